Background: an optimization exercise with open tools, aiming at small area, a short achievable clock period and few clock cycles per item. Do not read the settings as production practice. RTL that was checked went through simulation tests only; none was proved equivalent to the original. Runs are listed by start time; runs that overlapped did not see each other's results, and the first one shown may already differ from the original design. Not every run is shown, and edits may drop behaviour that the tests do not exercise. For runs 2 to 6, 8, 10 to 13, 17 and 23 to 25, only the layout was checked, not whether the RTL still works. Power is estimated from default activity; no workload was simulated.

==> design/flow/design.v <==
module Rsa256Core (
	input          i_clk,
	input          i_rst,
	input          i_start,
	input  [255:0] i_a,  
	input  [255:0] i_d,  
	input  [255:0] i_n,
	output [255:0] o_a_pow_d,  
	output         o_finished
);
logic [255:0] test_input_t, test_input_d, test_input_n ;
logic [255:0] read_t, read_d, read_n ;
logic mont_f ;
logic expsqr_f;
logic [1:0] state_r, state_w;
logic [255:0] i_t;
logic start_expo_by_sqr ;
logic expo_by_sqr ;
logic [255:0] decrypt ;
assign o_a_pow_d = decrypt ;
assign o_finished =  expsqr_f;
MoP mop(
.rst(i_rst),
.clk(i_clk), 
.Divisor_N(i_n),
.Multipiler(i_a), 
.curr_state(state_r),
.Modulo_m(i_t),
.MoP_Done(start_expo_by_sqr)
);
always_comb begin
	state_w = 0 ;
	case(state_r)
	0 : state_w = (i_start)? 1 : 0 ;
	1 : state_w = (start_expo_by_sqr)? 0 : 1 ;
	2 : state_w = 0 ;
	3 : state_w = 0 ;
	endcase
end
always_comb begin
	read_t = (start_expo_by_sqr)? i_t : test_input_t ;
	read_d = (i_start)? i_d : test_input_d  ;
	read_n = (i_start)? i_n : test_input_n  ;
end
EXPO_by_SQR expo_sqr(
    .i_clk(i_clk),
    .i_rst(i_rst),
    .i_start(expo_by_sqr),
    .i_a(test_input_t), 
    .i_d(test_input_d),
    .i_n(test_input_n),
    .finish_expsqr(expsqr_f),
	.finish_all(decrypt)
);
always_ff @(posedge i_clk or posedge i_rst) begin
	if(i_rst)  state_r <= 0 ;
	else state_r <= state_w ;
end
always_ff @(posedge i_clk or posedge i_rst) begin
	if(i_rst)  begin
		test_input_t <= 0 ;
		test_input_d <= 0 ;
		test_input_n <= 0 ;
		expo_by_sqr <= 0 ;
	end
	else begin
		test_input_t <= read_t ;
		test_input_d <= read_d ;
		test_input_n <= read_n ;
		expo_by_sqr <= start_expo_by_sqr ;
	end
end
endmodule
module EXPO_by_SQR(
	input i_clk,
	input i_rst,
	input i_start,
	input [255:0] i_a, 
	input [255:0] i_d,
	input [255:0] i_n,
	output finish_expsqr,
	output [255:0] finish_all
);
logic [255:0] t_r, t_w;
logic [255:0] m_r, m_w;
logic [255:0] m_mul_t ;
logic [255:0] t_mul_t ;
logic [255:0] d, n;
logic [7:0] counter_r, counter_w;
logic [7:0] delay_counter ;
logic finish_signal_r;
logic finish_mont1 ;
logic finish_mont2 ;
logic start_mont ;
logic stay_start;
assign finish_expsqr = finish_signal_r && (counter_r==0) ; 
assign finish_all = m_r ;
always_comb begin
    counter_w = (i_start || stay_start)? 0 : (finish_mont1 | finish_mont2)? counter_r + 1 : counter_r ;
end
always_comb begin
	m_w = (i_start)? 256'd1 :(stay_start)? m_r : (d[counter_r]==1 && finish_mont1)? m_mul_t : m_r ;
	t_w = (i_start)? i_a    :(stay_start)? t_r : (finish_mont2)? t_mul_t : t_r ;
end
Mont m_mul_t_mod_n( .i_N(n), .i_a(m_r), .i_b(t_r) , .output_mod(m_mul_t) , .mont_finish(finish_mont1) , .i_clk(i_clk) , .i_rst(i_rst) , .i_start(i_start) );
Mont t_mul_t_mod_n( .i_N(n), .i_a(t_r), .i_b(t_r) , .output_mod(t_mul_t) , .mont_finish(finish_mont2) , .i_clk(i_clk) , .i_rst(i_rst) , .i_start(i_start) );
always_ff @(posedge i_clk or posedge i_rst) begin
	if (i_rst) begin
		counter_r <= 0 ;
		delay_counter <= 0 ;
		t_r <= 0 ;
		m_r <= 0 ;
		finish_signal_r <= 0 ;
		stay_start <= 0 ;
		n <= 0 ;
		d <= 0 ;
	end
	else begin
		counter_r <= counter_w ;
		delay_counter <= counter_r ;
		t_r <= t_w ;
		m_r <= m_w ;
		finish_signal_r <= (counter_r==8'd255)? 1 : 0 ;
		stay_start <= i_start ;
		n <= (i_start)? i_n : n  ;
		d <= (i_start)? i_d : d  ;
	end
end
endmodule
module Mont(
	input  [255:0] i_N,  
	input  [255:0] i_a,  
	input  [255:0] i_b,
	output [255:0] output_mod,
	output mont_finish,
	input  i_clk,
	input  i_rst,
	input  i_start
);
integer  i;
logic [256:0] m_r, m_w;
logic [7:0] mont_counter_r, mont_counter_w;
logic finish_one_task ; 
logic [257:0] temp1;
logic [257:0] temp2;
logic plus_logic ;
logic odd_logic ;
logic one_more_time ;
logic [1:0]state_r, state_w ;
assign plus_logic = (i_a[mont_counter_r]==1) ; 
assign odd_logic  = (temp1[0]==1) ; 
assign mont_finish = finish_one_task ;
assign output_mod = m_r[255:0] ;
always_comb begin
	mont_counter_w = (i_start || state_r==1)? 0 : mont_counter_r + 1 ;
end
always_comb begin
	state_w = 0 ;
	case(state_r)
	0 :    state_w = (mont_counter_r==255)? 1 : 0 ;
	1 :    state_w = 2 ;
	2 :    state_w = 0 ;
	3 :    state_w = 0 ;
	endcase
end
always_comb begin
	temp1 = (plus_logic)? m_r+i_b : m_r ;
	temp2 = (odd_logic)? temp1+i_N : temp1 ;
	m_w = (state_r==1)? m_r : (mont_counter_r==255)? ((temp2[257:1]>{1'b0,i_N})? temp2[257:1] - {1'b0,i_N} : temp2[257:1]  ) : temp2[257:1]  ;
end
always_ff @(posedge i_clk or posedge i_rst) begin
	if (i_rst) begin
		mont_counter_r <= 0 ;
		m_r <= 0 ;
		finish_one_task <= 0 ;
		state_r <= 0 ;
	end
	else begin
		mont_counter_r <= (i_start)? 0 : mont_counter_w ;
		m_r <= (i_start || (state_r==1))? 0 : m_w ;
		finish_one_task <= (mont_counter_r==255)  ;
		state_r <= (i_start)? 0 : state_w ;
	end
end
endmodule
module MoP(
rst,
clk, 
curr_state,
Divisor_N,
Multipiler, 
Modulo_m,
MoP_Done
);
input          rst, clk;
input  [1 : 0] curr_state;
input  [255:0] Divisor_N;
input  [255:0] Multipiler;
output [255:0] Modulo_m;
output         MoP_Done;
parameter   IDLE = 2'd00;  
parameter	PREP = 2'd01;  
logic [257:0] mod_count_r, mod_count_w;
logic [8  :0] counter_r, counter_w;
logic [257:0] Temp_T_r, Temp_T_w;
logic [257:0] Divis_r, Divis_w;
logic save_w, save_r;
always@(posedge rst or posedge clk)begin
	if(rst)begin
		mod_count_r    <= 0;
		counter_r      <= 0;
		Temp_T_r       <= 0;
		Divis_r        <= 0;
		save_r         <= 0;
	end
	else begin
		mod_count_r    <= mod_count_w;
		counter_r      <= counter_w;
		Temp_T_r       <= Temp_T_w;
		Divis_r        <= Divis_w;
		save_r         <= save_w;
	end
end 
always_comb begin: counter_work
	save_w = save_r;
	counter_w = counter_r;
	if(curr_state != PREP)begin
		counter_w = 0;
		save_w = 0;
	end
	else begin
		counter_w = (counter_r == 256) ? 0 : counter_r + 1;
		save_w = (counter_r == 256);
	end
end
always_comb begin: Value_assignment
	mod_count_w  = mod_count_r;
	Temp_T_w     = Temp_T_r;
	Divis_w      = Divis_r;
	if(curr_state != PREP)begin
		mod_count_w  = 0;
		Temp_T_w     = Multipiler;
		Divis_w      = Divisor_N;
	end
	else begin
		if(counter_r == 256)begin
			mod_count_w = (Temp_T_r >= Divis_r) ? Temp_T_r - Divis_r : Temp_T_r;
		end
		Temp_T_w = ((Temp_T_r << 1) >= Divis_r) ? (Temp_T_r << 1) - Divis_r : (Temp_T_r << 1);
	end
end
assign Modulo_m = (mod_count_r[255:0]);
assign MoP_Done = save_r;
endmodule
==> design/flow/run.sh <==
#!/bin/bash
# synth_recipe.tcl (not shown) runs the flow's synth.tcl, then flattens the netlist and writes it again
# the make line also repeats each setting of config.mk as NAME=value (left out here)
make -C /OpenROAD-flow-scripts/flow DESIGN_CONFIG=/design/flow/config.mk WORK_HOME=/design/flow/orfs CLKGATE_MAP_FILE= SYNTH_SCRIPT=/design/flow/synth_recipe.tcl finish
==> design/flow/config.mk <==
export PLATFORM = sky130hd
export DESIGN_NAME = Rsa256Core
export DESIGN_NICKNAME = Rsa256Core
export VERILOG_FILES = /design/flow/design.v
export SDC_FILE = /design/flow/constraint.sdc
export NUM_CORES = 8
export LEC_CHECK = 0
export CAP_MARGIN = 20
export CORE_MARGIN = 2
export CORE_UTILIZATION = 40
export SETUP_SLACK_MARGIN = 0.5
export SLEW_MARGIN = 20
==> design/flow/constraint.sdc <==
create_clock -name core_clock -period 16.0 [get_ports {i_clk}]
set_input_delay 3.2000 -clock core_clock [delete_from_list [all_inputs] [get_ports {i_clk}]]
set_output_delay 3.2000 -clock core_clock [all_outputs]
set_load 0.01 [all_outputs]
==> impl_metrics.ini, run 1 <==
[placed_design]
dp_hpwl_mm = 1400
port_buffers = 1027
post_dp_cell_area_um2 = 310000
place.gp.congestion = 1.13

[cts]
tritoncts = built
clock_sinks = 3120
cts.htree.levels = 5
cts_buffer_depth = 4
tritoncts.num_buffers = 380
cts_root_buf = clkbuf_16
clk_pin_slew_ns = 0.07
clkLatencyLatePin_ns = 1.16

[critical_path]
startpoint = expo_sqr.m_mul_t_mod_n.mont_counter_r[1]
timing.rr.end = expo_sqr.m_mul_t_mod_n.m_r[61]
arrival_ns = 16.42
critical_path.endpoint_type = register
cpMaxStageDelayCell = or4_1
critical_path.startpoint_type = register
r2r-start = expo_sqr.m_mul_t_mod_n.mont_counter_r[1]
crit_path_end = expo_sqr.m_mul_t_mod_n.m_r[61]
critical_path_class = reg -> reg
max_stage_delay_ns = 0.81
cp_data_required_time_ns = 16.97
path_max_fanout = 23
crit_top_cell = buf_12
r2r_slack_ns = 0.54
rr_worst_depth = 55

[floorplan]
initial_core_util_pct = 40.1
die_w_um = 835
rows = 305
core_area_um2 = 688000
pin_count = 1028
die_height_um = 835
die_area_um2 = 697000

[power]
power_frac_seq_pct = 28.3
sw_frac_of_total_pct = 42.0
power_w = 0.0331
power.share.clock_pct = 29.3
intPower_w = 0.0192
power.density_nw_per_um2 = 102
combPwrFrac_pct = 42.4
ir_drop_v = 0.000180
leakagePower_nw = 147
p_switching_w = 0.0139

[sta]
finalHoldViolCount = 0
clock_skew_ns = 0.126
relSlewSlack_pct = 11.8
worst_pin_slew_ns = 1.31
setup_tns_ns = 0
slew_viol_final = 0
setup_violations = 0
min_period_ns = 15.46
rsz0062_at_grt = yes
period_share_pct = 96.6
fmax_ghz = 0.0647

[drt]
vias_per_cell = 6.39
initialDrtViolationCount = 42000
routed_wl_mm = 1660
ant_nets = 0
vias = 298000
wl_per_cell_um = 35.6
remaining_drc_errors = 0
first_pass_iters = 10

[global_route]
grt_pass1_wl_mm = 2230
grt_remaining_overflow = 0
grt_max_degree = 177
grt_pass1_vias = 274000
grt_antenna_before_repair = 361
track_usage_pct = 45.6

[job]
drv_cap = 0

[final_layout]
fin_area_um2 = 325000
synthToLayoutAreaGrowth_pct = 17.9
finalNetCount = 39700
drive_gt1_share_pct = 14.1

[yosys]
ys.flop_type = dfrtp_1
mappedNetlistArea_um2 = 276000
ys_ff_latch = 3120
ys_seq_area_share_pct = 28.3
async_flop_share_pct = 100
syn_avg_cell_area_um2 = 7.89
synth.distinct_cells = 115
synth_edf_count = 0
ys_warn_count = 4
syn_inst = 35000

[outcome]
status = finished clean

[hold_path]
hold_class = reg -> reg
-- metal layers --
metal | GRT usage, % | vias up | part of all wire [%] | routed length [um]
met5 | 1.54 | - | 0.19 | 3150
met4 | 20.7 | 158 | 5.4 | 90200
met3 | 24.8 | 2746 | 16 | 274000
met2 | 57.1 | 18700 | 36 | 601000
met1 | 62.4 | 147000 | 42 | 694000
li1 | - | 129000 | - | -
-- final cells by class --
cell class | instances | area [um^2]
antenna | 237 | 593
clock buffer | 496 | 10600
clock inverter | 213 | 3090
fill | 68600 | 363000
inverter | 1365 | 5130
multi-input combinational | 28400 | 185000
sequential | 3120 | 78100
tap | 9210 | 11500
timing repair buffer | 3631 | 31100
-- cell usage in the layout, fill, tap and decap left out, drive strengths merged, types with 237 or more instances in the layout --
| master | instances |
|---|---|
| nor3 | 446 |
| nand4 | 1032 |
| diode | 237 |
| nor2 | 2972 |
| a31oi | 242 |
| nand2 | 4435 |
| inv | 1393 |
| mux2i | 588 |
| dfrtp | 3120 |
| o21a | 249 |
| o21bai | 711 |
| clkbuf | 498 |
| mux2 | 1469 |
| o21ai | 3242 |
| xor2 | 732 |
| ha | 2052 |
| xnor2 | 1290 |
| clkdlybuf4s50 | 1026 |
| buf | 2603 |
| nand3 | 293 |
| a21oi | 4850 |
| a21o | 1095 |
-- worst min-delay path by stage --
stage / startpoint / endpoint / slack [ns] / cells after the start
5_1_grt: expo_sqr.t_mul_t_mod_n.state_r[1] / expo_sqr.t_mul_t_mod_n.state_r[1] / 0.49 / 1
6_report: mop.mod_count_r[137] / test_input_t[137] / 0.45 / 1
3_3_place_gp: expo_sqr.t_mul_t_mod_n.state_r[1] / expo_sqr.t_mul_t_mod_n.state_r[1] / 0.44 / 1
2_1_floorplan: mop.save_r / expo_by_sqr / 0.35 / 0
4_1_cts: expo_sqr.m_mul_t_mod_n.state_r[1] / expo_sqr.m_mul_t_mod_n.state_r[0] / 0.46 / 1
3_5_place_dp: expo_sqr.t_mul_t_mod_n.state_r[1] / expo_sqr.t_mul_t_mod_n.state_r[1] / 0.45 / 1
-- critical path: cells and delay by family (launching register included) --
kind / cells / cell delay (ns)
DFF: 1 / 0.55
AOI/OAI and AO/OA: 24 / 5.73
adders and majority gates: 2 / 0.76
buffers and inverters: 10 / 1.77
xor gates and xnor gates: 1 / 0.12
and+or+nand+nor: 17 / 5.81
muxes: 1 / 0.39
-- synthesized netlist by cell type, types with 30 or more instances --
library cell     n  area share [%]
a22oi_1         37            0.10
o211ai_1        96            0.26
a21o_1        1094             3.0
a221oi_1        91            0.29
nand4_1       1032             2.3
ha_1          2052             9.3
mux4_2         188             1.5
or4_1           41            0.11
o31ai_1        141            0.38
a211o_1         30           0.095
nand2_1       4434             6.0
o21bai_1       709             1.9
buf_2          148            0.27
nand3_1        293            0.53
xnor2_1       1290             4.1
a21oi_1       4849             8.8
mux2_2        1464             6.0
buf_1           65           0.088
nor4_1         141            0.32
clkbuf_1      1861             2.5
a41oi_1         42            0.13
a211oi_1       206            0.56
xor2_1         732             2.3
o41ai_1         48            0.15
nor3_1         442            0.80
o31a_1          43            0.14
mux2i_1        588             2.1
o21ai_1        122            0.22
o221ai_1        68            0.22
nor2_1        2972             4.0
a221o_1         43            0.16
nor2b_1        193            0.44
a21boi_0       193            0.53
or2_2           95            0.22
o21ai_0       3117             5.7
a31oi_1        242            0.55
and3_1         113            0.26
nand2b_1       210            0.48
a31o_2          37            0.12
inv_1         1365             1.9
dfrtp_1       3120              28
and2_1          86            0.19
and4_1          68            0.22
o21a_1         249            0.68
or3_1           98            0.22
-- power by group through the flow --
stage / combinational [W] / clock [W] / sequential, W
2_1_floorplan: 0.00961 / 0 / 0.00910
3_3_place_gp: 0.0135 / 0 / 0.00944
3_5_place_dp: 0.0135 / 0 / 0.00946
4_1_cts: 0.0136 / 0.00975 / 0.00932
5_1_grt: 0.0152 / 0.0100 / 0.00941
6_report: 0.0140 / 0.00970 / 0.00938
-- timing repair --
item,4_1_cts,5_1_grt
pin swaps,1,7
buffers inserted,11,10
gates resized for setup,19,73
hold buffers,0,0
setup endpoints to repair,513,514
-- flip-flops by register name, summed over array words and instances (netlist names), 2 cells and up --
signal / cells
test_input_t: 256
expo_sqr.t_mul_t_mod_n.mont_counter_r: 8
expo_sqr.t_r: 256
mop.mod_count_r: 256
mop.Temp_T_r: 258
test_input_d: 256
expo_sqr.t_mul_t_mod_n.m_r: 257
expo_sqr.m_r: 256
test_input_n: 256
mop.counter_r: 9
expo_sqr.m_mul_t_mod_n.m_r: 257
expo_sqr.counter_r: 8
expo_sqr.t_mul_t_mod_n.state_r: 2
expo_sqr.m_mul_t_mod_n.mont_counter_r: 8
expo_sqr.m_mul_t_mod_n.state_r: 2
expo_sqr.d: 256
mop.Divis_r: 256
expo_sqr.n: 256
-- metrics by stage --
step	utilization (%)	hold WS (ns)	worst slack, ns	std cells
6_report	47.3	0.451	0.543	46700
5_1_grt	47.2	0.487	0.386	46500
4_1_cts	47.1	0.461	0.561	46400
3_5_place_dp	45.1	0.454	-0.760	45700
3_3_place_gp	45.1	0.442	-0.917	45700
2_1_floorplan	-	0.352	-30.63	35000
-- cell families (layout without fill, tap and decap cells) --
group	count (synthesis)	after routing	share of synthesized area (%)
AO/OA/AOI/OAI	11700	11700	24.8
XOR/XNOR	2022	2022	6.42
flip-flops	3120	3120	28.3
buffers and inverters	3473	5705	4.85
AND/OR/NAND/NOR	10300	10300	16.6
multiplexers	2245	2245	9.66
other	0	237	0
adder cells (fa/ha/maj)	2060	2060	9.36
Testbench counts, summed over its fixed seeds: cycles 1,585,256, ops 24.
## Run 2: large edit since run 1, in outline
design/flow/design.v: 254 -> 4770 lines; modules unchanged: 0
  rsa_fa: new, 4 lines
  Rsa256Core: edited, 73 -> 4766 lines, shown in part
  removed: EXPO_by_SQR, Mont, MoP
==> module rsa_fa as of run 2 <==
module rsa_fa (input a, input b, input c, output s, output y);
  assign s = a ^ b ^ c;
  assign y = (a & b) | (a & c) | (b & c);
endmodule
==> module Rsa256Core, changes in run 2, first 75 of 4837 lines <==
@@ -1,73 +1,4766 @@
 module Rsa256Core (
-	input          i_clk,
-	input          i_rst,
-	input          i_start,
-	input  [255:0] i_a,  
-	input  [255:0] i_d,  
-	input  [255:0] i_n,
-	output [255:0] o_a_pow_d,  
-	output         o_finished
+  input          i_clk,
+  input          i_rst,
+  input          i_start,
+  input  [255:0] i_a,
+  input  [255:0] i_d,
+  input  [255:0] i_n,
+  output [255:0] o_a_pow_d,
+  output         o_finished
 );
-logic [255:0] test_input_t, test_input_d, test_input_n ;
-logic [255:0] read_t, read_d, read_n ;
-logic mont_f ;
-logic expsqr_f;
-logic [1:0] state_r, state_w;
-logic [255:0] i_t;
-logic start_expo_by_sqr ;
-logic expo_by_sqr ;
-logic [255:0] decrypt ;
-assign o_a_pow_d = decrypt ;
-assign o_finished =  expsqr_f;
-MoP mop(
-.rst(i_rst),
-.clk(i_clk), 
-.Divisor_N(i_n),
-.Multipiler(i_a), 
-.curr_state(state_r),
-.Modulo_m(i_t),
-.MoP_Done(start_expo_by_sqr)
-);
-always_comb begin
-	state_w = 0 ;
-	case(state_r)
-	0 : state_w = (i_start)? 1 : 0 ;
-	1 : state_w = (start_expo_by_sqr)? 0 : 1 ;
-	2 : state_w = 0 ;
-	3 : state_w = 0 ;
-	endcase
-end
-always_comb begin
-	read_t = (start_expo_by_sqr)? i_t : test_input_t ;
-	read_d = (i_start)? i_d : test_input_d  ;
-	read_n = (i_start)? i_n : test_input_n  ;
-end
-EXPO_by_SQR expo_sqr(
-    .i_clk(i_clk),
-    .i_rst(i_rst),
-    .i_start(expo_by_sqr),
-    .i_a(test_input_t), 
-    .i_d(test_input_d),
-    .i_n(test_input_n),
-    .finish_expsqr(expsqr_f),
-	.finish_all(decrypt)
-);
-always_ff @(posedge i_clk or posedge i_rst) begin
-	if(i_rst)  state_r <= 0 ;
-	else state_r <= state_w ;
-end
-always_ff @(posedge i_clk or posedge i_rst) begin
-	if(i_rst)  begin
-		test_input_t <= 0 ;
-		test_input_d <= 0 ;
-		test_input_n <= 0 ;
-		expo_by_sqr <= 0 ;
-	end
-	else begin
--- a/design/flow/config.mk
+++ b/design/flow/config.mk
@@ -11,2 +11,3 @@
 export SETUP_SLACK_MARGIN = 0.5
 export SLEW_MARGIN = 20
+export SYNTH_HIERARCHICAL = 1
==> run 2 against run 1 <==
Net effect: utilization shrank 1.4 points; non-clock buffer count shrank 2458; still clean; critical path depth shrank 35; critical endpoint is now B[251].
==> impl_metrics.ini, run 2 <==
[cts]
tritoncts = built
cts_buffer_depth = 4
tritoncts.num_buffers = 154
cts.htree.levels = 4
cts_resized = 0
cts_hold_buf = 0
clock_sinks = 1079
cts_root_buf = clkbuf_16
post_cts_buffers = 0
clk_pin_slew_ns = 0.06
clkLatencyLatePin_ns = 0.89

[hold_path]
hold_class = reg -> reg

[global_route]
grt_remaining_overflow = 0
grt_antenna_before_repair = 89
grt_max_degree = 178
track_usage_pct = 33.0
grt_pass1_vias = 103000
grt_pass1_wl_mm = 744

[placed_design]
dp_hpwl_mm = 404
post_dp_cell_area_um2 = 134000
place.gp.congestion = 1.04
port_buffers = 1027

[floorplan]
die_w_um = 556
initial_core_util_pct = 40.2
die_height_um = 556
pin_count = 1028
rows = 202
core_area_um2 = 303000
die_area_um2 = 309000

[final_layout]
drive_gt1_share_pct = 5.27
seqCellArea_um2 = 27100
multi_input_area_um2 = 89700
n_fill_cell = 28200
fin_area_um2 = 139000
finalNetCount = 15000
layout_commonest_cell = fa_1
largest_reg_flops = 258
regMostFlops = C
synthToLayoutAreaGrowth_pct = 13.9
layout_common_cells = 2060 x fa_1, 1816 x and2_1, 1027 x clkdlybuf4s50_1

[drt]
remaining_drc_errors = 0
vias_per_cell = 6.05
first_pass_iters = 7
initialDrtViolationCount = 10200
wl_per_cell_um = 31.9
routed_wl_mm = 513
ant_nets = 0
vias = 97300

[critical_path]
max_stage_delay_ns = 0.99
cpMaxStageDelayCell = dfrtp_1
cpLargestDelayFamily = compound AO/OA/AOI/OAI gates
critical_path.endpoint_type = register
r2r_slack_ns = 7.02
crit_chain = nor3b_2 -> buf_4 -> a21o_1 -> ha_1 -> a21oi_1 -> o21ai_0 -> a21oi_1 -> o31a_1 -> o21ai_0 -> a21oi_1 -> nand3_1 -> a211o_2 -> a211o_2 -> a21oi_4 -> nand2b_4 -> nor2_4 -> buf_4 -> buf_4 -> a221oi_1 -> o311ai_1
critical_path.startpoint_type = register
path_max_fanout = 66
arrival_ns = 9.61
cp_data_required_time_ns = 16.63
cp_num_buf_inv = 3
critical_path_class = reg -> reg

[yosys]
syn_avg_cell_area_um2 = 10.5
synth.most_common_cell = fa_1
ys.flop_type = edfxtp_1
ys_seq_area_share_pct = 22.2
netlist_top_cells_count = 2060 x fa_1, 1816 x and2_1, 818 x o21ai_0
synth_edf_count = 543
mappedNetlistArea_um2 = 122000
syn_inst = 11600
ys_warn_count = 7
yosysTopAreaCellShare_pct = 33.8
ys_ff_latch = 1079
netlist_top_cells_area = fa_1 34%, edfxtp_1 13%, and2_1 9.3%, dfxtp_1 8.7%, o21ai_0 3.4%
async_flop_share_pct = 0.371
yosys.area.top_type = fa_1
synth.distinct_cells = 99

[sta]
period_share_pct = 56.1
finalHoldViolCount = 0
clock_skew_ns = 0.0788
fmax_ghz = 0.111
min_period_ns = 8.98
setup_tns_ns = 0
worst_pin_slew_ns = 1.20
slew_viol_final = 0
setup_violations = 0
relSlewSlack_pct = 19.6
rsz0062_at_grt = no

[job]
drv_cap = 0

[outcome]
status = finished clean
-- run 2: cell types whose count changed after synthesis, moves of 1730 or more --
cell,delta
and2_1,+1730
ha_1,-1780
nor2_1,-2540
nand2_1,-3656
dfrtp_1,-3116
o21ai_0,-2299
fa_1,+2052
a21oi_1,-4228
-- run 2: kinds of logic after synthesis --
| group | count (synthesis) | synth area share [%] |
|---|---|---|
| AOI/OAI and AO/OA | 2471 | 12.4 |
| other | 1 | 0.00308 |
| DFF | 1079 | 22.2 |
| adders and majority gates | 2332 | 36.6 |
| and+or+nand+nor | 4023 | 18.2 |
| muxes | 307 | 4.15 |
| buffers and inverters | 1142 | 4.37 |
| xor gates and xnor gates | 283 | 2.03 |
-- run 2: stage by stage --
stage / hold slack [ns] / setup WS, ns / utilization, % / cells
final: 0.544 / 7.02 / 45.8 / 16100
after CTS: 0.538 / 7.22 / 45.8 / 16000
after global routing: 0.566 / 6.79 / 45.8 / 16000
after global placement: 0.551 / 7.55 / 44.1 / 15800
after floorplan: 0.492 / 0.831 / - / 11600
after detailed placement: 0.565 / 7.30 / 44.1 / 15800
-- run 2: final timing paths --
path,start,endpoint,cells past startpoint
max,state[0],B[251],20
min,B[256],A[256],0
max reg2reg,state[0],B[251],20
min reg2reg,B[256],A[256],0
max in group asynchronous,i_rst,state[2],2
min in group asynchronous,i_rst,fin_r,2
-- run 2: cell type report --
| cell class | count | share of cell area (%) |
|---|---|---|
| Antenna cell | 26 | 0.0469 |
| Clock inverter | 69 | 0.542 |
| Multi-Input combinational cell | 9417 | 64.6 |
| Inverter | 120 | 0.330 |
| Timing Repair Buffer | 1173 | 8.27 |
| Clock buffer | 203 | 3.15 |
| Tap cell | 3978 | 3.59 |
| Sequential cell | 1079 | 19.5 |
-- run 2: Yosys stat by module, one instance, submodules excluded --
module	times used	flip-flops and latches
Rsa256Core	1	1079
rsa_fa	2054	0
-- run 2: per-layer routing --
metal | wire length (um) | GRT usage (%)
met1 | 200000 | 42.5
met2 | 229000 | 50.7
met3 | 54200 | 9.87
met4 | 29500 | 16.1
met5 | 499 | 0
Power of run 2 is not shown: default switching activity piles up to over one toggle a cycle in this logic, so the estimate is an artifact.
## Run 3: large edit since run 2, in outline
design/flow/design.v: 4770 -> 6041 lines; modules unchanged: 1
  rsa_add: new, 1271 lines, not shown
  Rsa256Core: edited, 4766 -> 4766 lines, shown in part
==> module Rsa256Core, changes in run 3, first 49 of 6386 lines <==
@@ -9,7 +9,6 @@
   output         o_finished
 );
-  localparam ST_IDLE = 3'd0, ST_CONV = 3'd1, ST_SCAN = 3'd2, ST_SETUP = 3'd3, ST_MONT = 3'd4;
   localparam OP_SQ = 2'd0, OP_MUL = 2'd1, OP_OUT = 2'd2, OP_DONE = 2'd3;
-  reg  [2:0]  state;
+  reg         st_idle, st_conv, st_fix, st_scan, st_setup, st_mont;
   reg         fin_r;
   reg  [1:0]  op;         
@@ -19,8 +18,9 @@
   reg         scan_ph;
   reg  [15:0] d_l1;
-  reg  [257:0] S, C;
-  reg         cin;
+  reg  [257:0] Sn, Cn;   
+  reg         cinn;
   reg  [256:0] B, A;
-  reg  [3:0] dig, np;
+  reg  [3:0] dig, np, dB;
+  reg         sgn;
   assign o_a_pow_d = B[255:0];
   assign o_finished = fin_r;
@@ -35,49 +35,51 @@
     end
   endfunction
-  wire conv = (state == ST_CONV);
-  wire [257:0] cx = S | ({B, 1'b0} & {258{conv}});
-  wire [259:0] Pw = {1'b0, cx, 1'b1} + {1'b0, C, conv | cin};
-  wire [258:0] P = Pw[259:1];
-  wire [3:0] t0 = S[3:0] + C[3:0] + {3'd0, cin} + dig * B[3:0];
+  wire [256:0] cx = ~Sn[256:0] | ({B[255:0], 1'b0} & {257{st_conv}}) | (B & {257{st_fix}});
+  wire ymask = st_conv & ~sgn;
+  wire [256:0] cy = ~Cn[256:0] ^ {257{ymask}};
+  wire cci = st_conv ? ~sgn : (st_setup & ~cinn);
+  wire [256:0] P;
+  rsa_add u_add (.x(cx), .y(cy), .ci(cci), .s(P));
+  wire [3:0] t0 = ~Sn[3:0] + ~Cn[3:0] + {3'd0, ~cinn} + dB;
   wire [3:0] q = t0 * np;
-  wire [256:0] pp0 = B & {257{dig[0]}};
-  wire [255:0] qq0 = i_n & {256{q[0]}};
-  wire [256:0] pp1 = B & {257{dig[1]}};
-  wire [255:0] qq1 = i_n & {256{q[1]}};
-  wire [256:0] pp2 = B & {257{dig[2]}};
-  wire [255:0] qq2 = i_n & {256{q[2]}};
-  wire [256:0] pp3 = B & {257{dig[3]}};
-  wire [255:0] qq3 = i_n & {256{q[3]}};
-  wire [261:0] Vs, Vc;
+  wire [256:0] ppn0 = ~(B & {257{dig[0]}});
+  wire [255:0] qqn0 = ~(i_n & {256{q[0]}});
==> run 3 against run 2 <==
Net effect: still clean; die area down 7.3%; register-to-register slack better by 0.14 ns; utilization about the same; maximum frequency up 1.6%; first-iteration DRC count down 27%.
==> impl_metrics.ini, run 3 <==
[sta]
finalHoldViolCount = 0
setup_tns_ns = 0
setup_violations = 0
rsz0062_at_grt = no
worst_pin_slew_ns = 1.33
slew_viol_final = 0
fmax_ghz = 0.113
clock_skew_ns = 0.0398
period_share_pct = 55.3
relSlewSlack_pct = 11.3
min_period_ns = 8.84

[final_layout]
layout_commonest_cell = nand2_1
finalNetCount = 14100
layout_common_cells = 2438 x nand2_1, 2187 x fa_1, 1027 x clkdlybuf4s50_1
layout.cells.non_filler = 14700
n_fill_cell = 25800
synthToLayoutAreaGrowth_pct = 14.2
drive_gt1_share_pct = 5.31

[yosys]
ys_seq_area_share_pct = 21.8
synth.distinct_cells = 87
syn_avg_cell_area_um2 = 10.6
netlist_top_cells_count = 2438 x nand2_1, 2187 x fa_1, 799 x dfxtp_1
yosysTopAreaCellShare_pct = 38.8
synth.most_common_cell = nand2_1
mappedNetlistArea_um2 = 113000
synth_edf_count = 280
async_flop_share_pct = 0.645
syn_inst = 10600
ys_ff_latch = 1086
netlist_top_cells_area = fa_1 39%, dfxtp_1 14%, nand2_1 8.1%, edfxtp_1 7.4%, mux2i_1 3.4%
ys_warn_count = 7
yosys.area.top_type = fa_1
ys.flop_type = dfxtp_1

[critical_path]
critical_path_class = reg -> reg
r2r-start = st_conv
startpoint = st_conv
arrival_ns = 9.56
cpLargestDelayFamily = compound AO/OA/AOI/OAI gates
max_stage_delay_ns = 0.77
cpMaxStageDelayCell = dfrtp_4
crit_chain = inv_1 -> nor2_4 -> buf_4 -> buf_4 -> buf_4 -> xnor2_1 -> ha_1 -> nand2_1 -> o21ai_0 -> a221oi_1 -> o21ai_0 -> a21oi_1 -> o22ai_1 -> a221oi_1 -> nand2_1 -> a31oi_1 -> o21ai_1 -> a31o_1 -> fa_1 -> xor2_1 -> nor2_1 -> a211oi_1
critical_path.endpoint_type = register
critical_path.startpoint_type = register
path_max_fanout = 39
cp_data_required_time_ns = 16.72
crit_top_cell = buf_4
cp_num_buf_inv = 4

[hold_path]
hold_class = reg -> reg
holdCritStartpoint = idx[2]

[placed_design]
placed_cells = 14400
dp_hpwl_mm = 314
port_buffers = 1027
place.gp.congestion = 0.921

[floorplan]
rows = 195
die_w_um = 535
initial_core_util_pct = 40.1
pin_count = 1028
die_height_um = 535
core_area_um2 = 282000
die_area_um2 = 287000

[drt]
vias = 84500
initialDrtViolationCount = 7519
wl_per_cell_um = 28.1
remaining_drc_errors = 0
first_pass_iters = 6
ant_nets = 0
vias_per_cell = 5.73
routed_wl_mm = 415

[cts]
clock_sinks = 1086
cts_hold_buf = 0
cts_buffer_depth = 3
cts.htree.levels = 4
cts_resized = 0
clk_pin_slew_ns = 0.06
tritoncts.num_buffers = 148
post_cts_buffers = 0
tritoncts = built
clkLatencyLatePin_ns = 0.83
cts_root_buf = clkbuf_16

[job]
drv_cap = 0

[global_route]
grt_remaining_overflow = 0
grt_pass1_wl_mm = 620
grt_pass1_vias = 92100
grt_max_degree = 194
track_usage_pct = 29.1
grt_antenna_before_repair = 79

[outcome]
status = finished clean
[run 3: cell types whose count changed after synthesis, sizes merged, moves of 263 or more]
cell and change:
a21o -269, and2 -1800, and3 -518, dfxtp +267
edfxtp -263, nand2 +1660, o21ai -738
[run 3: logic make-up (layout without fill, tap and decap cells)]
kind of cell	after synthesis	count (layout)	share of synthesized area (%)
and+or+nand+nor	3518	3518	13.3
other	1	54	0.00332
buffers and inverters	1268	1587	5.37
adders and majority gates	2461	2461	41.8
muxes	548	548	6.64
xor gates and xnor gates	414	414	3.21
DFF	1086	1086	21.8
AOI/OAI and AO/OA	1335	1335	7.88
[run 3: final timing paths]
path,cells after the start,endpoint,slack [ns]
worst max-delay path,22,B[246],7.16
worst min-delay path,1,idx[2],0.52
worst max register to register,22,B[246],7.16
worst min register to register,1,idx[2],0.52
max in group asynchronous,2,st_idle,12.77
min in group asynchronous,2,fin_r,2.94
[run 3: final cells by class]
| type | count | area (um^2) | area share (%) |
|---|---|---|---|
| Timing Repair Buffer | 1163 | 11500 | 8.95 |
| Sequential cell | 1086 | 24600 | 19.1 |
| Tap cell | 3743 | 4680 | 3.63 |
| Clock buffer | 203 | 4230 | 3.28 |
| Multi-Input combinational cell | 8278 | 82400 | 63.9 |
| Clock inverter | 73 | 828 | 0.642 |
| Antenna cell | 52 | 130 | 0.101 |
| Inverter | 148 | 557 | 0.432 |
[run 3: metal layers]
metal / wire (um) / track usage [%] / part of all wire (%) / up-vias
met5: 216 / 0 / 0.052 / -
met4: 21000 / 14.1 / 5.1 / 30
met3: 35600 / 6.54 / 8.6 / 749
met2: 193000 / 46.0 / 46 / 4145
met1: 165000 / 37.8 / 40 / 44400
li1: - / - / - / 35200
[run 3: per-stage QoR]
step                area, um^2  util [%]  setup WS (ns)  hold slack (ns)
finish                  129000      45.8           7.16            0.521
global route            129000      45.8           6.58            0.532
detailed placement      124000      43.9           6.71            0.502
global placement        124000      43.9           6.84            0.490
floorplan               113000         -           8.16            0.426
CTS                     129000      45.7           6.71            0.524
[run 3: per-module statistics from Yosys (local to each module, per instance)]
module,flops+latches,cells inside,cell area [um^2]
Rsa256Core,1086,7341,60800
rsa_add,0,1236,11000
rsa_fa,0,1,20.0
Power of run 3 is left out for the same reason.
==> inputs of run 4 (changes only) <==
==> design/flow/flow/run.sh (new file) <==
#!/bin/bash
# Own layout flow: the standard synthesis, then the standard ORFS layout steps with
# repair_timing aiming for extra setup slack (the clock and constraints are unchanged).
set -uo pipefail
MARGIN=$(cat flow/margin.txt 2>/dev/null || echo 10)
bash standard.sh synth > synth.log 2>&1 || { tail -50 synth.log; exit 1; }
bash standard.sh SETUP_SLACK_MARGIN=$MARGIN finish > layout.log 2>&1 || { tail -50 layout.log; exit 1; }
==> design/flow/flow/margin.txt (new file) <==
10
==> design/flow/standard.sh (new file) <==
#!/bin/bash
# synth_recipe.tcl (not shown) runs the flow's synth.tcl, then flattens the netlist and writes it again
# the make line also repeats each setting of config.mk as NAME=value (left out here)
make -C /OpenROAD-flow-scripts/flow DESIGN_CONFIG=/design/flow/config.mk WORK_HOME=/design/flow/orfs CLKGATE_MAP_FILE= SYNTH_SCRIPT=/design/flow/synth_recipe.tcl "${@:-finish}"
removed: design/flow/run.sh
==> run 4 against run 3 <==
Net effect: now fails the layout checks on slew limit; sequential share of layout area down 0.34 points; non-clock buffer count rose by 77; highest routed layer unchanged; register-to-register slack better by 2.9 ns; first-iteration DRC count grew 3.1%; worst setup slack better by 2.9 ns; critical path type unchanged; critical endpoint is now Cn[124].
==> impl_metrics.ini, run 4 <==
[yosys]
yosysTopAreaCellShare_pct = 38.8
syn_avg_cell_area_um2 = 10.6
ys_warn_count = 7
netlist_top_cells_count = 2438 x nand2_1, 2187 x fa_1, 799 x dfxtp_1
ys_ff_latch = 1086
ys_seq_area_share_pct = 21.8
syn_inst = 10600
synth.distinct_cells = 87
synth_edf_count = 280
netlist_top_cells_area = fa_1 39%, dfxtp_1 14%, nand2_1 8.1%, edfxtp_1 7.4%, mux2i_1 3.4%
async_flop_share_pct = 0.645
mappedNetlistArea_um2 = 113000
ys.flop_type = dfxtp_1
synth.most_common_cell = nand2_1
yosys.area.top_type = fa_1

[sta]
fmax_ghz = 0.170
relSlewSlack_pct = -2.79
period_share_pct = 36.8
slew_viol_final = 44
finalHoldViolCount = 0
rsz0062_at_grt = yes
clock_skew_ns = 0.0775
worst_pin_slew_ns = 1.54
setup_tns_ns = 0
min_period_ns = 5.89
setup_violations = 0

[floorplan]
core_area_um2 = 282000
pin_count = 1028
die_area_um2 = 287000
rows = 195
die_height_um = 535
die_w_um = 535
initial_core_util_pct = 40.1

[critical_path]
cpMaxStageDelayCell = fa_2
rr_worst_depth = 22
max_stage_delay_ns = 0.60
critical_path.endpoint_type = register
cp_num_buf_inv = 5
crit_top_cell = fa_1
cpLargestDelayFamily = adder cells
r2r-start = Cn[0]
critical_path_class = reg -> reg
timing.rr.end = Cn[124]
cp_data_required_time_ns = 16.66
path_max_fanout = 7
crit_chain = inv_2 -> fa_1 -> ha_2 -> inv_2 -> fa_1 -> nor2b_1 -> ha_1 -> ha_4 -> ha_4 -> xnor2_4 -> xnor2_2 -> xnor2_2 -> xnor2_4 -> buf_12 -> buf_16 -> buf_16 -> nand2_2 -> fa_2 -> fa_2 -> fa_1 -> nor2b_1 -> a21oi_1
startpoint = Cn[0]
critical_path.startpoint_type = register
r2r_slack_ns = 10.11
crit_path_end = Cn[124]
arrival_ns = 6.55
cp.depth = 22

[job]
drv_cap = 0

[global_route]
grt_remaining_overflow = 0
grt_antenna_before_repair = 66
grt_pass1_vias = 92800
track_usage_pct = 29.8
grt_pass1_wl_mm = 632
grt_max_degree = 198

[placed_design]
port_buffers = 1027
place.gp.congestion = 0.929
dp_hpwl_mm = 316

[drt]
routed_wl_mm = 437
first_pass_iters = 6
wl_per_cell_um = 29.5
ant_nets = 0
vias = 85600
vias_per_cell = 5.77
initialDrtViolationCount = 7751
remaining_drc_errors = 0

[outcome]
check.faults = slew limit
status = finished with violations

[final_layout]
n_fill_cell = 25900
drive_gt1_share_pct = 7.07
layout_commonest_cell = nand2_1
layout_common_cells = 2432 x nand2_1, 2133 x fa_1, 1027 x clkdlybuf4s50_1
finalNetCount = 14100
synthToLayoutAreaGrowth_pct = 16.3

[cts]
cts_root_buf = clkbuf_16
tritoncts = built
clock_sinks = 1086
clk_pin_slew_ns = 0.06
tritoncts.num_buffers = 159
cts.htree.levels = 4
clkLatencyLatePin_ns = 0.86
cts_buffer_depth = 4

[hold_path]
hold_class = reg -> reg
-- run 4: cell counts after synthesis --
Identical to the previous run, type by type.
-- run 4: layout make-up --
cell class / instances / area (um^2) / area share [%]
well taps: 3743 / 4680 / 3.57
clock inverters: 67 / 818 / 0.623
clock buffers: 218 / 4530 / 3.45
inverters: 148 / 557 / 0.424
multi-input cells: 8278 / 82900 / 63.1
flip-flops and latches: 1086 / 24600 / 18.7
repair buffers: 1240 / 13100 / 10.0
diodes: 50 / 125 / 0.0953
-- run 4: worst register-to-register path, delay by kind of cell (launching register included) --
kind	cells	cell delay (ns)
fa+ha+maj	9	3.46
xor+xnor	4	0.78
buf+inv	5	0.75
flops	1	0.36
simple gates	3	0.32
compound gates	1	0.08
-- run 4: logic make-up after synthesis --
family	Yosys count	share of synthesized area (%)
muxes	548	6.64
and+or+nand+nor	3518	13.3
buffers and inverters	1268	5.37
AOI/OAI and AO/OA	1335	7.88
xor gates and xnor gates	414	3.21
other	1	0.00332
adders and majority gates	2461	41.8
DFF	1086	21.8
-- run 4: per-stage QoR --
| step | hold slack [ns] | cell area [um^2] | util (%) | worst slack [ns] | cells |
|---|---|---|---|---|---|
| floorplan | 0.426 | 113000 | - | 10.03 | 10600 |
| global placement | 0.497 | 124000 | 43.9 | 7.09 | 14400 |
| detailed placement | 0.506 | 124000 | 43.9 | 7.04 | 14400 |
| CTS | 0.518 | 130000 | 46.2 | 9.95 | 14700 |
| global route | 0.547 | 131000 | 46.6 | 9.98 | 14800 |
| finish | 0.513 | 131000 | 46.6 | 10.11 | 14800 |
-- run 4: timing repair --
item,4_1_cts,5_1_grt
gates cloned,10,24
gates resized for setup,76,124
setup endpoints to repair,641,463
hold buffers,0,0
buffers inserted,25,28
pin swaps,8,28
-- run 4: modules after synthesis (local to each module, per instance) --
module / flip-flops and latches / copies in the design
Rsa256Core: 1086 / 1
rsa_fa: 0 / 2054
rsa_add: 0 / 1
-- run 4: layer usage --
layer	up-vias	routed length, um	GRT usage (%)
met1	45100	171000	38.3
met2	4329	204000	47.4
li1	35400	-	-
met5	-	167	0
met4	24	23600	14.9
met3	825	38500	6.59
-- run 4: worst min path at each step --
stage | from | end | cells after the start
2_1_floorplan | B[163] | A[163] | 0
3_3_place_gp | idx[3] | idx[3] | 1
3_5_place_dp | idx[2] | idx[2] | 1
4_1_cts | idx[3] | idx[3] | 1
5_1_grt | idx[3] | idx[3] | 1
6_report | idx[3] | idx[3] | 1
Power of run 4 is left out for the same reason.
==> inputs of run 5 (changes only) <==
==> design/flow/flow/run.sh (replaced) <==
#!/bin/bash
# Own layout flow: the standard synthesis, then the standard ORFS layout steps with
# repair_timing aiming for extra setup slack (the clock and constraints are unchanged).
set -uo pipefail
KNOBS=$(cat flow/knobs.txt 2>/dev/null || echo "SETUP_SLACK_MARGIN=10")
bash standard.sh synth > synth.log 2>&1 || { tail -50 synth.log; exit 1; }
bash standard.sh $KNOBS finish > layout.log 2>&1 || { tail -50 layout.log; exit 1; }
==> design/flow/flow/knobs.txt (new file) <==
SETUP_SLACK_MARGIN=10 SKIP_BUFFER_REMOVAL=1
removed: design/flow/flow/margin.txt
==> run 5 against run 4 <==
Net effect: final cell count did not move; first-iteration DRC count did not move; count of clock-buffer cells in the layout did not move; largest cell class unchanged; cell area did not move; global-route usage did not move; non-clock buffer count did not move; utilization did not move; the layout still fails its checks (slew limit); die area did not move; worst setup slack did not move; worst hold slack did not move.
==> impl_metrics.ini, run 5 <==
[outcome]
status = finished with violations
check.faults = slew limit

[yosys]
syn_inst = 10600
synth.distinct_cells = 87
netlist_top_cells_area = fa_1 39%, dfxtp_1 14%, nand2_1 8.1%, edfxtp_1 7.4%, mux2i_1 3.4%
ys_ff_latch = 1086
synth_edf_count = 280
syn_avg_cell_area_um2 = 10.6
netlist_top_cells_count = 2438 x nand2_1, 2187 x fa_1, 799 x dfxtp_1
ys.flop_type = dfxtp_1
ys_warn_count = 7
yosys.area.top_type = fa_1
ys_seq_area_share_pct = 21.8
async_flop_share_pct = 0.645
yosysTopAreaCellShare_pct = 38.8
mappedNetlistArea_um2 = 113000
synth.most_common_cell = nand2_1

[final_layout]
drive_gt1_share_pct = 7.07
layout_commonest_cell = nand2_1
synthToLayoutAreaGrowth_pct = 16.3
layout.cells.non_filler = 14800
layout_common_cells = 2432 x nand2_1, 2133 x fa_1, 1027 x clkdlybuf4s50_1
finalNetCount = 14100

[floorplan]
core_area_um2 = 282000
pin_count = 1028
initial_core_util_pct = 40.1
die_w_um = 535
die_height_um = 535
rows = 195
die_area_um2 = 287000

[cts]
clock_sinks = 1086
tritoncts.num_buffers = 159
clk_pin_slew_ns = 0.06
cts.htree.levels = 4
tritoncts = built
clkLatencyLatePin_ns = 0.86
cts_root_buf = clkbuf_16
cts_buffer_depth = 4

[drt]
vias = 85600
wl_per_cell_um = 29.5
ant_nets = 0
first_pass_iters = 6
routed_wl_mm = 437
remaining_drc_errors = 0
initialDrtViolationCount = 7751
vias_per_cell = 5.77

[placed_design]
port_buffers = 1027
dp_hpwl_mm = 316
place_ws_ns = 7.04
place.gp.congestion = 0.929
placed_cells = 14400

[critical_path]
crit_top_cell = fa_1
arrival_ns = 6.55
cpLargestDelayFamily = adder cells
r2r_slack_ns = 10.11
critical_path.startpoint_type = register
max_stage_delay_ns = 0.60
cpMaxStageDelayCell = fa_2
critical_path.endpoint_type = register
critical_path_class = reg -> reg
cp_data_required_time_ns = 16.66
cp_num_buf_inv = 5
crit_chain = inv_2 -> fa_1 -> ha_2 -> inv_2 -> fa_1 -> nor2b_1 -> ha_1 -> ha_4 -> ha_4 -> xnor2_4 -> xnor2_2 -> xnor2_2 -> xnor2_4 -> buf_12 -> buf_16 -> buf_16 -> nand2_2 -> fa_2 -> fa_2 -> fa_1 -> nor2b_1 -> a21oi_1
path_max_fanout = 7

[sta]
period_share_pct = 36.8
clock_skew_ns = 0.0775
rsz0062_at_grt = yes
setup_violations = 0
worst_pin_slew_ns = 1.54
relSlewSlack_pct = -2.79
finalHoldViolCount = 0
fmax_ghz = 0.170
min_period_ns = 5.89
setup_tns_ns = 0
slew_viol_final = 44
finalWorstSetupSlack_ns = 10.11

[hold_path]
hold_class = reg -> reg

[global_route]
grt_antenna_before_repair = 66
track_usage_pct = 29.8
grt_pass1_vias = 92800
grt_max_degree = 198
grt_remaining_overflow = 0
grt_pass1_wl_mm = 632

[job]
drv_cap = 0
-- run 5: cell counts after synthesis --
No cell type changed its count.
-- run 5: layout make-up --
| type | count | area [um^2] |
|---|---|---|
| fill | 25900 | 150000 |
| multi-input combinational | 8278 | 82900 |
| sequential | 1086 | 24600 |
| timing repair buffer | 1240 | 13100 |
| tap | 3743 | 4680 |
| clock buffer | 218 | 4530 |
| clock inverter | 67 | 818 |
| inverter | 148 | 557 |
| antenna | 50 | 125 |
-- run 5: modules after synthesis (local to each module, per instance) --
module      copies in the design  flip-flops and latches  cell area, um^2  cells
rsa_fa                      2054                       0             20.0      1
Rsa256Core                     1                    1086            60800   7341
rsa_add                        1                       0            11000   1236
-- run 5: cells by family (layout without fill, tap and decap cells) --
group	Yosys count	in the layout	synth area share, %
muxes	548	548	6.64
buffers and inverters	1268	1673	5.37
adders and majority gates	2461	2461	41.8
and+or+nand+nor	3518	3518	13.3
DFF	1086	1086	21.8
other	1	52	0.00332
AOI/OAI and AO/OA	1335	1335	7.88
xor gates and xnor gates	414	414	3.21
-- run 5: repair_timing --
item                       in CTS  in global routing
resized for setup              76                124
buffers inserted               25                 28
setup endpoints to repair     641                463
pin swaps                       8                 28
gates cloned                   10                 24
hold buffers                    0                  0
-- run 5: routing by layer --
metal,track usage (%),wire length [um]
met5,0,167
met4,14.9,23600
met3,6.59,38500
met2,47.4,204000
met1,38.3,171000
-- run 5: path summary, 6_finish.rpt --
check                      cells after the start    from       to
max reg2reg                                   22   Cn[0]  Cn[124]
max in group asynchronous                      2   i_rst  st_idle
min in group asynchronous                      2   i_rst  st_mont
min                                            1  idx[3]   idx[3]
max                                           22   Cn[0]  Cn[124]
min reg2reg                                    1  idx[3]   idx[3]
-- run 5: stage by stage --
step	utilization [%]	hold slack [ns]	cell area, um^2
2_1_floorplan	-	0.426	113000
3_3_place_gp	43.9	0.497	124000
3_5_place_dp	43.9	0.506	124000
4_1_cts	46.2	0.518	130000
5_1_grt	46.6	0.547	131000
6_report	46.6	0.513	131000
Power of run 5 is left out for the same reason.
--- run 6: outline of the changes from run 5 ---
design/flow/design.v: 6041 -> 4276 lines; modules unchanged: 1
  rsa_han: new, 4 lines
  rsa_xor2: new, 1 line
  rsa_xnor2: new, 1 line
  rsa_nand2: new, 1 line
  rsa_nor2: new, 1 line
  rsa_inv: new, 1 line
  rsa_aoi21: new, 1 line
  rsa_oai21: new, 1 line
  rsa_q: new, 24 lines
  rsa_add: edited, 1271 -> 1269 lines, not shown
  Rsa256Core: edited, 4766 -> 2968 lines, shown in part
==> module rsa_han as of run 6 <==
module rsa_han (input a, input b, output s, output y);
  assign s = ~(a ^ b);
  assign y = a | b;
endmodule
==> module rsa_xor2 as of run 6 <==
module rsa_xor2 (input a, input b, output y); assign y = a ^ b; endmodule
==> module rsa_xnor2 as of run 6 <==
module rsa_xnor2 (input a, input b, output y); assign y = ~(a ^ b); endmodule
==> module rsa_nand2 as of run 6 <==
module rsa_nand2 (input a, input b, output y); assign y = ~(a & b); endmodule
==> module rsa_nor2 as of run 6 <==
module rsa_nor2 (input a, input b, output y); assign y = ~(a | b); endmodule
==> module rsa_inv as of run 6 <==
module rsa_inv (input a, output y); assign y = ~a; endmodule
==> module rsa_aoi21 as of run 6 <==
module rsa_aoi21 (input a, input b, input c, output y); assign y = ~((a & b) | c); endmodule
==> module rsa_oai21 as of run 6 <==
module rsa_oai21 (input a, input b, input c, output y); assign y = ~((a | b) & c); endmodule
==> module rsa_q as of run 6 <==
module rsa_q (input [3:0] sn, input [3:0] cn, input cinn, input [3:1] np, output [3:0] q);
  wire [3:0] p;
  rsa_xor2 xp0 (.a(sn[0]), .b(cn[0]), .y(p[0]));
  rsa_xor2 xp1 (.a(sn[1]), .b(cn[1]), .y(p[1]));
  rsa_xor2 xp2 (.a(sn[2]), .b(cn[2]), .y(p[2]));
  rsa_xor2 xp3 (.a(sn[3]), .b(cn[3]), .y(p[3]));
  wire [2:0] g = ~(sn[2:0] | cn[2:0]);
  wire c0 = ~cinn;
  wire c1 = g[0] | (p[0] & c0);
  wire c2 = g[1] | (p[1] & g[0]) | (p[1] & p[0] & c0);
  wire c3 = g[2] | (p[2] & g[1]) | (p[2] & p[1] & g[0]) | (p[2] & p[1] & p[0] & c0);
  wire [3:0] t;
  rsa_xor2 xt0 (.a(p[0]), .b(c0), .y(t[0]));
  rsa_xor2 xt1 (.a(p[1]), .b(c1), .y(t[1]));
  rsa_xor2 xt2 (.a(p[2]), .b(c2), .y(t[2]));
  rsa_xor2 xt3 (.a(p[3]), .b(c3), .y(t[3]));
  assign q[0] = t[0];
  assign q[1] = t[1] ^ (t[0] & np[1]);
  wire a = t[2], b = t[1] & np[1], c = t[0] & np[2], d = t[1] & t[0] & np[1];
  assign q[2] = a ^ b ^ c ^ d;
  wire k = ((a & b) ^ (c & d)) ^ ((a ^ b) & (c ^ d));
  wire f3 = (t[2] & np[1]) ^ (t[1] & np[2]) ^ (t[0] & np[3]) ^ k;
  rsa_xor2 xq3 (.a(t[3]), .b(f3), .y(q[3]));
endmodule
==> module Rsa256Core, changes in run 6, first 48 of 7606 lines <==
@@ -10,5 +10,5 @@
 );
   localparam OP_SQ = 2'd0, OP_MUL = 2'd1, OP_OUT = 2'd2, OP_DONE = 2'd3;
-  reg         st_idle, st_conv, st_fix, st_scan, st_setup, st_mont;
+  reg         st_idle, st_cl, st_ca, st_scan, st_setup, st_mont;
   reg         fin_r;
   reg  [1:0]  op;         
@@ -20,7 +20,10 @@
   reg  [257:0] Sn, Cn;   
   reg         cinn;
-  reg  [256:0] B, A;
-  reg  [3:0] dig, np, dB;
-  reg         sgn;
+  reg  [256:0] B;        
+  reg  [256:0] A;        
+  reg  [3:0]  dig, dign;    
+  reg  [7:0]  dBln;         
+  reg  [3:1]  np;           
+  reg         sgn;          
   assign o_a_pow_d = B[255:0];
   assign o_finished = fin_r;
@@ -31,4674 +34,2872 @@
     begin
       x = n;
-      for (t = 0; t < 5; t = t + 1) x = x * (2 - n * x);
+      for (t = 0; t < 3; t = t + 1) x = x * (4'd2 - n * x);
       neginv = -x;
     end
   endfunction
-  wire [256:0] cx = ~Sn[256:0] | ({B[255:0], 1'b0} & {257{st_conv}}) | (B & {257{st_fix}});
-  wire ymask = st_conv & ~sgn;
-  wire [256:0] cy = ~Cn[256:0] ^ {257{ymask}};
-  wire cci = st_conv ? ~sgn : (st_setup & ~cinn);
+  wire conv_last = (cnt == 9'd259);
+  wire cci = (st_ca & ~sgn & ~conv_last) | (~st_ca & ~cinn);
   wire [256:0] P;
-  rsa_add u_add (.x(cx), .y(cy), .ci(cci), .s(P));
-  wire [3:0] t0 = ~Sn[3:0] + ~Cn[3:0] + {3'd0, ~cinn} + dB;
-  wire [3:0] q = t0 * np;
+  rsa_add u_add (.x(~Sn[256:0]), .y(~Cn[256:0]), .ci(cci), .s(P));
+  wire [3:0] q0;
+  rsa_q u_q0 (.sn(Sn[3:0]), .cn(Cn[3:0]), .cinn(cinn), .np(np), .q(q0));
+  wire [3:0] q1;
+  rsa_q u_q1 (.sn(Sn[3:0]), .cn(Cn[3:0]), .cinn(cinn), .np(np), .q(q1));
+  wire [3:0] q2;
+  rsa_q u_q2 (.sn(Sn[3:0]), .cn(Cn[3:0]), .cinn(cinn), .np(np), .q(q2));
+  wire [3:0] q3;
+  rsa_q u_q3 (.sn(Sn[3:0]), .cn(Cn[3:0]), .cinn(cinn), .np(np), .q(q3));
--- a/design/flow/flow/run.sh
+++ b/design/flow/flow/run.sh
@@ -4,4 +4,5 @@
 set -uo pipefail
 KNOBS=$(cat flow/knobs.txt 2>/dev/null || echo "SETUP_SLACK_MARGIN=10")
+[[ -f flow/env.sh ]] && source flow/env.sh
 bash standard.sh synth > synth.log 2>&1 || { tail -50 synth.log; exit 1; }
 bash standard.sh $KNOBS finish > layout.log 2>&1 || { tail -50 layout.log; exit 1; }
==> design/flow/flow/env.sh (new file) <==
export BUFFER_PORTS_ARGS="-buffer_cell sky130_fd_sc_hd__buf_4"
==> design/flow/flow/knobs.txt (replaced) <==
SETUP_SLACK_MARGIN=11 SLEW_MARGIN=30
==> run 6 against run 5 <==
Net effect: the run now finishes clean; final cell count is 17% higher; clock skew is 0.023 ns lower; global-route usage is 0.76 points lower; highest routed layer unchanged.
==> impl_metrics.ini, run 6 <==
[placed_design]
place_ws_ns = 8.66
place.gp.congestion = 0.937
port_buffers = 1027
placed_cells = 16900
dp_hpwl_mm = 355

[cts]
clk_pin_slew_ns = 0.06
tritoncts.num_buffers = 152
clkLatencyLatePin_ns = 0.88
clock_sinks = 1094
tritoncts = built
cts.htree.levels = 4
cts_hold_buf = 0
cts_root_buf = clkbuf_16
cts_buffer_depth = 4

[final_layout]
layout.cells.non_filler = 17400
multi_input_area_um2 = 91800
layout_commonest_cell = nand2_1
finalNetCount = 16700
top_regs = Cn x258, Sn x258
n_fill_cell = 29200
synthToLayoutAreaGrowth_pct = 15.8
drive_gt1_share_pct = 20.3
layout_common_cells = 2680 x nand2_1, 2049 x fa_1, 1633 x inv_1
seqCellArea_um2 = 24900

[floorplan]
die_height_um = 562
die_area_um2 = 315000
core_area_um2 = 309000
rows = 204
die_w_um = 562
initial_core_util_pct = 40.2
pin_count = 1028

[drt]
first_pass_iters = 6
vias = 93900
wl_per_cell_um = 26.8
vias_per_cell = 5.40
remaining_drc_errors = 0
ant_nets = 0
initialDrtViolationCount = 7046
routed_wl_mm = 465

[critical_path]
rr_worst_depth = 23
cp_data_required_time_ns = 16.58
max_stage_delay_ns = 0.54
timing.rr.end = dBln[7]
path_max_fanout = 27
crit_top_cell = buf_4
r2r_slack_ns = 10.61
arrival_ns = 5.98
cpMaxStageDelayCell = fa_1
critical_path_class = reg -> reg
critical_path.startpoint_type = register
critical_path.endpoint_type = register
r2r-start = cnt[0]
crit_chain = buf_12 -> or2_4 -> buf_6 -> buf_8 -> o221ai_4 -> nand4_1 -> buf_4 -> buf_4 -> a21oi_4 -> a2111oi_4 -> buf_4 -> nand2_1 -> nand2b_1 -> fa_1 -> fa_1 -> inv_1 -> ha_1 -> a21o_1 -> a21oi_2 -> o21bai_1 -> a21oi_1 -> xnor2_1 -> a21oi_1

[yosys]
yosys.area.top_type = fa_1
netlist_top_cells_area = fa_1 33%, dfxtp_1 13%, ha_1 8.3%, nand2_1 8.1%, mux2_2 7.0%
ys.flop_type = dfxtp_1
ys_seq_area_share_pct = 19.9
syn_inst = 12500
synth.most_common_cell = nand2_1
netlist_top_cells_count = 2691 x nand2_1, 2051 x fa_1, 1642 x inv_1
yosysTopAreaCellShare_pct = 33.0
synth.distinct_cells = 92
syn_avg_cell_area_um2 = 9.98
synth_edf_count = 286
mappedNetlistArea_um2 = 124000
async_flop_share_pct = 0.640
ys_ff_latch = 1094
ys_warn_count = 7

[sta]
period_share_pct = 33.7
min_period_ns = 5.39
finalHoldViolCount = 0
relSlewSlack_pct = 26.6
rsz0062_at_grt = yes
setup_violations = 0
worst_pin_slew_ns = 1.10
finalWorstSetupSlack_ns = 10.61
slew_viol_final = 0
setup_tns_ns = 0
clock_skew_ns = 0.0544
fmax_ghz = 0.185

[global_route]
grt_remaining_overflow = 0
grt_antenna_before_repair = 82
grt_max_degree = 171
grt_pass1_vias = 97700
grt_pass1_wl_mm = 672
track_usage_pct = 29.0

[hold_path]
whs_path_depth = 1
hold_class = reg -> reg
hold_end = first
holdCritStartpoint = st_setup

[outcome]
status = finished clean

[job]
drv_cap = 0
## run 6: timing repair
item / in CTS / in global routing
gates resized for setup: 161 / 121
setup buffers: 60 / 86
cloned: 14 / 8
pin swaps: 40 / 79
endpoints found under the setup margin: 1014 / 565
endpoints found under the hold margin: 0 / 0
## run 6: cell type report
class	count	area share, %
tap	4120	3.58
antenna	41	0.0713
clock inverter	68	0.565
inverter	1649	4.31
clock buffer	207	2.91
multi-input combinational	8904	63.7
sequential	1094	17.3
timing repair buffer	1293	7.57
## run 6: routing by layer
metal	vias up	part of all wire (%)	GRT usage [%]	wire length, um
met4	38	5.8	14.2	27100
met1	48300	39	36.5	182000
met2	3846	47	47.5	218000
li1	40900	-	-	-
met3	866	8.1	6.09	37600
met5	-	0.048	0	225
## run 6: metrics by stage
step           hold slack, ns  instance area, um^2  utilization, %
5_1_grt                 0.511               144000            46.6
2_1_floorplan           0.352               126000               -
3_3_place_gp            0.489               135000            43.8
3_5_place_dp            0.486               136000            43.9
4_1_cts                 0.496               142000            46.0
6_report                0.503               144000            46.6
## run 6: worst max-delay path by stage
stage           start  endpoint  cells past startpoint
2_1_floorplan  A[256]   dBln[7]                     24
3_3_place_gp    op[0]   dBln[7]                     20
6_report       cnt[0]   dBln[7]                     23
3_5_place_dp    op[0]   dBln[7]                     20
5_1_grt        cnt[3]   dBln[7]                     27
4_1_cts         op[0]   dBln[7]                     20
## run 6: per-module statistics from Yosys (local to each module, per instance)
module | flip-flops and latches | cell area (um^2) | copies in the design | cells
rsa_xor2 | 0 | 8.76 | 293 | 1
Rsa256Core | 1094 | 65100 | 1 | 7691
rsa_add | 0 | 8070 | 1 | 1048
rsa_han | 0 | 27.5 | 259 | 5
rsa_fa | 0 | 20.0 | 2039 | 1
rsa_q | 0 | 170 | 4 | 23
## run 6: worst max-delay path: cells and delay by family (launching register included)
kind                     cells  cell delay [ns]
XOR/XNOR                     1             0.13
buffers and inverters        7             1.16
AO/OA/AOI/OAI                8             1.36
flip-flops                   1             0.42
AND/OR/NAND/NOR              4             0.63
adder cells (fa/ha/maj)      3             1.27
## run 6: cell families (layout without fill, tap and decap cells)
family / count (synthesis) / count (layout) / synth area share [%]
adder cells (fa/ha/maj): 2873 / 2873 / 41.3
AO/OA/AOI/OAI: 1274 / 1274 / 6.24
multiplexers: 1082 / 1082 / 10.7
flip-flops: 1094 / 1094 / 19.9
buffers and inverters: 2465 / 3217 / 8.32
XOR/XNOR: 349 / 350 / 2.46
other: 2 / 44 / 0.00604
AND/OR/NAND/NOR: 3319 / 3322 / 11.1
Power of run 6 is left out for the same reason.
==> run 7: too many edits to list; what changed since run 6 <==
design/flow/design.v: 4276 -> 4542 lines; modules unchanged: 9
  rsa_han: edited, 4 -> 4 lines
  rsa_or2: new, 1 line
  rsa_add: edited, 1269 -> 1269 lines, not shown
  Rsa256Core: edited, 2968 -> 3233 lines, shown in part
==> module rsa_han as of run 7 <==
module rsa_han (input a, input b, output s, output y);
  rsa_xnor2 u_s (.a(a), .b(b), .y(s));
  rsa_or2 u_y (.a(a), .b(b), .y(y));
endmodule
==> module rsa_or2 as of run 7 <==
module rsa_or2 (input a, input b, output y); assign y = a | b; endmodule
==> module Rsa256Core, changes in run 7, first 65 of 5967 lines <==
@@ -22,5 +22,7 @@
   reg  [256:0] B;        
   reg  [256:0] A;        
-  reg  [3:0]  dig, dign;    
+  reg  [3:0]  dig, dign, dnx;   
+  reg  [6:0]  didx;         
+  reg         conv_last;    
   reg  [7:0]  dBln;         
   reg  [3:1]  np;           
@@ -38,8 +40,268 @@
     end
   endfunction
-  wire conv_last = (cnt == 9'd259);
+  function automatic [7:0] mul4(input [3:0] x, input [3:0] y);
+    case ({x, y})
+      8'd0: mul4 = 8'd0;
+      8'd1: mul4 = 8'd0;
+      8'd2: mul4 = 8'd0;
+      8'd3: mul4 = 8'd0;
+      8'd4: mul4 = 8'd0;
+      8'd5: mul4 = 8'd0;
+      8'd6: mul4 = 8'd0;
+      8'd7: mul4 = 8'd0;
+      8'd8: mul4 = 8'd0;
+      8'd9: mul4 = 8'd0;
+      8'd10: mul4 = 8'd0;
+      8'd11: mul4 = 8'd0;
+      8'd12: mul4 = 8'd0;
+      8'd13: mul4 = 8'd0;
+      8'd14: mul4 = 8'd0;
+      8'd15: mul4 = 8'd0;
+      8'd16: mul4 = 8'd0;
+      8'd17: mul4 = 8'd1;
+      8'd18: mul4 = 8'd2;
+      8'd19: mul4 = 8'd3;
+      8'd20: mul4 = 8'd4;
+      8'd21: mul4 = 8'd5;
+      8'd22: mul4 = 8'd6;
+      8'd23: mul4 = 8'd7;
+      8'd24: mul4 = 8'd8;
+      8'd25: mul4 = 8'd9;
+      8'd26: mul4 = 8'd10;
+      8'd27: mul4 = 8'd11;
+      8'd28: mul4 = 8'd12;
+      8'd29: mul4 = 8'd13;
+      8'd30: mul4 = 8'd14;
+      8'd31: mul4 = 8'd15;
+      8'd32: mul4 = 8'd0;
+      8'd33: mul4 = 8'd2;
+      8'd34: mul4 = 8'd4;
+      8'd35: mul4 = 8'd6;
+      8'd36: mul4 = 8'd8;
+      8'd37: mul4 = 8'd10;
+      8'd38: mul4 = 8'd12;
+      8'd39: mul4 = 8'd14;
+      8'd40: mul4 = 8'd16;
+      8'd41: mul4 = 8'd18;
+      8'd42: mul4 = 8'd20;
+      8'd43: mul4 = 8'd22;
+      8'd44: mul4 = 8'd24;
+      8'd45: mul4 = 8'd26;
+      8'd46: mul4 = 8'd28;
+      8'd47: mul4 = 8'd30;
+      8'd48: mul4 = 8'd0;
+      8'd49: mul4 = 8'd3;
==> design/flow/flow/knobs.txt (replaced) <==
SETUP_SLACK_MARGIN=11.5 SLEW_MARGIN=30
==> run 7 against run 6 <==
Net effect: now fails the layout checks on slew limit; register-to-register slack gained 0.50 ns; synthesized cell count fell by 10%; sequential cell count is 12 higher; wire length rose by 9.7%; global-route usage up 3.5 points; final cell count is 5.4% lower; utilization is 4.1 points higher; non-clock buffer count grew 493; worst hold slack got worse by 0.065 ns; critical path type unchanged; critical endpoint is now Cn[112].
==> impl_metrics.ini, run 7 <==
[sta]
rsz0062_at_grt = yes
setup_violations = 0
setup_tns_ns = 0
relSlewSlack_pct = -4.83
finalHoldViolCount = 0
min_period_ns = 4.90
period_share_pct = 30.6
clock_skew_ns = 0.0744
fmax_ghz = 0.204
worst_pin_slew_ns = 1.57
hold_ws_ns = 0.438
slew_viol_final = 80

[placed_design]
post_dp_cell_area_um2 = 131000
dp_hpwl_mm = 352
place.gp.congestion = 0.952
port_buffers = 1027

[cts]
tritoncts = built
cts_buffer_depth = 4
clkLatencyLatePin_ns = 0.86
tritoncts.num_buffers = 151
cts_root_buf = clkbuf_16
clk_pin_slew_ns = 0.06
cts.htree.levels = 4
clock_sinks = 1106

[critical_path]
crit_chain = buf_6 -> buf_12 -> xor2_4 -> buf_12 -> xor2_4 -> buf_12 -> and3_4 -> ha_4 -> xor2_2 -> xnor2_1 -> xnor2_1 -> xnor2_2 -> xor2_4 -> buf_12 -> buf_16 -> nand2_1 -> fa_2 -> fa_1 -> fa_2 -> a2bb2oi_1
cp_data_required_time_ns = 16.73
path_max_fanout = 8
critical_path.endpoint_type = register
cp_num_buf_inv = 6
crit_top_cell = buf_12
critical_path_class = reg -> reg
arrival_ns = 5.63
cpLargestDelayFamily = adder cells
max_stage_delay_ns = 0.54
critical_path.startpoint_type = register
cpMaxStageDelayCell = fa_2

[global_route]
grt_antenna_before_repair = 162
grt_max_degree = 183
track_usage_pct = 32.5
grt_remaining_overflow = 0
grt_pass1_wl_mm = 724
grt_pass1_vias = 104000

[drt]
vias = 97000
ant_nets = 0
remaining_drc_errors = 0
vias_per_cell = 5.90
first_pass_iters = 8
routed_wl_mm = 511
initialDrtViolationCount = 8735
wl_per_cell_um = 31.1

[final_layout]
fin_area_um2 = 152000
synthToLayoutAreaGrowth_pct = 26.1
layout_common_cells = 2211 x nand2_1, 1316 x buf_4, 1230 x fa_1
top_regs = Cn x258, Sn x258
layout_commonest_cell = nand2_1
finalNetCount = 15600
drive_gt1_share_pct = 37.9
final_core_util_pct = 50.7

[yosys]
ys.flop_type = dfxtp_1
synth_edf_count = 298
ys_ff_latch = 1106
yosys.area.top_type = fa_1
async_flop_share_pct = 0.633
netlist_top_cells_area = fa_1 34%, dfxtp_1 13%, nand2_1 7.7%, edfxtp_1 7.4%, ha_1 5.8%
yosysTopAreaCellShare_pct = 33.9
syn_avg_cell_area_um2 = 10.8
ys_seq_area_share_pct = 20.9
mappedNetlistArea_um2 = 120000
synth.most_common_cell = nand2_1
netlist_top_cells_count = 2473 x nand2_1, 2042 x fa_1, 801 x dfxtp_1
syn_inst = 11200
synth.distinct_cells = 106
ys_warn_count = 7

[outcome]
check.faults = slew limit
status = finished with violations

[floorplan]
pin_count = 1028
rows = 201
die_w_um = 553
die_area_um2 = 306000
core_area_um2 = 300000
die_height_um = 553
initial_core_util_pct = 40.2

[job]
drv_cap = 0

[hold_path]
hold_class = reg -> reg
-- run 7: layout make-up --
| type | count | area (um^2) |
|---|---|---|
| fillers | 26300 | 148000 |
| multi-input cells | 9098 | 97400 |
| flip-flops and latches | 1106 | 26200 |
| repair buffers | 1786 | 17600 |
| well taps | 3958 | 4950 |
| clock buffers | 196 | 4150 |
| clock inverters | 79 | 951 |
| inverters | 99 | 388 |
| diodes | 109 | 273 |
-- run 7: kinds of logic after synthesis --
| logic type | count (synthesis) | synth area share, % |
|---|---|---|
| AOI/OAI and AO/OA | 1681 | 9.64 |
| xor gates and xnor gates | 608 | 4.42 |
| adders and majority gates | 2605 | 39.8 |
| buffers and inverters | 985 | 4.03 |
| DFF | 1106 | 20.9 |
| muxes | 794 | 9.37 |
| other | 2 | 0.00623 |
| and+or+nand+nor | 3407 | 11.9 |
-- run 7: layer usage --
layer | global-route usage [%] | part of all wire [%] | up-vias
met5 | 0 | 0.11 | -
met4 | 22.0 | 8.1 | 92
met3 | 9.21 | 9.7 | 1328
met2 | 52.8 | 47 | 5045
met1 | 37.2 | 35 | 50200
li1 | - | - | 40300
-- run 7: modules after synthesis, one instance, submodules excluded, a selection --
| module | flip-flops and latches | cells | times used |
|---|---|---|---|
| Rsa256Core | 1106 | 7235 | 1 |
| rsa_add | 0 | 1020 | 1 |
| rsa_fa | 0 | 1 | 2040 |
| rsa_or2 | 0 | 1 | 254 |
| rsa_q | 0 | 23 | 4 |
| rsa_xnor2 | 0 | 1 | 511 |
| rsa_xor2 | 0 | 1 | 36 |
-- run 7: what timing repair did --
item,in CTS,in global routing
setup buffers,466,110
setup endpoints to repair,1156,825
gates cloned,69,12
hold endpoints to repair,0,0
pin swaps,444,551
resized for setup,1653,880
hold buffers,0,0
-- run 7: worst paths after layout --
| kind | end | slack, ns | cells after the start | from |
|---|---|---|---|---|
| setup / recovery | Cn[112] | 11.10 | 20 | Sn[0] |
| hold / removal | Sn[40] | 0.44 | 1 | A[39] |
| setup reg to reg | Cn[112] | 11.10 | 20 | Sn[0] |
| hold reg to reg | Sn[40] | 0.44 | 1 | A[39] |
| max in group asynchronous | st_idle | 13.45 | 2 | i_rst |
| min in group asynchronous | fin_r | 2.28 | 2 | i_rst |
-- run 7: worst register-to-register path, delay by kind of cell, from the launching register on --
kind	cells	cell delay, ns
AOI/OAI and AO/OA	1	0.18
DFF	1	0.40
and+or+nand+nor	2	0.30
xor gates and xnor gates	7	1.40
adders and majority gates	4	1.56
buffers and inverters	6	0.96
-- run 7: through the flow --
stage / worst slack, ns / std cells
2_1_floorplan: 7.76 / 11200
3_3_place_gp: 9.42 / 15400
3_5_place_dp: 9.64 / 15400
4_1_cts: 11.23 / 16200
5_1_grt: 11.04 / 16400
6_report: 11.10 / 16400
Testbench counts for the RTL of run 7, summed over its fixed seeds: cycles 621,500, ops 24.
Power of run 7 is left out for the same reason.
## Run 8: large edit since run 7, in outline
design/flow/design.v: 4542 -> 4330 lines; modules unchanged: 11
  rsa_q: edited, 24 -> 32 lines
  Rsa256Core: edited, 3233 -> 3013 lines, shown in part
==> module rsa_q as of run 8 <==
module rsa_q (input [3:0] sn, input [3:0] cn, input cinn, input [3:0] dbn, input n1,
              input [3:0] f2, input [7:0] f3, output [3:0] q);
  wire [3:0] xn, yn;
  rsa_fa u_c0 (.a(sn[0]), .b(cn[0]), .c(dbn[0]), .s(xn[0]), .y(yn[1]));
  rsa_fa u_c1 (.a(sn[1]), .b(cn[1]), .c(dbn[1]), .s(xn[1]), .y(yn[2]));
  rsa_fa u_c2 (.a(sn[2]), .b(cn[2]), .c(dbn[2]), .s(xn[2]), .y(yn[3]));
  wire x3a;
  rsa_xor2 u_x3a (.a(sn[3]), .b(cn[3]), .y(x3a));
  rsa_xor2 u_x3b (.a(x3a), .b(dbn[3]), .y(xn[3]));
  assign yn[0] = cinn;
  wire [3:0] p;
  rsa_xor2 xp0 (.a(xn[0]), .b(yn[0]), .y(p[0]));
  rsa_xor2 xp1 (.a(xn[1]), .b(yn[1]), .y(p[1]));
  rsa_xor2 xp2 (.a(xn[2]), .b(yn[2]), .y(p[2]));
  rsa_xor2 xp3 (.a(xn[3]), .b(yn[3]), .y(p[3]));
  wire [2:0] g = ~(xn[2:0] | yn[2:0]);
  wire c1 = g[0];
  wire c2 = g[1] | (p[1] & g[0]);
  wire c3 = g[2] | (p[2] & g[1]) | (p[2] & p[1] & g[0]);
  wire [3:0] t;
  assign t[0] = p[0];
  rsa_xor2 xt1 (.a(p[1]), .b(c1), .y(t[1]));
  rsa_xor2 xt2 (.a(p[2]), .b(c2), .y(t[2]));
  rsa_xor2 xt3 (.a(p[3]), .b(c3), .y(t[3]));
  assign q[0] = t[0];
  wire m1 = t[0] & n1;
  wire m2 = f2[t[1:0]];
  wire m3 = f3[t[2:0]];
  rsa_xor2 xq1 (.a(t[1]), .b(m1), .y(q[1]));
  rsa_xor2 xq2 (.a(t[2]), .b(m2), .y(q[2]));
  rsa_xor2 xq3 (.a(t[3]), .b(m3), .y(q[3]));
endmodule
==> module Rsa256Core, changes in run 8, first 51 of 5503 lines <==
@@ -19,5 +19,5 @@
   reg  [15:0] d_l1;
   reg  [257:0] Sn, Cn;   
-  reg         cinn;
+  reg  [7:0]  lown;         
   reg  [256:0] B;        
   reg  [256:0] A;        
@@ -25,10 +25,26 @@
   reg  [6:0]  didx;         
   reg         conv_last;    
-  reg  [7:0]  dBln;         
-  reg  [3:1]  np;           
+  reg  [3:0]  dBn;          
+  reg         n1;           
+  reg  [3:0]  f2t;          
+  reg  [7:0]  f3t;          
   reg         sgn;          
   assign o_a_pow_d = B[255:0];
   assign o_finished = fin_r;
   wire dbit = d_l1[idx[3:0]];
+  function automatic [3:0] tbl2(input [3:0] np);
+    integer v;
+    reg [3:0] w;
+    begin
+      for (v = 0; v < 4; v = v + 1) begin w = v * np; tbl2[v] = w[2]; end
+    end
+  endfunction
+  function automatic [7:0] tbl3(input [3:0] np);
+    integer v;
+    reg [3:0] w;
+    begin
+      for (v = 0; v < 8; v = v + 1) begin w = v * np; tbl3[v] = w[3]; end
+    end
+  endfunction
   function automatic [3:0] neginv(input [3:0] n);
     reg [3:0] x;
@@ -301,15 +317,16 @@
     endcase
   endfunction
+  wire cinn = &lown;
   wire cci = (st_ca & ~sgn & ~conv_last) | (~st_ca & ~cinn);
   wire [256:0] P;
   rsa_add u_add (.x(Sn[256:0]), .y(Cn[256:0]), .ci(~cci), .s(P));
   wire [3:0] q0;
-  rsa_q u_q0 (.sn(Sn[3:0]), .cn(Cn[3:0]), .cinn(cinn), .np(np), .q(q0));
+  rsa_q u_q0 (.sn(Sn[3:0]), .cn(Cn[3:0]), .cinn(cinn), .dbn(dBn), .n1(n1), .f2(f2t), .f3(f3t), .q(q0));
   wire [3:0] q1;
-  rsa_q u_q1 (.sn(Sn[3:0]), .cn(Cn[3:0]), .cinn(cinn), .np(np), .q(q1));
+  rsa_q u_q1 (.sn(Sn[3:0]), .cn(Cn[3:0]), .cinn(cinn), .dbn(dBn), .n1(n1), .f2(f2t), .f3(f3t), .q(q1));
   wire [3:0] q2;
-  rsa_q u_q2 (.sn(Sn[3:0]), .cn(Cn[3:0]), .cinn(cinn), .np(np), .q(q2));
==> design/flow/flow/knobs.txt (replaced) <==
SETUP_SLACK_MARGIN=11 SLEW_MARGIN=30
==> run 8 against run 7 <==
Net effect: now clean on timing, DRC and antenna; critical endpoint is now f3t[7]; count of clock-buffer cells in the layout grew 5; die area shrank 3.6%; worst hold slack gained 0.0075 ns; synthesized cell count shrank 3.9%; synthesized area shrank 3.7%; cell area shrank 10%; highest routed layer unchanged.
==> impl_metrics.ini, run 8 <==
[hold_path]
hold_class = reg -> reg

[sta]
worst_pin_slew_ns = 1.08
min_period_ns = 5.23
clock_skew_ns = 0.0781
fmax_ghz = 0.191
finalWorstSetupSlack_ns = 10.77
setup_tns_ns = 0
finalHoldViolCount = 0
slew_viol_final = 0
rsz0062_at_grt = yes
relSlewSlack_pct = 28.1
hold_ws_ns = 0.446
setup_violations = 0
period_share_pct = 32.7

[critical_path]
cp_data_required_time_ns = 16.58
crit_top_cell = ha_4
max_stage_delay_ns = 0.53
critical_path_class = in -> reg
path_max_fanout = 4
cpLargestDelayFamily = adder cells
critical_path.endpoint_type = register
arrival_ns = 5.81
cpMaxStageDelayCell = fa_1
crit_chain = buf_12 -> nand2_8 -> inv_4 -> ha_4 -> nor2_4 -> ha_4 -> ha_4 -> and2_4 -> fa_1 -> inv_2 -> ha_4 -> xor2_2 -> xnor2_2 -> xnor2_2 -> xnor2_1
critical_path.startpoint_type = input pin
cp_num_buf_inv = 3

[cts]
clkLatencyLatePin_ns = 0.88
clk_pin_slew_ns = 0.06
cts.htree.levels = 4
clock_sinks = 1113
cts_buffer_depth = 4
tritoncts.num_buffers = 156
cts_hold_buf = 0
cts_root_buf = clkbuf_16
tritoncts = built

[floorplan]
initial_core_util_pct = 40.2
die_height_um = 543
die_w_um = 543
die_area_um2 = 294000
pin_count = 1028
core_area_um2 = 288000
rows = 197

[final_layout]
top_regs = Cn x258, Sn x258, B x257
final_core_util_pct = 47.1
layout_common_cells = 2587 x nand2_1, 1687 x fa_1, 1136 x buf_4
layout_commonest_cell = nand2_1
synthToLayoutAreaGrowth_pct = 17.1
drive_gt1_share_pct = 27.0
finalNetCount = 14500

[yosys]
syn_inst = 10700
mappedNetlistArea_um2 = 116000
netlist_top_cells_area = fa_1 36%, dfxtp_1 14%, nand2_1 8.7%, edfxtp_1 7.7%, mux2_2 7.0%
synth_edf_count = 298
synth.most_common_cell = nand2_1
ys.flop_type = dfxtp_1
syn_avg_cell_area_um2 = 10.8
ys_ff_latch = 1113
ys_warn_count = 7
netlist_top_cells_count = 2682 x nand2_1, 2063 x fa_1, 808 x dfxtp_1
async_flop_share_pct = 0.629
synth.distinct_cells = 97
yosys.area.top_type = fa_1
ys_seq_area_share_pct = 21.8
yosysTopAreaCellShare_pct = 35.6

[drt]
vias_per_cell = 5.91
ant_nets = 0
remaining_drc_errors = 0
first_pass_iters = 6
routed_wl_mm = 492
vias = 90600
initialDrtViolationCount = 9488
wl_per_cell_um = 32.1

[placed_design]
port_buffers = 1027
place_ws_ns = 9.45
place.gp.congestion = 1.01
dp_hpwl_mm = 358

[job]
drv_cap = 0

[global_route]
track_usage_pct = 32.0
grt_pass1_vias = 95400
grt_max_degree = 168
grt_antenna_before_repair = 129
grt_remaining_overflow = 0
grt_pass1_wl_mm = 682

[outcome]
status = finished clean
run 8: changes by cell type in the layout (fill, tap and decap cells not counted), sizes merged, moves of 250 or more:
cell and change:
buf -507, or2 -250, nor2b +323, xnor2 -261, a21oi +296, a2bb2oi -315
ha -270, xor2 +264
run 8: cell families (layout without fill, tap and decap cells):
family,Yosys count,in the layout,synth area share [%]
AOI/OAI and AO/OA,1309,1309,6.78
xor gates and xnor gates,609,611,4.60
adders and majority gates,2356,2356,38.7
buffers and inverters,945,1646,3.95
DFF,1113,1113,21.8
muxes,995,995,11.7
other,1,104,0.00323
and+or+nand+nor,3421,3421,12.4
run 8: Yosys stat by module (local to each module, per instance), a selection:
| module | copies in the design | cell area [um^2] | cells |
|---|---|---|---|
| Rsa256Core | 1 | 63400 | 7271 |
| rsa_add | 1 | 8150 | 1065 |
| rsa_q | 4 | 126 | 9 |
| rsa_fa | 2060 | 20.0 | 1 |
| rsa_xnor2 | 263 | 8.76 | 1 |
| rsa_xor2 | 48 | 8.76 | 1 |
| rsa_or2 | 6 | 6.26 | 1 |
run 8: area by class of cell:
class	instances	area, um^2
diodes	93	233
clock buffers	201	4300
clock inverters	80	920
fillers	26400	152000
inverters	85	322
multi-input cells	8703	88600
flip-flops and latches	1113	25300
well taps	3781	4730
repair buffers	1280	11500
run 8: layer usage:
metal	vias to the layer above	GRT usage, %	share of wire (%)
met1	47100	38.3	36
li1	36900	-	-
met5	-	0	0.063
met2	5381	50.0	45
met4	50	22.7	8.8
met3	1177	8.51	10
run 8: path summary, 6_finish.rpt:
check,startpoint,endpoint,slack (ns),cells after the start
worst max-delay path,i_n[0],f3t[7],10.77,15
worst min-delay path,A[83],Sn[84],0.45,1
worst max register to register,dBn[1],Cn[156],10.78,17
worst min register to register,A[83],Sn[84],0.45,1
max in group asynchronous,i_rst,st_idle,13.35,2
min in group asynchronous,i_rst,st_cl,2.35,2
run 8: metrics by stage:
stage	std cells	area (um^2)
global placement	14800	126000
floorplan	10800	116000
detailed placement	14800	126000
CTS	15100	132000
finish	15300	136000
global route	15300	136000
run 8: repair_timing:
item	4_1_cts	5_1_grt
pin swaps	22	307
gates cloned	14	32
endpoints found under the setup margin	857	528
resized for setup	126	626
buffers inserted	35	64
Power of run 8 is left out for the same reason.
==> inputs of run 9 (changes only) <==
==> design/flow/design.v: back to that of run 7 <==
==> run 9 against run 8 <==
Net effect: still clean; final cell count grew 3.3%; maximum frequency grew 5.6%; register-to-register slack gained 0.28 ns; sequential cell count shrank 7; worst setup slack gained 0.28 ns; wire length shrank 4.5%; clock skew shrank 0.034 ns; critical path type is now reg -> out; largest cell class unchanged.
==> impl_metrics.ini, run 9 <==
[outcome]
status = finished clean

[cts]
cts_root_buf = clkbuf_16
clk_pin_slew_ns = 0.06
cts_buffer_depth = 4
tritoncts = built
cts_hold_buf = 0
clkLatencyLatePin_ns = 0.87
clock_sinks = 1106
tritoncts.num_buffers = 154
cts.htree.levels = 4

[critical_path]
cpLargestDelayFamily = flip-flops
critical_path.startpoint_type = register
cp_data_required_time_ns = 12.80
cpMaxStageDelayCell = dfxtp_1
cp.depth = 1
critical_path_class = reg -> out
critical_path.endpoint_type = output pin
cp_num_buf_inv = 1
arrival_ns = 1.75
r2r_slack_ns = 11.06
path_max_fanout = 7
rr_worst_depth = 14
max_stage_delay_ns = 0.68
crit_chain = buf_4

[hold_path]
hold_class = reg -> reg
whs_path_depth = 1

[sta]
clock_skew_ns = 0.0444
fmax_ghz = 0.202
rsz0062_at_grt = yes
hold_ws_ns = 0.448
setup_tns_ns = 0
relSlewSlack_pct = 24.1
setup_violations = 0
slew_viol_final = 0
finalHoldViolCount = 0
period_share_pct = 30.9
min_period_ns = 4.95
worst_pin_slew_ns = 1.14

[final_layout]
multi_input_area_um2 = 91400
layout_commonest_cell = nand2_1
finalNetCount = 15000
layout_common_cells = 2467 x nand2_1, 2041 x fa_1, 1130 x buf_4
n_fill_cell = 27800
top_regs = Cn x258, Sn x258
drive_gt1_share_pct = 20.2
synthToLayoutAreaGrowth_pct = 13.9
seqCellArea_um2 = 25200

[yosys]
netlist_top_cells_count = 2473 x nand2_1, 2042 x fa_1, 801 x dfxtp_1
ys_ff_latch = 1106
yosys.area.top_type = fa_1
syn_inst = 11200
synth_edf_count = 298
ys_warn_count = 7
synth.most_common_cell = nand2_1
synth.distinct_cells = 106
async_flop_share_pct = 0.633
netlist_top_cells_area = fa_1 34%, dfxtp_1 13%, nand2_1 7.7%, edfxtp_1 7.4%, ha_1 5.8%
ys_seq_area_share_pct = 20.9
yosysTopAreaCellShare_pct = 33.9
mappedNetlistArea_um2 = 120000
syn_avg_cell_area_um2 = 10.8
ys.flop_type = dfxtp_1

[drt]
initialDrtViolationCount = 8485
remaining_drc_errors = 0
ant_nets = 0
vias_per_cell = 5.88
vias = 93100
routed_wl_mm = 469
wl_per_cell_um = 29.6
first_pass_iters = 6

[global_route]
grt_pass1_vias = 99800
grt_antenna_before_repair = 153
track_usage_pct = 30.1
grt_max_degree = 254
grt_pass1_wl_mm = 681
grt_remaining_overflow = 0

[floorplan]
core_area_um2 = 300000
die_w_um = 553
pin_count = 1028
die_area_um2 = 306000
die_height_um = 553
rows = 201
initial_core_util_pct = 40.2

[placed_design]
port_buffers = 1027
place.gp.congestion = 0.995
dp_hpwl_mm = 351

[job]
drv_cap = 0
## run 9: changes by cell type in the layout (fill, tap and decap cells not counted), sizes merged, moves of 61 or more
cell / delta
a21o: +61
a21oi: -296
a2bb2oi: +315
a31oi: +198
buf: -63
ha: +270
mux2: -202
nand2: -210
nor2: +202
nor2b: -323
or2: +250
xnor2: +261
xor2: -264
## run 9: cell families after synthesis
logic type	share of synthesized area, %
AOI/OAI and AO/OA	9.64
xor gates and xnor gates	4.42
adders and majority gates	39.8
buffers and inverters	4.03
DFF	20.9
muxes	9.37
other	0.00623
and+or+nand+nor	11.9
## run 9: modules after synthesis (local to each module, per instance), a selection
| module | times used | cells | flip-flops and latches | cell area (um^2) |
|---|---|---|---|---|
| Rsa256Core | 1 | 7235 | 1106 | 64500 |
| rsa_fa | 2040 | 1 | 0 | 20.0 |
| rsa_q | 4 | 23 | 0 | 170 |
| rsa_or2 | 254 | 1 | 0 | 6.26 |
| rsa_xor2 | 36 | 1 | 0 | 8.76 |
| rsa_add | 1 | 1020 | 0 | 8080 |
| rsa_xnor2 | 511 | 1 | 0 | 8.76 |
## run 9: path summary, 6_finish.rpt
| kind | to | from |
|---|---|---|
| max reg2reg | Sn[4] | Cn[0] |
| min reg2reg | Sn[140] | A[139] |
| min | Sn[140] | A[139] |
| max in group asynchronous | st_idle | i_rst |
| max | o_a_pow_d[223] | B[223] |
| min in group asynchronous | st_scan | i_rst |
## run 9: layout make-up
| cell class | instances | share of cell area [%] |
|---|---|---|
| sequential | 1106 | 18.4 |
| clock inverter | 72 | 0.618 |
| antenna | 97 | 0.177 |
| multi-input combinational | 9098 | 66.6 |
| tap | 3958 | 3.61 |
| clock buffer | 208 | 3.07 |
| inverter | 99 | 0.276 |
| timing repair buffer | 1201 | 7.26 |
## run 9: repair_timing
item                                    4_1_cts  5_1_grt
buffers inserted                             20       26
endpoints found under the hold margin         0        0
endpoints found under the setup margin      729      528
pin swaps                                    14       15
cloned                                        9        7
gates resized for setup                      95       49
## run 9: through the flow
stage | std cells | area (um^2) | setup WS (ns) | util (%)
6_report | 15800 | 137000 | 11.05 | 45.8
2_1_floorplan | 11200 | 121000 | 7.76 | -
3_3_place_gp | 15400 | 130000 | 9.85 | 43.4
3_5_place_dp | 15400 | 130000 | 9.72 | 43.4
4_1_cts | 15700 | 136000 | 10.99 | 45.5
5_1_grt | 15800 | 137000 | 10.94 | 45.8
## run 9: routing by layer
metal | global-route usage (%) | up-vias | share of wire, %
li1 | - | 39100 | -
met1 | 36.2 | 48300 | 37
met2 | 48.7 | 4659 | 47
met3 | 7.44 | 1068 | 9.2
met4 | 18.1 | 78 | 6.7
met5 | 0 | - | 0.10
Testbench counts for the RTL of run 9, summed over its fixed seeds: cycles 621,500, ops 24.
Power of run 9 is left out for the same reason.
## Run 10: large edit since run 9, in outline
design/flow/design.v: 4542 -> 6500 lines; modules unchanged: 10
  rsa_qn: new, 4 lines
  rsa_add: edited, 1269 -> 1347 lines
  Rsa256Core: edited, 3233 -> 5133 lines, shown in part
  removed: rsa_q
==> module rsa_qn as of run 10 <==
module rsa_qn (input [15:0] sn, input [15:0] cn, input cinn, input [7:0] db, output [7:0] q);
  wire [15:0] u = ~sn + ~cn + {15'd0, ~cinn} + {db, 8'd0};
  assign q = u[15:8];
endmodule
==> module rsa_add, changes in run 10 <==
@@ -1,4 +1,4 @@
-module rsa_add (input [256:0] x, input [256:0] y, input ci, output [256:0] s);
-  wire [256:0] p0 = x ^ y, g0 = x & y;
+module rsa_add (input [272:0] x, input [272:0] y, input ci, output [272:0] s);
+  wire [272:0] p0 = x ^ y, g0 = x & y;
   wire g0_1 = g0[0] | (p0[0] & ci);
   wire g0_3 = g0[2] | (p0[2] & g0[1]);
@@ -258,4 +258,20 @@
   wire g0_257 = g0[256] | (p0[256] & g0[255]);
   wire p0_257 = p0[256] & p0[255];
+  wire g0_259 = g0[258] | (p0[258] & g0[257]);
+  wire p0_259 = p0[258] & p0[257];
+  wire g0_261 = g0[260] | (p0[260] & g0[259]);
+  wire p0_261 = p0[260] & p0[259];
+  wire g0_263 = g0[262] | (p0[262] & g0[261]);
+  wire p0_263 = p0[262] & p0[261];
+  wire g0_265 = g0[264] | (p0[264] & g0[263]);
+  wire p0_265 = p0[264] & p0[263];
+  wire g0_267 = g0[266] | (p0[266] & g0[265]);
+  wire p0_267 = p0[266] & p0[265];
+  wire g0_269 = g0[268] | (p0[268] & g0[267]);
+  wire p0_269 = p0[268] & p0[267];
+  wire g0_271 = g0[270] | (p0[270] & g0[269]);
+  wire p0_271 = p0[270] & p0[269];
+  wire g0_273 = g0[272] | (p0[272] & g0[271]);
+  wire p0_273 = p0[272] & p0[271];
   wire g1_3 = g0_3 | (p0_3 & g0_1);
   wire p1_3 = p0_3 & p0[0];
@@ -386,4 +402,12 @@
   wire g1_255 = g0_255 | (p0_255 & g0_253);
   wire p1_255 = p0_255 & p0_253;
+  wire g1_259 = g0_259 | (p0_259 & g0_257);
+  wire p1_259 = p0_259 & p0_257;
+  wire g1_263 = g0_263 | (p0_263 & g0_261);
+  wire p1_263 = p0_263 & p0_261;
+  wire g1_267 = g0_267 | (p0_267 & g0_265);
+  wire p1_267 = p0_267 & p0_265;
+  wire g1_271 = g0_271 | (p0_271 & g0_269);
+  wire p1_271 = p0_271 & p0_269;
   wire g2_7 = g1_7 | (p1_7 & g1_3);
   wire p2_7 = p1_7 & p1_3;
@@ -450,4 +474,8 @@
   wire g2_255 = g1_255 | (p1_255 & g1_251);
   wire p2_255 = p1_255 & p1_251;
+  wire g2_263 = g1_263 | (p1_263 & g1_259);
+  wire p2_263 = p1_263 & p1_259;
+  wire g2_271 = g1_271 | (p1_271 & g1_267);
+  wire p2_271 = p1_271 & p1_267;
   wire g3_15 = g2_15 | (p2_15 & g2_7);
   wire p3_15 = p2_15 & p2_7;
@@ -482,4 +510,6 @@
   wire g3_255 = g2_255 | (p2_255 & g2_247);
   wire p3_255 = p2_255 & p2_247;
+  wire g3_271 = g2_271 | (p2_271 & g2_263);
+  wire p3_271 = p2_271 & p2_263;
   wire g4_31 = g3_31 | (p3_31 & g3_15);
   wire p4_31 = p3_31 & p3_15;
@@ -534,4 +564,6 @@
   wire g11_239 = g3_239 | (p3_239 & g10_223);
   wire p11_239 = p3_239 & p10_223;
+  wire g11_271 = g3_271 | (p3_271 & g7_255);
+  wire p11_271 = p3_271 & p7_255;
   wire g12_23 = g2_23 | (p2_23 & g3_15);
   wire p12_23 = p2_23 & p3_15;
@@ -564,4 +596,6 @@
   wire g12_247 = g2_247 | (p2_247 & g11_239);
   wire p12_247 = p2_247 & p11_239;
+  wire g12_263 = g2_263 | (p2_263 & g7_255);
+  wire p12_263 = p2_263 & p7_255;
   wire g13_11 = g1_11 | (p1_11 & g2_7);
   wire p13_11 = p1_11 & p2_7;
@@ -626,4 +660,8 @@
   wire g13_251 = g1_251 | (p1_251 & g12_247);
   wire p13_251 = p1_251 & p12_247;
+  wire g13_259 = g1_259 | (p1_259 & g7_255);
+  wire p13_259 = p1_259 & p7_255;
+  wire g13_267 = g1_267 | (p1_267 & g12_263);
+  wire p13_267 = p1_267 & p12_263;
   wire g14_5 = g0_5 | (p0_5 & g1_3);
   wire p14_5 = p0_5 & p1_3;
@@ -754,4 +792,12 @@
   wire g14_257 = g0_257 | (p0_257 & g7_255);
   wire p14_257 = p0_257 & p7_255;
+  wire g14_261 = g0_261 | (p0_261 & g13_259);
+  wire p14_261 = p0_261 & p13_259;
+  wire g14_265 = g0_265 | (p0_265 & g12_263);
+  wire p14_265 = p0_265 & p12_263;
+  wire g14_269 = g0_269 | (p0_269 & g13_267);
+  wire p14_269 = p0_269 & p13_267;
+  wire g14_273 = g0_273 | (p0_273 & g11_271);
+  wire p14_273 = p0_273 & p11_271;
   wire g15_2 = g0[1] | (p0[1] & g0_1);
   wire p15_2 = p0[1] & p0[0];
@@ -1010,4 +1056,20 @@
   wire g15_256 = g0[255] | (p0[255] & g7_255);
   wire p15_256 = p0[255] & p7_255;
+  wire g15_258 = g0[257] | (p0[257] & g14_257);
+  wire p15_258 = p0[257] & p14_257;
+  wire g15_260 = g0[259] | (p0[259] & g13_259);
+  wire p15_260 = p0[259] & p13_259;
+  wire g15_262 = g0[261] | (p0[261] & g14_261);
+  wire p15_262 = p0[261] & p14_261;
+  wire g15_264 = g0[263] | (p0[263] & g12_263);
+  wire p15_264 = p0[263] & p12_263;
+  wire g15_266 = g0[265] | (p0[265] & g14_265);
+  wire p15_266 = p0[265] & p14_265;
+  wire g15_268 = g0[267] | (p0[267] & g13_267);
+  wire p15_268 = p0[267] & p13_267;
+  wire g15_270 = g0[269] | (p0[269] & g14_269);
+  wire p15_270 = p0[269] & p14_269;
+  wire g15_272 = g0[271] | (p0[271] & g11_271);
+  wire p15_272 = p0[271] & p11_271;
   rsa_xnor2 ux0 (.a(p0[0]), .b(ci), .y(s[0]));
   rsa_xnor2 ux1 (.a(p0[1]), .b(g0_1), .y(s[1]));
@@ -1267,3 +1329,19 @@
   rsa_xnor2 ux255 (.a(p0[255]), .b(g7_255), .y(s[255]));
   rsa_xnor2 ux256 (.a(p0[256]), .b(g15_256), .y(s[256]));
+  rsa_xnor2 ux257 (.a(p0[257]), .b(g14_257), .y(s[257]));
+  rsa_xnor2 ux258 (.a(p0[258]), .b(g15_258), .y(s[258]));
+  rsa_xnor2 ux259 (.a(p0[259]), .b(g13_259), .y(s[259]));
+  rsa_xnor2 ux260 (.a(p0[260]), .b(g15_260), .y(s[260]));
+  rsa_xnor2 ux261 (.a(p0[261]), .b(g14_261), .y(s[261]));
+  rsa_xnor2 ux262 (.a(p0[262]), .b(g15_262), .y(s[262]));
+  rsa_xnor2 ux263 (.a(p0[263]), .b(g12_263), .y(s[263]));
+  rsa_xnor2 ux264 (.a(p0[264]), .b(g15_264), .y(s[264]));
+  rsa_xnor2 ux265 (.a(p0[265]), .b(g14_265), .y(s[265]));
+  rsa_xnor2 ux266 (.a(p0[266]), .b(g15_266), .y(s[266]));
+  rsa_xnor2 ux267 (.a(p0[267]), .b(g13_267), .y(s[267]));
+  rsa_xnor2 ux268 (.a(p0[268]), .b(g15_268), .y(s[268]));
+  rsa_xnor2 ux269 (.a(p0[269]), .b(g14_269), .y(s[269]));
+  rsa_xnor2 ux270 (.a(p0[270]), .b(g15_270), .y(s[270]));
+  rsa_xnor2 ux271 (.a(p0[271]), .b(g11_271), .y(s[271]));
+  rsa_xnor2 ux272 (.a(p0[272]), .b(g15_272), .y(s[272]));
 endmodule
==> module Rsa256Core, changes in run 10, first 61 of 8266 lines <==
@@ -11,3155 +11,5038 @@
   localparam OP_SQ = 2'd0, OP_MUL = 2'd1, OP_OUT = 2'd2, OP_DONE = 2'd3;
   reg         st_idle, st_cl, st_ca, st_scan, st_setup, st_mont;
+  reg         ph_in, ph_nt, ph_fr;
   reg         fin_r;
-  reg  [1:0]  op;         
-  reg         first;      
+  reg  [1:0]  op;           
+  reg         first;        
   reg  [8:0]  cnt;
-  reg  [7:0]  idx;        
+  reg         last;         
+  reg  [7:0]  idx;          
   reg         scan_ph;
   reg  [15:0] d_l1;
-  reg  [257:0] Sn, Cn;   
-  reg         cinn;
-  reg  [256:0] B;        
-  reg  [256:0] A;        
-  reg  [3:0]  dig, dign, dnx;   
-  reg  [6:0]  didx;         
-  reg         conv_last;    
-  reg  [7:0]  dBln;         
-  reg  [3:1]  np;           
-  reg         sgn;          
-  assign o_a_pow_d = B[255:0];
+  reg  [281:0] Sn, Cn;     
+  reg  [15:0] lown;      
+  reg  [272:0] B;          
+  reg  [272:0] A;          
+  reg  [271:0] NT;        
+  reg  [7:0]  q;          
+  reg  [7:0]  dig, dign, dnx;   
+  reg  [6:0]  didx;           
+  reg  [7:0]  dB;         
+  reg         sgn;            
+  reg  [15:0] F;         
+  reg  [15:0] nu;             
+  reg  [15:0] npr;            
+  assign o_a_pow_d = B[256:1];
   assign o_finished = fin_r;
   wire dbit = d_l1[idx[3:0]];
-  function automatic [3:0] neginv(input [3:0] n);
-    reg [3:0] x;
-    integer t;
-    begin
-      x = n;
-      for (t = 0; t < 3; t = t + 1) x = x * (4'd2 - n * x);
-      neginv = -x;
-    end
-  endfunction
-  function automatic [7:0] mul4(input [3:0] x, input [3:0] y);
-    case ({x, y})
-      8'd0: mul4 = 8'd0;
-      8'd1: mul4 = 8'd0;
-      8'd2: mul4 = 8'd0;
-      8'd3: mul4 = 8'd0;
-      8'd4: mul4 = 8'd0;
-      8'd5: mul4 = 8'd0;
-      8'd6: mul4 = 8'd0;
-      8'd7: mul4 = 8'd0;
==> run 10 against run 9 <==
Net effect: synthesized cell count up 68%; largest cell class unchanged; cell area up 64%; still clean; final cell count grew 60%; die area increased by 62%; first-iteration DRC count rose by 110%; utilization increased by 0.15 points; non-clock buffer count up 330; clock skew is 0.040 ns higher; sequential share of layout area decreased by 2.9 points; synthesized area is 63% higher; global-route usage is 5.6 points higher; worst setup slack got worse by 1.3 ns.
==> impl_metrics.ini, run 10 <==
[floorplan]
die_height_um = 704
die_area_um2 = 496000
pin_count = 1028
die_w_um = 704
rows = 257
core_area_um2 = 489000
initial_core_util_pct = 40.1

[critical_path]
r2r-start = lown[15]
timing.rr.end = dB[7]
startpoint = lown[15]
arrival_ns = 6.94
r2r_slack_ns = 9.76
cp_data_required_time_ns = 16.70
path_max_fanout = 5
critical_path.startpoint_type = register
crit_path_end = dB[7]
critical_path.endpoint_type = register
critical_path_class = reg -> reg
rr_worst_depth = 25

[cts]
tritoncts.num_buffers = 205
clk_pin_slew_ns = 0.06
cts_root_buf = clkbuf_16
cts_hold_buf = 0
tritoncts = built
clock_sinks = 1539
clkLatencyLatePin_ns = 1.00
cts.htree.levels = 4
cts_buffer_depth = 4

[yosys]
ys_ff_latch = 1539
syn_inst = 18800
netlist_top_cells_count = 5068 x nand2_1, 4383 x fa_1, 1223 x clkbuf_1
ys.flop_type = dfxtp_1
synth.distinct_cells = 100
synth_edf_count = 329
async_flop_share_pct = 0.650
ys_seq_area_share_pct = 17.4
netlist_top_cells_area = fa_1 45%, dfxtp_1 12%, nand2_1 9.7%, edfxtp_1 5.0%, ha_1 4.0%
yosysTopAreaCellShare_pct = 44.7
yosys.area.top_type = fa_1
ys_warn_count = 7
synth.most_common_cell = nand2_1
mappedNetlistArea_um2 = 196000
syn_avg_cell_area_um2 = 10.4

[final_layout]
layout_commonest_cell = nand2_1
top_regs = Cn x281, Sn x281
synthToLayoutAreaGrowth_pct = 14.6
n_fill_cell = 45100
drive_gt1_share_pct = 17.9
finalNetCount = 24400
layout.cells.non_filler = 25400
layout_common_cells = 4997 x nand2_1, 4377 x fa_1, 1239 x buf_4

[hold_path]
hold_class = reg -> reg

[placed_design]
dp_hpwl_mm = 651
placed_cells = 24600
port_buffers = 1027
place.gp.congestion = 0.982

[drt]
remaining_drc_errors = 0
first_pass_iters = 8
routed_wl_mm = 909
wl_per_cell_um = 35.8
ant_nets = 0
vias_per_cell = 6.26
initialDrtViolationCount = 17800
vias = 159000

[sta]
min_period_ns = 6.24
finalHoldViolCount = 0
relSlewSlack_pct = 15.2
clock_skew_ns = 0.0839
fmax_ghz = 0.160
slew_viol_final = 0
setup_tns_ns = 0
period_share_pct = 39.0
setup_violations = 0
rsz0062_at_grt = yes
worst_pin_slew_ns = 1.26

[global_route]
grt_remaining_overflow = 0
track_usage_pct = 35.6
grt_max_degree = 187
grt_pass1_vias = 165000
grt_antenna_before_repair = 138
grt_pass1_wl_mm = 1260

[job]
drv_cap = 0

[outcome]
status = finished clean
run 10: cell type report:
| type | count | area, um^2 | share of cell area [%] |
|---|---|---|---|
| Clock inverter | 94 | 1040 | 0.463 |
| Clock buffer | 287 | 5940 | 2.64 |
| Inverter | 209 | 832 | 0.370 |
| Sequential cell | 1539 | 34800 | 15.5 |
| Multi-Input combinational cell | 15200 | 159000 | 70.9 |
| Tap cell | 6475 | 8100 | 3.61 |
| Timing Repair Buffer | 1531 | 14400 | 6.39 |
| Antenna cell | 99 | 248 | 0.110 |
run 10: metrics by stage:
step	hold WS [ns]	worst slack [ns]	area, um^2	util (%)
floorplan	0.388	10.02	196000	-
global placement	0.453	9.14	206000	42.1
detailed placement	0.455	9.20	206000	42.1
CTS	0.465	9.74	219000	44.9
global route	0.497	9.51	225000	45.9
finish	0.465	9.76	225000	45.9
run 10: logic make-up (layout without fill, tap and decap cells):
| logic type | Yosys count | count (layout) | share of synthesized area (%) |
|---|---|---|---|
| other cells | 1 | 101 | 0.00191 |
| compound gates | 2740 | 2740 | 9.16 |
| simple gates | 6201 | 6201 | 12.4 |
| fa+ha+maj | 5005 | 5005 | 48.7 |
| mux | 838 | 838 | 6.11 |
| buf+inv | 2087 | 2121 | 4.51 |
| xor+xnor | 365 | 365 | 1.64 |
| flops | 1539 | 1539 | 17.4 |
run 10: layer usage:
metal | wire length (um) | GRT usage (%) | part of all wire (%) | vias to the layer above
li1 | - | - | - | 61200
met3 | 118000 | 12.7 | 13 | 2778
met5 | 1150 | 0.452 | 0.13 | -
met1 | 320000 | 43.6 | 35 | 83100
met2 | 389000 | 52.2 | 43 | 11700
met4 | 80800 | 25.6 | 8.9 | 94
run 10: timing repair:
| item | CTS | global route |
|---|---|---|
| setup buffers | 103 | 138 |
| endpoints found under the setup margin | 1405 | 1022 |
| pin swaps | 184 | 344 |
| resized for setup | 1049 | 819 |
| gates cloned | 31 | 15 |
run 10: modules after synthesis (local to each module, per instance), a selection:
module	flops+latches	times used	cells	cell area (um^2)
rsa_xnor2	0	294	1	8.76
rsa_fa	0	4349	1	20.0
rsa_or2	0	21	1	6.26
Rsa256Core	1539	1	12800	96400
rsa_qn	0	1	133	1050
rsa_add	0	1	1170	8900
run 10: worst min-delay path by stage:
| stage | to | cells past startpoint | startpoint | slack [ns] |
|---|---|---|---|---|
| floorplan | st_ca | 0 | st_cl | 0.39 |
| global placement | F[0] | 2 | F[0] | 0.45 |
| detailed placement | F[0] | 2 | F[0] | 0.46 |
| CTS | F[0] | 2 | F[0] | 0.46 |
| global route | B[116] | 1 | B[116] | 0.50 |
| finish | F[0] | 2 | F[0] | 0.46 |
run 10: critical path, cell delays in order (launching register included):
cell and delay (ns):
dfxtp_2 0.32, nand4_1 0.13, nor4_4 0.37, inv_2 0.09, fa_2 0.42, fa_2 0.39, a211o_1 0.32, a21oi_2 0.19
o31ai_4 0.09, buf_6 0.16, o21ai_4 0.19, nor2_2 0.06, fa_1 0.55, ha_4 0.21, fa_1 0.54, inv_2 0.04
fa_2 0.53, inv_2 0.05, ha_4 0.24, a21oi_4 0.14, xnor2_2 0.14, xnor2_1 0.14, xnor3_1 0.25, xnor2_1 0.17
xnor2_1 0.14, mux2i_1 0.08
Power of run 10 is not shown: the default activity estimate is doubtful for this run.
==> inputs of run 11 (changes only) <==
--- a/design/flow/design.v
+++ b/design/flow/design.v
@@ -15,6 +15,7 @@
 module rsa_aoi21 (input a, input b, input c, output y); assign y = ~((a & b) | c); endmodule
 module rsa_oai21 (input a, input b, input c, output y); assign y = ~((a | b) & c); endmodule
-module rsa_qn (input [15:0] sn, input [15:0] cn, input cinn, input [7:0] db, output [7:0] q);
-  wire [15:0] u = ~sn + ~cn + {15'd0, ~cinn} + {db, 8'd0};
+module rsa_qn (input [15:0] sn, input [15:0] cn, input cinn, input [7:0] dbsn, input [7:0] dbcn,
+              output [7:0] q);
+  wire [15:0] u = ~sn + ~cn + {15'd0, ~cinn} + {~dbsn, 8'd0} + {~dbcn, 8'd0};
   assign q = u[15:8];
 endmodule
@@ -1366,4 +1367,80 @@
   rsa_xnor2 ux272 (.a(p0[272]), .b(g15_272), .y(s[272]));
 endmodule
+module rsa_mulcs (input [7:0] a, input [7:0] b, output [7:0] sn, output [7:0] cn);
+  wire [63:0] ppn;
+  assign ppn[0] = ~(a[0] & b[0]);
+  assign ppn[1] = ~(a[0] & b[1]);
+  assign ppn[2] = ~(a[0] & b[2]);
+  assign ppn[3] = ~(a[0] & b[3]);
+  assign ppn[4] = ~(a[0] & b[4]);
+  assign ppn[5] = ~(a[0] & b[5]);
+  assign ppn[6] = ~(a[0] & b[6]);
+  assign ppn[7] = ~(a[0] & b[7]);
+  assign ppn[8] = ~(a[1] & b[0]);
+  assign ppn[9] = ~(a[1] & b[1]);
+  assign ppn[10] = ~(a[1] & b[2]);
+  assign ppn[11] = ~(a[1] & b[3]);
+  assign ppn[12] = ~(a[1] & b[4]);
+  assign ppn[13] = ~(a[1] & b[5]);
+  assign ppn[14] = ~(a[1] & b[6]);
+  assign ppn[16] = ~(a[2] & b[0]);
+  assign ppn[17] = ~(a[2] & b[1]);
+  assign ppn[18] = ~(a[2] & b[2]);
+  assign ppn[19] = ~(a[2] & b[3]);
+  assign ppn[20] = ~(a[2] & b[4]);
+  assign ppn[21] = ~(a[2] & b[5]);
+  assign ppn[24] = ~(a[3] & b[0]);
+  assign ppn[25] = ~(a[3] & b[1]);
+  assign ppn[26] = ~(a[3] & b[2]);
+  assign ppn[27] = ~(a[3] & b[3]);
+  assign ppn[28] = ~(a[3] & b[4]);
+  assign ppn[32] = ~(a[4] & b[0]);
+  assign ppn[33] = ~(a[4] & b[1]);
+  assign ppn[34] = ~(a[4] & b[2]);
+  assign ppn[35] = ~(a[4] & b[3]);
+  assign ppn[40] = ~(a[5] & b[0]);
+  assign ppn[41] = ~(a[5] & b[1]);
+  assign ppn[42] = ~(a[5] & b[2]);
+  assign ppn[48] = ~(a[6] & b[0]);
+  assign ppn[49] = ~(a[6] & b[1]);
+  assign ppn[56] = ~(a[7] & b[0]);
+  wire ms4349, mc4349; rsa_fa u_mf4349 (.a(ppn[6]), .b(ppn[13]), .c(ppn[20]), .s(ms4349), .y(mc4349));
+  wire ms4350, mc4350; rsa_fa u_mf4350 (.a(ppn[7]), .b(ppn[14]), .c(ppn[21]), .s(ms4350), .y(mc4350));
+  wire ms4351, mc4351; rsa_fa u_mf4351 (.a(ppn[28]), .b(ppn[35]), .c(ppn[42]), .s(ms4351), .y(mc4351));
+  wire ms4352, mc4352; rsa_fa u_mf4352 (.a(ppn[4]), .b(ppn[11]), .c(ppn[18]), .s(ms4352), .y(mc4352));
+  wire ms4353, mc4353; rsa_fa u_mf4353 (.a(ppn[5]), .b(ppn[12]), .c(ppn[19]), .s(ms4353), .y(mc4353));
+  wire ms4354, mc4354; rsa_fa u_mf4354 (.a(ppn[26]), .b(ppn[33]), .c(ppn[40]), .s(ms4354), .y(mc4354));
+  wire ms4355, mc4355; rsa_fa u_mf4355 (.a(ppn[27]), .b(ppn[34]), .c(ppn[41]), .s(ms4355), .y(mc4355));
+  wire mhs21, mhc21; rsa_han u_mh21 (.a(ppn[48]), .b(ms4349), .s(mhs21), .y(mhc21));
+  wire ms4356, mc4356; rsa_fa u_mf4356 (.a(ppn[49]), .b(ppn[56]), .c(mc4349), .s(ms4356), .y(mc4356));
+  wire mhs22, mhc22; rsa_han u_mh22 (.a(ms4350), .b(ms4351), .s(mhs22), .y(mhc22));
+  wire ms4357, mc4357; rsa_fa u_mf4357 (.a(ppn[3]), .b(ppn[10]), .c(ppn[17]), .s(ms4357), .y(mc4357));
+  wire ms4358, mc4358; rsa_fa u_mf4358 (.a(ppn[25]), .b(ppn[32]), .c(ms4352), .s(ms4358), .y(mc4358));
+  wire ms4359, mc4359; rsa_fa u_mf4359 (.a(mc4352), .b(ms4353), .c(ms4354), .s(ms4359), .y(mc4359));
+  wire ms4360, mc4360; rsa_fa u_mf4360 (.a(mc4353), .b(mc4354), .c(ms4355), .s(ms4360), .y(mc4360));
+  wire ms4361, mc4361; rsa_fa u_mf4361 (.a(mc4355), .b(mhc21), .c(ms4356), .s(ms4361), .y(mc4361));
+  wire ms4362, mc4362; rsa_fa u_mf4362 (.a(ppn[2]), .b(ppn[9]), .c(ppn[16]), .s(ms4362), .y(mc4362));
+  wire mhs23, mhc23; rsa_han u_mh23 (.a(ppn[24]), .b(ms4357), .s(mhs23), .y(mhc23));
+  wire mhs24, mhc24; rsa_han u_mh24 (.a(mc4357), .b(ms4358), .s(mhs24), .y(mhc24));
+  wire mhs25, mhc25; rsa_han u_mh25 (.a(mc4358), .b(ms4359), .s(mhs25), .y(mhc25));
+  wire ms4363, mc4363; rsa_fa u_mf4363 (.a(mhs21), .b(mc4359), .c(ms4360), .s(ms4363), .y(mc4363));
+  wire ms4364, mc4364; rsa_fa u_mf4364 (.a(mhs22), .b(mc4360), .c(ms4361), .s(ms4364), .y(mc4364));
+  assign sn[0] = ppn[0];
+  assign cn[0] = 1'b1;
+  assign sn[1] = ppn[1];
+  assign cn[1] = ppn[8];
+  assign sn[2] = ms4362;
+  assign cn[2] = 1'b1;
+  assign sn[3] = mc4362;
+  assign cn[3] = mhs23;
+  assign sn[4] = mhc23;
+  assign cn[4] = mhs24;
+  assign sn[5] = mhc24;
+  assign cn[5] = mhs25;
+  assign sn[6] = mhc25;
+  assign cn[6] = ms4363;
+  assign sn[7] = mc4363;
+  assign cn[7] = ms4364;
+endmodule
 module Rsa256Core (
   input          i_clk,
@@ -1388,5 +1465,5 @@
   reg  [15:0] d_l1;
   reg  [281:0] Sn, Cn;     
-  reg  [15:0] lown;      
+  reg         cinn;           
   reg  [272:0] B;          
   reg  [272:0] A;          
@@ -1395,13 +1472,13 @@
   reg  [7:0]  dig, dign, dnx;   
   reg  [6:0]  didx;           
-  reg  [7:0]  dB;         
+  reg  [7:0]  dBsn, dBcn;   
   reg         sgn;            
   reg  [15:0] F;         
   reg  [15:0] nu;             
+  reg  [15:0] nlo;            
   reg  [15:0] npr;            
   assign o_a_pow_d = B[256:1];
   assign o_finished = fin_r;
   wire dbit = d_l1[idx[3:0]];
-  wire cinn = &lown;
   function automatic [7:0] mulk(input [7:0] x, input [7:0] y);
     mulk = x * y;
@@ -1411,5 +1488,7 @@
   rsa_add u_add (.x(Sn[272:0]), .y(Cn[272:0]), .ci(~cci), .s(P));
   wire [7:0] qnext;
-  rsa_qn u_qn (.sn(Sn[15:0]), .cn(Cn[15:0]), .cinn(cinn), .db(dB), .q(qnext));
+  rsa_qn u_qn (.sn(Sn[15:0]), .cn(Cn[15:0]), .cinn(cinn), .dbsn(dBsn), .dbcn(dBcn), .q(qnext));
+  wire [7:0] mmsn, mmcn, m0sn, m0cn;
+  rsa_mulcs u_mm (.a(dign), .b(B[7:0]), .sn(mmsn), .cn(mmcn));
   wire [271:0] qqn0 = ~(NT & {272{q[0]}});
   wire [272:0] ppn0 = ~(B & {273{dig[0]}});
@@ -6379,9 +6458,13 @@
   assign Vsn[289] = 1'b1;
   assign Vcn[289] = 1'b1;
-  wire [311:0] xsrc = (op == OP_SQ) ? {39'd0, B} : (op == OP_MUL) ? {39'd0, A} : {311'd0, 1'b1};
-  wire [7:0] dfetch = xsrc[didx * 8 +: 8];
+  wire [311:0] xsb = {39'd0, B};
+  wire [311:0] xsa = {39'd0, A};
+  wire [7:0] dfb = xsb[didx * 8 +: 8];
+  wire [7:0] dfa = xsa[didx * 8 +: 8];
+  wire [7:0] dfetch = (op == OP_SQ) ? dfb : (op == OP_MUL) ? dfa : 8'd0;
   wire [23:0] lowP = ~Sn[23:0] + ~Cn[23:0] + {23'd0, ~cinn};
   wire [23:0] bnew = first ? B[23:0] : lowP;
   wire [23:0] dfirst = (op == OP_SQ) ? bnew : (op == OP_MUL) ? A[23:0] : 24'd1;
+  rsa_mulcs u_m0 (.a(dfirst[7:0]), .b(bnew[7:0]), .sn(m0sn), .cn(m0cn));
   wire mont_last = st_mont && (cnt == 35);
   wire scan_done = st_scan && scan_ph && (dbit || idx == 8'd0);
@@ -6425,4 +6508,5 @@
       F <= 0;
       nu <= i_n[16:1];
+      nlo <= i_n[15:0];
       npr <= 16'h8000;
     end
@@ -6437,5 +6521,5 @@
       if (ph_in && cnt < 15) begin
         npr <= {~nu[0], npr[15:1]};
-        nu <= ({1'b0, nu} + (nu[0] ? 17'd0 : {1'b0, i_n[15:0]})) >> 1;
+        nu <= ({1'b0, nu} + (nu[0] ? 17'd0 : {1'b0, nlo})) >> 1;
       end
       if (ph_nt) npr <= npr << 1;
@@ -6458,5 +6542,6 @@
       dnx <= dfirst[23:16];
       didx <= 7'd3;
-      dB <= mulk(dfirst[7:0], bnew[7:0]);
+      dBsn <= m0sn;
+      dBcn <= m0cn;
       q <= 0;
       if (op == OP_DONE) begin
@@ -6473,5 +6558,6 @@
       dnx <= dfetch;
       didx <= didx + 7'd1;
-      dB <= mulk(dign, B[7:0]);
+      dBsn <= mmsn;
+      dBcn <= mmcn;
       q <= qnext;
       if (cnt == 35) begin
@@ -6491,9 +6577,9 @@
       Sn <= Vsn[289:8];
       Cn <= Vcn[289:8];
-      lown <= {Vsn[7:0], Vcn[7:0]};
+      cinn <= &{Vsn[7:0], Vcn[7:0]};
     end else begin
       Sn <= st_cl ? ~sconv : {282{1'b1}};
       Cn <= st_cl ? ~cconv : {282{1'b1}};
-      lown <= {{15{1'b1}}, ~d_zero};
+      cinn <= ~d_zero;
     end
   end
==> run 11 against run 10 <==
Net effect: sequential cell count grew 9; sequential share of layout area grew 0.83 points; count of clock-buffer cells in the layout shrank 18; cell area shrank 4.0%; worst hold slack gained 0.0060 ns; synthesized area grew 0.15%; clock skew grew 0.026 ns; die area grew 0.15%; final cell count shrank 1.3%; synthesized cell count is essentially flat; wire length shrank 2.7%; critical endpoint is now sgn.
==> impl_metrics.ini, run 11 <==
[outcome]
status = finished clean

[sta]
relSlewSlack_pct = 21.5
period_share_pct = 31.6
setup_violations = 0
min_period_ns = 5.06
worst_pin_slew_ns = 1.17
clock_skew_ns = 0.110
fmax_ghz = 0.198
setup_tns_ns = 0
rsz0062_at_grt = yes
finalHoldViolCount = 0
slew_viol_final = 0

[final_layout]
layout.cells.non_filler = 25100
finalNetCount = 24100
seqCellArea_um2 = 35200
drive_gt1_share_pct = 14.0
multi_input_area_um2 = 154000
layout_commonest_cell = nand2_1
layout_common_cells = 5123 x nand2_1, 4398 x fa_1, 1186 x buf_4
top_regs = Cn x281, Sn x281
synthToLayoutAreaGrowth_pct = 9.86
n_fill_cell = 46200

[critical_path]
critical_path_class = reg -> reg
cp_data_required_time_ns = 16.83
rr_worst_depth = 18
critical_path.startpoint_type = register
critical_path.endpoint_type = register
r2r-start = Cn[29]
arrival_ns = 5.89
timing.rr.end = sgn
r2r_slack_ns = 10.94
path_max_fanout = 8

[floorplan]
die_w_um = 705
pin_count = 1028
die_area_um2 = 497000
initial_core_util_pct = 40.1
rows = 257
die_height_um = 705
core_area_um2 = 489000

[cts]
cts_root_buf = clkbuf_16
cts.htree.levels = 4
clock_sinks = 1548
tritoncts = built
cts_buffer_depth = 4
clk_pin_slew_ns = 0.06
tritoncts.num_buffers = 198
clkLatencyLatePin_ns = 0.98

[power]
p_switching_w = 0.00758
sw_frac_of_total_pct = 42.5
intPower_w = 0.0103
leakagePower_nw = 51.0
power.density_nw_per_um2 = 82.8
power_frac_seq_pct = 31.8
combPwrFrac_pct = 41.3
ir_drop_v = 0.0000817
power.share.clock_pct = 26.9
power_w = 0.0179

[drt]
routed_wl_mm = 885
initialDrtViolationCount = 19100
wl_per_cell_um = 35.3
ant_nets = 0
vias = 156000
first_pass_iters = 7
vias_per_cell = 6.22
remaining_drc_errors = 0

[yosys]
ys_warn_count = 7
syn_avg_cell_area_um2 = 10.5
syn_inst = 18800
mappedNetlistArea_um2 = 196000

[hold_path]
hold_end = F[0]
whs_path_depth = 2
hold_class = reg -> reg
holdCritStartpoint = F[0]

[placed_design]
port_buffers = 1027
place.gp.congestion = 0.985
dp_hpwl_mm = 653
placed_cells = 24600

[global_route]
grt_pass1_wl_mm = 1240
grt_remaining_overflow = 0
grt_max_degree = 202
grt_antenna_before_repair = 96
track_usage_pct = 34.8
grt_pass1_vias = 162000

[job]
drv_cap = 0
[run 11: what timing repair did]
item,in CTS,in global routing
gates cloned,10,9
gates resized for setup,512,84
hold buffers,0,0
endpoints found under the hold margin,0,0
setup endpoints to repair,1269,684
pin swaps,4,9
setup buffers,22,15
[run 11: per-layer routing]
metal | GRT usage, % | part of all wire [%]
met5 | 0 | 0.064
met4 | 18.2 | 6.6
met3 | 13.8 | 14
met2 | 51.5 | 43
met1 | 44.0 | 37
[run 11: how the worst max path moves through the flow]
stage	start	endpoint	slack, ns
6_report	Cn[29]	sgn	10.94
5_1_grt	Cn[12]	A[254]	10.93
4_1_cts	Cn[126]	sgn	10.98
3_5_place_dp	dig[1]	Cn[266]	9.52
3_3_place_gp	dig[5]	Cn[115]	9.31
2_1_floorplan	cinn	dBcn[7]	11.34
[run 11: area by class of cell]
cell class / instances / share of cell area (%)
inverter: 174 / 0.313
multi-input combinational: 15200 / 71.3
clock buffer: 269 / 2.64
timing repair buffer: 1298 / 5.21
clock inverter: 101 / 0.458
tap: 6475 / 3.75
sequential: 1548 / 16.3
antenna: 45 / 0.0522
[run 11: power groups by stage]
stage | registers, W | logic (W) | clock network, W
after CTS | 0.00562 | 0.00715 | 0.00482
final | 0.00568 | 0.00738 | 0.00480
after floorplan | 0.00502 | 0.00454 | 0
after detailed placement | 0.00570 | 0.00704 | 0
after global placement | 0.00570 | 0.00697 | 0
after global routing | 0.00567 | 0.00790 | 0.00495
[run 11: stage by stage]
stage	instance area [um^2]	utilization [%]	worst slack [ns]	hold slack, ns
3_3_place_gp	206000	42.1	9.31	0.451
6_report	216000	44.1	10.94	0.471
2_1_floorplan	196000	-	11.34	0.388
3_5_place_dp	206000	42.1	9.52	0.456
5_1_grt	216000	44.1	10.93	0.492
4_1_cts	215000	43.9	10.98	0.466
[run 11: worst max-delay path, stage by stage (launching register included)]
cell and delay (ns):
dfxtp_1 0.39, ha_1 0.41, nand4_1 0.22, nor2_2 0.25, nand3_1 0.22, a31oi_4 0.38, o2111ai_4 0.19, buf_12 0.18
a21oi_4 0.55, buf_12 0.19, o2111ai_4 0.17, nand3_4 0.19, buf_12 0.16, a21oi_4 0.13, o41ai_4 0.46, a31o_1 0.31
xnor2_4 0.19, a22oi_1 0.23, nor2_1 0.05
==> inputs of run 12 (changes only) <==
==> design/flow/flow/knobs.txt (replaced) <==
SETUP_SLACK_MARGIN=11.5 SLEW_MARGIN=40
==> run 12 against run 11 <==
Net effect: highest routed layer unchanged; cell area rose by 8.6%; utilization rose by 3.8 points; still clean on timing, DRC and antenna; clock skew rose by 0.024 ns; final cell count rose by 3.3%; wire length rose by 15%; largest power group unchanged; die area did not move; sequential power fell by 2%; synthesized cell count did not move.
==> impl_metrics.ini, run 12 <==
[outcome]
status = finished clean

[floorplan]
core_area_um2 = 489000
pin_count = 1028
die_w_um = 705
rows = 257
initial_core_util_pct = 40.1
die_area_um2 = 497000
die_height_um = 705

[cts]
clkLatencyLatePin_ns = 1.06
clock_sinks = 1548
cts_hold_buf = 0
cts.htree.levels = 4
tritoncts.num_buffers = 198
cts_root_buf = clkbuf_16
tritoncts = built
cts_buffer_depth = 4
clk_pin_slew_ns = 0.06

[drt]
remaining_drc_errors = 0
vias = 167000
initialDrtViolationCount = 23700
wl_per_cell_um = 39.4
ant_nets = 0
met2_length_mm = 408
routed_wl_mm = 1020
wl_met1_mm = 341
first_pass_iters = 8
vias_per_cell = 6.45
wl_met3_mm = 163
top_signal_layer_used = met5

[yosys]
syn_avg_cell_area_um2 = 10.5
mappedNetlistArea_um2 = 196000
syn_inst = 18800
ys_warn_count = 7

[final_layout]
seqCellArea_um2 = 35600
multi_input_area_um2 = 158000
layout_common_cells = 5004 x nand2_1, 3509 x fa_1, 1292 x buf_4
finalNetCount = 24900
synthToLayoutAreaGrowth_pct = 19.3
top_regs = Cn x281, Sn x281
n_fill_cell = 44200
layout_commonest_cell = nand2_1
drive_gt1_share_pct = 24.0

[placed_design]
place.gp.congestion = 1.01
dp_hpwl_mm = 658
place_ws_ns = 9.59
port_buffers = 1027

[critical_path]
cpLargestDelayFamily = flip-flops
crit_chain = buf_6
critical_path_class = reg -> out
max_stage_delay_ns = 0.51
path_max_fanout = 1
critical_path.endpoint_type = output pin
cpMaxStageDelayCell = dfrtp_2
cp_num_buf_inv = 1
arrival_ns = 1.73
cp_data_required_time_ns = 12.80
critical_path.startpoint_type = register

[global_route]
grt_remaining_overflow = 0
grt_pass1_vias = 167000
track_usage_pct = 38.7
grt_max_degree = 137
grt_antenna_before_repair = 184
grt_pass1_wl_mm = 1350

[hold_path]
hold_class = reg -> reg

[sta]
relSlewSlack_pct = 21.7
slew_viol_final = 0
fmax_ghz = 0.203
worst_pin_slew_ns = 1.17
clock_skew_ns = 0.134
setup_tns_ns = 0
finalWorstSetupSlack_ns = 11.07
setup_violations = 0
period_share_pct = 30.8
rsz0062_at_grt = yes
min_period_ns = 4.93
finalHoldViolCount = 0

[power]
intPower_w = 0.0107
combPwrFrac_pct = 43.9
power.density_nw_per_um2 = 79.7
ir_drop_v = 0.000104
power.share.clock_pct = 26.3
power_frac_seq_pct = 29.8
leakagePower_nw = 59.5
sw_frac_of_total_pct = 42.8
p_switching_w = 0.00800

[job]
drv_cap = 0
-- run 12: per-stage QoR --
stage	utilization (%)	total power [W]	cell area, um^2	instances	hold slack [ns]
2_1_floorplan	-	0.00956	196000	18800	0.388
3_3_place_gp	42.0	0.0126	206000	24600	0.452
3_5_place_dp	42.3	0.0127	207000	24600	0.457
4_1_cts	45.9	0.0178	225000	25500	0.466
5_1_grt	47.8	0.0192	234000	25800	0.496
6_report	47.9	0.0187	234000	25900	0.466
-- run 12: power groups by stage --
stage               combinational (W)  clock (W)  sequential, W
global placement              0.00692          0        0.00571
finish                        0.00819    0.00491        0.00556
global route                  0.00862    0.00502        0.00554
detailed placement            0.00702          0        0.00571
floorplan                     0.00454          0        0.00502
CTS                           0.00748    0.00488        0.00548
-- run 12: layout make-up --
class,count,area share (%)
multi-input combinational,15200,67.5
clock buffer,262,2.41
antenna,85,0.0908
timing repair buffer,2077,10.5
tap,6475,3.46
sequential,1548,15.2
inverter,174,0.289
clock inverter,107,0.487
-- run 12: path summary, 6_finish.rpt --
kind | from | endpoint | slack, ns | cells past startpoint
setup / recovery | fin_r | o_finished | 11.07 | 1
hold / removal | F[0] | F[0] | 0.47 | 2
setup reg to reg | q[1] | Cn[196] | 11.35 | 15
hold reg to reg | F[0] | F[0] | 0.47 | 2
max in group asynchronous | i_rst | ph_nt | 13.28 | 2
min in group asynchronous | i_rst | fin_r | 2.19 | 2
-- run 12: routing by layer --
metal  track usage [%]  vias up
met5             0.817        -
li1                  -    62300
met3              17.6     3960
met1              46.2    85900
met2              53.5    14800
met4              30.9      128
-- run 12: what timing repair did --
item,in CTS,in global routing
endpoints found under the setup margin,1455,1136
resized for setup,1364,1297
pin swaps,134,786
buffers inserted,376,237
gates cloned,118,102
-- run 12: worst min-delay path, cell delays in order (launching register included) --
cell and delay (ns):
dfxtp_1 0.31, inv_1 0.05, o41ai_1 0.06
==> inputs of run 13 (changes only) <==
==> design/flow/flow/knobs.txt (replaced) <==
SETUP_SLACK_MARGIN=11.25 SLEW_MARGIN=40
==> run 13 against run 12 <==
Net effect: still clean; global-route usage decreased by 2.0 points; wire length decreased by 7.4%; die area unchanged; non-clock buffer count decreased by 400; critical path depth increased by 17; worst hold slack improved by 0.0062 ns; count of clock-buffer cells in the layout increased by 18; sequential power about the same; worst setup slack improved by 0.10 ns; largest power group unchanged.
==> impl_metrics.ini, run 13 <==
[outcome]
status = finished clean

[drt]
ant_nets = 0
initialDrtViolationCount = 20900
first_pass_iters = 6
routed_wl_mm = 944
remaining_drc_errors = 0
vias_per_cell = 6.30
wl_per_cell_um = 37.1
vias = 160000

[hold_path]
whs_path_depth = 2
hold_class = reg -> reg
holdCritStartpoint = npr[0]
hold_end = npr[0]

[global_route]
grt_remaining_overflow = 0
grt_max_degree = 184
grt_pass1_wl_mm = 1290
grt_antenna_before_repair = 132
track_usage_pct = 36.7
grt_pass1_vias = 164000

[final_layout]
top_regs = Cn x281, Sn x281
drive_gt1_share_pct = 16.3
finalNetCount = 24500
layout_common_cells = 5122 x nand2_1, 4398 x fa_1, 1366 x buf_4
synthToLayoutAreaGrowth_pct = 13.1
final_core_util_pct = 45.4
n_fill_cell = 45800
layout_commonest_cell = nand2_1

[floorplan]
die_w_um = 705
core_area_um2 = 489000
pin_count = 1028
die_height_um = 705
die_area_um2 = 497000
initial_core_util_pct = 40.1
rows = 257

[yosys]
ys_warn_count = 7
syn_avg_cell_area_um2 = 10.5
syn_inst = 18800
mappedNetlistArea_um2 = 196000

[cts]
tritoncts.num_buffers = 197
tritoncts = built
clock_sinks = 1548
clkLatencyLatePin_ns = 0.98
cts.htree.levels = 4
cts_buffer_depth = 4
clk_pin_slew_ns = 0.06
cts_root_buf = clkbuf_16

[critical_path]
max_stage_delay_ns = 0.62
arrival_ns = 5.69
critical_path.endpoint_type = register
r2r-start = Cn[52]
r2r_slack_ns = 11.17
crit_chain = ha_1 -> nand4_1 -> nor4_4 -> buf_4 -> nand2_1 -> o2bb2ai_4 -> nor3_4 -> buf_12 -> a21oi_4 -> o2111ai_4 -> nand3_4 -> buf_12 -> a21oi_4 -> buf_4 -> o32ai_2 -> o31a_1 -> xnor2_4 -> mux2_2
timing.rr.end = B[269]
critical_path.startpoint_type = register
critical_path_class = reg -> reg
cp_data_required_time_ns = 16.86
rr_worst_depth = 18
cpMaxStageDelayCell = a21oi_4
path_max_fanout = 9

[power]
power.density_nw_per_um2 = 81.7
power_frac_seq_pct = 30.4
leakagePower_nw = 54.2
power.share.clock_pct = 26.7
ir_drop_v = 0.0000966
power_w = 0.0182
intPower_w = 0.0104
combPwrFrac_pct = 42.9
p_switching_w = 0.00774
sw_frac_of_total_pct = 42.6

[sta]
setup_violations = 0
slew_viol_final = 0
rsz0062_at_grt = yes
fmax_ghz = 0.207
finalWorstSetupSlack_ns = 11.17
worst_pin_slew_ns = 1.03
relSlewSlack_pct = 31.1
finalHoldViolCount = 0
min_period_ns = 4.83
clock_skew_ns = 0.0928
setup_tns_ns = 0
period_share_pct = 30.2

[job]
drv_cap = 0

[placed_design]
dp_hpwl_mm = 658
port_buffers = 1027
place_ws_ns = 9.50
place.gp.congestion = 0.985
[run 13: layer usage]
layer | vias to the layer above | part of all wire (%) | GRT usage [%]
met5 | - | 0.096 | 0.481
met4 | 78 | 7.6 | 22.1
met3 | 2797 | 15 | 16.4
met2 | 12400 | 42 | 52.9
met1 | 83800 | 35 | 45.0
li1 | 61400 | - | -
[run 13: timing repair]
item | in CTS | in global routing
buffers inserted | 304 | 40
cloned | 45 | 26
setup endpoints to repair | 1376 | 779
pin swaps | 13 | 29
hold buffers | 0 | 0
gates resized for setup | 799 | 147
[run 13: per-stage QoR]
stage	hold slack (ns)	cell area, um^2	std cells
3_3_place_gp	0.451	206000	24600
6_report	0.472	222000	25500
4_1_cts	0.465	220000	25300
3_5_place_dp	0.455	207000	24600
5_1_grt	0.489	222000	25400
2_1_floorplan	0.388	196000	18800
[run 13: final cells by class]
type	instances	area (um^2)	area share, %
antenna	69	173	0.0777
clock buffer	280	5890	2.65
clock inverter	88	895	0.403
inverter	174	681	0.306
multi-input combinational	15200	154000	69.5
sequential	1548	35600	16.0
tap	6475	8100	3.65
timing repair buffer	1677	16400	7.39
[run 13: how the worst max path moves through the flow]
stage                       from         end  slack (ns)  cells past startpoint
after detailed placement  dig[1]     Cn[266]        9.50                     11
final                     Cn[52]      B[269]       11.17                     18
after global routing       fin_r  o_finished       11.15                      1
after CTS                  fin_r  o_finished       11.10                      1
after global placement    dig[5]     Cn[115]        9.31                     11
after floorplan             cinn     dBcn[7]       11.34                     12
[run 13: power by group through the flow]
stage | Sequential (W) | Combinational, W | Clock (W)
6_report | 0.00553 | 0.00779 | 0.00485
5_1_grt | 0.00552 | 0.00826 | 0.00498
4_1_cts | 0.00546 | 0.00746 | 0.00484
3_5_place_dp | 0.00570 | 0.00708 | 0
3_3_place_gp | 0.00570 | 0.00697 | 0
2_1_floorplan | 0.00502 | 0.00454 | 0
[run 13: critical path, delay by kind of cell, from the launching register on]
family / cells / cell delay, ns
compound gates: 6 / 1.83
buf+inv: 4 / 0.69
fa+ha+maj: 1 / 0.39
flops: 1 / 0.38
xor+xnor: 1 / 0.17
mux: 1 / 0.30
simple gates: 5 / 0.90
==> inputs of run 14 (changes only) <==
--- a/design/flow/design.v
+++ b/design/flow/design.v
@@ -1453,19 +1453,26 @@
   output         o_finished
 );
-  localparam OP_SQ = 2'd0, OP_MUL = 2'd1, OP_OUT = 2'd2, OP_DONE = 2'd3;
+  localparam OP_SQ = 3'd0, OP_MUL1 = 3'd1, OP_MUL3 = 3'd2, OP_PRE = 3'd3, OP_OUT = 3'd4, OP_DONE = 3'd5,
+             OP_NONE = 3'd7;
   reg         st_idle, st_cl, st_ca, st_scan, st_setup, st_mont;
   reg         ph_in, ph_nt, ph_fr;
   reg         fin_r;
-  reg  [1:0]  op;           
+  reg  [2:0]  op;           
+  reg  [2:0]  mulpend;      
+  reg         sqleft;       
+  reg         pre_bit;      
+  reg         wr_a3;        
+  reg         keepb;        
   reg         first;        
   reg  [8:0]  cnt;
   reg         last;         
-  reg  [7:0]  idx;          
+  reg  [8:0]  idx;          
   reg         scan_ph;
-  reg  [15:0] d_l1;
+  reg  [16:0] d_l1;         
   reg  [281:0] Sn, Cn;     
   reg         cinn;           
   reg  [272:0] B;          
   reg  [272:0] A;          
+  reg  [272:0] A3;         
   reg  [271:0] NT;        
   reg  [7:0]  q;          
@@ -1480,5 +1487,7 @@
   assign o_a_pow_d = B[256:1];
   assign o_finished = fin_r;
-  wire dbit = d_l1[idx[3:0]];
+  wire dbit = d_l1[idx[3:0] + 1];
+  wire dbit1 = d_l1[idx[3:0]];
+  wire [256:0] dpad = {i_d, 1'b0};
   function automatic [7:0] mulk(input [7:0] x, input [7:0] y);
     mulk = x * y;
@@ -6462,12 +6471,16 @@
   wire [7:0] dfb = xsb[didx * 8 +: 8];
   wire [7:0] dfa = xsa[didx * 8 +: 8];
-  wire [7:0] dfetch = (op == OP_SQ) ? dfb : (op == OP_MUL) ? dfa : 8'd0;
+  wire [311:0] xs3 = {39'd0, A3};
+  wire [7:0] df3 = xs3[didx * 8 +: 8];
+  wire [7:0] dfetch = (op == OP_SQ) ? dfb : (op == OP_MUL1 || op == OP_PRE) ? dfa : (op == OP_MUL3) ? df3 : 8'd0;
   wire [23:0] lowP = ~Sn[23:0] + ~Cn[23:0] + {23'd0, ~cinn};
-  wire [23:0] bnew = first ? B[23:0] : lowP;
-  wire [23:0] dfirst = (op == OP_SQ) ? bnew : (op == OP_MUL) ? A[23:0] : 24'd1;
+  wire [23:0] bnew = (first || keepb) ? B[23:0] : lowP;
+  wire [23:0] dfirst = (op == OP_SQ) ? bnew : (op == OP_MUL1 || op == OP_PRE) ? A[23:0] :
+                            (op == OP_MUL3) ? A3[23:0] : 24'd1;
   rsa_mulcs u_m0 (.a(dfirst[7:0]), .b(bnew[7:0]), .sn(m0sn), .cn(m0cn));
   wire mont_last = st_mont && (cnt == 35);
-  wire scan_done = st_scan && scan_ph && (dbit || idx == 8'd0);
-  wire d_zero = st_scan && scan_ph && !dbit && idx == 8'd0;
+  wire scan_done = st_scan && scan_ph && (dbit || idx == 9'd0);
+  wire d_zero = st_scan && scan_ph && !dbit && idx == 9'd0;
+  wire win11 = dbit && dbit1 && idx != 9'd0;
   wire nt_first = ph_nt && (cnt == 0);
   wire nmbit = npr[15];
@@ -6498,5 +6511,5 @@
   end
   always @(posedge i_clk) begin
-    d_l1 <= i_d[{idx[7:4], 4'd0} +: 16];
+    d_l1 <= dpad[{idx[7:4], 4'd0} +: 17];
     if (st_idle) begin
       A <= {17'd0, i_a};
@@ -6504,5 +6517,5 @@
       cnt <= 0;
       last <= 1'b0;
-      idx <= 8'd255;
+      idx <= 9'd255;
       scan_ph <= 1'b0;
       F <= 0;
@@ -6528,8 +6541,16 @@
       scan_ph <= ~scan_ph;
       first <= 1'b1;
+      wr_a3 <= 1'b0;
+      keepb <= 1'b0;
       if (scan_ph) begin
-        if (dbit) op <= (idx == 8'd0) ? OP_OUT : OP_SQ;
-        else if (idx == 8'd0) begin op <= OP_DONE; first <= 1'b0; end
-        if (idx != 8'd0) idx <= idx - 8'd1;
+        if (dbit) begin
+          op <= (idx == 9'd0) ? OP_OUT : OP_SQ;
+          mulpend <= OP_PRE;
+          sqleft <= 1'b0;
+          pre_bit <= dbit1;
+          idx <= idx - 9'd2;
+        end else if (idx == 9'd0) begin
+          op <= OP_DONE; first <= 1'b0;
+        end else idx <= idx - 9'd1;
       end
     end
@@ -6537,5 +6558,8 @@
       cnt <= 0;
       first <= 1'b0;
-      if (!first) B <= P;
+      if (!first && !keepb) B <= P;
+      if (wr_a3) A3 <= P;
+      wr_a3 <= 1'b0;
+      keepb <= 1'b0;
       dig <= dfirst[7:0];
       dign <= dfirst[15:8];
@@ -6562,12 +6586,16 @@
       q <= qnext;
       if (cnt == 35) begin
-        case (op)
-          OP_SQ: if (dbit) op <= OP_MUL;
-                 else if (idx == 8'd0) op <= OP_OUT;
-                 else begin op <= OP_SQ; idx <= idx - 8'd1; end
-          OP_MUL: if (idx == 8'd0) op <= OP_OUT;
-                  else begin op <= OP_SQ; idx <= idx - 8'd1; end
-          default: op <= OP_DONE;
-        endcase
+        wr_a3 <= (op == OP_PRE);
+        keepb <= (op == OP_PRE) && !pre_bit;
+        if (op == OP_OUT) op <= OP_DONE;
+        else if (op == OP_SQ && sqleft) sqleft <= 1'b0;
+        else if (op == OP_SQ && mulpend != OP_NONE) begin op <= mulpend; mulpend <= OP_NONE; end
+        else if (idx[8]) op <= OP_OUT;
+        else begin
+          op <= OP_SQ;
+          sqleft <= win11;
+          mulpend <= !dbit ? OP_NONE : win11 ? OP_MUL3 : OP_MUL1;
+          idx <= idx - (win11 ? 9'd2 : 9'd1);
+        end
       end
     end
==> run 14 against run 13 <==
Net effect: worst setup slack worse by 0.066 ns; sequential cell count up 283; maximum frequency down 1.3%; global-route usage down 1.2 points; worst hold slack worse by 0.042 ns; cell area up 8.1%; synthesized cell count up 6.0%; critical endpoint is now o_a_pow_d[98]; count of clock-buffer cells in the layout up 6; via count up 5.7%; wire length up 4.3%.
==> impl_metrics.ini, run 14 <==
[sta]
fmax_ghz = 0.204
worst_pin_slew_ns = 1.08
clock_skew_ns = 0.127
min_period_ns = 4.89
setup_tns_ns = 0
relSlewSlack_pct = 28.3
period_share_pct = 30.6
setup_violations = 0
hold_ws_ns = 0.430
finalHoldViolCount = 0
rsz0062_at_grt = yes
slew_viol_final = 0

[drt]
vias_per_cell = 6.24
vias = 170000
wl_per_cell_um = 36.2
ant_nets = 0
first_pass_iters = 8
initialDrtViolationCount = 22300
remaining_drc_errors = 0
routed_wl_mm = 985

[global_route]
grt_max_degree = 163
grt_antenna_before_repair = 108
grt_remaining_overflow = 0
track_usage_pct = 35.5
grt_pass1_vias = 172000
grt_pass1_wl_mm = 1340

[critical_path]
cp.depth = 1
max_stage_delay_ns = 0.51
path_max_fanout = 2
cp_num_buf_inv = 1
cp_data_required_time_ns = 12.80
critical_path_class = reg -> out
startpoint = B[99]
cpLargestDelayFamily = flip-flops
arrival_ns = 1.69
r2r_slack_ns = 11.24
crit_path_end = o_a_pow_d[98]
critical_path.endpoint_type = output pin
timing.rr.end = Cn[247]
rr_worst_depth = 13
cpMaxStageDelayCell = dfxtp_4
critical_path.startpoint_type = register
crit_chain = buf_6
r2r-start = q[2]

[final_layout]
layout_common_cells = 5142 x nand2_1, 4387 x fa_1, 1266 x a21oi_1
top_regs = Cn x281, Sn x281
drive_gt1_share_pct = 17.1
synthToLayoutAreaGrowth_pct = 14.4
n_fill_cell = 47900
layout.cells.non_filler = 27200
finalNetCount = 25800
layout_commonest_cell = nand2_1

[yosys]
mappedNetlistArea_um2 = 210000
ys_warn_count = 7
syn_avg_cell_area_um2 = 10.5
syn_inst = 19900

[cts]
tritoncts = built
clkLatencyLatePin_ns = 1.07
clock_sinks = 1831
cts.htree.levels = 4
clk_pin_slew_ns = 0.06
cts_root_buf = clkbuf_16
cts_buffer_depth = 4
tritoncts.num_buffers = 232

[placed_design]
port_buffers = 1027
dp_hpwl_mm = 660
place.gp.congestion = 0.970
placed_cells = 26200

[floorplan]
core_area_um2 = 522000
initial_core_util_pct = 40.2
die_w_um = 728
rows = 265
die_height_um = 728
pin_count = 1028
die_area_um2 = 530000

[outcome]
status = finished clean

[job]
drv_cap = 0

[hold_path]
hold_class = reg -> reg
[run 14: worst min-delay path by stage]
stage,startpoint,end,slack [ns],depth (start not counted)
3_3_place_gp,st_cl,st_ca,0.40,0
2_1_floorplan,st_cl,st_ca,0.37,0
4_1_cts,st_cl,st_ca,0.42,0
3_5_place_dp,st_cl,st_ca,0.40,0
6_report,st_cl,st_ca,0.43,0
5_1_grt,st_cl,st_ca,0.45,0
[run 14: cell type report]
cell class | count | area [um^2] | area share, %
Antenna cell | 53 | 133 | 0.0553
Clock buffer | 286 | 6370 | 2.65
Clock inverter | 151 | 1770 | 0.736
Inverter | 213 | 815 | 0.339
Multi-Input combinational cell | 15900 | 160000 | 66.5
Sequential cell | 1831 | 44000 | 18.3
Tap cell | 6942 | 8690 | 3.62
Timing Repair Buffer | 1778 | 18600 | 7.74
[run 14: per-stage QoR]
stage	worst slack (ns)	util [%]	cell area, um^2
final	11.11	46.0	240000
after global routing	11.11	46.0	240000
after CTS	11.09	45.4	237000
after detailed placement	9.57	42.4	221000
after global placement	9.16	42.1	220000
after floorplan	11.29	-	210000
[run 14: metal layers]
layer	track usage [%]	vias to the layer above	part of all wire (%)
li1	-	65300	-
met1	43.9	87900	35
met2	51.2	13400	42
met3	14.2	3124	15
met4	23.6	72	8.5
met5	0.154	-	0.053
[run 14: what timing repair did]
| item | CTS | global route |
|---|---|---|
| pin swaps | 12 | 38 |
| setup endpoints to repair | 1639 | 927 |
| gates resized for setup | 1042 | 216 |
| hold buffers | 0 | 0 |
| setup buffers | 317 | 76 |
| gates cloned | 56 | 53 |
Testbench counts for the RTL of run 14, summed over its fixed seeds: cycles 318,787, ops 24.
Power of run 14 is not shown: the default activity estimate is doubtful for this run.
==> inputs of run 15 (changes only) <==
--- a/design/flow/config.mk
+++ b/design/flow/config.mk
@@ -8,5 +8,5 @@
 export CAP_MARGIN = 20
 export CORE_MARGIN = 2
-export CORE_UTILIZATION = 40
+export CORE_UTILIZATION = 60
 export SETUP_SLACK_MARGIN = 0.5
 export SLEW_MARGIN = 20
==> run 15 against run 14 <==
Net effect: count of clock-buffer cells in the layout is 4 higher; via count is 2.2% higher; worst setup slack better by 0.031 ns.
==> impl_metrics.ini, run 15 <==
[outcome]
status = finished clean

[sta]
relSlewSlack_pct = 26.3
min_period_ns = 4.86
slew_viol_final = 0
rsz0062_at_grt = yes
worst_pin_slew_ns = 1.11
clock_skew_ns = 0.0919
finalHoldViolCount = 0
period_share_pct = 30.4
fmax_ghz = 0.206
setup_violations = 0
setup_tns_ns = 0

[floorplan]
rows = 217
core_area_um2 = 349000
initial_core_util_pct = 60.2
die_height_um = 595
die_area_um2 = 354000
pin_count = 1028
die_w_um = 595

[global_route]
grt_pass1_wl_mm = 1300
grt_max_degree = 136
track_usage_pct = 52.2
grt_pass1_vias = 174000
grt_remaining_overflow = 0
grt_antenna_before_repair = 110

[final_layout]
seqCellArea_um2 = 44000
layout.cells.non_filler = 24800
layout_commonest_cell = nand2_1
top_regs = Cn x281, Sn x281
synthToLayoutAreaGrowth_pct = 12.0
n_fill_cell = 27000
multi_input_area_um2 = 159000
drive_gt1_share_pct = 16.6
finalNetCount = 25700
layout_common_cells = 5146 x nand2_1, 4371 x fa_1, 1381 x buf_4

[drt]
vias_per_cell = 6.99
ant_nets = 0
wl_per_cell_um = 38.5
met2_length_mm = 384
vias = 173000
top_signal_layer_used = met5
wl_met1_mm = 306
initialDrtViolationCount = 24800
first_pass_iters = 9
wl_met3_mm = 159
routed_wl_mm = 955
remaining_drc_errors = 0

[hold_path]
hold_class = reg -> reg

[critical_path]
critical_path_class = reg -> reg
cp_data_required_time_ns = 16.87
path_max_fanout = 8
critical_path.endpoint_type = register
critical_path.startpoint_type = register
arrival_ns = 5.73
r2r_slack_ns = 11.14

[cts]
tritoncts.num_buffers = 223
cts_root_buf = clkbuf_16
clk_pin_slew_ns = 0.06
tritoncts = built
clock_sinks = 1831
cts_buffer_depth = 4
clkLatencyLatePin_ns = 1.02
cts.htree.levels = 4
cts_hold_buf = 0

[placed_design]
dp_hpwl_mm = 642
port_buffers = 1027
placed_cells = 23800
place.gp.congestion = 1.02

[yosys]
ys_warn_count = 7
mappedNetlistArea_um2 = 210000
syn_inst = 19900
syn_avg_cell_area_um2 = 10.5

[job]
drv_cap = 0
==> run 15: timing repair <==
action,CTS,global route
endpoints found under the setup margin,1547,846
hold endpoints to repair,0,0
cloned,44,52
gates resized for setup,848,173
setup buffers,294,65
pin swaps,12,91
==> run 15: layout make-up <==
type	count	area share, %
clock inverters	128	0.637
repair buffers	1733	7.28
multi-input cells	15900	67.8
flip-flops and latches	1831	18.7
clock buffers	290	2.66
inverters	213	0.347
well taps	4599	2.45
diodes	66	0.0703
==> run 15: worst max-delay path, stage by stage, from the launching register on <==
cell       delay [ns]
dfxtp_1          0.35
ha_1             0.41
nand4_1          0.29
nor3_1           0.76
inv_1            0.09
nor4_1           0.70
buf_4            0.28
o2111ai_2        0.14
nand3_4          0.13
buf_12           0.17
a21oi_4          0.08
buf_12           0.16
o41ai_4          0.45
a31o_1           0.28
xnor2_2          0.14
mux2_2           0.29
==> run 15: metal layers <==
layer / vias up / track usage [%]
met2: 16000 / 72.5
met4: 120 / 43.1
met5: - / 0.297
li1: 65100 / -
met3: 4246 / 22.2
met1: 87900 / 63.2
==> run 15: per-stage QoR <==
step,util [%],area (um^2),worst slack (ns),hold WS [ns]
finish,67.4,235000,11.14,0.466
CTS,66.6,232000,11.18,0.462
detailed placement,62.5,218000,9.93,0.441
floorplan,-,210000,11.29,0.367
global route,67.4,235000,11.19,0.482
global placement,62.2,217000,9.73,0.452
==> run 15: worst paths after layout <==
kind | from | endpoint | cells past startpoint
max | Cn[197] | B[272] | 15
min | st_cl | st_ca | 0
max reg2reg | Cn[197] | B[272] | 15
min reg2reg | st_cl | st_ca | 0
max in group asynchronous | i_rst | st_mont | 2
min in group asynchronous | i_rst | ph_fr | 2
Power of run 15 is not shown: the default activity estimate is doubtful for this run.
## Run 16: large edit since run 15, in outline
design/flow/design.v: 6614 -> 6637 lines; modules unchanged: 10
  rsa_qn: edited, 5 -> 69 lines
  rsa_add: edited, 1347 -> 1339 lines
  rsa_mulcs: edited, 76 -> 76 lines, not shown
  Rsa256Core: edited, 5170 -> 5137 lines, shown in part
==> module rsa_qn as of run 16 <==
module rsa_qn (input [15:0] sn, input [15:0] cn, input cinn, input [7:0] dbsn, input [7:0] dbcn,
              input [1:0] qc, input [1:0] hc, output [7:0] q);
  wire [2:0] cpn;
  assign cpn[0] = ~(qc[0] & hc[0]);
  assign cpn[1] = ~(qc[0] & hc[1]);
  assign cpn[2] = ~(qc[1] & hc[0]);
  wire qs4333, qc4333; rsa_fa u_qf4333 (.a(sn[14]), .b(cn[14]), .c(dbsn[6]), .s(qs4333), .y(qc4333));
  wire qs4334, qc4334; rsa_fa u_qf4334 (.a(sn[15]), .b(cn[15]), .c(dbsn[7]), .s(qs4334), .y(qc4334));
  wire qs4335, qc4335; rsa_fa u_qf4335 (.a(dbcn[7]), .b(cpn[1]), .c(cpn[2]), .s(qs4335), .y(qc4335));
  wire qs4336, qc4336; rsa_fa u_qf4336 (.a(sn[8]), .b(cn[8]), .c(dbsn[0]), .s(qs4336), .y(qc4336));
  wire qs4337, qc4337; rsa_fa u_qf4337 (.a(sn[9]), .b(cn[9]), .c(dbsn[1]), .s(qs4337), .y(qc4337));
  wire qs4338, qc4338; rsa_fa u_qf4338 (.a(sn[10]), .b(cn[10]), .c(dbsn[2]), .s(qs4338), .y(qc4338));
  wire qs4339, qc4339; rsa_fa u_qf4339 (.a(sn[11]), .b(cn[11]), .c(dbsn[3]), .s(qs4339), .y(qc4339));
  wire qs4340, qc4340; rsa_fa u_qf4340 (.a(sn[12]), .b(cn[12]), .c(dbsn[4]), .s(qs4340), .y(qc4340));
  wire qs4341, qc4341; rsa_fa u_qf4341 (.a(sn[13]), .b(cn[13]), .c(dbsn[5]), .s(qs4341), .y(qc4341));
  wire qs4342, qc4342; rsa_fa u_qf4342 (.a(dbcn[6]), .b(cpn[0]), .c(qs4333), .s(qs4342), .y(qc4342));
  wire qs4343, qc4343; rsa_fa u_qf4343 (.a(qc4333), .b(qs4334), .c(qs4335), .s(qs4343), .y(qc4343));
  wire qs4344, qc4344; rsa_fa u_qf4344 (.a(cinn), .b(sn[0]), .c(cn[0]), .s(qs4344), .y(qc4344));
  wire qhs26, qhc26; rsa_han u_qh26 (.a(sn[1]), .b(cn[1]), .s(qhs26), .y(qhc26));
  wire qhs27, qhc27; rsa_han u_qh27 (.a(sn[2]), .b(cn[2]), .s(qhs27), .y(qhc27));
  wire qhs28, qhc28; rsa_han u_qh28 (.a(sn[3]), .b(cn[3]), .s(qhs28), .y(qhc28));
  wire qhs29, qhc29; rsa_han u_qh29 (.a(sn[4]), .b(cn[4]), .s(qhs29), .y(qhc29));
  wire qhs30, qhc30; rsa_han u_qh30 (.a(sn[5]), .b(cn[5]), .s(qhs30), .y(qhc30));
  wire qhs31, qhc31; rsa_han u_qh31 (.a(sn[6]), .b(cn[6]), .s(qhs31), .y(qhc31));
  wire qhs32, qhc32; rsa_han u_qh32 (.a(sn[7]), .b(cn[7]), .s(qhs32), .y(qhc32));
  wire qhs33, qhc33; rsa_han u_qh33 (.a(dbcn[0]), .b(qs4336), .s(qhs33), .y(qhc33));
  wire qs4345, qc4345; rsa_fa u_qf4345 (.a(dbcn[1]), .b(qc4336), .c(qs4337), .s(qs4345), .y(qc4345));
  wire qs4346, qc4346; rsa_fa u_qf4346 (.a(dbcn[2]), .b(qc4337), .c(qs4338), .s(qs4346), .y(qc4346));
  wire qs4347, qc4347; rsa_fa u_qf4347 (.a(dbcn[3]), .b(qc4338), .c(qs4339), .s(qs4347), .y(qc4347));
  wire qs4348, qc4348; rsa_fa u_qf4348 (.a(dbcn[4]), .b(qc4339), .c(qs4340), .s(qs4348), .y(qc4348));
  wire qs4349, qc4349; rsa_fa u_qf4349 (.a(dbcn[5]), .b(qc4340), .c(qs4341), .s(qs4349), .y(qc4349));
  wire qhs34, qhc34; rsa_han u_qh34 (.a(qc4341), .b(qs4342), .s(qhs34), .y(qhc34));
  wire qhs35, qhc35; rsa_han u_qh35 (.a(qc4342), .b(qs4343), .s(qhs35), .y(qhc35));
  wire [15:0] vsn, vcn;
  assign vsn[0] = qs4344;
  assign vcn[0] = 1'b1;
  assign vsn[1] = qc4344;
  assign vcn[1] = qhs26;
  assign vsn[2] = qhc26;
  assign vcn[2] = qhs27;
  assign vsn[3] = qhc27;
  assign vcn[3] = qhs28;
  assign vsn[4] = qhc28;
  assign vcn[4] = qhs29;
  assign vsn[5] = qhc29;
  assign vcn[5] = qhs30;
  assign vsn[6] = qhc30;
  assign vcn[6] = qhs31;
  assign vsn[7] = qhc31;
  assign vcn[7] = qhs32;
  assign vsn[8] = qhc32;
  assign vcn[8] = qhs33;
  assign vsn[9] = qhc33;
  assign vcn[9] = qs4345;
  assign vsn[10] = qc4345;
  assign vcn[10] = qs4346;
  assign vsn[11] = qc4346;
  assign vcn[11] = qs4347;
  assign vsn[12] = qc4347;
  assign vcn[12] = qs4348;
  assign vsn[13] = qc4348;
  assign vcn[13] = qs4349;
  assign vsn[14] = qc4349;
  assign vcn[14] = qhs34;
  assign vsn[15] = qhc34;
  assign vcn[15] = qhs35;
  wire [15:0] un = vsn + vcn + 16'd1;
  assign q = ~un[15:8];
endmodule
==> module rsa_add, changes in run 16 <==
@@ -1,4 +1,4 @@
-module rsa_add (input [272:0] x, input [272:0] y, input ci, output [272:0] s);
-  wire [272:0] p0 = x ^ y, g0 = x & y;
+module rsa_add (input [270:0] x, input [270:0] y, input ci, output [270:0] s);
+  wire [270:0] p0 = x ^ y, g0 = x & y;
   wire g0_1 = g0[0] | (p0[0] & ci);
   wire g0_3 = g0[2] | (p0[2] & g0[1]);
@@ -272,6 +272,4 @@
   wire g0_271 = g0[270] | (p0[270] & g0[269]);
   wire p0_271 = p0[270] & p0[269];
-  wire g0_273 = g0[272] | (p0[272] & g0[271]);
-  wire p0_273 = p0[272] & p0[271];
   wire g1_3 = g0_3 | (p0_3 & g0_1);
   wire p1_3 = p0_3 & p0[0];
@@ -798,6 +796,4 @@
   wire g14_269 = g0_269 | (p0_269 & g13_267);
   wire p14_269 = p0_269 & p13_267;
-  wire g14_273 = g0_273 | (p0_273 & g11_271);
-  wire p14_273 = p0_273 & p11_271;
   wire g15_2 = g0[1] | (p0[1] & g0_1);
   wire p15_2 = p0[1] & p0[0];
@@ -1070,6 +1066,4 @@
   wire g15_270 = g0[269] | (p0[269] & g14_269);
   wire p15_270 = p0[269] & p14_269;
-  wire g15_272 = g0[271] | (p0[271] & g11_271);
-  wire p15_272 = p0[271] & p11_271;
   rsa_xnor2 ux0 (.a(p0[0]), .b(ci), .y(s[0]));
   rsa_xnor2 ux1 (.a(p0[1]), .b(g0_1), .y(s[1]));
@@ -1343,5 +1337,3 @@
   rsa_xnor2 ux269 (.a(p0[269]), .b(g14_269), .y(s[269]));
   rsa_xnor2 ux270 (.a(p0[270]), .b(g15_270), .y(s[270]));
-  rsa_xnor2 ux271 (.a(p0[271]), .b(g11_271), .y(s[271]));
-  rsa_xnor2 ux272 (.a(p0[272]), .b(g15_272), .y(s[272]));
 endmodule
==> module Rsa256Core, changes in run 16, first 51 of 7478 lines <==
@@ -26,10 +26,11 @@
   reg         scan_ph;
   reg  [16:0] d_l1;         
-  reg  [281:0] Sn, Cn;     
+  reg  [279:0] Sn, Cn;     
   reg         cinn;           
-  reg  [272:0] B;          
-  reg  [272:0] A;          
-  reg  [272:0] A3;         
-  reg  [271:0] NT;        
+  reg  [270:0] B;          
+  reg  [270:0] A;          
+  reg  [270:0] A3;         
+  reg  [269:0] NT;        
+  reg  [1:0] hcorr;   
   reg  [7:0]  q;          
   reg  [7:0]  dig, dign, dnx;   
@@ -37,8 +38,8 @@
   reg  [7:0]  dBsn, dBcn;   
   reg         sgn;            
-  reg  [15:0] F;         
-  reg  [15:0] nu;             
-  reg  [15:0] nlo;            
-  reg  [15:0] npr;            
+  reg  [13:0] F;         
+  reg  [13:0] nu;         
+  reg  [13:0] nlo;        
+  reg  [13:0] npr;        
   assign o_a_pow_d = B[256:1];
   assign o_finished = fin_r;
@@ -49,28 +50,29 @@
     mulk = x * y;
   endfunction
-  wire cci = F[15] | ~cinn;
-  wire [272:0] P;
-  rsa_add u_add (.x(Sn[272:0]), .y(Cn[272:0]), .ci(~cci), .s(P));
+  wire cci = F[13] | ~cinn;
+  wire [270:0] P;
+  rsa_add u_add (.x(Sn[270:0]), .y(Cn[270:0]), .ci(~cci), .s(P));
   wire [7:0] qnext;
-  rsa_qn u_qn (.sn(Sn[15:0]), .cn(Cn[15:0]), .cinn(cinn), .dbsn(dBsn), .dbcn(dBcn), .q(qnext));
+  rsa_qn u_qn (.sn(Sn[15:0]), .cn(Cn[15:0]), .cinn(cinn), .dbsn(dBsn), .dbcn(dBcn),
+               .qc(q[1:0]), .hc(hcorr), .q(qnext));
   wire [7:0] mmsn, mmcn, m0sn, m0cn;
   rsa_mulcs u_mm (.a(dign), .b(B[7:0]), .sn(mmsn), .cn(mmcn));
-  wire [271:0] qqn0 = ~(NT & {272{q[0]}});
-  wire [272:0] ppn0 = ~(B & {273{dig[0]}});
-  wire [271:0] qqn1 = ~(NT & {272{q[1]}});
-  wire [272:0] ppn1 = ~(B & {273{dig[1]}});
-  wire [271:0] qqn2 = ~(NT & {272{q[2]}});
-  wire [272:0] ppn2 = ~(B & {273{dig[2]}});
--- a/design/flow/config.mk
+++ b/design/flow/config.mk
@@ -8,5 +8,5 @@
 export CAP_MARGIN = 20
 export CORE_MARGIN = 2
-export CORE_UTILIZATION = 60
+export CORE_UTILIZATION = 40
 export SETUP_SLACK_MARGIN = 0.5
 export SLEW_MARGIN = 20
==> run 16 against run 15 <==
Net effect: count of clock-buffer cells in the layout is 2 higher; worst hold slack got worse by 0.045 ns; final cell count up 5.6%; global-route usage decreased by 17 points; utilization shrank 22 points; worst setup slack better by 0.034 ns; first-iteration DRC count is 22% lower.
==> impl_metrics.ini, run 16 <==
[final_layout]
layout_common_cells = 5093 x nand2_1, 4367 x fa_1, 1341 x buf_4
finalNetCount = 24900
synthToLayoutAreaGrowth_pct = 13.4
layout.cells.non_filler = 26200
top_regs = Cn x279, Sn x279
drive_gt1_share_pct = 17.1
layout_commonest_cell = nand2_1

[global_route]
grt_pass1_wl_mm = 1290
grt_remaining_overflow = 0
grt_pass1_vias = 167000
grt_max_degree = 173
grt_antenna_before_repair = 88
track_usage_pct = 34.8

[cts]
clock_sinks = 1813
tritoncts = built
tritoncts.num_buffers = 225
cts_root_buf = clkbuf_16
clk_pin_slew_ns = 0.06
cts_hold_buf = 0
cts_buffer_depth = 4
clkLatencyLatePin_ns = 1.02
cts.htree.levels = 4

[critical_path]
cp_data_required_time_ns = 12.80
critical_path.endpoint_type = output pin
r2r_slack_ns = 11.22
rr_worst_depth = 16
critical_path_class = reg -> out
path_max_fanout = 2
crit_path_end = o_a_pow_d[1]
r2r-start = Cn[58]
critical_path.startpoint_type = register
arrival_ns = 1.63
timing.rr.end = A[126]
startpoint = B[2]

[drt]
vias = 163000
ant_nets = 0
routed_wl_mm = 930
first_pass_iters = 9
remaining_drc_errors = 0
initialDrtViolationCount = 19300
wl_per_cell_um = 35.5
vias_per_cell = 6.24

[hold_path]
hold_class = reg -> reg

[outcome]
status = finished clean

[sta]
period_share_pct = 30.2
clock_skew_ns = 0.0859
setup_violations = 0
min_period_ns = 4.83
rsz0062_at_grt = yes
worst_pin_slew_ns = 1.02
relSlewSlack_pct = 32.2
finalHoldViolCount = 0
setup_tns_ns = 0
slew_viol_final = 0
fmax_ghz = 0.207

[power]
power.density_nw_per_um2 = 81.9
intPower_w = 0.0114
sw_frac_of_total_pct = 40.4
power_frac_seq_pct = 33.6
power_w = 0.0192
leakagePower_nw = 57.8
combPwrFrac_pct = 37.3
ir_drop_v = 0.0000987
p_switching_w = 0.00775
power.share.clock_pct = 29.1

[yosys]
ys_warn_count = 7
syn_inst = 19200
mappedNetlistArea_um2 = 206000
syn_avg_cell_area_um2 = 10.8

[floorplan]
die_w_um = 722
die_area_um2 = 522000
core_area_um2 = 513000
initial_core_util_pct = 40.2
die_height_um = 722
pin_count = 1028
rows = 263

[placed_design]
placed_cells = 25300
port_buffers = 1027
dp_hpwl_mm = 655
place.gp.congestion = 0.982

[job]
drv_cap = 0
## run 16: final cells by class
class / count / area [um^2]
well taps: 6757 / 8450
clock inverters: 133 / 1560
clock buffers: 292 / 6200
multi-input cells: 15300 / 157000
repair buffers: 1719 / 16600
diodes: 46 / 115
flip-flops and latches: 1813 / 43600
fillers: 47400 / 279000
inverters: 130 / 513
## run 16: how the worst min path moves through the flow
stage | from | end | cells after the start
after global placement | st_cl | st_ca | 0
final | st_cl | st_ca | 0
after global routing | st_cl | st_ca | 0
after detailed placement | st_cl | st_ca | 0
after floorplan | st_cl | st_ca | 0
after CTS | st_cl | st_ca | 0
## run 16: critical path, stage by stage (launching register included)
cell	delay [ns]
dfxtp_2	0.35
buf_12	0.13
buf_8	0.13
## run 16: metrics by stage
step | area (um^2) | hold WS [ns] | setup slack, ns | util (%)
after floorplan | 206000 | 0.367 | 11.33 | -
after global placement | 216000 | 0.401 | 9.20 | 42.1
after detailed placement | 217000 | 0.396 | 9.34 | 42.3
after CTS | 232000 | 0.416 | 11.12 | 45.1
after global routing | 234000 | 0.432 | 11.12 | 45.6
final | 234000 | 0.421 | 11.17 | 45.6
## run 16: repair_timing
action	CTS	global route
endpoints found under the setup margin	1664	854
pin swaps	22	53
gates cloned	40	18
endpoints found under the hold margin	0	0
setup buffers	313	56
resized for setup	963	169
## run 16: power groups by stage
stage	Sequential [W]	Clock, W	Combinational [W]
5_1_grt	0.00644	0.00576	0.00760
3_3_place_gp	0.00657	0	0.00640
4_1_cts	0.00638	0.00558	0.00680
2_1_floorplan	0.00591	0	0.00402
6_report	0.00645	0.00558	0.00714
3_5_place_dp	0.00657	0	0.00653
## run 16: per-layer routing
metal	share of wire, %	GRT usage, %	wire (um)	vias up
met5	0.057	0.425	531	-
met4	7.5	20.8	69500	62
met3	14	13.8	130000	2416
met2	43	51.0	398000	11800
met1	36	43.4	332000	85800
li1	-	-	-	63300
Testbench counts for the RTL of run 16, summed over its fixed seeds: cycles 310,004, ops 24.
## Run 17: large edit since run 16, in outline
design/flow/design.v: 6637 -> 7324 lines; modules unchanged: 11
  rsa_qn: edited, 69 -> 93 lines, not shown
  rsa_addlo: new, 466 lines, not shown
  rsa_mulw: new, 204 lines, not shown
  rsa_muln: new, 76 lines
  Rsa256Core: edited, 5137 -> 5130 lines, shown in part
  removed: rsa_mulcs
==> module rsa_muln as of run 17 <==
module rsa_muln (input [7:0] a, input [7:0] b, output [7:0] sn, output [7:0] cn);
  wire [35:0] ppn;
  assign ppn[0] = ~(a[0] & b[0]);
  assign ppn[1] = ~(a[0] & b[1]);
  assign ppn[2] = ~(a[0] & b[2]);
  assign ppn[3] = ~(a[0] & b[3]);
  assign ppn[4] = ~(a[0] & b[4]);
  assign ppn[5] = ~(a[0] & b[5]);
  assign ppn[6] = ~(a[0] & b[6]);
  assign ppn[7] = ~(a[0] & b[7]);
  assign ppn[8] = ~(a[1] & b[0]);
  assign ppn[9] = ~(a[1] & b[1]);
  assign ppn[10] = ~(a[1] & b[2]);
  assign ppn[11] = ~(a[1] & b[3]);
  assign ppn[12] = ~(a[1] & b[4]);
  assign ppn[13] = ~(a[1] & b[5]);
  assign ppn[14] = ~(a[1] & b[6]);
  assign ppn[15] = ~(a[2] & b[0]);
  assign ppn[16] = ~(a[2] & b[1]);
  assign ppn[17] = ~(a[2] & b[2]);
  assign ppn[18] = ~(a[2] & b[3]);
  assign ppn[19] = ~(a[2] & b[4]);
  assign ppn[20] = ~(a[2] & b[5]);
  assign ppn[21] = ~(a[3] & b[0]);
  assign ppn[22] = ~(a[3] & b[1]);
  assign ppn[23] = ~(a[3] & b[2]);
  assign ppn[24] = ~(a[3] & b[3]);
  assign ppn[25] = ~(a[3] & b[4]);
  assign ppn[26] = ~(a[4] & b[0]);
  assign ppn[27] = ~(a[4] & b[1]);
  assign ppn[28] = ~(a[4] & b[2]);
  assign ppn[29] = ~(a[4] & b[3]);
  assign ppn[30] = ~(a[5] & b[0]);
  assign ppn[31] = ~(a[5] & b[1]);
  assign ppn[32] = ~(a[5] & b[2]);
  assign ppn[33] = ~(a[6] & b[0]);
  assign ppn[34] = ~(a[6] & b[1]);
  assign ppn[35] = ~(a[7] & b[0]);
  wire rsa_mulns4380, rsa_mulnc4380; rsa_fa u_rsa_mulnf4380 (.a(ppn[6]), .b(ppn[13]), .c(ppn[19]), .s(rsa_mulns4380), .y(rsa_mulnc4380));
  wire rsa_mulns4381, rsa_mulnc4381; rsa_fa u_rsa_mulnf4381 (.a(ppn[7]), .b(ppn[14]), .c(ppn[20]), .s(rsa_mulns4381), .y(rsa_mulnc4381));
  wire rsa_mulns4382, rsa_mulnc4382; rsa_fa u_rsa_mulnf4382 (.a(ppn[25]), .b(ppn[29]), .c(ppn[32]), .s(rsa_mulns4382), .y(rsa_mulnc4382));
  wire rsa_mulns4383, rsa_mulnc4383; rsa_fa u_rsa_mulnf4383 (.a(ppn[4]), .b(ppn[11]), .c(ppn[17]), .s(rsa_mulns4383), .y(rsa_mulnc4383));
  wire rsa_mulns4384, rsa_mulnc4384; rsa_fa u_rsa_mulnf4384 (.a(ppn[5]), .b(ppn[12]), .c(ppn[18]), .s(rsa_mulns4384), .y(rsa_mulnc4384));
  wire rsa_mulns4385, rsa_mulnc4385; rsa_fa u_rsa_mulnf4385 (.a(ppn[23]), .b(ppn[27]), .c(ppn[30]), .s(rsa_mulns4385), .y(rsa_mulnc4385));
  wire rsa_mulns4386, rsa_mulnc4386; rsa_fa u_rsa_mulnf4386 (.a(ppn[24]), .b(ppn[28]), .c(ppn[31]), .s(rsa_mulns4386), .y(rsa_mulnc4386));
  wire rsa_mulnhs19, rsa_mulnhc19; rsa_han u_rsa_mulnh19 (.a(ppn[33]), .b(rsa_mulns4380), .s(rsa_mulnhs19), .y(rsa_mulnhc19));
  wire rsa_mulns4387, rsa_mulnc4387; rsa_fa u_rsa_mulnf4387 (.a(ppn[34]), .b(ppn[35]), .c(rsa_mulnc4380), .s(rsa_mulns4387), .y(rsa_mulnc4387));
  wire rsa_mulnhs20, rsa_mulnhc20; rsa_han u_rsa_mulnh20 (.a(rsa_mulns4381), .b(rsa_mulns4382), .s(rsa_mulnhs20), .y(rsa_mulnhc20));
  wire rsa_mulns4388, rsa_mulnc4388; rsa_fa u_rsa_mulnf4388 (.a(ppn[3]), .b(ppn[10]), .c(ppn[16]), .s(rsa_mulns4388), .y(rsa_mulnc4388));
  wire rsa_mulns4389, rsa_mulnc4389; rsa_fa u_rsa_mulnf4389 (.a(ppn[22]), .b(ppn[26]), .c(rsa_mulns4383), .s(rsa_mulns4389), .y(rsa_mulnc4389));
  wire rsa_mulns4390, rsa_mulnc4390; rsa_fa u_rsa_mulnf4390 (.a(rsa_mulnc4383), .b(rsa_mulns4384), .c(rsa_mulns4385), .s(rsa_mulns4390), .y(rsa_mulnc4390));
  wire rsa_mulns4391, rsa_mulnc4391; rsa_fa u_rsa_mulnf4391 (.a(rsa_mulnc4384), .b(rsa_mulnc4385), .c(rsa_mulns4386), .s(rsa_mulns4391), .y(rsa_mulnc4391));
  wire rsa_mulns4392, rsa_mulnc4392; rsa_fa u_rsa_mulnf4392 (.a(rsa_mulnc4386), .b(rsa_mulnhc19), .c(rsa_mulnhs20), .s(rsa_mulns4392), .y(rsa_mulnc4392));
  wire rsa_mulns4393, rsa_mulnc4393; rsa_fa u_rsa_mulnf4393 (.a(ppn[2]), .b(ppn[9]), .c(ppn[15]), .s(rsa_mulns4393), .y(rsa_mulnc4393));
  wire rsa_mulnhs21, rsa_mulnhc21; rsa_han u_rsa_mulnh21 (.a(ppn[21]), .b(rsa_mulns4388), .s(rsa_mulnhs21), .y(rsa_mulnhc21));
  wire rsa_mulnhs22, rsa_mulnhc22; rsa_han u_rsa_mulnh22 (.a(rsa_mulnc4388), .b(rsa_mulns4389), .s(rsa_mulnhs22), .y(rsa_mulnhc22));
  wire rsa_mulnhs23, rsa_mulnhc23; rsa_han u_rsa_mulnh23 (.a(rsa_mulnc4389), .b(rsa_mulns4390), .s(rsa_mulnhs23), .y(rsa_mulnhc23));
  wire rsa_mulns4394, rsa_mulnc4394; rsa_fa u_rsa_mulnf4394 (.a(rsa_mulnhs19), .b(rsa_mulnc4390), .c(rsa_mulns4391), .s(rsa_mulns4394), .y(rsa_mulnc4394));
  wire rsa_mulns4395, rsa_mulnc4395; rsa_fa u_rsa_mulnf4395 (.a(rsa_mulns4387), .b(rsa_mulnc4391), .c(rsa_mulns4392), .s(rsa_mulns4395), .y(rsa_mulnc4395));
  assign sn[0] = ppn[0];
  assign cn[0] = 1'b1;
  assign sn[1] = ppn[1];
  assign cn[1] = ppn[8];
  assign sn[2] = rsa_mulns4393;
  assign cn[2] = 1'b1;
  assign sn[3] = rsa_mulnc4393;
  assign cn[3] = rsa_mulnhs21;
  assign sn[4] = rsa_mulnhc21;
  assign cn[4] = rsa_mulnhs22;
  assign sn[5] = rsa_mulnhc22;
  assign cn[5] = rsa_mulnhs23;
  assign sn[6] = rsa_mulnhc23;
  assign cn[6] = rsa_mulns4394;
  assign sn[7] = rsa_mulnc4394;
  assign cn[7] = rsa_mulns4395;
endmodule
==> module Rsa256Core, changes in run 17, first 38 of 9945 lines <==
@@ -26,5 +26,5 @@
   reg         scan_ph;
   reg  [16:0] d_l1;         
-  reg  [279:0] Sn, Cn;     
+  reg  [271:0] Sn, Cn;     
   reg         cinn;           
   reg  [270:0] B;          
@@ -36,5 +36,6 @@
   reg  [7:0]  dig, dign, dnx;   
   reg  [6:0]  didx;           
-  reg  [7:0]  dBsn, dBcn;   
+  reg  [15:0] X1sn, X1cn;   
+  reg  [7:0]  X2sn, X2cn;     
   reg         sgn;            
   reg  [13:0] F;         
@@ -54,8 +55,10 @@
   rsa_add u_add (.x(Sn[270:0]), .y(Cn[270:0]), .ci(~cci), .s(P));
   wire [7:0] qnext;
-  rsa_qn u_qn (.sn(Sn[15:0]), .cn(Cn[15:0]), .cinn(cinn), .dbsn(dBsn), .dbcn(dBcn),
+  rsa_qn u_qn (.sn(Sn[15:0]), .cn(Cn[15:0]), .cinn(cinn), .x1sn(X1sn), .x1cn(X1cn), .x2sn(X2sn), .x2cn(X2cn),
                .qc(q[1:0]), .hc(hcorr), .q(qnext));
-  wire [7:0] mmsn, mmcn, m0sn, m0cn;
-  rsa_mulcs u_mm (.a(dign), .b(B[7:0]), .sn(mmsn), .cn(mmcn));
+  wire [15:0] w1sn, w1cn, f1sn, f1cn;
+  wire [7:0] w2sn, w2cn, f2sn, f2cn;
+  rsa_mulw u_w1 (.a(dign), .b(B[15:0]), .sn(w1sn), .cn(w1cn));
+  rsa_muln u_w2 (.a(dnx), .b(B[7:0]), .sn(w2sn), .cn(w2cn));
   wire [269:0] qqn0 = ~(NT & {270{q[0]}});
   wire [270:0] ppn0 = ~(B & {271{dig[0]}});
@@ -74,4942 +77,4922 @@
   wire [269:0] qqn7 = ~(NT & {270{q[7]}});
   wire [270:0] ppn7 = ~(B & {271{dig[7]}});
-  wire [287:0] Vsn, Vcn;
-  wire ts0, tc0; rsa_fa u_tf0 (.a(Sn[11]), .b(Cn[11]), .c(qqn0[11]), .s(ts0), .y(tc0));
-  wire ts1, tc1; rsa_fa u_tf1 (.a(Sn[12]), .b(Cn[12]), .c(qqn0[12]), .s(ts1), .y(tc1));
-  wire ts2, tc2; rsa_fa u_tf2 (.a(ppn0[4]), .b(qqn1[11]), .c(ppn1[3]), .s(ts2), .y(tc2));
-  wire ts3, tc3; rsa_fa u_tf3 (.a(Sn[13]), .b(Cn[13]), .c(qqn0[13]), .s(ts3), .y(tc3));
-  wire ts4, tc4; rsa_fa u_tf4 (.a(ppn0[5]), .b(qqn1[12]), .c(ppn1[4]), .s(ts4), .y(tc4));
==> run 17 against run 16 <==
Net effect: synthesized cell count rose by 5.3%; cell area increased by 3.6%; still clean on timing, DRC and antenna; synthesized area is 3.7% higher; die area rose by 3.7%; largest cell class unchanged; worst hold slack got worse by 0.016 ns; sequential share of layout area down 0.30 points; highest routed layer unchanged; wire length is 4.9% higher; non-clock buffer count rose by 61; final cell count is 4.7% higher; global-route usage up 0.50 points.
==> impl_metrics.ini, run 17 <==
[outcome]
status = finished clean

[floorplan]
rows = 268
initial_core_util_pct = 40.2
die_area_um2 = 541000
die_w_um = 735
pin_count = 1028
core_area_um2 = 533000
die_height_um = 735

[job]
drv_cap = 0

[sta]
setup_tns_ns = 0
min_period_ns = 4.88
clock_skew_ns = 0.137
relSlewSlack_pct = 25.0
finalHoldViolCount = 0
fmax_ghz = 0.205
rsz0062_at_grt = yes
setup_violations = 0
worst_pin_slew_ns = 1.13
slew_viol_final = 0
period_share_pct = 30.5

[final_layout]
synthToLayoutAreaGrowth_pct = 13.4
drive_gt1_share_pct = 17.0
n_fill_cell = 49100
final_core_util_pct = 45.5
fin_area_um2 = 243000
finalNetCount = 26000
layout_common_cells = 5387 x nand2_1, 4525 x fa_1, 1339 x buf_4
top_regs = Cn x272, Sn x272
layout_commonest_cell = nand2_1

[drt]
vias = 172000
ant_nets = 0
first_pass_iters = 7
vias_per_cell = 6.26
initialDrtViolationCount = 21800
wl_per_cell_um = 35.6
remaining_drc_errors = 0
routed_wl_mm = 976

[yosys]
ys_warn_count = 7
syn_inst = 20200
syn_avg_cell_area_um2 = 10.6
mappedNetlistArea_um2 = 214000

[global_route]
grt_pass1_vias = 177000
grt_pass1_wl_mm = 1360
grt_remaining_overflow = 0
grt_antenna_before_repair = 97
track_usage_pct = 35.3
grt_max_degree = 185

[critical_path]
timing.rr.end = X2cn[7]
startpoint = B[14]
r2r_slack_ns = 11.18
critical_path.startpoint_type = register
cp_num_buf_inv = 2
arrival_ns = 1.68
max_stage_delay_ns = 0.36
cpMaxStageDelayCell = dfxtp_4
crit_path_end = o_a_pow_d[13]
rr_worst_depth = 15
r2r-start = Cn[9]
cp.depth = 2
path_max_fanout = 2
crit_chain = buf_12 -> buf_8
cp_data_required_time_ns = 12.80
critical_path_class = reg -> out
cpLargestDelayFamily = flip-flops
critical_path.endpoint_type = output pin

[cts]
cts_hold_buf = 0
clock_sinks = 1837
clk_pin_slew_ns = 0.06
tritoncts = built
cts_buffer_depth = 4
cts.htree.levels = 4
clkLatencyLatePin_ns = 1.05
cts_root_buf = clkbuf_16
tritoncts.num_buffers = 225

[placed_design]
post_dp_cell_area_um2 = 225000
dp_hpwl_mm = 673
port_buffers = 1027
place.gp.congestion = 0.974

[hold_path]
hold_class = reg -> reg
[run 17: worst register-to-register path, stage by stage, from the launching register on]
cell	delay (ns)
dfxtp_2	0.51
xnor2_1	0.23
nor2_1	0.26
nand2_1	0.14
o21ai_1	0.26
a21oi_2	0.07
xnor2_1	0.27
mux2_2	0.30
nand2_1	0.07
o21ai_1	0.39
nand2_1	0.17
fa_1	0.49
xnor2_1	0.23
fa_1	0.48
fa_1	0.45
mux2_2	0.27
[run 17: per-stage QoR]
step           worst slack [ns]  hold slack (ns)  instances
6_report                  11.12            0.405      27400
5_1_grt                   11.06            0.421      27400
4_1_cts                   11.08            0.407      27300
3_5_place_dp               9.59            0.409      26400
3_3_place_gp               9.24            0.407      26400
2_1_floorplan             11.35            0.366      20200
[run 17: repair_timing]
item	in CTS	in global routing
setup buffers	342	56
resized for setup	1103	87
setup endpoints to repair	1605	620
pin swaps	17	13
cloned	73	14
[run 17: how the worst min path moves through the flow]
stage | slack [ns] | from | endpoint | depth (start not counted)
floorplan | 0.37 | A[270] | Sn[271] | 1
global placement | 0.41 | dz | cinn | 1
detailed placement | 0.41 | dz | cinn | 1
CTS | 0.41 | dz | cinn | 1
global route | 0.42 | dz | cinn | 1
finish | 0.40 | dz | cinn | 1
[run 17: cell type report]
type | count | area [um^2] | area share [%]
diodes | 53 | 133 | 0.0547
multi-input cells | 16200 | 163000 | 67.1
clock buffers | 303 | 6340 | 2.61
flip-flops and latches | 1837 | 44400 | 18.3
clock inverters | 119 | 1430 | 0.589
well taps | 7020 | 8780 | 3.62
inverters | 117 | 454 | 0.187
repair buffers | 1780 | 18200 | 7.49
[run 17: layer usage]
layer | up-vias | part of all wire, % | track usage, %
met4 | 64 | 8.2 | 23.0
met5 | - | 0.049 | 0
met2 | 13100 | 42 | 50.5
met3 | 2839 | 14 | 14.0
li1 | 66200 | - | -
met1 | 89500 | 36 | 44.3
Power of run 17 is not shown: the default activity estimate is doubtful for this run.
==> inputs of run 18 (changes only) <==
==> design/flow/design.v: back to that of run 16 <==
==> design/flow/flow/knobs.txt (replaced) <==
SETUP_SLACK_MARGIN=11.4 SLEW_MARGIN=40
==> run 18 against run 17 <==
Net effect: still clean; sequential cell count fell by 24; global-route usage rose by 0.78 points; sequential share of layout area barely moved; synthesized area fell by 3.6%; wire length rose by 1.1%; cell area fell by 1.7%; worst hold slack improved by 0.012 ns; utilization rose by 0.92 points; die area fell by 3.5%; non-clock buffer count rose by 110; critical path type unchanged; highest routed layer unchanged.
==> impl_metrics.ini, run 18 <==
[outcome]
status = finished clean

[critical_path]
path_max_fanout = 2
cpMaxStageDelayCell = dfxtp_2
critical_path.startpoint_type = register
crit_chain = buf_12 -> buf_8
arrival_ns = 1.62
critical_path_class = reg -> out
cp_data_required_time_ns = 12.80
critical_path.endpoint_type = output pin
r2r_slack_ns = 11.35
max_stage_delay_ns = 0.36

[yosys]
syn_inst = 19200
syn_avg_cell_area_um2 = 10.8
mappedNetlistArea_um2 = 206000
ys_warn_count = 7

[sta]
min_period_ns = 4.82
worst_pin_slew_ns = 1.11
fmax_ghz = 0.207
rsz0062_at_grt = yes
finalWorstSetupSlack_ns = 11.18
relSlewSlack_pct = 25.9
hold_ws_ns = 0.416
finalHoldViolCount = 0
setup_violations = 0
setup_tns_ns = 0
period_share_pct = 30.1
clock_skew_ns = 0.113
slew_viol_final = 0

[floorplan]
die_area_um2 = 522000
die_w_um = 722
core_area_um2 = 513000
die_height_um = 722
pin_count = 1028
initial_core_util_pct = 40.2
rows = 263

[power]
power.density_nw_per_um2 = 79.9
power_w = 0.0190
ir_drop_v = 0.0000997
leakagePower_nw = 59.4

[final_layout]
layout_commonest_cell = nand2_1
layout.cells.non_filler = 26300
layout_common_cells = 5090 x nand2_1, 4305 x fa_1, 1299 x buf_4
drive_gt1_share_pct = 18.8
synthToLayoutAreaGrowth_pct = 15.6
top_regs = Cn x279, Sn x279
finalNetCount = 25100

[drt]
wl_met3_mm = 146
remaining_drc_errors = 0
vias = 167000
initialDrtViolationCount = 21700
routed_wl_mm = 986
met2_length_mm = 415
wl_met1_mm = 342
vias_per_cell = 6.34
first_pass_iters = 8
ant_nets = 0
top_signal_layer_used = met5
wl_per_cell_um = 37.4

[global_route]
grt_remaining_overflow = 0
grt_pass1_wl_mm = 1330
track_usage_pct = 36.1
grt_max_degree = 142
grt_antenna_before_repair = 77
grt_pass1_vias = 171000

[cts]
tritoncts = built
cts_buffer_depth = 4
clock_sinks = 1813
clkLatencyLatePin_ns = 1.03
clk_pin_slew_ns = 0.06
tritoncts.num_buffers = 219
cts_root_buf = clkbuf_16
cts.htree.levels = 4

[placed_design]
placed_cells = 25300
place_ws_ns = 9.78
place.gp.congestion = 0.972
dp_hpwl_mm = 660
port_buffers = 1027

[hold_path]
hold_class = reg -> reg

[job]
drv_cap = 0
## run 18: worst max-delay path, delay by kind of cell, from the launching register on
| kind | cells | cell delay, ns |
|---|---|---|
| buffers and inverters | 2 | 0.27 |
| flip-flops | 1 | 0.36 |
## run 18: metal layers
metal | vias to the layer above | global-route usage (%)
met5 | - | 0
met4 | 64 | 22.9
met3 | 2917 | 14.8
met2 | 13100 | 52.6
met1 | 87200 | 44.4
li1 | 63700 | -
## run 18: area by class of cell
cell class,count,area [um^2]
fillers,46800,275000
multi-input cells,15300,158000
flip-flops and latches,1813,43600
repair buffers,1890,20400
well taps,6757,8450
clock buffers,281,5980
clock inverters,130,1470
inverters,130,518
diodes,46,115
## run 18: final timing paths
path	cells past startpoint	startpoint	end
min in group asynchronous	2	i_rst	fin_r
max reg2reg	13	q[4]	Cn[79]
min reg2reg	0	st_cl	st_ca
max in group asynchronous	2	i_rst	ph_nt
min	0	st_cl	st_ca
max	2	B[1]	o_a_pow_d[0]
## run 18: repair_timing
item                       4_1_cts  5_1_grt
buffers inserted               365       89
gates resized for setup       1136      412
setup endpoints to repair     1708      934
hold buffers                     0        0
gates cloned                    89       61
pin swaps                       40       87
## run 18: where the power goes
part	total [W]	internal, W	switching, W
registers	0.00644	0.00543	0.00101
clock network	0.00538	0.00300	0.00238
logic	0.00723	0.00289	0.00433
## run 18: metrics by stage
| step | utilization [%] | area [um^2] |
|---|---|---|
| 2_1_floorplan | - | 206000 |
| 3_3_place_gp | 42.1 | 216000 |
| 3_5_place_dp | 42.3 | 217000 |
| 4_1_cts | 45.6 | 234000 |
| 5_1_grt | 46.4 | 238000 |
| 6_report | 46.5 | 238000 |
Testbench counts for the RTL of run 18, summed over its fixed seeds: cycles 310,004, ops 24.
==> inputs of run 19 (changes only) <==
==> design/flow/flow/knobs.txt (replaced) <==
SETUP_SLACK_MARGIN=11.4 SLEW_MARGIN=40 TNS_END_PERCENT=10
==> run 19 against run 18 <==
Net effect: critical path depth shrank 1; utilization shrank 0.70 points; wire length shrank 4.8%; clock skew shrank 0.026 ns; via count shrank 1.6%; maximum frequency shrank 1.6%; clock power grew 3%; highest routed layer unchanged; combinational power shrank 1%; global-route usage shrank 0.83 points; register-to-register slack lost 0.16 ns; synthesized cell count is the same.
==> impl_metrics.ini, run 19 <==
[critical_path]
startpoint = B[177]
crit_chain = buf_4
cp_num_buf_inv = 1
cp_data_required_time_ns = 12.80
max_stage_delay_ns = 0.49
arrival_ns = 1.70
r2r-start = q[3]
path_max_fanout = 11
r2r_slack_ns = 11.19
timing.rr.end = Cn[236]
cpMaxStageDelayCell = dfxtp_4
critical_path.endpoint_type = output pin
critical_path_class = reg -> out
rr_worst_depth = 11
critical_path.startpoint_type = register
cpLargestDelayFamily = flip-flops

[power]
power.density_nw_per_um2 = 81.5
leakagePower_nw = 58.2
power_w = 0.0191
ir_drop_v = 0.000111

[final_layout]
top_regs = Cn x279, Sn x279
fin_area_um2 = 235000
n_fill_cell = 47500
drive_gt1_share_pct = 18.0
synthToLayoutAreaGrowth_pct = 13.8
seqCellArea_um2 = 43600
finalNetCount = 24900
layout_commonest_cell = nand2_1
multi_input_area_um2 = 158000
layout_common_cells = 5090 x nand2_1, 4346 x fa_1, 1506 x buf_4

[drt]
ant_nets = 0
initialDrtViolationCount = 19900
routed_wl_mm = 939
first_pass_iters = 7
vias = 164000
vias_per_cell = 6.27
remaining_drc_errors = 0
wl_per_cell_um = 35.8

[sta]
fmax_ghz = 0.204
worst_pin_slew_ns = 1.01
period_share_pct = 30.6
rsz0062_at_grt = yes
min_period_ns = 4.90
slew_viol_final = 0
clock_skew_ns = 0.0861
finalHoldViolCount = 0
setup_violations = 0
relSlewSlack_pct = 31.0
setup_tns_ns = 0

[global_route]
grt_remaining_overflow = 0
grt_antenna_before_repair = 70
grt_max_degree = 134
grt_pass1_vias = 169000
track_usage_pct = 35.3
grt_pass1_wl_mm = 1310

[cts]
clkLatencyLatePin_ns = 1.03
clock_sinks = 1813
cts.htree.levels = 4
tritoncts.num_buffers = 228
clk_pin_slew_ns = 0.06
cts_hold_buf = 0
tritoncts = built
cts_root_buf = clkbuf_16
cts_buffer_depth = 4

[hold_path]
hold_end = st_ca
whs_path_depth = 0
hold_class = reg -> reg
holdCritStartpoint = st_cl

[placed_design]
place.gp.congestion = 0.978
port_buffers = 1027
post_dp_cell_area_um2 = 217000
dp_hpwl_mm = 660

[floorplan]
die_area_um2 = 522000
die_w_um = 722
die_height_um = 722
core_area_um2 = 513000
pin_count = 1028
rows = 263
initial_core_util_pct = 40.2

[job]
drv_cap = 0

[outcome]
status = finished clean

[yosys]
ys_warn_count = 7
mappedNetlistArea_um2 = 206000
syn_inst = 19200
syn_avg_cell_area_um2 = 10.8
[run 19: layout make-up]
cell class	count	share of cell area, %
timing repair buffer	1761	7.15
clock buffer	281	2.62
multi-input combinational	15300	67.1
clock inverter	150	0.675
inverter	130	0.223
sequential	1813	18.6
tap	6757	3.60
antenna	30	0.0320
[run 19: what timing repair did]
action                                   CTS  global route
pin swaps                                 34           101
buffers inserted                         272           120
gates cloned                              66             9
gates resized for setup                  821           317
endpoints found under the setup margin  1623          1428
[run 19: per-stage QoR]
step	hold WS (ns)	instances	utilization [%]	setup slack, ns
floorplan	0.367	19200	-	9.45
global route	0.456	26200	45.7	11.14
CTS	0.437	26000	45.2	11.11
finish	0.428	26200	45.8	11.10
global placement	0.416	25300	42.1	9.03
detailed placement	0.423	25300	42.3	9.45
[run 19: report_power, final]
group	total [W]	internal [W]	switching, W	leakage (nW)
registers	0.00646	0.00543	0.00103	15.7
clock network	0.00553	0.00302	0.00251	3.72
logic	0.00716	0.00288	0.00428	38.8
[run 19: worst max-delay path by stage]
stage | to | slack, ns | depth (start not counted)
global route | o_a_pow_d[202] | 11.14 | 1
floorplan | Cn[1] | 9.45 | 5
finish | o_a_pow_d[176] | 11.10 | 1
detailed placement | Cn[122] | 9.45 | 12
CTS | o_a_pow_d[20] | 11.11 | 2
global placement | A[249] | 9.03 | 15
[run 19: routing by layer]
metal / track usage, % / part of all wire [%]
met5: 0.296 / 0.073
met4: 21.7 / 7.9
met3: 13.3 / 14
met2: 51.7 / 43
met1: 44.1 / 36
==> inputs of run 20 (changes only) <==
==> design/flow/flow/knobs.txt (replaced) <==
SETUP_SLACK_MARGIN=11.25 SLEW_MARGIN=40
--- a/design/flow/config.mk
+++ b/design/flow/config.mk
@@ -8,5 +8,5 @@
 export CAP_MARGIN = 20
 export CORE_MARGIN = 2
-export CORE_UTILIZATION = 40
+export CORE_UTILIZATION = 55
 export SETUP_SLACK_MARGIN = 0.5
 export SLEW_MARGIN = 20
==> run 20 against run 19 <==
Net effect: cell area decreased by 1.5%; register-to-register slack about the same; worst setup slack improved by 0.055 ns; synthesized cell count unchanged; first-iteration DRC count increased by 5.4%; critical path type unchanged; combinational power decreased by 2%; via count increased by 0.13%; largest cell class unchanged; synthesized area unchanged; sequential share of layout area increased by 0.26 points; sequential power about the same; largest power group unchanged.
==> impl_metrics.ini, run 20 <==
[drt]
wl_per_cell_um = 37.1
vias = 165000
first_pass_iters = 8
remaining_drc_errors = 0
ant_nets = 0
vias_per_cell = 6.74
routed_wl_mm = 906
initialDrtViolationCount = 20900

[sta]
relSlewSlack_pct = 29.6
setup_violations = 0
period_share_pct = 30.3
clock_skew_ns = 0.0812
min_period_ns = 4.84
finalHoldViolCount = 0
finalWorstSetupSlack_ns = 11.16
setup_tns_ns = 0
rsz0062_at_grt = yes
slew_viol_final = 0
fmax_ghz = 0.206
worst_pin_slew_ns = 1.05

[final_layout]
finalNetCount = 24900
multi_input_area_um2 = 157000
seqCellArea_um2 = 43600
top_regs = Cn x279, Sn x279
final_core_util_pct = 62.1
synthToLayoutAreaGrowth_pct = 12.1
layout_common_cells = 5086 x nand2_1, 4365 x fa_1, 1445 x buf_4
n_fill_cell = 30800
layout_commonest_cell = nand2_1
drive_gt1_share_pct = 17.1

[floorplan]
pin_count = 1028
die_w_um = 617
die_area_um2 = 380000
die_height_um = 617
core_area_um2 = 373000
rows = 224
initial_core_util_pct = 55.4

[cts]
cts_buffer_depth = 4
cts_root_buf = clkbuf_16
cts.htree.levels = 4
tritoncts = built
clkLatencyLatePin_ns = 1.02
clock_sinks = 1813
clk_pin_slew_ns = 0.06
tritoncts.num_buffers = 223

[placed_design]
place_ws_ns = 9.50
dp_hpwl_mm = 622
port_buffers = 1027
place.gp.congestion = 0.998

[global_route]
grt_antenna_before_repair = 81
busiest_layer = met2
met2_usage_pct = 66.9
grt_pass1_wl_mm = 1260
use_met1_pct = 59.7
grt_use_met3_pct = 16.8
grt_pass1_vias = 168000
grt_remaining_overflow = 0
track_usage_pct = 47.1
grt_max_degree = 225

[power]
leakagePower_nw = 57.8
sw_frac_of_total_pct = 40.5
p_switching_w = 0.00765
combPwrFrac_pct = 37.3
power.share.clock_pct = 28.5
intPower_w = 0.0112
power.density_nw_per_um2 = 81.5
ir_drop_v = 0.000113
power_frac_seq_pct = 34.2

[yosys]
syn_avg_cell_area_um2 = 10.8
mappedNetlistArea_um2 = 206000
syn_inst = 19200
ys_warn_count = 7

[outcome]
status = finished clean

[critical_path]
arrival_ns = 1.64
critical_path.startpoint_type = register
cp_data_required_time_ns = 12.80
critical_path.endpoint_type = output pin
path_max_fanout = 2
critical_path_class = reg -> out

[job]
drv_cap = 0

[hold_path]
hold_class = reg -> reg
[run 20: changes by cell type in the layout (fill, tap and decap cells not counted), moves of 22 or more]
cell / previous run / this run
ha_1: 542 / 570
buf_4: 1506 / 1445
dfxtp_1: 871 / 902
dfxtp_2: 50 / 28
o21ai_0: 576 / 598
buf_6: 59 / 85
[run 20: cell type report]
class                           count  area share, %
Antenna cell                       49         0.0530
Sequential cell                  1813           18.8
Tap cell                         4972           2.69
Multi-Input combinational cell  15300           67.7
Clock inverter                    125          0.593
Clock buffer                      295           2.64
Inverter                          130          0.223
Timing Repair Buffer             1732           7.23
[run 20: worst max-delay path, stage by stage (launching register included)]
cell and delay, ns:
dfxtp_2 0.34, buf_12 0.17, buf_6 0.12
[run 20: through the flow]
step	power [W]	instance area (um^2)	hold slack [ns]	instances
finish	0.0189	231000	0.423	24400
CTS	0.0185	229000	0.421	24300
global route	0.0194	231000	0.424	24400
detailed placement	0.0130	215000	0.407	23500
global placement	0.0129	214000	0.406	23500
floorplan	0.00993	206000	0.367	19200
[run 20: metal layers]
metal  part of all wire [%]  vias to the layer above
met5                  0.053                        -
met4                    9.1                       60
met3                     14                     2875
met2                     42                    12800
met1                     35                    85400
li1                       -                    63300
[run 20: final timing paths]
check                       start             to  slack (ns)  cells past startpoint
max in group asynchronous   i_rst          ph_nt       13.45                      2
max reg2reg                Sn[98]         A[150]       11.19                     17
min reg2reg                 st_cl          st_ca        0.42                      0
min                         st_cl          st_ca        0.42                      0
min in group asynchronous   i_rst          st_ca        2.21                      2
max                        B[100]  o_a_pow_d[99]       11.16                      2
[run 20: timing repair]
| item | CTS | global route |
|---|---|---|
| endpoints found under the setup margin | 1651 | 766 |
| setup buffers | 306 | 54 |
| pin swaps | 21 | 28 |
| resized for setup | 849 | 150 |
| hold buffers | 0 | 0 |
| gates cloned | 53 | 25 |
[run 20: power groups by stage]
stage               registers (W)  logic [W]  clock network [W]
floorplan                 0.00591    0.00402                  0
global route              0.00642    0.00746            0.00554
detailed placement        0.00656    0.00647                  0
CTS                       0.00637    0.00673            0.00536
finish                    0.00644    0.00704            0.00539
global placement          0.00656    0.00636                  0
==> inputs of run 21 (changes only) <==
--- a/design/flow/config.mk
+++ b/design/flow/config.mk
@@ -8,5 +8,7 @@
 export CAP_MARGIN = 20
 export CORE_MARGIN = 2
-export CORE_UTILIZATION = 55
+export CORE_UTILIZATION = 48
+export CTS_CLUSTER_DIAMETER = 80
+export CTS_CLUSTER_SIZE = 30
 export SETUP_SLACK_MARGIN = 0.5
 export SLEW_MARGIN = 20
==> run 21 against run 20 <==
Net effect: still clean; clock power is 17% lower; synthesized cell count stayed put; maximum frequency hardly changed; sequential cell count stayed put; first-iteration DRC count is 2.7% lower; final cell count is 2.1% higher; global-route usage is 6.8 points lower; wire length is 0.42% lower; count of clock-buffer cells in the layout is 138 lower; worst setup slack better by 0.0026 ns; critical path type is now reg -> reg; largest power group unchanged.
==> impl_metrics.ini, run 21 <==
[final_layout]
layout_common_cells = 5092 x nand2_1, 4368 x fa_1, 1423 x buf_4
multi_input_area_um2 = 157000
finalNetCount = 24800
synthToLayoutAreaGrowth_pct = 11.2
seqCellArea_um2 = 43500
top_regs = Cn x279, Sn x279
layout_commonest_cell = nand2_1
n_fill_cell = 37600
drive_gt1_share_pct = 16.4

[global_route]
grt_remaining_overflow = 0
track_usage_pct = 40.3
grt_pass1_wl_mm = 1250
grt_antenna_before_repair = 69
grt_pass1_vias = 165000
grt_max_degree = 177

[drt]
remaining_drc_errors = 0
routed_wl_mm = 902
initialDrtViolationCount = 20400
vias = 162000
first_pass_iters = 8
vias_per_cell = 6.49
wl_per_cell_um = 36.2
ant_nets = 0

[critical_path]
critical_path.startpoint_type = register
path_max_fanout = 40
arrival_ns = 5.65
max_stage_delay_ns = 0.56
cpMaxStageDelayCell = fa_1
critical_path_class = reg -> reg
cp_data_required_time_ns = 16.81
crit_top_cell = fa_1
critical_path.endpoint_type = register
crit_chain = buf_12 -> buf_16 -> buf_16 -> nand2_1 -> fa_1 -> fa_1 -> fa_1 -> fa_1 -> fa_1 -> fa_1 -> a2bb2oi_1
cpLargestDelayFamily = adder cells
cp_num_buf_inv = 3

[sta]
hold_ws_ns = 0.432
setup_tns_ns = 0
slew_viol_final = 0
finalHoldViolCount = 0
rsz0062_at_grt = yes
worst_pin_slew_ns = 0.996
min_period_ns = 4.84
relSlewSlack_pct = 33.1
period_share_pct = 30.3
fmax_ghz = 0.207
clock_skew_ns = 0.0805
setup_violations = 0

[power]
p_switching_w = 0.00765
sw_frac_of_total_pct = 42.9
ir_drop_v = 0.0000808
power_frac_seq_pct = 35.9
leakagePower_nw = 56.4
combPwrFrac_pct = 39.1
intPower_w = 0.0102
power.share.clock_pct = 25.0
power.density_nw_per_um2 = 77.7

[cts]
tritoncts = built
cts.htree.levels = 4
cts_buffer_depth = 4
clk_pin_slew_ns = 0.10
tritoncts.num_buffers = 145
clkLatencyLatePin_ns = 0.98
clock_sinks = 1813
cts_root_buf = clkbuf_16

[yosys]
syn_avg_cell_area_um2 = 10.8
syn_inst = 19200
ys_warn_count = 7
mappedNetlistArea_um2 = 206000

[floorplan]
die_height_um = 660
die_w_um = 660
initial_core_util_pct = 48.3
pin_count = 1028
core_area_um2 = 428000
rows = 240
die_area_um2 = 435000

[placed_design]
place.gp.congestion = 0.997
port_buffers = 1027
dp_hpwl_mm = 633

[job]
drv_cap = 0

[hold_path]
hold_class = reg -> reg

[outcome]
status = finished clean
==> run 21: worst reg2reg max path: stages, from the launching register on <==
cell,delay (ns)
edfxtp_1,0.45
buf_12,0.25
buf_16,0.24
buf_16,0.30
nand2_1,0.20
fa_1,0.48
fa_1,0.56
fa_1,0.46
fa_1,0.43
fa_1,0.46
fa_1,0.51
a2bb2oi_1,0.34
==> run 21: power groups by stage <==
stage	Sequential, W	Combinational [W]	Clock [W]
after floorplan	0.00591	0.00402	0
after detailed placement	0.00654	0.00646	0
after CTS	0.00634	0.00668	0.00447
after global placement	0.00653	0.00636	0
after global routing	0.00639	0.00743	0.00462
final	0.00640	0.00697	0.00446
==> run 21: area by class of cell <==
type / instances / area share (%)
Multi-Input combinational cell: 15300 / 68.2
Sequential cell: 1813 / 19.0
Timing Repair Buffer: 1693 / 6.91
Tap cell: 5687 / 3.10
Clock buffer: 157 / 1.65
Clock inverter: 108 / 0.868
Inverter: 130 / 0.225
Antenna cell: 34 / 0.0371
==> run 21: worst paths after layout <==
kind | startpoint | slack [ns] | cells past startpoint | end
worst min-delay path | st_cl | 0.43 | 0 | st_ca
worst max register to register | q[3] | 11.16 | 11 | Cn[41]
worst min register to register | st_cl | 0.43 | 0 | st_ca
worst max-delay path | q[3] | 11.16 | 11 | Cn[41]
min in group asynchronous | i_rst | 2.33 | 2 | fin_r
max in group asynchronous | i_rst | 13.25 | 2 | st_mont
==> run 21: timing repair <==
action,in CTS,in global routing
hold buffers,0,0
setup endpoints to repair,1600,725
setup buffers,301,38
pin swaps,12,35
gates cloned,24,33
resized for setup,817,176
endpoints found under the hold margin,0,0
==> run 21: metal layers <==
metal | part of all wire [%] | GRT usage (%) | routed length, um | vias up
li1 | - | - | - | 63000
met1 | 35 | 50.4 | 316000 | 84500
met2 | 43 | 58.9 | 387000 | 11600
met3 | 14 | 14.5 | 122000 | 2531
met4 | 8.5 | 26.6 | 76500 | 70
met5 | 0.062 | 0 | 558 | -
==> run 21: metrics by stage <==
stage	worst slack, ns	cells	cell area (um^2)	power [W]	util [%]
2_1_floorplan	11.33	19200	206000	0.00993	-
3_3_place_gp	9.95	24200	215000	0.0129	50.3
3_5_place_dp	10.02	24200	216000	0.0130	50.4
4_1_cts	11.13	24800	227000	0.0175	53.1
5_1_grt	11.17	24900	229000	0.0184	53.6
6_report	11.16	24900	229000	0.0178	53.7
==> inputs of run 22 (changes only) <==
--- a/design/flow/config.mk
+++ b/design/flow/config.mk
@@ -9,6 +9,4 @@
 export CORE_MARGIN = 2
 export CORE_UTILIZATION = 48
-export CTS_CLUSTER_DIAMETER = 80
-export CTS_CLUSTER_SIZE = 30
 export SETUP_SLACK_MARGIN = 0.5
 export SLEW_MARGIN = 20
==> run 22 against run 21 <==
Net effect: still clean; synthesized area unchanged; cell area is 0.87% higher; non-clock buffer count grew 1; largest cell class unchanged; highest routed layer unchanged.
==> impl_metrics.ini, run 22 <==
[power]
power.density_nw_per_um2 = 81.5
ir_drop_v = 0.000126
power_w = 0.0189
leakagePower_nw = 57.4

[final_layout]
layout.cells.non_filler = 25100
synthToLayoutAreaGrowth_pct = 12.2
n_fill_cell = 37400
finalNetCount = 24900
drive_gt1_share_pct = 16.9
final_core_util_pct = 54.1
top_regs = Cn x279, Sn x279
layout_common_cells = 5090 x nand2_1, 4366 x fa_1, 1420 x buf_4
layout_commonest_cell = nand2_1

[floorplan]
die_height_um = 660
pin_count = 1028
die_area_um2 = 435000
core_area_um2 = 428000
die_w_um = 660
initial_core_util_pct = 48.3
rows = 240

[drt]
vias_per_cell = 6.49
remaining_drc_errors = 0
ant_nets = 0
routed_wl_mm = 904
wl_per_cell_um = 36.1
first_pass_iters = 7
initialDrtViolationCount = 19700
vias = 163000

[critical_path]
path_max_fanout = 2
arrival_ns = 1.63
cp_data_required_time_ns = 12.80
critical_path.endpoint_type = output pin
critical_path_class = reg -> out
critical_path.startpoint_type = register

[placed_design]
placed_cells = 24200
port_buffers = 1027
place_ws_ns = 10.02
place.gp.congestion = 0.997
dp_hpwl_mm = 633

[yosys]
syn_inst = 19200
mappedNetlistArea_um2 = 206000
syn_avg_cell_area_um2 = 10.8
ys_warn_count = 7

[sta]
finalHoldViolCount = 0
rsz0062_at_grt = yes
period_share_pct = 30.2
setup_tns_ns = 0
slew_viol_final = 0
min_period_ns = 4.83
fmax_ghz = 0.207
relSlewSlack_pct = 30.8
clock_skew_ns = 0.0934
finalWorstSetupSlack_ns = 11.17
setup_violations = 0
worst_pin_slew_ns = 1.03

[global_route]
track_usage_pct = 40.4
grt_max_degree = 177
grt_pass1_wl_mm = 1250
grt_remaining_overflow = 0
grt_use_met3_pct = 14.4
met2_usage_pct = 59.0
use_met1_pct = 50.7
busiest_layer = met2
grt_antenna_before_repair = 68
grt_pass1_vias = 166000

[cts]
cts.htree.levels = 4
cts_buffer_depth = 4
tritoncts.num_buffers = 221
tritoncts = built
clock_sinks = 1813
cts_hold_buf = 0
cts_root_buf = clkbuf_16
clkLatencyLatePin_ns = 1.01
clk_pin_slew_ns = 0.06

[outcome]
status = finished clean

[job]
drv_cap = 0

[hold_path]
hold_class = reg -> reg
## run 22: area by class of cell
type / instances / area [um^2] / area share [%]
clock inverter: 139 / 1580 / 0.683
sequential: 1813 / 43500 / 18.8
antenna: 27 / 67.6 / 0.0292
multi-input combinational: 15300 / 157000 / 67.7
clock buffer: 278 / 6030 / 2.60
timing repair buffer: 1694 / 15900 / 6.87
tap: 5687 / 7120 / 3.07
inverter: 130 / 515 / 0.223
## run 22: worst paths after layout
check | depth (start not counted) | startpoint | slack [ns] | end
min in group asynchronous | 2 | i_rst | 2.27 | fin_r
hold reg to reg | 0 | st_cl | 0.42 | st_ca
max in group asynchronous | 2 | i_rst | 13.30 | ph_nt
hold / removal | 0 | st_cl | 0.42 | st_ca
setup reg to reg | 11 | q[3] | 11.22 | Cn[16]
setup / recovery | 2 | B[1] | 11.17 | o_a_pow_d[0]
## run 22: power by group
| group | leakage, nW | total (W) | switching (W) | internal, W |
|---|---|---|---|---|
| combinational | 38.0 | 0.00701 | 0.00422 | 0.00279 |
| sequential | 15.7 | 0.00641 | 0.000984 | 0.00543 |
| clock | 3.70 | 0.00544 | 0.00239 | 0.00305 |
| total | 57.4 | 0.0189 | 0.00759 | 0.0113 |
## run 22: layer usage
metal  wire (um)  up-vias
li1            -    63300
met1      317000    84800
met2      386000    11900
met3      121000     2626
met4       78700       74
met5         696        -
## run 22: repair_timing
item                       4_1_cts  5_1_grt
resized for setup              837      177
cloned                          26       28
hold endpoints to repair         0        0
setup buffers                  303       38
setup endpoints to repair     1620      719
pin swaps                       17       35
## run 22: worst max-delay path, stage by stage (launching register included)
cell,delay (ns)
dfxtp_2,0.33
buf_6,0.14
buf_6,0.15
## run 22: metrics by stage
| step | hold slack [ns] | instance area [um^2] |
|---|---|---|
| finish | 0.421 | 231000 |
| CTS | 0.423 | 229000 |
| floorplan | 0.367 | 206000 |
| global route | 0.441 | 231000 |
| global placement | 0.415 | 215000 |
| detailed placement | 0.408 | 216000 |
## Run 23: large edit since run 22, in outline
design/flow/design.v: 6637 -> 6601 lines; modules unchanged: 10
  rsa_qn: edited, 69 -> 83 lines, not shown
  rsa_add: edited, 1339 -> 1325 lines
  rsa_mulcs: edited, 76 -> 76 lines
  Rsa256Core: edited, 5137 -> 5101 lines, shown in part
==> module rsa_add, changes in run 23 <==
@@ -1,4 +1,4 @@
-module rsa_add (input [270:0] x, input [270:0] y, input ci, output [270:0] s);
-  wire [270:0] p0 = x ^ y, g0 = x & y;
+module rsa_add (input [268:0] x, input [268:0] y, input ci, output [268:0] s);
+  wire [268:0] p0 = x ^ y, g0 = x & y;
   wire g0_1 = g0[0] | (p0[0] & ci);
   wire g0_3 = g0[2] | (p0[2] & g0[1]);
@@ -270,6 +270,4 @@
   wire g0_269 = g0[268] | (p0[268] & g0[267]);
   wire p0_269 = p0[268] & p0[267];
-  wire g0_271 = g0[270] | (p0[270] & g0[269]);
-  wire p0_271 = p0[270] & p0[269];
   wire g1_3 = g0_3 | (p0_3 & g0_1);
   wire p1_3 = p0_3 & p0[0];
@@ -406,6 +404,4 @@
   wire g1_267 = g0_267 | (p0_267 & g0_265);
   wire p1_267 = p0_267 & p0_265;
-  wire g1_271 = g0_271 | (p0_271 & g0_269);
-  wire p1_271 = p0_271 & p0_269;
   wire g2_7 = g1_7 | (p1_7 & g1_3);
   wire p2_7 = p1_7 & p1_3;
@@ -474,6 +470,4 @@
   wire g2_263 = g1_263 | (p1_263 & g1_259);
   wire p2_263 = p1_263 & p1_259;
-  wire g2_271 = g1_271 | (p1_271 & g1_267);
-  wire p2_271 = p1_271 & p1_267;
   wire g3_15 = g2_15 | (p2_15 & g2_7);
   wire p3_15 = p2_15 & p2_7;
@@ -508,6 +502,4 @@
   wire g3_255 = g2_255 | (p2_255 & g2_247);
   wire p3_255 = p2_255 & p2_247;
-  wire g3_271 = g2_271 | (p2_271 & g2_263);
-  wire p3_271 = p2_271 & p2_263;
   wire g4_31 = g3_31 | (p3_31 & g3_15);
   wire p4_31 = p3_31 & p3_15;
@@ -562,6 +554,4 @@
   wire g11_239 = g3_239 | (p3_239 & g10_223);
   wire p11_239 = p3_239 & p10_223;
-  wire g11_271 = g3_271 | (p3_271 & g7_255);
-  wire p11_271 = p3_271 & p7_255;
   wire g12_23 = g2_23 | (p2_23 & g3_15);
   wire p12_23 = p2_23 & p3_15;
@@ -1064,6 +1054,4 @@
   wire g15_268 = g0[267] | (p0[267] & g13_267);
   wire p15_268 = p0[267] & p13_267;
-  wire g15_270 = g0[269] | (p0[269] & g14_269);
-  wire p15_270 = p0[269] & p14_269;
   rsa_xnor2 ux0 (.a(p0[0]), .b(ci), .y(s[0]));
   rsa_xnor2 ux1 (.a(p0[1]), .b(g0_1), .y(s[1]));
@@ -1335,5 +1323,3 @@
   rsa_xnor2 ux267 (.a(p0[267]), .b(g13_267), .y(s[267]));
   rsa_xnor2 ux268 (.a(p0[268]), .b(g15_268), .y(s[268]));
-  rsa_xnor2 ux269 (.a(p0[269]), .b(g14_269), .y(s[269]));
-  rsa_xnor2 ux270 (.a(p0[270]), .b(g15_270), .y(s[270]));
 endmodule
==> module rsa_mulcs as of run 23 <==
module rsa_mulcs (input [7:0] a, input [7:0] b, output [7:0] sn, output [7:0] cn);
  wire [63:0] ppn;
  assign ppn[0] = ~(a[0] & b[0]);
  assign ppn[1] = ~(a[0] & b[1]);
  assign ppn[2] = ~(a[0] & b[2]);
  assign ppn[3] = ~(a[0] & b[3]);
  assign ppn[4] = ~(a[0] & b[4]);
  assign ppn[5] = ~(a[0] & b[5]);
  assign ppn[6] = ~(a[0] & b[6]);
  assign ppn[7] = ~(a[0] & b[7]);
  assign ppn[8] = ~(a[1] & b[0]);
  assign ppn[9] = ~(a[1] & b[1]);
  assign ppn[10] = ~(a[1] & b[2]);
  assign ppn[11] = ~(a[1] & b[3]);
  assign ppn[12] = ~(a[1] & b[4]);
  assign ppn[13] = ~(a[1] & b[5]);
  assign ppn[14] = ~(a[1] & b[6]);
  assign ppn[16] = ~(a[2] & b[0]);
  assign ppn[17] = ~(a[2] & b[1]);
  assign ppn[18] = ~(a[2] & b[2]);
  assign ppn[19] = ~(a[2] & b[3]);
  assign ppn[20] = ~(a[2] & b[4]);
  assign ppn[21] = ~(a[2] & b[5]);
  assign ppn[24] = ~(a[3] & b[0]);
  assign ppn[25] = ~(a[3] & b[1]);
  assign ppn[26] = ~(a[3] & b[2]);
  assign ppn[27] = ~(a[3] & b[3]);
  assign ppn[28] = ~(a[3] & b[4]);
  assign ppn[32] = ~(a[4] & b[0]);
  assign ppn[33] = ~(a[4] & b[1]);
  assign ppn[34] = ~(a[4] & b[2]);
  assign ppn[35] = ~(a[4] & b[3]);
  assign ppn[40] = ~(a[5] & b[0]);
  assign ppn[41] = ~(a[5] & b[1]);
  assign ppn[42] = ~(a[5] & b[2]);
  assign ppn[48] = ~(a[6] & b[0]);
  assign ppn[49] = ~(a[6] & b[1]);
  assign ppn[56] = ~(a[7] & b[0]);
  wire ms4285, mc4285; rsa_fa u_mf4285 (.a(ppn[6]), .b(ppn[13]), .c(ppn[20]), .s(ms4285), .y(mc4285));
  wire ms4286, mc4286; rsa_fa u_mf4286 (.a(ppn[7]), .b(ppn[14]), .c(ppn[21]), .s(ms4286), .y(mc4286));
  wire ms4287, mc4287; rsa_fa u_mf4287 (.a(ppn[28]), .b(ppn[35]), .c(ppn[42]), .s(ms4287), .y(mc4287));
  wire ms4288, mc4288; rsa_fa u_mf4288 (.a(ppn[4]), .b(ppn[11]), .c(ppn[18]), .s(ms4288), .y(mc4288));
  wire ms4289, mc4289; rsa_fa u_mf4289 (.a(ppn[5]), .b(ppn[12]), .c(ppn[19]), .s(ms4289), .y(mc4289));
  wire ms4290, mc4290; rsa_fa u_mf4290 (.a(ppn[26]), .b(ppn[33]), .c(ppn[40]), .s(ms4290), .y(mc4290));
  wire ms4291, mc4291; rsa_fa u_mf4291 (.a(ppn[27]), .b(ppn[34]), .c(ppn[41]), .s(ms4291), .y(mc4291));
  wire mhs21, mhc21; rsa_han u_mh21 (.a(ppn[48]), .b(ms4285), .s(mhs21), .y(mhc21));
  wire ms4292, mc4292; rsa_fa u_mf4292 (.a(ppn[49]), .b(ppn[56]), .c(mc4285), .s(ms4292), .y(mc4292));
  wire mhs22, mhc22; rsa_han u_mh22 (.a(ms4286), .b(ms4287), .s(mhs22), .y(mhc22));
  wire ms4293, mc4293; rsa_fa u_mf4293 (.a(ppn[3]), .b(ppn[10]), .c(ppn[17]), .s(ms4293), .y(mc4293));
  wire ms4294, mc4294; rsa_fa u_mf4294 (.a(ppn[25]), .b(ppn[32]), .c(ms4288), .s(ms4294), .y(mc4294));
  wire ms4295, mc4295; rsa_fa u_mf4295 (.a(mc4288), .b(ms4289), .c(ms4290), .s(ms4295), .y(mc4295));
  wire ms4296, mc4296; rsa_fa u_mf4296 (.a(mc4289), .b(mc4290), .c(ms4291), .s(ms4296), .y(mc4296));
  wire ms4297, mc4297; rsa_fa u_mf4297 (.a(mc4291), .b(mhc21), .c(mhs22), .s(ms4297), .y(mc4297));
  wire ms4298, mc4298; rsa_fa u_mf4298 (.a(ppn[2]), .b(ppn[9]), .c(ppn[16]), .s(ms4298), .y(mc4298));
  wire mhs23, mhc23; rsa_han u_mh23 (.a(ppn[24]), .b(ms4293), .s(mhs23), .y(mhc23));
  wire mhs24, mhc24; rsa_han u_mh24 (.a(mc4293), .b(ms4294), .s(mhs24), .y(mhc24));
  wire mhs25, mhc25; rsa_han u_mh25 (.a(mc4294), .b(ms4295), .s(mhs25), .y(mhc25));
  wire ms4299, mc4299; rsa_fa u_mf4299 (.a(mhs21), .b(mc4295), .c(ms4296), .s(ms4299), .y(mc4299));
  wire ms4300, mc4300; rsa_fa u_mf4300 (.a(ms4292), .b(mc4296), .c(ms4297), .s(ms4300), .y(mc4300));
  assign sn[0] = ppn[0];
  assign cn[0] = 1'b1;
  assign sn[1] = ppn[1];
  assign cn[1] = ppn[8];
  assign sn[2] = ms4298;
  assign cn[2] = 1'b1;
  assign sn[3] = mc4298;
  assign cn[3] = mhs23;
  assign sn[4] = mhc23;
  assign cn[4] = mhs24;
  assign sn[5] = mhc24;
  assign cn[5] = mhs25;
  assign sn[6] = mhc25;
  assign cn[6] = ms4299;
  assign sn[7] = mc4299;
  assign cn[7] = ms4300;
endmodule
==> module Rsa256Core, changes in run 23, first 53 of 7414 lines <==
@@ -26,11 +26,11 @@
   reg         scan_ph;
   reg  [16:0] d_l1;         
-  reg  [279:0] Sn, Cn;     
+  reg  [277:0] Sn, Cn;     
   reg         cinn;           
-  reg  [270:0] B;          
-  reg  [270:0] A;          
-  reg  [270:0] A3;         
-  reg  [269:0] NT;        
-  reg  [1:0] hcorr;   
+  reg  [268:0] B;          
+  reg  [268:0] A;          
+  reg  [268:0] A3;         
+  reg  [267:0] NT;        
+  reg  [3:0] hcorr;   
   reg  [7:0]  q;          
   reg  [7:0]  dig, dign, dnx;   
@@ -38,8 +38,8 @@
   reg  [7:0]  dBsn, dBcn;   
   reg         sgn;            
-  reg  [13:0] F;         
-  reg  [13:0] nu;         
-  reg  [13:0] nlo;        
-  reg  [13:0] npr;        
+  reg  [11:0] F;         
+  reg  [11:0] nu;         
+  reg  [11:0] nlo;        
+  reg  [11:0] npr;        
   assign o_a_pow_d = B[256:1];
   assign o_finished = fin_r;
@@ -50,29 +50,29 @@
     mulk = x * y;
   endfunction
-  wire cci = F[13] | ~cinn;
-  wire [270:0] P;
-  rsa_add u_add (.x(Sn[270:0]), .y(Cn[270:0]), .ci(~cci), .s(P));
+  wire cci = F[11] | ~cinn;
+  wire [268:0] P;
+  rsa_add u_add (.x(Sn[268:0]), .y(Cn[268:0]), .ci(~cci), .s(P));
   wire [7:0] qnext;
   rsa_qn u_qn (.sn(Sn[15:0]), .cn(Cn[15:0]), .cinn(cinn), .dbsn(dBsn), .dbcn(dBcn),
-               .qc(q[1:0]), .hc(hcorr), .q(qnext));
+               .qc(q[3:0]), .hc(hcorr), .q(qnext));
   wire [7:0] mmsn, mmcn, m0sn, m0cn;
   rsa_mulcs u_mm (.a(dign), .b(B[7:0]), .sn(mmsn), .cn(mmcn));
-  wire [269:0] qqn0 = ~(NT & {270{q[0]}});
-  wire [270:0] ppn0 = ~(B & {271{dig[0]}});
-  wire [269:0] qqn1 = ~(NT & {270{q[1]}});
-  wire [270:0] ppn1 = ~(B & {271{dig[1]}});
-  wire [269:0] qqn2 = ~(NT & {270{q[2]}});
-  wire [270:0] ppn2 = ~(B & {271{dig[2]}});
-  wire [269:0] qqn3 = ~(NT & {270{q[3]}});
==> run 23 against run 22 <==
Net effect: still clean on timing, DRC and antenna; critical path depth increased by 16; sequential share of layout area shrank 0.49 points; clock skew is 0.037 ns higher; final cell count is 2.8% higher; maximum frequency decreased by 2.2%; non-clock buffer count up 217; wire length grew 4.7%; sequential cell count down 18; worst hold slack better by 0.058 ns; count of clock-buffer cells in the layout increased by 31; die area about the same; synthesized cell count increased by 2.3%; highest routed layer unchanged.
==> impl_metrics.ini, run 23 <==
[critical_path]
cp_data_required_time_ns = 16.87
arrival_ns = 5.80
critical_path.startpoint_type = register
rr_worst_depth = 18
r2r-start = Cn[32]
crit_path_end = A[110]
startpoint = Cn[32]
timing.rr.end = A[110]
critical_path_class = reg -> reg
path_max_fanout = 5
r2r_slack_ns = 11.06
critical_path.endpoint_type = register
crit_chain = ha_1 -> a21oi_1 -> o21ai_0 -> a221oi_2 -> o221ai_2 -> a21oi_4 -> buf_12 -> o31ai_4 -> a21boi_1 -> buf_4 -> o21ai_4 -> a21boi_0 -> o21bai_1 -> a21o_1 -> a21o_1 -> xnor2_1 -> a21oi_1 -> o21ai_0
max_stage_delay_ns = 0.88
cpMaxStageDelayCell = xnor2_1

[yosys]
ys_warn_count = 7
mappedNetlistArea_um2 = 206000
syn_inst = 19600
syn_avg_cell_area_um2 = 10.5

[global_route]
track_usage_pct = 41.5
grt_pass1_wl_mm = 1280
grt_antenna_before_repair = 97
grt_max_degree = 197
grt_remaining_overflow = 0
grt_pass1_vias = 170000

[sta]
worst_pin_slew_ns = 1.12
relSlewSlack_pct = 24.5
finalHoldViolCount = 0
slew_viol_final = 0
period_share_pct = 30.9
clock_skew_ns = 0.131
setup_violations = 0
fmax_ghz = 0.203
hold_ws_ns = 0.479
rsz0062_at_grt = yes
setup_tns_ns = 0
min_period_ns = 4.94

[final_layout]
layout.cells.non_filler = 25800
finalNetCount = 25500
fin_area_um2 = 236000
top_regs = Cn x277, Sn x277
layout_commonest_cell = nand2_1
synthToLayoutAreaGrowth_pct = 14.7
drive_gt1_share_pct = 18.1
layout_common_cells = 5075 x nand2_1, 4306 x fa_1, 1443 x buf_4

[cts]
cts_buffer_depth = 4
clock_sinks = 1795
tritoncts.num_buffers = 222
cts_hold_buf = 0
cts_root_buf = clkbuf_16
clk_pin_slew_ns = 0.07
tritoncts = built
clkLatencyLatePin_ns = 1.04
cts.htree.levels = 4

[floorplan]
rows = 240
die_height_um = 659
core_area_um2 = 428000
pin_count = 1028
die_w_um = 659
die_area_um2 = 435000
initial_core_util_pct = 48.2

[placed_design]
dp_hpwl_mm = 635
post_dp_cell_area_um2 = 216000
port_buffers = 1027
placed_cells = 24600
place.gp.congestion = 0.984

[drt]
ant_nets = 0
routed_wl_mm = 946
wl_per_cell_um = 36.7
vias_per_cell = 6.56
first_pass_iters = 7
remaining_drc_errors = 0
initialDrtViolationCount = 22600
vias = 169000

[outcome]
status = finished clean

[job]
drv_cap = 0

[hold_path]
hold_class = reg -> reg
holdCritStartpoint = npr[0]
-- run 23: cell count changes in the layout (fill, tap and decap cells not counted), sizes merged, moves of 20 or more --
cell | previous run | this run
fa | 4370 | 4343
clkinv | 93 | 51
diode | 27 | 65
a21oi | 723 | 1273
clkbuf | 306 | 372
a21o | 240 | 268
buf | 1647 | 1822
o21ai | 701 | 674
inv | 140 | 169
a2bb2oi | 527 | 1
o21a | 31 | 11
nor2b | 44 | 563
-- run 23: stage by stage --
stage | utilization (%) | worst slack [ns]
final | 55.3 | 11.06
after global routing | 55.3 | 11.03
after CTS | 54.2 | 11.15
after detailed placement | 50.4 | 9.60
after global placement | 50.2 | 8.82
after floorplan | - | 11.30
-- run 23: critical path: cells and delay by family, from the launching register on --
kind / cells / cell delay, ns
buf+inv: 2 / 0.39
xor+xnor: 1 / 0.88
fa+ha+maj: 1 / 0.35
compound gates: 14 / 2.90
flops: 1 / 0.33
-- run 23: layout make-up --
type	count	area, um^2
Clock buffer	309	6330
Antenna cell	65	163
Tap cell	5687	7120
Inverter	154	608
Clock inverter	107	1350
Multi-Input combinational cell	15700	158000
Timing Repair Buffer	1911	19600
Fill cell	37300	191000
Sequential cell	1795	43300
-- run 23: worst min-delay path by stage --
| stage | cells after the start | endpoint | slack [ns] |
|---|---|---|---|
| detailed placement | 2 | F[0] | 0.47 |
| floorplan | 0 | st_ca | 0.37 |
| finish | 2 | npr[0] | 0.48 |
| CTS | 2 | F[0] | 0.48 |
| global placement | 2 | F[0] | 0.46 |
| global route | 2 | op[1] | 0.52 |
-- run 23: per-layer routing --
| metal | share of wire, % | GRT usage [%] | routed length (um) | vias to the layer above |
|---|---|---|---|---|
| met5 | 0.071 | 0.233 | 669 | - |
| met4 | 9.1 | 28.9 | 86500 | 80 |
| met3 | 16 | 16.5 | 147000 | 3073 |
| met2 | 41 | 58.4 | 386000 | 13900 |
| met1 | 34 | 52.3 | 326000 | 87400 |
| li1 | - | - | - | 64500 |
-- run 23: timing repair --
action,4_1_cts,5_1_grt
setup buffers,359,139
gates cloned,53,68
setup endpoints to repair,1528,845
resized for setup,1089,354
pin swaps,67,155
Power of run 23 is not shown: the default activity estimate is doubtful for this run.
--- run 24: outline of the changes from run 23 ---
design/flow/design.v: 6601 -> 6656 lines; modules unchanged: 10
  rsa_qn: edited, 83 -> 69 lines
  rsa_add: edited, 1325 -> 1339 lines
  rsa_mulcs: edited, 76 -> 76 lines, not shown
  Rsa256Core: edited, 5101 -> 5156 lines, shown in part
==> module rsa_qn as of run 24 <==
module rsa_qn (input [15:0] sn, input [15:0] cn, input cinn, input [7:0] dbsn, input [7:0] dbcn,
              input [1:0] qc, input [1:0] hc, output [7:0] q);
  wire [2:0] cpn;
  assign cpn[0] = ~(qc[0] & hc[0]);
  assign cpn[1] = ~(qc[0] & hc[1]);
  assign cpn[2] = ~(qc[1] & hc[0]);
  wire qs4333, qc4333; rsa_fa u_qf4333 (.a(sn[14]), .b(cn[14]), .c(dbsn[6]), .s(qs4333), .y(qc4333));
  wire qs4334, qc4334; rsa_fa u_qf4334 (.a(sn[15]), .b(cn[15]), .c(dbsn[7]), .s(qs4334), .y(qc4334));
  wire qs4335, qc4335; rsa_fa u_qf4335 (.a(dbcn[7]), .b(cpn[1]), .c(cpn[2]), .s(qs4335), .y(qc4335));
  wire qs4336, qc4336; rsa_fa u_qf4336 (.a(sn[8]), .b(cn[8]), .c(dbsn[0]), .s(qs4336), .y(qc4336));
  wire qs4337, qc4337; rsa_fa u_qf4337 (.a(sn[9]), .b(cn[9]), .c(dbsn[1]), .s(qs4337), .y(qc4337));
  wire qs4338, qc4338; rsa_fa u_qf4338 (.a(sn[10]), .b(cn[10]), .c(dbsn[2]), .s(qs4338), .y(qc4338));
  wire qs4339, qc4339; rsa_fa u_qf4339 (.a(sn[11]), .b(cn[11]), .c(dbsn[3]), .s(qs4339), .y(qc4339));
  wire qs4340, qc4340; rsa_fa u_qf4340 (.a(sn[12]), .b(cn[12]), .c(dbsn[4]), .s(qs4340), .y(qc4340));
  wire qs4341, qc4341; rsa_fa u_qf4341 (.a(sn[13]), .b(cn[13]), .c(dbsn[5]), .s(qs4341), .y(qc4341));
  wire qs4342, qc4342; rsa_fa u_qf4342 (.a(dbcn[6]), .b(cpn[0]), .c(qs4333), .s(qs4342), .y(qc4342));
  wire qs4343, qc4343; rsa_fa u_qf4343 (.a(qc4333), .b(qs4334), .c(qs4335), .s(qs4343), .y(qc4343));
  wire qs4344, qc4344; rsa_fa u_qf4344 (.a(cinn), .b(sn[0]), .c(cn[0]), .s(qs4344), .y(qc4344));
  wire qhs26, qhc26; rsa_han u_qh26 (.a(sn[1]), .b(cn[1]), .s(qhs26), .y(qhc26));
  wire qhs27, qhc27; rsa_han u_qh27 (.a(sn[2]), .b(cn[2]), .s(qhs27), .y(qhc27));
  wire qhs28, qhc28; rsa_han u_qh28 (.a(sn[3]), .b(cn[3]), .s(qhs28), .y(qhc28));
  wire qhs29, qhc29; rsa_han u_qh29 (.a(sn[4]), .b(cn[4]), .s(qhs29), .y(qhc29));
  wire qhs30, qhc30; rsa_han u_qh30 (.a(sn[5]), .b(cn[5]), .s(qhs30), .y(qhc30));
  wire qhs31, qhc31; rsa_han u_qh31 (.a(sn[6]), .b(cn[6]), .s(qhs31), .y(qhc31));
  wire qhs32, qhc32; rsa_han u_qh32 (.a(sn[7]), .b(cn[7]), .s(qhs32), .y(qhc32));
  wire qhs33, qhc33; rsa_han u_qh33 (.a(dbcn[0]), .b(qs4336), .s(qhs33), .y(qhc33));
  wire qs4345, qc4345; rsa_fa u_qf4345 (.a(dbcn[1]), .b(qc4336), .c(qs4337), .s(qs4345), .y(qc4345));
  wire qs4346, qc4346; rsa_fa u_qf4346 (.a(dbcn[2]), .b(qc4337), .c(qs4338), .s(qs4346), .y(qc4346));
  wire qs4347, qc4347; rsa_fa u_qf4347 (.a(dbcn[3]), .b(qc4338), .c(qs4339), .s(qs4347), .y(qc4347));
  wire qs4348, qc4348; rsa_fa u_qf4348 (.a(dbcn[4]), .b(qc4339), .c(qs4340), .s(qs4348), .y(qc4348));
  wire qs4349, qc4349; rsa_fa u_qf4349 (.a(dbcn[5]), .b(qc4340), .c(qs4341), .s(qs4349), .y(qc4349));
  wire qhs34, qhc34; rsa_han u_qh34 (.a(qc4341), .b(qs4342), .s(qhs34), .y(qhc34));
  wire qhs35, qhc35; rsa_han u_qh35 (.a(qc4342), .b(qs4343), .s(qhs35), .y(qhc35));
  wire [15:0] vsn, vcn;
  assign vsn[0] = qs4344;
  assign vcn[0] = 1'b1;
  assign vsn[1] = qc4344;
  assign vcn[1] = qhs26;
  assign vsn[2] = qhc26;
  assign vcn[2] = qhs27;
  assign vsn[3] = qhc27;
  assign vcn[3] = qhs28;
  assign vsn[4] = qhc28;
  assign vcn[4] = qhs29;
  assign vsn[5] = qhc29;
  assign vcn[5] = qhs30;
  assign vsn[6] = qhc30;
  assign vcn[6] = qhs31;
  assign vsn[7] = qhc31;
  assign vcn[7] = qhs32;
  assign vsn[8] = qhc32;
  assign vcn[8] = qhs33;
  assign vsn[9] = qhc33;
  assign vcn[9] = qs4345;
  assign vsn[10] = qc4345;
  assign vcn[10] = qs4346;
  assign vsn[11] = qc4346;
  assign vcn[11] = qs4347;
  assign vsn[12] = qc4347;
  assign vcn[12] = qs4348;
  assign vsn[13] = qc4348;
  assign vcn[13] = qs4349;
  assign vsn[14] = qc4349;
  assign vcn[14] = qhs34;
  assign vsn[15] = qhc34;
  assign vcn[15] = qhs35;
  wire [15:0] un = vsn + vcn + 16'd1;
  assign q = ~un[15:8];
endmodule
==> module rsa_add, changes in run 24 <==
@@ -1,4 +1,4 @@
-module rsa_add (input [268:0] x, input [268:0] y, input ci, output [268:0] s);
-  wire [268:0] p0 = x ^ y, g0 = x & y;
+module rsa_add (input [270:0] x, input [270:0] y, input ci, output [270:0] s);
+  wire [270:0] p0 = x ^ y, g0 = x & y;
   wire g0_1 = g0[0] | (p0[0] & ci);
   wire g0_3 = g0[2] | (p0[2] & g0[1]);
@@ -270,4 +270,6 @@
   wire g0_269 = g0[268] | (p0[268] & g0[267]);
   wire p0_269 = p0[268] & p0[267];
+  wire g0_271 = g0[270] | (p0[270] & g0[269]);
+  wire p0_271 = p0[270] & p0[269];
   wire g1_3 = g0_3 | (p0_3 & g0_1);
   wire p1_3 = p0_3 & p0[0];
@@ -404,4 +406,6 @@
   wire g1_267 = g0_267 | (p0_267 & g0_265);
   wire p1_267 = p0_267 & p0_265;
+  wire g1_271 = g0_271 | (p0_271 & g0_269);
+  wire p1_271 = p0_271 & p0_269;
   wire g2_7 = g1_7 | (p1_7 & g1_3);
   wire p2_7 = p1_7 & p1_3;
@@ -470,4 +474,6 @@
   wire g2_263 = g1_263 | (p1_263 & g1_259);
   wire p2_263 = p1_263 & p1_259;
+  wire g2_271 = g1_271 | (p1_271 & g1_267);
+  wire p2_271 = p1_271 & p1_267;
   wire g3_15 = g2_15 | (p2_15 & g2_7);
   wire p3_15 = p2_15 & p2_7;
@@ -502,4 +508,6 @@
   wire g3_255 = g2_255 | (p2_255 & g2_247);
   wire p3_255 = p2_255 & p2_247;
+  wire g3_271 = g2_271 | (p2_271 & g2_263);
+  wire p3_271 = p2_271 & p2_263;
   wire g4_31 = g3_31 | (p3_31 & g3_15);
   wire p4_31 = p3_31 & p3_15;
@@ -554,4 +562,6 @@
   wire g11_239 = g3_239 | (p3_239 & g10_223);
   wire p11_239 = p3_239 & p10_223;
+  wire g11_271 = g3_271 | (p3_271 & g7_255);
+  wire p11_271 = p3_271 & p7_255;
   wire g12_23 = g2_23 | (p2_23 & g3_15);
   wire p12_23 = p2_23 & p3_15;
@@ -1054,4 +1064,6 @@
   wire g15_268 = g0[267] | (p0[267] & g13_267);
   wire p15_268 = p0[267] & p13_267;
+  wire g15_270 = g0[269] | (p0[269] & g14_269);
+  wire p15_270 = p0[269] & p14_269;
   rsa_xnor2 ux0 (.a(p0[0]), .b(ci), .y(s[0]));
   rsa_xnor2 ux1 (.a(p0[1]), .b(g0_1), .y(s[1]));
@@ -1323,3 +1335,5 @@
   rsa_xnor2 ux267 (.a(p0[267]), .b(g13_267), .y(s[267]));
   rsa_xnor2 ux268 (.a(p0[268]), .b(g15_268), .y(s[268]));
+  rsa_xnor2 ux269 (.a(p0[269]), .b(g14_269), .y(s[269]));
+  rsa_xnor2 ux270 (.a(p0[270]), .b(g15_270), .y(s[270]));
 endmodule
==> module Rsa256Core, changes in run 24, first 56 of 7492 lines <==
@@ -9,11 +9,13 @@
   output         o_finished
 );
-  localparam OP_SQ = 3'd0, OP_MUL1 = 3'd1, OP_MUL3 = 3'd2, OP_PRE = 3'd3, OP_OUT = 3'd4, OP_DONE = 3'd5,
-             OP_NONE = 3'd7;
+  localparam OP_SQ = 4'd0, OP_MUL1 = 4'd1, OP_MUL3 = 4'd2, OP_PRE = 4'd3, OP_OUT = 4'd4, OP_DONE = 4'd5,
+             OP_FSQ = 4'd6, OP_FMUL = 4'd8, OP_GOSCAN = 4'd9, OP_NONE = 4'd15;
   reg         st_idle, st_cl, st_ca, st_scan, st_setup, st_mont;
   reg         ph_in, ph_nt, ph_fr;
   reg         fin_r;
-  reg  [2:0]  op;           
-  reg  [2:0]  mulpend;      
+  reg  [3:0]  op;           
+  reg  [3:0]  mulpend;      
+  reg         fast, fpend, wr_a;
+  reg  [1:0]  fcnt;
   reg         sqleft;       
   reg         pre_bit;      
@@ -26,11 +28,11 @@
   reg         scan_ph;
   reg  [16:0] d_l1;         
-  reg  [277:0] Sn, Cn;     
+  reg  [279:0] Sn, Cn;     
   reg         cinn;           
-  reg  [268:0] B;          
-  reg  [268:0] A;          
-  reg  [268:0] A3;         
-  reg  [267:0] NT;        
-  reg  [3:0] hcorr;   
+  reg  [270:0] B;          
+  reg  [270:0] A;          
+  reg  [270:0] A3;         
+  reg  [269:0] NT;        
+  reg  [1:0] hcorr;   
   reg  [7:0]  q;          
   reg  [7:0]  dig, dign, dnx;   
@@ -38,8 +40,8 @@
   reg  [7:0]  dBsn, dBcn;   
   reg         sgn;            
-  reg  [11:0] F;         
-  reg  [11:0] nu;         
-  reg  [11:0] nlo;        
-  reg  [11:0] npr;        
+  reg  [13:0] F;         
+  reg  [13:0] nu;         
+  reg  [13:0] nlo;        
+  reg  [13:0] npr;        
   assign o_a_pow_d = B[256:1];
   assign o_finished = fin_r;
@@ -50,29 +52,29 @@
     mulk = x * y;
   endfunction
-  wire cci = F[11] | ~cinn;
-  wire [268:0] P;
-  rsa_add u_add (.x(Sn[268:0]), .y(Cn[268:0]), .ci(~cci), .s(P));
+  wire cci = F[13] | ~cinn;
==> run 24 against run 23 <==
Net effect: sequential share of layout area about the same; critical path depth up 2; wire length rose by 4.3%; worst hold slack worse by 0.045 ns; worst setup slack improved by 0.11 ns; maximum frequency grew 2.2%; utilization is 0.67 points lower; cell area is 1.1% higher; register-to-register slack improved by 0.11 ns; critical endpoint is now A[161]; largest cell class unchanged.
==> impl_metrics.ini, run 24 <==
[yosys]
mappedNetlistArea_um2 = 211000
ys_warn_count = 7
syn_inst = 19900
syn_avg_cell_area_um2 = 10.6

[critical_path]
timing.rr.end = A[161]
cp_data_required_time_ns = 16.85
path_max_fanout = 7
rr_worst_depth = 20
critical_path.startpoint_type = register
arrival_ns = 5.68
r2r_slack_ns = 11.17
r2r-start = Cn[82]
critical_path_class = reg -> reg
critical_path.endpoint_type = register

[final_layout]
finalNetCount = 25600
drive_gt1_share_pct = 18.2
n_fill_cell = 37800
multi_input_area_um2 = 162000
final_core_util_pct = 54.6
layout_commonest_cell = nand2_1
top_regs = Cn x279, Sn x279
seqCellArea_um2 = 43800
layout_common_cells = 5109 x nand2_1, 4365 x fa_1, 1554 x buf_4
synthToLayoutAreaGrowth_pct = 13.4

[global_route]
grt_remaining_overflow = 0
grt_pass1_vias = 176000
grt_antenna_before_repair = 104
grt_pass1_wl_mm = 1360
grt_max_degree = 210
track_usage_pct = 43.3

[hold_path]
whs_path_depth = 1
hold_class = reg -> reg
holdCritStartpoint = pre_bit
hold_end = keepb

[sta]
worst_pin_slew_ns = 0.975
relSlewSlack_pct = 33.1
setup_violations = 0
finalHoldViolCount = 0
clock_skew_ns = 0.0957
hold_ws_ns = 0.434
min_period_ns = 4.83
rsz0062_at_grt = yes
setup_tns_ns = 0
slew_viol_final = 0
period_share_pct = 30.2
fmax_ghz = 0.207

[floorplan]
pin_count = 1028
core_area_um2 = 438000
die_height_um = 667
initial_core_util_pct = 48.2
die_w_um = 667
rows = 243
die_area_um2 = 444000

[cts]
clk_pin_slew_ns = 0.07
cts_root_buf = clkbuf_16
cts_hold_buf = 0
cts.htree.levels = 4
clkLatencyLatePin_ns = 1.01
tritoncts = built
cts_buffer_depth = 4
clock_sinks = 1820
tritoncts.num_buffers = 224

[drt]
remaining_drc_errors = 0
wl_per_cell_um = 38.1
vias_per_cell = 6.76
vias = 175000
initialDrtViolationCount = 23700
first_pass_iters = 14
routed_wl_mm = 987
ant_nets = 0

[placed_design]
place.gp.congestion = 0.993
dp_hpwl_mm = 667
port_buffers = 1027

[job]
drv_cap = 0

[power]
power.density_nw_per_um2 = 107
ir_drop_v = 0.000107
leakagePower_nw = 86.3

[outcome]
status = finished clean
[run 24: cell types whose count changed in the layout (fill, tap and decap cells not counted), moves of 248 or more]
| cell | previous run | this run |
|---|---|---|
| a221oi_1 | 5 | 282 |
| a2bb2oi_1 | 1 | 512 |
| nor2b_1 | 553 | 48 |
| nor3_1 | 40 | 288 |
| a21oi_1 | 1234 | 717 |
| a22o_1 | 271 | 528 |
[run 24: cell type report]
type                       instances  share of cell area, %
antenna                           53                 0.0555
timing repair buffer            1830                   7.34
tap                             5757                   3.01
inverter                         137                  0.228
clock inverter                   126                  0.586
clock buffer                     295                   2.65
sequential                      1820                   18.3
multi-input combinational      15900                   67.8
[run 24: metal layers]
metal / track usage [%] / share of wire, %
met1: 53.5 / 34
met2: 61.7 / 42
met3: 18.3 / 15
met4: 29.1 / 8.8
met5: 0.727 / 0.098
[run 24: how the worst max path moves through the flow]
stage	startpoint	to	slack (ns)	cells after the start
after floorplan	ph_nt	NT[0]	10.84	4
after global placement	q[0]	Cn[187]	9.87	11
after detailed placement	i_n[255]	A[50]	9.84	8
after CTS	B[120]	o_a_pow_d[119]	11.17	1
after global routing	Cn[80]	A[161]	11.10	20
final	Cn[82]	A[161]	11.17	20
[run 24: power breakdown]
part	total [W]	internal (W)	switching (W)	leakage (nW)
clock network	0.00560	0.00316	0.00244	3.77
registers	0.00662	0.00552	0.00110	15.7
logic	0.0134	0.00608	0.00732	66.8
total	0.0256	0.0148	0.0109	86.3
[run 24: timing repair]
item / CTS / global route
endpoints found under the setup margin: 1524 / 520
cloned: 57 / 23
gates resized for setup: 908 / 343
buffers inserted: 338 / 63
pin swaps: 43 / 72
[run 24: critical path: stages (launching register included)]
cell and delay [ns]:
dfxtp_1 0.36, ha_1 0.39, a21oi_1 0.16, o21ai_0 0.20, a221oi_2 0.41, o22a_1 0.28
a21oi_1 0.12, o21a_4 0.30, nor2_1 0.13, buf_4 0.22, o31ai_4 0.07, buf_6 0.15
a21oi_4 0.38, inv_1 0.20, a21o_1 0.26, a21o_1 0.24, xnor2_4 0.27, nor2_1 0.08
nor3_1 0.20, a21oi_1 0.06, o21ai_0 0.16
[run 24: through the flow]
stage | cells | worst slack [ns] | cell area, um^2 | power (W)
2_1_floorplan | 19900 | 10.84 | 211000 | 0.0141
3_3_place_gp | 24900 | 9.87 | 219000 | 0.0188
3_5_place_dp | 24900 | 9.84 | 221000 | 0.0190
4_1_cts | 25700 | 11.17 | 236000 | 0.0248
5_1_grt | 25800 | 11.10 | 239000 | 0.0265
6_report | 25900 | 11.17 | 239000 | 0.0256
==> inputs of run 25 (changes only) <==
--- a/design/flow/design.v
+++ b/design/flow/design.v
@@ -6505,4 +6505,5 @@
   rsa_mulcs u_m0 (.a(dfirst[7:0]), .b(bnew[7:0]), .sn(m0sn), .cn(m0cn));
   wire mont_last = st_mont && (cnt == 34);
+  wire [270:0] aext = {15'd0, (st_idle && i_n[255]) ? {1'b1, 255'd0} : i_a};
   wire scan_done = st_scan && scan_ph && (fpend || dbit || idx == 9'd0);
   wire d_zero = st_scan && scan_ph && !fpend && !dbit && idx == 9'd0;
@@ -6541,5 +6542,5 @@
       fpend <= i_n[255];
       wr_a <= 1'b0;
-      A <= i_n[255] ? {15'd0, 1'b1, 255'd0} : {15'd0, i_a};
+      A <= aext;
       sgn <= 1'b0;
       cnt <= 0;
@@ -6621,5 +6622,5 @@
       dBcn <= mmcn;
       q <= qnext;
-      if (op == OP_FSQ) A <= {15'd0, i_a};
+      if (op == OP_FSQ) A <= aext;
       if (cnt == 34) begin
         wr_a3 <= (op == OP_PRE);
==> run 25 against run 24 <==
Net effect: wire length down 0.41%; count of clock-buffer cells in the layout down 6; sequential cell count unchanged; worst hold slack better by 0.0032 ns; first-iteration DRC count up 0.85%; combinational power down 13%; maximum frequency down 1.3%.
==> impl_metrics.ini, run 25 <==
[outcome]
status = finished clean

[drt]
wl_per_cell_um = 38.5
wl_met3_mm = 142
top_signal_layer_used = met5
first_pass_iters = 13
routed_wl_mm = 983
ant_nets = 0
initialDrtViolationCount = 23900
remaining_drc_errors = 0
vias_per_cell = 6.72
vias = 171000
wl_met1_mm = 331
met2_length_mm = 410

[power]
leakagePower_nw = 83.8
ir_drop_v = 0.000105
power.density_nw_per_um2 = 99.6

[hold_path]
hold_class = reg -> reg

[sta]
min_period_ns = 4.89
setup_violations = 0
slew_viol_final = 0
finalWorstSetupSlack_ns = 11.11
fmax_ghz = 0.204
finalHoldViolCount = 0
setup_tns_ns = 0
worst_pin_slew_ns = 1.06
relSlewSlack_pct = 28.7
period_share_pct = 30.6
clock_skew_ns = 0.133
rsz0062_at_grt = yes

[critical_path]
critical_path.startpoint_type = register
critical_path.endpoint_type = register
cp_data_required_time_ns = 16.86
arrival_ns = 5.75
path_max_fanout = 5
critical_path_class = reg -> reg

[placed_design]
place_ws_ns = 9.47
place.gp.congestion = 1.01
dp_hpwl_mm = 675
port_buffers = 1027

[final_layout]
top_regs = Cn x279, Sn x279
finalNetCount = 25200
synthToLayoutAreaGrowth_pct = 13.1
layout_common_cells = 5274 x nand2_1, 4367 x fa_1, 1447 x buf_4
drive_gt1_share_pct = 17.4
layout_commonest_cell = nand2_1

[yosys]
syn_avg_cell_area_um2 = 10.6
ys_warn_count = 7
mappedNetlistArea_um2 = 207000
syn_inst = 19500

[floorplan]
die_area_um2 = 437000
initial_core_util_pct = 48.2
pin_count = 1028
rows = 241
die_height_um = 661
die_w_um = 661
core_area_um2 = 430000

[job]
drv_cap = 0

[cts]
cts_hold_buf = 0
clkLatencyLatePin_ns = 1.06
clk_pin_slew_ns = 0.07
tritoncts.num_buffers = 222
cts_buffer_depth = 4
tritoncts = built
cts.htree.levels = 4
clock_sinks = 1820
cts_root_buf = clkbuf_16

[global_route]
grt_remaining_overflow = 0
grt_max_degree = 138
grt_antenna_before_repair = 145
grt_pass1_wl_mm = 1340
track_usage_pct = 43.7
grt_pass1_vias = 173000
## run 25: area by class of cell
| class | instances | area (um^2) |
|---|---|---|
| fillers | 37300 | 196000 |
| multi-input cells | 15400 | 157000 |
| flip-flops and latches | 1820 | 43700 |
| repair buffers | 1779 | 17300 |
| well taps | 5710 | 7140 |
| clock buffers | 289 | 6120 |
| clock inverters | 128 | 1470 |
| inverters | 275 | 1060 |
| diodes | 126 | 315 |
## run 25: metrics by stage
stage          cell area (um^2)  utilization [%]  total power (W)  std cells  hold WS, ns
2_1_floorplan            207000                -           0.0128      19500        0.367
3_3_place_gp             216000             50.2           0.0170      24500        0.438
3_5_place_dp             217000             50.4           0.0172      24500        0.428
4_1_cts                  231000             53.7           0.0227      25300        0.424
5_1_grt                  234000             54.4           0.0242      25400        0.437
6_report                 234000             54.5           0.0233      25500        0.437
## run 25: what timing repair did
action                      CTS  global route
setup endpoints to repair  1602           692
gates resized for setup     904           234
gates cloned                 43            34
setup buffers               310            59
pin swaps                    20            47
## run 25: worst paths after layout
check	from	end	slack, ns	cells past startpoint
setup / recovery	Cn[160]	A[256]	11.11	15
hold / removal	st_cl	st_ca	0.44	0
setup reg to reg	Cn[160]	A[256]	11.11	15
hold reg to reg	st_cl	st_ca	0.44	0
max in group asynchronous	i_rst	ph_nt	13.22	2
min in group asynchronous	i_rst	st_ca	2.31	2
## run 25: critical path, stage by stage, from the launching register on
cell and delay (ns):
dfxtp_1 0.42, ha_1 0.47, nand4_1 0.13, buf_4 0.18, or2_2 0.39, nor4_2 0.56, nand3_1 0.45, o41ai_4 0.40
buf_4 0.22, a21boi_4 0.08, inv_2 0.13, o21ai_4 0.09, a21oi_1 0.46, xnor2_2 0.25, o32ai_2 0.45, nor3_1 0.08
## run 25: metal layers
metal	global-route usage, %	vias up
li1	-	64900
met1	52.8	88600
met2	62.3	14500
met3	17.0	3419
met4	34.7	62
met5	0.0332	-
## run 25: where the power goes
group          internal (W)  total [W]  switching [W]
clock network       0.00305    0.00548        0.00243
registers           0.00542    0.00615       0.000724
logic               0.00508     0.0117        0.00663
total                0.0136     0.0233        0.00978
==> inputs of run 26 (changes only) <==
--- a/design/flow/design.v
+++ b/design/flow/design.v
@@ -1511,5 +1511,5 @@
   localparam OP_SQ = 4'd0, OP_MUL1 = 4'd1, OP_MUL3 = 4'd2, OP_PRE = 4'd3, OP_OUT = 4'd4, OP_DONE = 4'd5,
              OP_FSQ = 4'd6, OP_FMUL = 4'd8, OP_GOSCAN = 4'd9, OP_NONE = 4'd15;
-  reg         st_idle, st_cl, st_ca, st_scan, st_setup, st_mont;
+  reg         st_idle, st_cl, st_ca, st_scan, st_setup, st_mont, st_sh;
   reg         ph_in, ph_nt, ph_fr;
   reg         fin_r;
@@ -6497,6 +6497,11 @@
   wire [303:0] xs3 = {33'd0, A3};
   wire [7:0] df3 = xs3[didx * 8 +: 8];
-  wire [7:0] dfetch = (op == OP_SQ || op == OP_FSQ) ? dfb : (op == OP_MUL1 || op == OP_PRE || op == OP_FMUL) ? dfa :
-                         (op == OP_MUL3) ? df3 : 8'd0;
+  reg src_b, src_a, src_a3;
+  always @(posedge i_clk) begin
+    src_b <= (op == OP_SQ) || (op == OP_FSQ);
+    src_a <= (op == OP_MUL1) || (op == OP_PRE) || (op == OP_FMUL);
+    src_a3 <= (op == OP_MUL3);
+  end
+  wire [7:0] dfetch = src_b ? dfb : src_a ? dfa : src_a3 ? df3 : 8'd0;
   wire [23:0] lowP = ~Sn[23:0] + ~Cn[23:0] + {23'd0, ~cinn};
   wire [23:0] bnew = (first || keepb) ? B[23:0] : lowP;
@@ -6518,5 +6523,5 @@
   always @(posedge i_clk or posedge i_rst) begin
     if (i_rst) begin
-      st_idle <= 1'b1; st_cl <= 1'b0; st_ca <= 1'b0; st_scan <= 1'b0; st_setup <= 1'b0; st_mont <= 1'b0;
+      st_idle <= 1'b1; st_sh <= 1'b0; st_cl <= 1'b0; st_ca <= 1'b0; st_scan <= 1'b0; st_setup <= 1'b0; st_mont <= 1'b0;
       ph_in <= 1'b0; ph_nt <= 1'b0; ph_fr <= 1'b0;
       fin_r <= 1'b0;
@@ -6524,5 +6529,6 @@
       fin_r <= st_ca && ph_fr && last;
       st_idle <= (st_idle && !i_start) || (st_ca && ph_fr && last);
-      st_cl <= (st_idle && i_start) || (st_ca && !(ph_fr && last) && !(ph_nt && last)) || (st_setup && op == OP_DONE);
+      st_cl <= (st_idle && i_start) || (st_ca && !(ph_fr && last) && !(ph_nt && last)) || st_sh;
+      st_sh <= st_setup && op == OP_DONE;
       st_ca <= st_cl;
       st_scan <= (st_ca && ph_nt && last) || (st_scan && !scan_done) || (st_setup && op == OP_GOSCAN);
@@ -6536,4 +6542,7 @@
     end
   end
+  wire a_en = st_idle || (st_ca && !ph_nt) || (st_setup && (op == OP_DONE || wr_a)) || st_sh || (st_mont && op == OP_FSQ);
+  wire [270:0] a_alt = st_sh ? (A >> 14) : aext;
+  always @(posedge i_clk) if (a_en) A <= (st_ca || st_setup) ? P : a_alt;
   always @(posedge i_clk) begin
     d_l1 <= dpad[{idx[7:4], 4'd0} +: 17];
@@ -6542,5 +6551,4 @@
       fpend <= i_n[255];
       wr_a <= 1'b0;
-      A <= aext;
       sgn <= 1'b0;
       cnt <= 0;
@@ -6555,5 +6563,4 @@
     if (st_ca) begin
       sgn <= P[270];
-      if (!ph_nt) A <= P;
       if (ph_nt) NT <= P[269:0];
       if (ph_fr) F <= F << 1;
@@ -6595,5 +6602,4 @@
       if (wr_a3) A3 <= P;
       wr_a3 <= 1'b0;
-      if (wr_a) A <= P;
       wr_a <= 1'b0;
       if (op == OP_GOSCAN) scan_ph <= 1'b0;
@@ -6607,5 +6613,4 @@
       q <= 0;
       if (op == OP_DONE) begin
-        A <= P >> 14;
         F <= P[13:0];
         sgn <= 1'b0;
@@ -6622,5 +6627,4 @@
       dBcn <= mmcn;
       q <= qnext;
-      if (op == OP_FSQ) A <= aext;
       if (cnt == 34) begin
         wr_a3 <= (op == OP_PRE);
==> design/flow/flow/knobs.txt (replaced) <==
SETUP_SLACK_MARGIN=11.25 SLEW_MARGIN=50
==> run 26 against run 25 <==
Net effect: worst hold slack better by 0.028 ns; cell area is 0.83% lower; sequential power fell by 7.3%; highest routed layer unchanged; register-to-register slack improved by 0.16 ns; worst setup slack improved by 0.073 ns; synthesized cell count decreased by 3.8%; final cell count down 3.5%; utilization fell by 0.15 points; wire length fell by 8.9%; sequential share of layout area up 1.3 points.
==> impl_metrics.ini, run 26 <==
[outcome]
status = finished clean

[critical_path]
timing.rr.end = Cn[49]
arrival_ns = 1.62
critical_path_class = reg -> out
r2r-start = dig[0]
critical_path.endpoint_type = output pin
path_max_fanout = 2
rr_worst_depth = 14
r2r_slack_ns = 11.27
critical_path.startpoint_type = register
cp_data_required_time_ns = 12.80

[final_layout]
drive_gt1_share_pct = 17.1
multi_input_area_um2 = 154000
finalNetCount = 24400
top_regs = Cn x279, Sn x279
layout_commonest_cell = nand2_1
n_fill_cell = 37200
synthToLayoutAreaGrowth_pct = 12.4
final_core_util_pct = 54.3
seqCellArea_um2 = 46500
layout_common_cells = 5118 x nand2_1, 4360 x fa_1, 1318 x buf_4

[drt]
vias = 161000
first_pass_iters = 7
remaining_drc_errors = 0
vias_per_cell = 6.55
initialDrtViolationCount = 20100
routed_wl_mm = 895
wl_per_cell_um = 36.4
ant_nets = 0

[sta]
setup_tns_ns = 0
finalHoldViolCount = 0
clock_skew_ns = 0.124
fmax_ghz = 0.208
min_period_ns = 4.82
rsz0062_at_grt = yes
relSlewSlack_pct = 40.7
period_share_pct = 30.1
setup_violations = 0
worst_pin_slew_ns = 0.881
slew_viol_final = 0

[floorplan]
initial_core_util_pct = 48.3
rows = 240
die_w_um = 660
die_height_um = 660
die_area_um2 = 436000
core_area_um2 = 428000
pin_count = 1028

[cts]
cts_hold_buf = 0
cts.htree.levels = 4
cts_buffer_depth = 4
cts_root_buf = clkbuf_16
clock_sinks = 1824
tritoncts.num_buffers = 219
tritoncts = built
clkLatencyLatePin_ns = 1.02
clk_pin_slew_ns = 0.06

[global_route]
grt_antenna_before_repair = 65
grt_pass1_wl_mm = 1260
grt_remaining_overflow = 0
grt_max_degree = 126
grt_pass1_vias = 166000
track_usage_pct = 40.6

[hold_path]
whs_path_depth = 0
hold_class = reg -> reg
holdCritStartpoint = st_cl
hold_end = st_ca

[yosys]
ys_warn_count = 7
syn_inst = 18700
mappedNetlistArea_um2 = 207000
syn_avg_cell_area_um2 = 11.0

[power]
power.density_nw_per_um2 = 89.5
ir_drop_v = 0.0000803
power_w = 0.0208
leakagePower_nw = 82.7

[placed_design]
port_buffers = 1027
dp_hpwl_mm = 641
place.gp.congestion = 0.992

[job]
drv_cap = 0
[run 26: cell types whose count changed in the layout (fill, tap and decap cells not counted), moves of 156 or more]
cell / before / now
a21oi_1: 754 / 476
a222oi_1: 262 / 13
a22oi_1: 19 / 266
dfxtp_1: 900 / 653
nand2_1: 5274 / 5118
edfxtp_1: 622 / 893
[run 26: cell type report]
type                       instances  area share (%)
clock buffer                     278            2.57
timing repair buffer            1695            7.20
tap                             5687            3.06
antenna                           23          0.0248
inverter                         144           0.247
clock inverter                   131           0.724
multi-input combinational      14800            66.2
sequential                      1824            20.0
[run 26: per-layer routing]
layer / vias to the layer above / track usage [%] / wire length, um
met1: 84700 / 52.0 / 321000
met3: 2506 / 14.2 / 120000
met2: 11800 / 59.4 / 384000
met5: - / 0 / 343
li1: 62200 / - / -
met4: 50 / 25.0 / 69500
[run 26: how the worst max path moves through the flow]
stage / startpoint / endpoint / slack, ns
floorplan: st_mont / A[0] / 10.27
global placement: dig[2] / Cn[220] / 9.53
detailed placement: dig[2] / Cn[208] / 10.11
CTS: B[231] / o_a_pow_d[230] / 11.14
global route: B[3] / o_a_pow_d[2] / 11.18
finish: B[3] / o_a_pow_d[2] / 11.18
[run 26: per-stage QoR]
step	instances	setup slack [ns]	instance area (um^2)	hold slack, ns
final	24600	11.18	232000	0.466
after global routing	24600	11.18	232000	0.479
after CTS	24500	11.14	231000	0.473
after detailed placement	23800	10.11	217000	0.463
after global placement	23700	9.53	215000	0.456
after floorplan	18700	10.27	207000	0.367
[run 26: where the power goes]
| part | internal (W) | leakage, nW | switching [W] | total [W] |
|---|---|---|---|---|
| clock network | 0.00315 | 3.71 | 0.00236 | 0.00551 |
| logic | 0.00439 | 63.0 | 0.00521 | 0.00960 |
| registers | 0.00526 | 16.1 | 0.000443 | 0.00570 |
[run 26: worst max-delay path, cell delays in order (launching register included)]
cell	delay (ns)
dfxtp_2	0.37
buf_12	0.13
buf_8	0.13
[run 26: what timing repair did]
item / CTS / global route
cloned: 43 / 12
setup endpoints to repair: 1517 / 554
pin swaps: 16 / 31
gates resized for setup: 731 / 181
buffers inserted: 317 / 35
Testbench counts for the RTL of run 26, summed over its fixed seeds: cycles 302,996, ops 24.
==> inputs of run 27 (changes only) <==
--- a/design/flow/design.v
+++ b/design/flow/design.v
@@ -1517,4 +1517,5 @@
   reg  [3:0]  mulpend;      
   reg         fast, fpend, wr_a;
+  reg         fstart;       
   reg  [1:0]  fcnt;
   reg         sqleft;       
@@ -6510,5 +6511,5 @@
   rsa_mulcs u_m0 (.a(dfirst[7:0]), .b(bnew[7:0]), .sn(m0sn), .cn(m0cn));
   wire mont_last = st_mont && (cnt == 34);
-  wire [270:0] aext = {15'd0, (st_idle && i_n[255]) ? {1'b1, 255'd0} : i_a};
+  wire [270:0] aext = {15'd0, i_a};
   wire scan_done = st_scan && scan_ph && (fpend || dbit || idx == 9'd0);
   wire d_zero = st_scan && scan_ph && !fpend && !dbit && idx == 9'd0;
@@ -6520,5 +6521,5 @@
   wire [279:0] creg = (nz ^ {280{~sgn}}) | {279'd0, 1'b1};
   wire [279:0] cconv = ph_nt ? (nz & {280{nmbit}}) : last ? (n2 & {280{sgn}}) : creg;
-  wire [279:0] sconv = ph_nt ? (nt_first ? 280'd0 : {9'd0, NT, 1'b0}) : {8'd0, A, 1'b0};
+  wire [279:0] sconv = ph_nt ? (nt_first ? 280'd0 : {9'd0, NT, 1'b0}) : fstart ? {23'd1, 256'd0} : {8'd0, A, 1'b0};
   always @(posedge i_clk or posedge i_rst) begin
     if (i_rst) begin
@@ -6549,4 +6550,5 @@
     if (st_idle) begin
       fast <= i_n[255];
+      fstart <= i_n[255];
       fpend <= i_n[255];
       wr_a <= 1'b0;
@@ -6562,4 +6564,5 @@
     end
     if (st_ca) begin
+      fstart <= 1'b0;
       sgn <= P[270];
       if (ph_nt) NT <= P[269:0];
==> run 27 against run 26 <==
Net effect: still clean on timing, DRC and antenna; non-clock buffer count rose by 34; clock skew fell by 0.0075 ns; register-to-register slack got worse by 0.02 ns; global-route usage fell by 0.31 points; sequential power fell by 1%; count of clock-buffer cells in the layout rose by 11; first-iteration DRC count rose by 6.8%.
==> impl_metrics.ini, run 27 <==
[placed_design]
port_buffers = 1027
dp_hpwl_mm = 621
place_ws_ns = 10.15
place.gp.congestion = 0.988

[drt]
vias_per_cell = 6.56
remaining_drc_errors = 0
routed_wl_mm = 902
vias = 162000
ant_nets = 0
initialDrtViolationCount = 21500
first_pass_iters = 8
wl_per_cell_um = 36.6

[sta]
slew_viol_final = 0
finalHoldViolCount = 0
rsz0062_at_grt = yes
min_period_ns = 4.79
finalWorstSetupSlack_ns = 11.21
worst_pin_slew_ns = 0.860
setup_tns_ns = 0
period_share_pct = 30.0
hold_ws_ns = 0.463
fmax_ghz = 0.209
clock_skew_ns = 0.117
relSlewSlack_pct = 42.7
setup_violations = 0

[critical_path]
r2r-start = q[4]
path_max_fanout = 2
rr_worst_depth = 13
critical_path.startpoint_type = register
startpoint = B[3]
crit_path_end = o_a_pow_d[2]
arrival_ns = 1.59
r2r_slack_ns = 11.25
critical_path_class = reg -> out
critical_path.endpoint_type = output pin
cp_data_required_time_ns = 12.80
timing.rr.end = Cn[147]

[global_route]
grt_remaining_overflow = 0
grt_max_degree = 129
grt_pass1_wl_mm = 1250
grt_pass1_vias = 165000
track_usage_pct = 40.3
grt_antenna_before_repair = 62

[floorplan]
initial_core_util_pct = 48.1
die_height_um = 661
die_area_um2 = 436000
rows = 241
die_w_um = 661
core_area_um2 = 430000
pin_count = 1028

[outcome]
status = finished clean

[final_layout]
finalNetCount = 24400
layout_common_cells = 5109 x nand2_1, 4358 x fa_1, 1354 x buf_4
final_core_util_pct = 54.3
layout_commonest_cell = nand2_1
n_fill_cell = 37100
top_regs = Cn x279, Sn x279
synthToLayoutAreaGrowth_pct = 12.8
drive_gt1_share_pct = 17.2

[cts]
clock_sinks = 1825
cts.htree.levels = 4
tritoncts = built
cts_buffer_depth = 4
clkLatencyLatePin_ns = 1.02
tritoncts.num_buffers = 222
cts_root_buf = clkbuf_16
clk_pin_slew_ns = 0.06

[yosys]
syn_avg_cell_area_um2 = 11.1
ys_warn_count = 7
syn_inst = 18600
mappedNetlistArea_um2 = 207000

[hold_path]
whs_path_depth = 1
hold_class = reg -> reg

[power]
power.density_nw_per_um2 = 82.2
ir_drop_v = 0.0000999
power_w = 0.0192
leakagePower_nw = 82.9

[job]
drv_cap = 0
[run 27: final cells by class]
class	instances	area, um^2	share of cell area, %
inverter	135	529	0.227
timing repair buffer	1729	17600	7.55
tap	5710	7140	3.06
sequential	1825	46500	19.9
antenna	32	80.1	0.0343
clock buffer	289	6140	2.63
clock inverter	128	1430	0.614
multi-input combinational	14800	154000	66.0
[run 27: worst min-delay path by stage]
stage	startpoint	end	slack, ns
2_1_floorplan	st_cl	st_ca	0.37
3_3_place_gp	F[0]	F[0]	0.46
3_5_place_dp	npr[0]	npr[0]	0.47
4_1_cts	pre_bit	keepb	0.46
5_1_grt	pre_bit	keepb	0.47
6_report	pre_bit	keepb	0.46
[run 27: per-layer routing]
metal | global-route usage [%] | up-vias | part of all wire [%] | routed length [um]
li1 | - | 62000 | - | -
met3 | 13.7 | 2573 | 14 | 126000
met1 | 52.4 | 84600 | 36 | 324000
met5 | 0 | - | 0.051 | 461
met4 | 26.8 | 50 | 8.3 | 74900
met2 | 57.4 | 12500 | 42 | 376000
[run 27: worst max-delay path: stages, from the launching register on]
cell     delay [ns]
dfxtp_2        0.33
buf_12         0.13
buf_8          0.13
[run 27: report_power, final]
group | total (W) | switching, W | internal [W]
clock network | 0.00546 | 0.00240 | 0.00305
registers | 0.00563 | 0.000396 | 0.00523
logic | 0.00809 | 0.00454 | 0.00355
total | 0.0192 | 0.00734 | 0.0118
[run 27: metrics by stage]
step / instances / cell area (um^2)
2_1_floorplan: 18700 / 207000
3_3_place_gp: 23700 / 215000
3_5_place_dp: 23800 / 217000
5_1_grt: 24600 / 233000
6_report: 24700 / 233000
4_1_cts: 24500 / 231000
[run 27: repair_timing]
item	in CTS	in global routing
hold buffers	0	0
setup endpoints to repair	1612	610
setup buffers	302	41
resized for setup	683	152
pin swaps	14	19
gates cloned	55	39
Testbench counts for the RTL of run 27, summed over its fixed seeds: cycles 302,996, ops 24.
==> inputs of run 28 (changes only) <==
==> design/flow/flow/knobs.txt (replaced) <==
SETUP_SLACK_MARGIN=11.4 SLEW_MARGIN=50
==> run 28 against run 27 <==
Net effect: still clean on timing, DRC and antenna; critical path depth is the same; clock skew grew 0.0027 ns; global-route usage grew 1.1 points; wire length grew 2.8%; clock power is essentially flat; highest routed layer unchanged.
==> impl_metrics.ini, run 28 <==
[outcome]
status = finished clean

[sta]
worst_pin_slew_ns = 0.822
fmax_ghz = 0.209
finalHoldViolCount = 0
min_period_ns = 4.80
relSlewSlack_pct = 44.6
slew_viol_final = 0
setup_violations = 0
setup_tns_ns = 0
clock_skew_ns = 0.119
rsz0062_at_grt = yes
period_share_pct = 30.0

[final_layout]
n_fill_cell = 36600
drive_gt1_share_pct = 20.1
top_regs = Cn x279, Sn x279
layout.cells.non_filler = 24800
layout_commonest_cell = nand2_1
finalNetCount = 24600
synthToLayoutAreaGrowth_pct = 15.1
layout_common_cells = 5100 x nand2_1, 4066 x fa_1, 1214 x buf_4

[global_route]
grt_max_degree = 129
grt_pass1_vias = 167000
track_usage_pct = 41.4
grt_remaining_overflow = 0
grt_pass1_wl_mm = 1270
grt_antenna_before_repair = 67

[yosys]
mappedNetlistArea_um2 = 207000
syn_avg_cell_area_um2 = 11.1
ys_warn_count = 7
syn_inst = 18600

[power]
power.density_nw_per_um2 = 81.6
intPower_w = 0.0120
power_w = 0.0194
sw_frac_of_total_pct = 38.3
power.share.clock_pct = 28.1
leakagePower_nw = 84.4
combPwrFrac_pct = 42.9
ir_drop_v = 0.000101
p_switching_w = 0.00744
power_frac_seq_pct = 29.0

[cts]
cts_buffer_depth = 4
cts_root_buf = clkbuf_16
clkLatencyLatePin_ns = 1.03
clock_sinks = 1825
tritoncts = built
cts.htree.levels = 4
tritoncts.num_buffers = 222
clk_pin_slew_ns = 0.06

[critical_path]
timing.rr.end = Cn[69]
r2r-start = q[4]
max_stage_delay_ns = 0.33
cp_num_buf_inv = 2
arrival_ns = 1.60
path_max_fanout = 2
cpLargestDelayFamily = flip-flops
r2r_slack_ns = 11.21
cpMaxStageDelayCell = dfxtp_2
critical_path.endpoint_type = output pin
cp_data_required_time_ns = 12.80
crit_chain = buf_12 -> buf_8
rr_worst_depth = 14
critical_path.startpoint_type = register
critical_path_class = reg -> out

[floorplan]
die_height_um = 661
pin_count = 1028
die_area_um2 = 436000
rows = 241
initial_core_util_pct = 48.1
core_area_um2 = 430000
die_w_um = 661

[placed_design]
port_buffers = 1027
placed_cells = 23800
place.gp.congestion = 0.988
dp_hpwl_mm = 621

[drt]
wl_per_cell_um = 37.4
vias = 164000
ant_nets = 0
routed_wl_mm = 927
first_pass_iters = 9
initialDrtViolationCount = 22300
remaining_drc_errors = 0
vias_per_cell = 6.63

[hold_path]
hold_end = keepb
whs_path_depth = 1
holdCritStartpoint = pre_bit
hold_class = reg -> reg

[job]
drv_cap = 0
run 28: cell types whose count changed in the layout (fill, tap and decap cells not counted), moves of 33 or more:
cell	change
fa_1	-292
fa_2	+292
buf_6	+182
buf_4	-140
buf_16	+51
dfxtp_1	-41
dfxtp_2	+36
buf_12	+33
run 28: routing by layer:
metal,global-route usage (%),vias to the layer above,wire [um]
met1,53.1,85900,327000
met5,0.388,-,495
met4,28.3,46,78200
li1,-,62300,-
met3,15.3,2855,137000
met2,58.2,13300,385000
run 28: stage by stage:
| stage | setup WS [ns] | hold slack, ns | instance area [um^2] | utilization [%] |
|---|---|---|---|---|
| after CTS | 11.16 | 0.460 | 234000 | 54.4 |
| after floorplan | 10.01 | 0.367 | 207000 | - |
| after detailed placement | 10.15 | 0.467 | 217000 | 50.5 |
| after global placement | 9.46 | 0.457 | 215000 | 50.1 |
| final | 11.20 | 0.467 | 238000 | 55.4 |
| after global routing | 11.19 | 0.469 | 238000 | 55.4 |
run 28: power by group through the flow:
stage	clock (W)	sequential (W)	combinational, W
floorplan	0	0.00555	0.00495
CTS	0.00545	0.00561	0.00790
finish	0.00546	0.00564	0.00833
global route	0.00562	0.00564	0.00892
global placement	0	0.00582	0.00747
detailed placement	0	0.00579	0.00763
run 28: timing repair:
action                     in CTS  in global routing
cloned                         96                 45
hold buffers                    0                  0
setup buffers                 356                 76
setup endpoints to repair    1660               1046
pin swaps                      49                172
resized for setup            1051                507
run 28: how the worst max path moves through the flow:
stage	from	end	slack, ns	depth (start not counted)
final	B[3]	o_a_pow_d[2]	11.20	2
after global routing	B[3]	o_a_pow_d[2]	11.19	2
after CTS	B[3]	o_a_pow_d[2]	11.16	2
after detailed placement	Cn[98]	sgn	10.15	16
after global placement	Cn[10]	A[210]	9.46	16
after floorplan	st_mont	A[0]	10.01	5
run 28: area by class of cell:
| type | count | area (um^2) | share of cell area [%] |
|---|---|---|---|
| inverters | 135 | 536 | 0.225 |
| diodes | 43 | 108 | 0.0452 |
| clock inverters | 128 | 1430 | 0.601 |
| flip-flops and latches | 1825 | 46600 | 19.6 |
| clock buffers | 289 | 6140 | 2.58 |
| multi-input cells | 14800 | 155000 | 65.2 |
| well taps | 5710 | 7140 | 3.00 |
| repair buffers | 1866 | 20900 | 8.78 |

static timing again, ports no longer ideal:
In the flow no input, the clock included, has a driving cell. The finished layouts below were timed again as built, in two steps.
Step 1 assumes that a clkbuf_16 drives the clock port and a buf_2 every other input.
Step 2 moves the port delays by t, midway between the first and last clock arrival at a register: inputs arrive t later, outputs are due t later. That takes back most of the time a late clock gives input paths.
Slacks: ideal / step 1 / step 2; pairs: ideal / step 1.
run | t, ns | setup slack, ns | cell pins on the clock port's net
run 1 | 1.248 | 0.543 / 0.543 / 0.543 | 1
run 2 | 0.965 | 7.016 / 7.016 / 7.016 | 1
run 3 | 0.910 | 7.157 / 7.157 / 7.157 | 1
run 4 | 0.931 | 10.105 / 10.105 / 9.569 | 1
run 5 | 0.931 | 10.105 / 10.105 / 9.569 | 1
run 6 | 0.963 | 10.605 / 10.605 / 10.430 | 1
run 7 | 0.929 | 11.100 / 11.100 / 10.443 | 1
run 8 | 0.951 | 10.773 / 10.784 / 9.867 | 1
run 9 | 0.954 | 11.051 / 10.946 / 10.523 | 1
run 10 | 1.089 | 9.759 / 9.759 / 9.759 | 1
run 11 | 1.040 | 10.941 / 10.855 / 10.941 | 1
run 12 | 1.108 | 11.066 / 10.955 / 11.006 | 1
run 13 | 1.048 | 11.171 / 11.060 / 11.153 | 1
run 14 | 1.143 | 11.105 / 10.971 / 11.057 | 1
run 15 | 1.107 | 11.137 / 11.006 / 11.065 | 1
run 16 | 1.099 | 11.171 / 11.049 / 11.184 | 1
run 17 | 1.096 | 11.115 / 11.001 / 11.012 | 1
run 18 | 1.097 | 11.179 / 11.056 / 11.055 | 1
run 19 | 1.113 | 11.102 / 10.979 / 11.191 | 1
run 20 | 1.113 | 11.157 / 11.028 / 11.124 | 1
run 21 | 1.071 | 11.160 / 11.036 / 11.143 | 1
run 22 | 1.100 | 11.169 / 11.033 / 11.149 | 1
run 23 | 1.119 | 11.062 / 11.041 / 11.062 | 1
run 24 | 1.101 | 11.169 / 11.040 / 10.335 | 1
run 25 | 1.129 | 11.108 / 11.002 / 10.364 | 1
run 26 | 1.086 | 11.181 / 11.053 / 10.208 | 1
run 27 | 1.071 | 11.207 / 11.097 / 11.247 | 1
run 28 | 1.103 | 11.204 / 11.067 / 11.213 | 1
The setup slack of run 26, which loses most, moves by -0.128 ns with the drivers and by -0.973 ns with both steps.
